This is an optimization exercise on Yosys and OpenROAD, whose aim is small area and a short achievable clock period, not a production implementation.
RTL that was checked went through simulation tests only; none was proved equivalent to the original.
Order is by start time. A run may have started before the one above it ended, and the first run may already hold edits.
Some runs may be left out. An edit can pass the tests and still lose a function that they never use.
No functional check of the RTL was part of runs 1, 2, 13, 15 to 17 and 19.

$ cat flow/design.v
module uart_tx (
    input wire rst,        	   
    input wire clk,        	   
    input wire [7:0] data, 	   
    input wire [31:0] baudrate,    
    input wire valid,      	   
    input wire [1:0] stop_bits,    
    input wire parity_en,	   
    input wire parity_type,	   
    output reg ready,      	   
    output reg tx	   	   
);
localparam [2:0]
    IDLE        = 3'd0,     
    START_BIT   = 3'd1,     
    DATA_BITS   = 3'd2,     
    PARITY_BIT  = 3'd3,	    
    STOP_BIT    = 3'd4;	    
reg [7:0] shift_reg;
reg [2:0] bit_count;
reg [2:0]  state;
reg parity_bit;
wire final_parity;
assign final_parity = parity_type ? ~(^data) : ^data;
reg [31:0] baud_counter;
wire [31:0] baud_limit;
assign baud_limit = (25000000/baudrate) - 1;
reg valid_prev;
always @(posedge clk or posedge rst) begin
    if (rst) begin
        state <= IDLE;
        tx <= 1'b1;
        ready <= 1'b1;
        shift_reg <= 0;
        bit_count <= 0;
	baud_counter <= 0;
	valid_prev <= 1'b0;
	parity_bit <= 1'b0;
    end else begin
	    valid_prev <= valid;
        case (state)
            IDLE: begin
                tx <= 1'b1;
                if (ready && valid && !valid_prev) begin
                    state <= START_BIT;
                    shift_reg <= data;
		    baud_counter <= 0;
                    ready <= 1'b0;
		    parity_bit <= final_parity;
                end
            end
            START_BIT: begin
                tx <= 1'b0;  
                if (baud_counter == baud_limit) begin
                    state <= DATA_BITS;
		    baud_counter <= 0;
		    bit_count <= 0;
	        end else begin
		    baud_counter <= baud_counter +1;
                end
            end
            DATA_BITS: begin
                tx <= shift_reg[0]; 
                if (baud_counter == baud_limit) begin
                    shift_reg <= {1'b0, shift_reg[7:1]};  
		    baud_counter <= 0;
		    bit_count <= bit_count + 1;
                    if (bit_count == 7) begin  
                        state <= parity_en ? PARITY_BIT : STOP_BIT;
                    end
                end else begin
                    baud_counter <= baud_counter + 1;
                end
            end
	    PARITY_BIT: begin
		    tx <= parity_bit;
		    if (baud_counter == baud_limit) begin
			    state <= STOP_BIT;
		    end else begin
		    baud_counter <= baud_counter +1;
	            end
	    end
            STOP_BIT: begin
                tx <= 1'b1; 
		if (stop_bits == 2'd0) begin
			if (baud_counter == (baud_limit*2)) begin
				baud_counter <= 0;
				state <= IDLE;
				ready <= 1'b1;
                        end else begin
				baud_counter <= baud_counter +1;
			end
		end else if (stop_bits == 2'd1) begin
			if (baud_counter == (baud_limit*3)) begin
                                baud_counter <= 0;
                                state <= IDLE;
                                ready <= 1'b1;
                        end else begin
                                baud_counter <= baud_counter +1;
                        end
	        end else if (stop_bits == 2'd2) begin
			if (baud_counter == (baud_limit*5/2)) begin
				baud_counter <= 0;
				state <= IDLE;
				ready <= 1'b1;
                        end else begin
				baud_counter <= baud_counter +1;
			end
		end
	    end
        endcase
    end
end
endmodule
module uart_rx (
    input wire rst,        	   
    input wire clk,        	   
    input wire rx,	   	   
    input wire [31:0] baudrate,    
    input wire valid,      	   
    input wire [1:0] stop_bits,    
    input wire parity_en,	   
    input wire parity_type,	   
    output wire parity_valid,	   
    output reg ready,      	   
    output reg [7:0] rx_data
);
reg [31:0] baud_counter;
reg [3:0] bit_counter;
reg [2:0] state;
reg parity_bit;
reg parity_calc;
reg rx_prev;
localparam [2:0]
    IDLE        = 3'd0,     
    START_BIT   = 3'd1,     
    DATA_BITS   = 3'd2,       
    PARITY_BIT  = 3'd3,	    
    STOP_BIT    = 3'd4;	    
wire [31:0] baud_limit;
wire [31:0] half_baud_limit;
assign baud_limit = (25000000/baudrate) - 1;
assign half_baud_limit = baud_limit / 2;
always @(posedge clk or posedge rst) begin
    if (rst) begin
        state        <= IDLE;
        bit_counter  <= 0;
	baud_counter <= 0;
	rx_data      <= 0;
	ready        <= 1'b1;
	parity_bit   <= 1'b0;
	parity_calc  <= 1'b0;
	rx_prev      <= 1'b1;
    end else begin
	    rx_prev  <= rx;
	    case (state)
		    IDLE: begin
			    ready   <= 1'b1;
			    rx_data <= 0;
			    if (valid && rx_prev && !rx) begin   
				    state <= START_BIT;
				    baud_counter <= 0;
				    parity_calc  <= 1'b0;
				    ready        <= 1'b0;
			    end
		    end
		    START_BIT: begin
			    if (baud_counter == half_baud_limit) begin
				    if (valid && !rx) begin
					    state <= DATA_BITS;
					    baud_counter <= 0;
					    bit_counter  <= 0;
				    end else begin
					    state <= IDLE;
				    end
			    end else begin
				    baud_counter <= baud_counter +1;
			    end
		    end
		    DATA_BITS: begin
			    if (baud_counter == baud_limit) begin
				    baud_counter <= 0;
				    if (valid) begin
					    rx_data[bit_counter] <= rx;
					    parity_calc <= parity_calc ^ rx;
				    end
				    if (bit_counter == 7) begin
					    if (parity_en) begin
						    state <= PARITY_BIT;
					    end else begin
						    state <= STOP_BIT;
					    end
				    end else begin
					    bit_counter <= bit_counter + 1;
				    end
			    end else begin
				    baud_counter <= baud_counter + 1;
			    end
		    end
		    PARITY_BIT: begin
			    if (baud_counter == baud_limit) begin
				    baud_counter <= 0;
				    if (valid) parity_bit <= rx;
				    state <= STOP_BIT;
		            end else begin
				    baud_counter <= baud_counter + 1;
			    end
		    end
		    STOP_BIT: begin
			    if (stop_bits == 2'd0) begin
				    if (baud_counter == baud_limit) begin
					    baud_counter <= 0;
					    state <= IDLE;
					    ready <= 1'b1;
				    end else begin
					    baud_counter <= baud_counter +1;
				    end
			    end else if (stop_bits == 2'd1) begin
				    if (baud_counter == (baud_limit*2)) begin
					    baud_counter <= 0;
					    state <= IDLE;
					    ready <= 1'b1;
				    end else begin
					    baud_counter <= baud_counter +1;
				    end
			    end else if (stop_bits == 2'd2) begin
				    if (baud_counter == (baud_limit + half_baud_limit)) begin
					    baud_counter <= 0;
					    state <= IDLE;
					    ready <= 1'b1;
				    end else begin
					    baud_counter <= baud_counter +1;
				    end
			    end
		    end
	    endcase
    end
end
assign parity_valid = parity_en ? ((parity_type == 0) ? (parity_calc == parity_bit) : (parity_calc != parity_bit)) : 1'b1;
endmodule
module uart_top (
    input  wire        clk,
    input  wire        rst,
    input  wire [31:0] baudrate,
    input  wire [1:0]  stop_bits,
    input  wire        parity_en,
    input  wire        parity_type,
    input  wire [7:0]  tx_data,
    input  wire        tx_valid,
    output wire        tx_ready,
    output wire        tx,
    input  wire        rx,
    input  wire        rx_valid,
    output wire        rx_ready,
    output wire [7:0]  rx_data,
    output wire        rx_parity_valid
);
uart_tx u_tx (
    .rst(rst),
    .clk(clk),
    .data(tx_data),
    .baudrate(baudrate),
    .valid(tx_valid),
    .stop_bits(stop_bits),
    .parity_en(parity_en),
    .parity_type(parity_type),
    .ready(tx_ready),
    .tx(tx)
);
uart_rx u_rx (
    .rst(rst),
    .clk(clk),
    .rx(rx),
    .baudrate(baudrate),
    .valid(rx_valid),
    .stop_bits(stop_bits),
    .parity_en(parity_en),
    .parity_type(parity_type),
    .parity_valid(rx_parity_valid),
    .ready(rx_ready),
    .rx_data(rx_data)
);
endmodule
$ cat flow/run.sh
#!/bin/bash
# synth_recipe.tcl (not shown) runs the flow's synth.tcl, then flattens the netlist and writes it again
# the make line also repeats each setting of config.mk as NAME=value (left out here)
make -C /OpenROAD-flow-scripts/flow DESIGN_CONFIG=/design/flow/config.mk WORK_HOME=/design/flow/orfs CLKGATE_MAP_FILE= SYNTH_SCRIPT=/design/flow/synth_recipe.tcl finish
$ cat flow/config.mk
export PLATFORM = sky130hd
export DESIGN_NAME = uart_top
export DESIGN_NICKNAME = uart_top
export VERILOG_FILES = /design/flow/design.v
export SDC_FILE = /design/flow/constraint.sdc
export NUM_CORES = 4
export LEC_CHECK = 0
export CAP_MARGIN = 20
export CORE_MARGIN = 2
export CORE_UTILIZATION = 40
export PLACE_DENSITY = 0.6
export SLEW_MARGIN = 20
$ cat flow/constraint.sdc
create_clock -name core_clock -period 120.0 [get_ports {clk}]
set_input_delay 24.0000 -clock core_clock [delete_from_list [all_inputs] [get_ports {clk}]]
set_output_delay 24.0000 -clock core_clock [all_outputs]
set_load 0.01 [all_outputs]
==> reports/metrics.cfg, run 1 <==
[run_status]
run_status=no timing/DRC/antenna violations

[job]
max_cap_violations=0

[placed_design]
finalWeightedCongestion=1.05
place_inst=8028
dp.final_hpwl_mm=156
placement.io_buffers=60

[worst_setup_path]
critical_path.most_common_cell=sky130_fd_sc_hd__ha_1
setup.worst_path.start_class=primary input
critical-path-slowest-cell=sky130_fd_sc_hd__nor4b_2
worst-r2r-cell-count=14
timing.critical_path.required_ns=120.28
slowest_delay_ns=0.96
crit-reg2reg-launch=u_rx.baud_counter[0]
timing_worst_setup_path_type=primary input to flop
setup_slack_reg_to_reg_ns=114.67
cp_top_family=compound AO/OA/AOI/OAI gates
critPathMaxFanout=43
cp.buffers_inverters=25
r2r_end=u_rx.baud_counter[19]
cp-end-kind=flop
critPathArrivalTime_ns=112.64

[timing]
slew_viol_final=0
timing.fmax_mhz=8.90
setup_tns_ns=0
final.period_utilization=0.936
max_slew_margin=0.244
setup_repair_after_global_routing_missed_its_margin=no
period_minus_slack_ns=112.35
worstMarginPinSlew_ns=1.13
timing.clock.skew_ns=0.0198
hold_violation_total_from_the_final_report=0
timing.final.setup_violations=0

[cells_and_area]
final_cell_count_no_fill=8049
num-nets-final=7172
layout.area.seq_mm2=0.00253
n_fill_cell=12000
area_growth_pct=5.25
post_route_cells_drive_above_1_share=0.0606
layout_top_registers=u_rx.baud_counter x32, u_tx.baud_counter x32
multi_input_area_mm2=0.0415

[logic_synthesis]
netlist_area_mm2=0.0463
edff_count_synth=0
synth_async_sr_flop_share=1.00
syn_avg_cell_area_um2=6.97
post-synth-top-area-cell=sky130_fd_sc_hd__ha_1
synth-seq-area-share=0.0547
synthesized_instance_count=6649
netlist-cell-type-count=132
synth_seq_cells=101
postSynth.topFlopCell=sky130_fd_sc_hd__dfrtp_1
synthesis.yosys.warnings=2
area_share_of_the_largest_cell_type_after_synthesis=0.160
synth_top_cells_by_area=sky130_fd_sc_hd__ha_1 (16%), sky130_fd_sc_hd__xnor2_1 (8.3%), sky130_fd_sc_hd__a21oi_1 (5.6%)

[cts]
clk_latency_ns=0.39
cts-root-to-sink-buffers=2
clock_root_buffer=sky130_fd_sc_hd__clkbuf_16
cts_hold_buffers=0
cts_buffers=9
clk_transition_reported_paths_ns=0.09
cts_tree=yes
cts-htree-levels=3
cts_post_setup_buffers_inserted=0
cts_resized=0
cts.sink_count=101

[drt]
detail_route.vias_per_cell=6.51
post_drt_wl_per_cell_um=24.4
routed-via-count=52400
route.final.wire_length_mm=197
drt_pass1_iterations=6
drtIter0Drc=5809
ant_nets=0
drc_errors=0

[grt]
track_usage=0.318
global_route.overflow_total=0
grt_first_pass_wirelength_mm=295
grt_start_max_net_pins=65
first_global_vias=48600
initial_antenna_violation_count=10

[worst_hold_path]
startpoint_of_the_lowest_slack_hold_path=u_rx.rx_data[0]
worstHoldPathType=flop to flop
worstHoldEndpoint=u_rx.rx_data[0]
worst_hold_path.num_cells=1

[floorplan]
initial_core_util=0.404
num_rows=124
dieArea_mm2=0.119
die_h_um=344
floorplan.core_area_mm2=0.115
ioPinCount=61
die_width_um=344

==> kinds of logic (layout without fill, tap and decap cells) <==
| logic type | after synthesis | in the layout | synth area share |
|---|---|---|---|
| other cells | 1 | 5 | 0.0000810 |
| compound gates | 2205 | 2205 | 0.323 |
| buf+inv | 598 | 482 | 0.0527 |
| xor+xnor | 609 | 609 | 0.123 |
| fa+ha+maj | 595 | 595 | 0.161 |
| mux | 130 | 130 | 0.0303 |
| flops | 101 | 101 | 0.0547 |
| simple gates | 2410 | 2410 | 0.256 |
==> synthesized netlist by cell type, types with 58 or more instances <==
cell                         n
sky130_fd_sc_hd__nor2_1    648
sky130_fd_sc_hd__nand2_1   611
sky130_fd_sc_hd__ha_1      593
sky130_fd_sc_hd__a21oi_1   516
sky130_fd_sc_hd__xnor2_1   438
sky130_fd_sc_hd__o21ai_0   413
sky130_fd_sc_hd__inv_1     295
sky130_fd_sc_hd__nor3_1    234
sky130_fd_sc_hd__a21o_1    205
sky130_fd_sc_hd__nand3_1   197
sky130_fd_sc_hd__clkbuf_1  186
sky130_fd_sc_hd__o21a_1    157
sky130_fd_sc_hd__xor2_1    145
sky130_fd_sc_hd__a31oi_1   118
sky130_fd_sc_hd__dfrtp_1    97
sky130_fd_sc_hd__nand2b_1   94
sky130_fd_sc_hd__nand4_1    86
sky130_fd_sc_hd__and3_1     81
sky130_fd_sc_hd__mux2_2     79
sky130_fd_sc_hd__a211oi_1   70
sky130_fd_sc_hd__or3_1      70
sky130_fd_sc_hd__and2_1     67
sky130_fd_sc_hd__nor2b_1    66
sky130_fd_sc_hd__o31ai_1    66
sky130_fd_sc_hd__o21bai_1   65
sky130_fd_sc_hd__nor4_1     58
==> layout make-up <==
cell class / instances / share of cell area
antenna: 4 / 0.000205
clock buffer: 9 / 0.00462
clock inverter: 7 / 0.00187
inverter: 298 / 0.0230
multi-input combinational: 5950 / 0.851
sequential: 101 / 0.0519
tap: 1512 / 0.0388
timing repair buffer: 168 / 0.0289
==> cells in the final DEF, fill, tap and decap left out, types with 45 or more instances in the layout <==
master / instances
sky130_fd_sc_hd__nand4_1: 86
sky130_fd_sc_hd__o211ai_1: 46
sky130_fd_sc_hd__xnor2_1: 438
sky130_fd_sc_hd__xor2_1: 145
sky130_fd_sc_hd__a21o_1: 205
sky130_fd_sc_hd__buf_4: 108
sky130_fd_sc_hd__inv_1: 294
sky130_fd_sc_hd__a21oi_1: 514
sky130_fd_sc_hd__and3_1: 81
sky130_fd_sc_hd__and2_1: 67
sky130_fd_sc_hd__o21a_1: 157
sky130_fd_sc_hd__nor2_1: 645
sky130_fd_sc_hd__ha_1: 593
sky130_fd_sc_hd__mux2_2: 79
sky130_fd_sc_hd__a211oi_1: 70
sky130_fd_sc_hd__nor4_1: 57
sky130_fd_sc_hd__clkdlybuf4s50_1: 59
sky130_fd_sc_hd__a31oi_1: 117
sky130_fd_sc_hd__nand2b_1: 93
sky130_fd_sc_hd__nor2b_1: 65
sky130_fd_sc_hd__mux2i_1: 50
sky130_fd_sc_hd__o21ai_0: 411
sky130_fd_sc_hd__or3_1: 70
sky130_fd_sc_hd__o21bai_1: 65
sky130_fd_sc_hd__or2_2: 45
sky130_fd_sc_hd__dfrtp_1: 97
sky130_fd_sc_hd__nand2_1: 611
sky130_fd_sc_hd__nor3_1: 231
sky130_fd_sc_hd__nand3_1: 197
sky130_fd_sc_hd__o31ai_1: 66
==> how the worst max path moves through the flow <==
stage                            start                     to  slack, ns  cells after the start
final                     baudrate[16]  u_rx.baud_counter[19]       7.65                    311
after global routing      baudrate[16]  u_rx.baud_counter[19]       3.01                    312
after CTS                 baudrate[16]  u_rx.baud_counter[19]      10.13                    312
after detailed placement  baudrate[16]  u_rx.baud_counter[19]      10.02                    312
after global placement    baudrate[16]  u_rx.baud_counter[19]      11.10                    308
after floorplan            baudrate[0]  u_tx.baud_counter[12]      20.74                    356
==> through the flow <==
step | utilization | hold slack [ns] | area [um2] | worst slack, ns
2_1_floorplan | - | 0.456 | 46300 | 20.74
3_3_place_gp | 0.422 | 0.477 | 48400 | 11.10
3_5_place_dp | 0.422 | 0.488 | 48400 | 10.02
4_1_cts | 0.425 | 0.506 | 48700 | 10.13
5_1_grt | 0.425 | 0.532 | 48700 | 3.01
6_report | 0.425 | 0.505 | 48800 | 7.65
==> layer usage <==
metal,global-route usage,up-vias,share of wire
li1,-,24500,-
met1,0.417,24700,0.42
met2,0.511,2622,0.43
met3,0.0467,601,0.088
met4,0.155,6,0.058
met5,0,-,0.00022
Power of run 1 is not shown: the default activity estimate is doubtful for this run.
==> run 2, diff against run 1 <==
==> flow/design.v (replaced) <==
module uart_tx (
    input  wire        rst,
    input  wire        clk,
    input  wire [7:0]  data,
    input  wire [24:0] b,
    input  wire        z,
    input  wire        valid,
    input  wire [1:0]  stop_bits,
    input  wire        parity_en,
    input  wire        parity_type,
    output reg         ready,
    output reg         tx
);
localparam [1:0] START = 2'd0, DATA = 2'd1, PARITY = 2'd2, STOP = 2'd3;
reg [1:0]  state;
reg [7:0]  shift_reg;
reg        parity_bit;
reg [2:0]  cnt;          
reg        valid_prev;
reg [24:0] d;
reg        neg;
wire last = ~ready & neg & ~z;    
reg       tick;
reg [2:0] cmax;
always @(*) begin
    tick = 1'b1;
    cmax = 3'd0;
    if (state == STOP) begin
        case ({parity_en, stop_bits})
            3'b100:         begin tick = 1'b1;                      cmax = 3'd0; end
            3'b101, 3'b000: begin tick = (cnt == 3'd1);             cmax = 3'd1; end
            3'b110:         begin tick = (cnt != 3'd1);             cmax = 3'd2; end
            3'b001:         begin tick = (cnt == 3'd2);             cmax = 3'd2; end
            default:        begin tick = (cnt == 3'd1) | (cnt == 3'd4); cmax = 3'd4; end
        endcase
    end
end
wire        reload = ready | last;
wire [24:0] d_next;
wire        neg_next;
uart_acc acc (
    .d(d), .load(reload), .b(b), .sub1(~reload & tick), .sub2(reload),
    .q(d_next), .neg(neg_next)
);
wire start = ready & valid & ~valid_prev;
always @(posedge clk or posedge rst) begin
    if (rst) begin
        state      <= START;
        tx         <= 1'b1;
        ready      <= 1'b1;
        valid_prev <= 1'b0;
    end else begin
        valid_prev <= valid;
        if (ready) begin
            tx <= 1'b1;
            if (start) begin
                ready <= 1'b0;
                state <= START;
            end
        end else begin
            case (state)
                START:   tx <= 1'b0;
                DATA:    tx <= shift_reg[0];
                PARITY:  tx <= parity_bit;
                default: tx <= 1'b1;
            endcase
            if (last) begin
                case (state)
                    START:   state <= DATA;
                    DATA:    if (cnt == 3'd7) state <= parity_en ? PARITY : STOP;
                    PARITY:  state <= STOP;
                    default: ready <= 1'b1;
                endcase
            end
        end
    end
end
always @(posedge clk) begin
    d   <= d_next;
    neg <= neg_next;
    if (ready) begin
        cnt <= 3'd0;
        if (start) begin
            shift_reg  <= data;
            parity_bit <= parity_type;
        end
    end else if (last) begin
        if (state == DATA) begin
            shift_reg  <= {1'b0, shift_reg[7:1]};
            parity_bit <= parity_bit ^ shift_reg[0];
            cnt        <= cnt + 3'd1;
        end
    end else if (state == STOP) begin
        cnt <= (cnt == cmax) ? 3'd0 : cnt + 3'd1;
    end
end
endmodule
module uart_rx (
    input  wire        rst,
    input  wire        clk,
    input  wire        rx,
    input  wire [24:0] b,
    input  wire        z,
    input  wire        valid,
    input  wire [1:0]  stop_bits,
    input  wire        parity_en,
    input  wire        parity_type,
    output reg         parity_valid,
    output reg         ready,
    output reg  [7:0]  rx_data
);
localparam [2:0] IDLE = 3'd0, START = 3'd1, DATA = 3'd2, PARITY = 3'd3, STOP = 3'd4;
reg [2:0]  state;
reg [2:0]  cnt;
reg        parity_bit;
reg        parity_calc;
reg        rx_prev;
reg [24:0] d;
reg        neg;
reg       tick;
reg [2:0] cmax;
always @(*) begin
    tick = 1'b1;
    cmax = 3'd0;
    if (state == STOP) begin
        case (stop_bits)
            2'd1:    begin tick = (cnt == 3'd1); cmax = 3'd1; end
            2'd2:    begin tick = (cnt != 3'd1); cmax = 3'd2; end
            default: begin tick = 1'b1;          cmax = 3'd0; end
        endcase
    end
end
wire in_start = (state == START);
wire idle     = (state == IDLE);
wire [25:0] bw;
assign bw[0] = 1'b0;
genvar i;
generate
    for (i = 0; i < 25; i = i + 1) begin : g_lt
        assign bw[i+1] = (d[i] & b[i]) | (d[i] & bw[i]) | (b[i] & bw[i]);
    end
endgenerate
wire last = (neg | (in_start & bw[25])) & ~z & ~idle;
wire reload = idle | last;
wire [24:0] d_next;
wire        neg_next;
uart_acc acc (
    .d(d), .load(reload), .b(b),
    .sub1(~reload & ~in_start & tick), .sub2(reload | in_start),
    .q(d_next), .neg(neg_next)
);
always @(posedge clk or posedge rst) begin
    if (rst) begin
        state       <= IDLE;
        rx_data     <= 8'd0;
        ready       <= 1'b1;
        parity_bit  <= 1'b0;
        parity_calc <= 1'b0;
        rx_prev     <= 1'b1;
    end else begin
        rx_prev <= rx;
        case (state)
            IDLE: begin
                ready   <= 1'b1;
                rx_data <= 8'd0;
                if (valid && rx_prev && !rx) begin
                    state       <= START;
                    parity_calc <= 1'b0;
                    ready       <= 1'b0;
                end
            end
            START: if (last) state <= (valid && !rx) ? DATA : IDLE;
            DATA: if (last) begin
                if (valid) begin
                    rx_data[cnt] <= rx;
                    parity_calc  <= parity_calc ^ rx;
                end
                if (cnt == 3'd7) state <= parity_en ? PARITY : STOP;
            end
            PARITY: if (last) begin
                if (valid) parity_bit <= rx;
                state <= STOP;
            end
            default: if (last) begin
                state <= IDLE;
                ready <= 1'b1;
            end
        endcase
    end
end
always @(posedge clk) begin
    parity_valid <= ~parity_en | (parity_calc ^ parity_bit ^ ~parity_type);
    d   <= d_next;
    neg <= neg_next;
    if (idle || in_start) cnt <= 3'd0;
    else if (state == DATA) begin
        if (last) cnt <= cnt + 3'd1;
    end else if (state == STOP) begin
        if (!last) cnt <= (cnt == cmax) ? 3'd0 : cnt + 3'd1;
    end
end
endmodule
module uart_top (
    input  wire        clk,
    input  wire        rst,
    input  wire [31:0] baudrate,
    input  wire [1:0]  stop_bits,
    input  wire        parity_en,
    input  wire        parity_type,
    input  wire [7:0]  tx_data,
    input  wire        tx_valid,
    output wire        tx_ready,
    output wire        tx,
    input  wire        rx,
    input  wire        rx_valid,
    output wire        rx_ready,
    output wire [7:0]  rx_data,
    output wire        rx_parity_valid
);
reg [24:0] b;        
reg        b_hi;     
reg [1:0]  sb;
reg        pe, pt;
always @(posedge clk) begin
    b    <= baudrate[24:0];
    b_hi <= |baudrate[31:25];
    sb   <= stop_bits;
    pe   <= parity_en;
    pt   <= parity_type;
end
wire z = b_hi | (b > 25'd25000000);
uart_tx u_tx (
    .rst(rst), .clk(clk), .data(tx_data), .b(b), .z(z), .valid(tx_valid),
    .stop_bits(sb), .parity_en(pe), .parity_type(pt),
    .ready(tx_ready), .tx(tx)
);
uart_rx u_rx (
    .rst(rst), .clk(clk), .rx(rx), .b(b), .z(z), .valid(rx_valid),
    .stop_bits(sb), .parity_en(pe), .parity_type(pt),
    .parity_valid(rx_parity_valid), .ready(rx_ready), .rx_data(rx_data)
);
endmodule
module uart_acc (
    input  wire [24:0] d,
    input  wire        load,
    input  wire [24:0] b,
    input  wire        sub1,
    input  wire        sub2,
    output wire [24:0] q,
    output wire        neg
);
localparam [24:0] E0 = 25'd8554431;    
wire [26:0] x = {2'b11, load ? E0 : d};
wire [26:0] y = (sub1 ? {2'b00, b} : 27'd0) | (sub2 ? {1'b0, b, 1'b0} : 27'd0);
wire [27:0] c;
assign c[0] = 1'b0;
genvar i;
generate
    for (i = 0; i < 27; i = i + 1) begin : g
        assign c[i+1] = (x[i] & y[i]) | (x[i] & c[i]) | (y[i] & c[i]);
    end
endgenerate
wire [26:0] s = x ^ y ^ c[26:0];
assign q   = s[24:0];
assign neg = ~s[26];
endmodule
==> run 2 against run 1 <==
Net effect:
- sequential share of layout area rose by 27 points
- still clean
- design area fell by 84%
- global-route usage fell by 13 points
- worst hold slack improved by 0.0054 ns
- cell count fell by 88%
- first-iteration DRC count fell by 94%
- die area fell by 85%
- wire length fell by 92%
- register-to-register slack got worse by 7.2 ns
- non-clock buffer count fell by 103
- critical endpoint is now tx_ready
==> reports/metrics.cfg, run 2 <==
[timing]
final.period_utilization=0.217
slew_viol_final=0
timing.fmax_mhz=38.3
timing.final.setup_violations=0
hold_slack_ns=0.510
worstMarginPinSlew_ns=0.855
setup_repair_after_global_routing_missed_its_margin=no
hold_violation_total_from_the_final_report=0
timing.clock.skew_ns=0.00745
max_slew_margin=0.414
setup_tns_ns=0
period_minus_slack_ns=26.10

[floorplan]
initial_core_util=0.407
die_h_um=134
dieArea_mm2=0.0179
floorplan.core_area_mm2=0.0165
num_rows=47
die_width_um=134
ioPinCount=61

[cts]
cts_tree=yes
clock_root_buffer=sky130_fd_sc_hd__clkbuf_16
cts_buffers=17
cts-root-to-sink-buffers=2
clk_transition_reported_paths_ns=0.05
cts_hold_buffers=0
cts-htree-levels=4
cts.sink_count=118
cts_post_setup_buffers_inserted=0
clk_latency_ns=0.42
cts_resized=0

[worst_setup_path]
setup_slack_reg_to_reg_ns=107.50
setup.worst_path.start_class=flop
crit-reg2reg-launch=b[13]
worst-r2r-cell-count=33
critPathArrivalTime_ns=2.10
cp_cell_sequence=clkdlybuf4s50_1
critical-path-slowest-cell=sky130_fd_sc_hd__dfstp_2
cp_top_family=flip-flops
critPathMaxFanout=37
r2r_end=u_rx.d[24]
timing_worst_setup_path_type=flop to output pin
slowest_delay_ns=1.01
cp-end-kind=output pin
timing.critical_path.required_ns=96.00
cp.buffers_inverters=1
crit_start=u_tx.ready
worst-path-stages=1

[logic_synthesis]
synth_common_cells=sky130_fd_sc_hd__dfxtp_1 (89), sky130_fd_sc_hd__nand2_1 (63), sky130_fd_sc_hd__inv_1 (61)
synth_top_cells_by_area=sky130_fd_sc_hd__dfxtp_1 (26%), sky130_fd_sc_hd__fa_1 (14%), sky130_fd_sc_hd__dfrtp_1 (6.0%)
post-synth-top-area-cell=sky130_fd_sc_hd__dfxtp_1
synth-seq-area-share=0.380
synthesis.yosys.warnings=3
synth_seq_cells=118
edff_count_synth=9
postSynth.topFlopCell=sky130_fd_sc_hd__dfxtp_1
syn_avg_cell_area_um2=9.54
synth_async_sr_flop_share=0.169
yosysMostFrequentCell=sky130_fd_sc_hd__dfxtp_1
synthesized_instance_count=705
area_share_of_the_largest_cell_type_after_synthesis=0.265
netlist_area_mm2=0.00673
netlist-cell-type-count=76

[drt]
detail_route.vias_per_cell=5.35
routed-via-count=5253
drt_pass1_iterations=4
drc_errors=0
drtIter0Drc=323
route.final.wire_length_mm=15.6
ant_nets=0
post_drt_wl_per_cell_um=15.8

[worst_hold_path]
startpoint_of_the_lowest_slack_hold_path=u_rx.parity_bit
worstHoldEndpoint=u_rx.parity_bit
worstHoldPathType=flop to flop
worst_hold_path.num_cells=1

[placed_design]
place_inst=950
placement.io_buffers=60
finalWeightedCongestion=0.820
place_area_mm2=0.00742
dp.final_hpwl_mm=10.9

[grt]
global_route.overflow_total=0
first_global_vias=5413
grt_start_max_net_pins=38
initial_antenna_violation_count=0
track_usage=0.187
grt_first_pass_wirelength_mm=26.8

[cells_and_area]
layout.area.seq_mm2=0.00256
num-nets-final=868
area_growth_pct=19.5
layout_top_registers=b x25, u_rx.d x25, u_tx.d x25
final_cell_count_no_fill=982
layout.cells.most_common=sky130_fd_sc_hd__dfxtp_1
multi_input_area_mm2=0.00373
post_route_cells_drive_above_1_share=0.0774
number_of_antenna_diodes=0
n_fill_cell=1553
finish.instance_area_mm2=0.00804
layout_common_cells=sky130_fd_sc_hd__dfxtp_1 (89), sky130_fd_sc_hd__nand2_1 (63), sky130_fd_sc_hd__inv_1 (61)

[job]
max_cap_violations=0

[run_status]
run_status=no timing/DRC/antenna violations

-- run 2: layout make-up --
type,instances,share of cell area
Multi-Input combinational cell,486,0.464
Sequential cell,118,0.318
Timing Repair Buffer,65,0.0794
Clock buffer,25,0.0618
Tap cell,220,0.0342
Inverter,61,0.0285
Clock inverter,7,0.0145
-- run 2: worst max-delay path by stage --
stage	to	slack (ns)
floorplan	u_tx.parity_bit	95.01
global placement	tx_ready	94.36
detailed placement	u_tx.shift_reg[4]	94.33
CTS	tx_ready	93.88
global route	tx_ready	93.80
finish	tx_ready	93.90
-- run 2: logic make-up (layout without fill, tap and decap cells) --
family,count (synthesis),after routing,share of synthesized area
AOI/OAI and AO/OA,151,151,0.152
muxes,15,15,0.0246
and+or+nand+nor,241,241,0.181
adders and majority gates,71,71,0.185
xor gates and xnor gates,8,8,0.0104
DFF,118,118,0.380
buffers and inverters,101,158,0.0668
-- run 2: per-stage QoR --
| step | util | setup WS (ns) |
|---|---|---|
| 6_report | 0.486 | 93.90 |
| 5_1_grt | 0.486 | 93.80 |
| 2_1_floorplan | - | 95.01 |
| 3_3_place_gp | 0.449 | 94.36 |
| 3_5_place_dp | 0.449 | 94.33 |
| 4_1_cts | 0.486 | 93.88 |
-- run 2: per-layer routing --
layer / vias to the layer above / global-route usage / share of wire
met4: 0 / 0.0674 / 0.014
met5: - / 0 / 0
li1: 2521 / - / -
met3: 21 / 0.0415 / 0.042
met1: 2589 / 0.252 / 0.47
met2: 122 / 0.298 / 0.47
Power of run 2 is not shown: the default activity estimate is doubtful for this run.
==> run 3, diff against run 2 <==
--- a/flow/design.v
+++ b/flow/design.v
@@ -9,3 +9,3 @@
     input  wire        parity_en,
-    input  wire        parity_type,
+    input  wire        parity_type,  
     output reg         ready,
@@ -19,5 +19,6 @@
 reg        valid_prev;
+reg        busy;         
 reg [24:0] d;
 reg        neg;
-wire last = ~ready & neg & ~z;    
+wire last = busy & neg & ~z;    
 reg       tick;
@@ -37,3 +38,3 @@
 end
-wire        reload = ready | last;
+wire        reload = ~busy | last;
 wire [24:0] d_next;
@@ -44,8 +45,8 @@
 );
-wire start = ready & valid & ~valid_prev;
+wire start = ~busy & valid & ~valid_prev;
 always @(posedge clk or posedge rst) begin
     if (rst) begin
-        state      <= START;
         tx         <= 1'b1;
         ready      <= 1'b1;
+        busy       <= 1'b0;
         valid_prev <= 1'b0;
@@ -53,3 +54,3 @@
         valid_prev <= valid;
-        if (ready) begin
+        if (!busy) begin
             tx <= 1'b1;
@@ -57,3 +58,3 @@
                 ready <= 1'b0;
-                state <= START;
+                busy  <= 1'b1;
             end
@@ -66,9 +67,5 @@
             endcase
-            if (last) begin
-                case (state)
-                    START:   state <= DATA;
-                    DATA:    if (cnt == 3'd7) state <= parity_en ? PARITY : STOP;
-                    PARITY:  state <= STOP;
-                    default: ready <= 1'b1;
-                endcase
+            if (last && state == STOP) begin
+                ready <= 1'b1;
+                busy  <= 1'b0;
             end
@@ -80,3 +77,12 @@
     neg <= neg_next;
-    if (ready) begin
+    if (!busy) state <= START;
+    else if (last) begin
+        case (state)
+            START:   state <= DATA;
+            DATA:    if (cnt == 3'd7) state <= parity_en ? PARITY : STOP;
+            PARITY:  state <= STOP;
+            default: ;
+        endcase
+    end
+    if (!busy) begin
         cnt <= 3'd0;
@@ -222,3 +228,3 @@
 reg [1:0]  sb;
-reg        pe, pt;
+reg        pe;
 always @(posedge clk) begin
@@ -228,3 +234,2 @@
     pe   <= parity_en;
-    pt   <= parity_type;
 end
@@ -233,3 +238,3 @@
     .rst(rst), .clk(clk), .data(tx_data), .b(b), .z(z), .valid(tx_valid),
-    .stop_bits(sb), .parity_en(pe), .parity_type(pt),
+    .stop_bits(sb), .parity_en(pe), .parity_type(parity_type),
     .ready(tx_ready), .tx(tx)
@@ -238,3 +243,3 @@
     .rst(rst), .clk(clk), .rx(rx), .b(b), .z(z), .valid(rx_valid),
-    .stop_bits(sb), .parity_en(pe), .parity_type(pt),
+    .stop_bits(sb), .parity_en(pe), .parity_type(parity_type),
     .parity_valid(rx_parity_valid), .ready(rx_ready), .rx_data(rx_data)
--- a/flow/config.mk
+++ b/flow/config.mk
@@ -10,2 +10,5 @@
 export CORE_UTILIZATION = 40
+export CTS_BUF_LIST = sky130_fd_sc_hd__clkbuf_4
+export CTS_CLUSTER_DIAMETER = 100
+export CTS_CLUSTER_SIZE = 30
 export PLACE_DENSITY = 0.6
==> run 3 against run 2 <==
Net effect:
- still clean on timing, DRC and antenna
- global-route usage increased by 0.79 points
- synthesized cell count is 3.0% higher
- design area down 0.96%
- synthesized area is 3.6% higher
- die area grew 3.5%
- fmax is 1.8% higher
- sequential cell count unchanged
- critical endpoint is now rx_ready
==> reports/metrics.cfg, run 3 <==
[grt]
track_usage=0.195
initial_antenna_violation_count=1
grt_first_pass_wirelength_mm=28.1
first_global_vias=5610
global_route.overflow_total=0
grt_start_max_net_pins=29

[drt]
wl_met3_um=795
drt_pass1_iterations=6
ant_nets=0
topRoutingLayerUsed=met4
detail_route.vias_per_cell=5.60
post_drt_wl_per_cell_um=17.0
met2WireLength_mm=8.23
routed-via-count=5608
drtIter0Drc=322
route.final.wire_length_mm=17.0
drc_errors=0
m1WireLength_mm=7.74

[logic_synthesis]
synth_top_cells_by_area=sky130_fd_sc_hd__dfxtp_1 (26%), sky130_fd_sc_hd__fa_1 (14%), sky130_fd_sc_hd__dfrtp_1 (5.4%)
synth-seq-area-share=0.366
post-synth-top-area-cell=sky130_fd_sc_hd__dfxtp_1
area_share_of_the_largest_cell_type_after_synthesis=0.259
synthesis.yosys.warnings=3
synthesized_instance_count=726
synth_common_cells=sky130_fd_sc_hd__dfxtp_1 (90), sky130_fd_sc_hd__inv_1 (71), sky130_fd_sc_hd__nand2_1 (58)
netlist-cell-type-count=75
netlist_area_mm2=0.00697
edff_count_synth=9
synth_async_sr_flop_share=0.161
yosysMostFrequentCell=sky130_fd_sc_hd__dfxtp_1
synth_seq_cells=118
syn_avg_cell_area_um2=9.60
postSynth.topFlopCell=sky130_fd_sc_hd__dfxtp_1

[timing]
slew_viol_final=0
hold_violation_total_from_the_final_report=0
timing.clock.skew_ns=0.0151
worstMarginPinSlew_ns=0.843
period_minus_slack_ns=25.65
timing.final.setup_violations=0
final.period_utilization=0.214
setup_tns_ns=0
setup_repair_after_global_routing_missed_its_margin=no
timing.fmax_mhz=39.0
max_slew_margin=0.438

[placed_design]
placement.io_buffers=60
place_inst=969
dp.final_hpwl_mm=12.2
finalWeightedCongestion=0.844

[cts]
clock_root_buffer=sky130_fd_sc_hd__clkbuf_4
cts_hold_buffers=0
cts.sink_count=118
clk_latency_ns=0.55
cts-htree-levels=4
clk_transition_reported_paths_ns=0.10
cts_buffers=17
cts-root-to-sink-buffers=2
cts_tree=yes
cts_resized=0
cts_post_setup_buffers_inserted=0

[worst_setup_path]
crit_start=u_rx.ready
cp_cell_sequence=clkdlybuf4s50_1
slowest_delay_ns=0.56
critPathMaxFanout=2
crit-reg2reg-launch=b[10]
worst-r2r-cell-count=32
r2r_end=u_rx.d[24]
timing.critical_path.required_ns=96.00
setup_slack_reg_to_reg_ns=107.56
cp_top_family=flip-flops
worst-path-stages=1
timing.critical_path.to=rx_ready
timing_worst_setup_path_type=flop to output pin
critPathArrivalTime_ns=1.65
setup.worst_path.start_class=flop
cp-end-kind=output pin
cp.buffers_inverters=1
critical-path-slowest-cell=sky130_fd_sc_hd__dfstp_2

[floorplan]
die_h_um=136
initial_core_util=0.406
die_width_um=136
num_rows=48
dieArea_mm2=0.0185
floorplan.core_area_mm2=0.0172
ioPinCount=61

[cells_and_area]
num-nets-final=881
final_cell_count_no_fill=1002
n_fill_cell=1672
post_route_cells_drive_above_1_share=0.0838
layout_top_registers=b x25, u_rx.d x25, u_tx.d x25
layout_common_cells=sky130_fd_sc_hd__dfxtp_1 (90), sky130_fd_sc_hd__inv_1 (71), sky130_fd_sc_hd__clkdlybuf4s50_1 (60)
area_growth_pct=14.2
layout.cells.most_common=sky130_fd_sc_hd__dfxtp_1

[run_status]
run_status=no timing/DRC/antenna violations

[worst_hold_path]
worstHoldPathType=flop to flop

[job]
max_cap_violations=0

==> run 3: per-stage QoR <==
| stage | utilization | cell area (um2) | hold slack (ns) | setup slack, ns |
|---|---|---|---|---|
| after global placement | 0.448 | 7700 | 0.497 | 94.48 |
| final | 0.464 | 7960 | 0.521 | 94.35 |
| after CTS | 0.463 | 7960 | 0.514 | 94.31 |
| after global routing | 0.464 | 7960 | 0.540 | 94.28 |
| after floorplan | - | 6970 | 0.466 | 95.17 |
| after detailed placement | 0.448 | 7700 | 0.495 | 94.40 |
==> run 3: worst min-delay path by stage <==
stage	from	endpoint	slack [ns]	cells after the start
2_1_floorplan	u_rx.parity_calc	u_rx.parity_calc	0.47	1
3_3_place_gp	u_rx.parity_calc	u_rx.parity_calc	0.50	1
3_5_place_dp	u_rx.parity_calc	u_rx.parity_calc	0.49	1
4_1_cts	u_rx.parity_calc	u_rx.parity_calc	0.51	1
5_1_grt	u_tx.ready	u_tx.ready	0.54	1
6_report	u_rx.parity_calc	u_rx.parity_calc	0.52	1
==> run 3: cell type report <==
class / instances / area [um2] / area share
inverter: 71 / 267 / 0.0335
sequential: 118 / 2550 / 0.321
timing repair buffer: 69 / 668 / 0.0839
clock buffer: 19 / 143 / 0.0179
multi-input combinational: 486 / 3930 / 0.494
antenna: 1 / 2.50 / 0.000314
tap: 225 / 282 / 0.0354
clock inverter: 13 / 115 / 0.0145
==> run 3: logic make-up after synthesis <==
logic type / after synthesis / share of synthesized area
compound gates: 198 / 0.209
xor+xnor: 7 / 0.00880
fa+ha+maj: 70 / 0.177
buf+inv: 122 / 0.0702
flops: 118 / 0.366
mux: 13 / 0.0208
simple gates: 198 / 0.148
==> run 3: routing by layer <==
layer	track usage	up-vias
met4	0.0625	0
li1	-	2679
met5	0	-
met2	0.319	155
met1	0.260	2750
met3	0.0403	24
Power of run 3 is not shown: the default activity estimate is doubtful for this run.
==> run 4, diff against run 3 <==
--- a/flow/config.mk
+++ b/flow/config.mk
@@ -10,5 +10,2 @@
 export CORE_UTILIZATION = 40
-export CTS_BUF_LIST = sky130_fd_sc_hd__clkbuf_4
-export CTS_CLUSTER_DIAMETER = 100
-export CTS_CLUSTER_SIZE = 30
 export PLACE_DENSITY = 0.6
==> run 4 against run 3 <==
Net effect:
- utilization is 1.9 points higher
- worst hold slack worse by 0.0088 ns
- critical path depth stayed put
- clock skew is 0.0071 ns lower
- sequential share of layout area is 1.3 points lower
- sequential cell count stayed put
- still clean on timing, DRC and antenna
- highest routed layer unchanged
- design area is 4.1% higher
- wire length is 0.41% higher
==> reports/metrics.cfg, run 4 <==
[placed_design]
placement.io_buffers=60
place_area_mm2=0.00770
finalWeightedCongestion=0.844
preCtsSetupSlack_ns=94.40
place_inst=969
dp.final_hpwl_mm=12.2

[cts]
clk_transition_reported_paths_ns=0.05
cts-htree-levels=4
cts_tree=yes
cts_buffers=17
cts-root-to-sink-buffers=2
clock_root_buffer=sky130_fd_sc_hd__clkbuf_16
clk_latency_ns=0.41
cts_post_setup_buffers_inserted=0
cts.sink_count=118
cts_hold_buffers=0
cts_resized=0

[grt]
grt_start_max_net_pins=29
grt_first_pass_wirelength_mm=28.4
track_usage=0.197
global_route.overflow_total=0
first_global_vias=5645
initial_antenna_violation_count=0

[cells_and_area]
number_of_antenna_diodes=0
area_growth_pct=18.9
n_fill_cell=1632
layout_common_cells=sky130_fd_sc_hd__dfxtp_1 (90), sky130_fd_sc_hd__inv_1 (71), sky130_fd_sc_hd__clkdlybuf4s50_1 (60)
multi_input_area_mm2=0.00393
layout.cells.most_common=sky130_fd_sc_hd__dfxtp_1
layout.area.seq_mm2=0.00255
finish.instance_area_mm2=0.00829
layout_top_registers=b x25, u_rx.d x25, u_tx.d x25
post_route_cells_drive_above_1_share=0.0863
final_cell_count_no_fill=1001
num-nets-final=881

[drt]
drtIter0Drc=308
drt_pass1_iterations=5
ant_nets=0
routed-via-count=5593
drc_errors=0
met2WireLength_mm=8.27
post_drt_wl_per_cell_um=17.1
topRoutingLayerUsed=met4
wl_met3_um=761
detail_route.vias_per_cell=5.59
m1WireLength_mm=7.80
route.final.wire_length_mm=17.1

[logic_synthesis]
synth-seq-area-share=0.366
syn_avg_cell_area_um2=9.60
synth_top_cells_by_area=sky130_fd_sc_hd__dfxtp_1 (26%), sky130_fd_sc_hd__fa_1 (14%), sky130_fd_sc_hd__dfrtp_1 (5.4%)
netlist-cell-type-count=75
synth_async_sr_flop_share=0.161
synthesized_instance_count=726
synth_common_cells=sky130_fd_sc_hd__dfxtp_1 (90), sky130_fd_sc_hd__inv_1 (71), sky130_fd_sc_hd__nand2_1 (58)
area_share_of_the_largest_cell_type_after_synthesis=0.259
postSynth.topFlopCell=sky130_fd_sc_hd__dfxtp_1
netlist_area_mm2=0.00697
post-synth-top-area-cell=sky130_fd_sc_hd__dfxtp_1
edff_count_synth=9
synthesis.yosys.warnings=3
synth_seq_cells=118
yosysMostFrequentCell=sky130_fd_sc_hd__dfxtp_1

[floorplan]
die_h_um=136
num_rows=48
ioPinCount=61
dieArea_mm2=0.0185
die_width_um=136
floorplan.core_area_mm2=0.0172
initial_core_util=0.406

[worst_setup_path]
timing_worst_setup_path_type=flop to output pin
critPathArrivalTime_ns=1.50
setup.worst_path.start_class=flop
cp_cell_sequence=clkdlybuf4s50_1
critPathMaxFanout=2
cp-end-kind=output pin
cp.buffers_inverters=1
slowest_delay_ns=0.55
timing.critical_path.required_ns=96.00
critical-path-slowest-cell=sky130_fd_sc_hd__clkdlybuf4s50_1
cp_top_family=buffers and inverters

[timing]
max_slew_margin=0.433
setup_tns_ns=0
final.period_utilization=0.213
hold_violation_total_from_the_final_report=0
smallest_setup_slack_after_layout_ns=94.50
timing.final.setup_violations=0
period_minus_slack_ns=25.50
worstMarginPinSlew_ns=0.851
slew_viol_final=0
setup_repair_after_global_routing_missed_its_margin=no
timing.fmax_mhz=39.2
timing.clock.skew_ns=0.00799

[job]
max_cap_violations=0

[run_status]
run_status=no timing/DRC/antenna violations

[worst_hold_path]
worstHoldPathType=flop to flop

## run 4: cell counts after synthesis
Identical to the previous run, type by type.
## run 4: routing by layer
metal,track usage,vias up
met5,0,-
met4,0.0567,0
met3,0.0436,22
met2,0.322,142
met1,0.262,2747
li1,-,2682
## run 4: logic make-up after synthesis
kind of cell,Yosys count,share of synthesized area
AND/OR/NAND/NOR,198,0.148
adder cells (fa/ha/maj),70,0.177
AO/OA/AOI/OAI,198,0.209
flip-flops,118,0.366
multiplexers,13,0.0208
buffers and inverters,122,0.0702
XOR/XNOR,7,0.00880
## run 4: area by class of cell
class / instances / share of cell area
Tap cell: 225 / 0.0340
Multi-Input combinational cell: 486 / 0.474
Clock inverter: 9 / 0.0121
Timing Repair Buffer: 69 / 0.0806
Inverter: 71 / 0.0322
Sequential cell: 118 / 0.308
Clock buffer: 23 / 0.0589
## run 4: worst paths after layout
check                            startpoint          endpoint  slack, ns  depth (start not counted)
max                              u_rx.ready          rx_ready      94.50                          1
min                        u_rx.parity_calc  u_rx.parity_calc       0.51                          1
max reg2reg                           b[10]        u_rx.d[24]     107.54                         32
min reg2reg                u_rx.parity_calc  u_rx.parity_calc       0.51                          1
max in group asynchronous               rst     u_rx.state[1]      95.46                          2
min in group asynchronous               rst   u_tx.valid_prev      24.04                          2
## run 4: through the flow
stage	hold slack, ns	utilization
2_1_floorplan	0.466	-
3_3_place_gp	0.497	0.448
3_5_place_dp	0.495	0.448
4_1_cts	0.507	0.483
5_1_grt	0.531	0.483
6_report	0.513	0.483
Power of run 4 is not shown: the default activity estimate is doubtful for this run.
==> run 5, diff against run 4 <==
--- a/flow/config.mk
+++ b/flow/config.mk
@@ -10,2 +10,5 @@
 export CORE_UTILIZATION = 40
+export CTS_BUF_LIST = sky130_fd_sc_hd__clkbuf_8
+export CTS_CLUSTER_DIAMETER = 200
+export CTS_CLUSTER_SIZE = 50
 export PLACE_DENSITY = 0.6
==> run 5 against run 4 <==
Net effect:
- fmax shrank 0.14%
- non-clock buffer count is the same
- design area shrank 2.3%
- register-to-register slack is essentially flat
- count of clock-buffer cells in the layout shrank 2
- die area is the same
- critical path depth is the same
- clock skew grew 0.0038 ns
==> reports/metrics.cfg, run 5 <==
[logic_synthesis]
edff_count_synth=9
syn_avg_cell_area_um2=9.60
yosysMostFrequentCell=sky130_fd_sc_hd__dfxtp_1
synth_common_cells=sky130_fd_sc_hd__dfxtp_1 (90), sky130_fd_sc_hd__inv_1 (71), sky130_fd_sc_hd__nand2_1 (58)
netlist-cell-type-count=75
postSynth.topFlopCell=sky130_fd_sc_hd__dfxtp_1
area_share_of_the_largest_cell_type_after_synthesis=0.259
netlist_area_mm2=0.00697
synth-seq-area-share=0.366
post-synth-top-area-cell=sky130_fd_sc_hd__dfxtp_1
synthesized_instance_count=726
synth_top_cells_by_area=sky130_fd_sc_hd__dfxtp_1 (26%), sky130_fd_sc_hd__fa_1 (14%), sky130_fd_sc_hd__dfrtp_1 (5.4%)
synthesis.yosys.warnings=3
synth_seq_cells=118
synth_async_sr_flop_share=0.161

[timing]
timing.clock.skew_ns=0.0118
max_slew_margin=0.444
worstMarginPinSlew_ns=0.834
smallest_setup_slack_after_layout_ns=94.46
setup_repair_after_global_routing_missed_its_margin=no
period_minus_slack_ns=25.54
timing.final.setup_violations=0
setup_tns_ns=0
slew_viol_final=0
hold_violation_total_from_the_final_report=0
final.period_utilization=0.213
timing.fmax_mhz=39.2

[floorplan]
dieArea_mm2=0.0185
num_rows=48
initial_core_util=0.406
die_width_um=136
floorplan.core_area_mm2=0.0172
ioPinCount=61
die_h_um=136

[cells_and_area]
area_growth_pct=16.2
number_of_antenna_diodes=0
layout.cells.most_common=sky130_fd_sc_hd__dfxtp_1
post_route_cells_drive_above_1_share=0.0863
num-nets-final=881
layout_common_cells=sky130_fd_sc_hd__dfxtp_1 (90), sky130_fd_sc_hd__inv_1 (73), sky130_fd_sc_hd__clkdlybuf4s50_1 (60)
layout_top_registers=b x25, u_rx.d x25, u_tx.d x25

[drt]
wl_met3_um=751
drtIter0Drc=339
met2WireLength_mm=8.20
ant_nets=0
topRoutingLayerUsed=met4
drt_pass1_iterations=5
m1WireLength_mm=7.79
route.final.wire_length_mm=17.0
detail_route.vias_per_cell=5.58
drc_errors=0
routed-via-count=5583
post_drt_wl_per_cell_um=17.0

[worst_setup_path]
slowest_delay_ns=0.55
setup.worst_path.start_class=flop
cp_cell_sequence=clkdlybuf4s50_1
critical-path-slowest-cell=sky130_fd_sc_hd__dfstp_2
critPathMaxFanout=2
critPathArrivalTime_ns=1.54
timing_worst_setup_path_type=flop to output pin
cp.buffers_inverters=1
timing.critical_path.required_ns=96.00
cp-end-kind=output pin
cp_top_family=flip-flops

[placed_design]
dp.final_hpwl_mm=12.2
placement.io_buffers=60
preCtsSetupSlack_ns=94.40
finalWeightedCongestion=0.844

[cts]
cts_buffers=17
cts_tree=yes
cts-root-to-sink-buffers=2
cts.sink_count=118
cts_hold_buffers=0
clk_latency_ns=0.45
cts-htree-levels=4
cts_resized=0
clk_transition_reported_paths_ns=0.07
cts_post_setup_buffers_inserted=0
clock_root_buffer=sky130_fd_sc_hd__clkbuf_8

[run_status]
run_status=no timing/DRC/antenna violations

[grt]
initial_antenna_violation_count=0
grt_first_pass_wirelength_mm=28.3
grt_start_max_net_pins=29
global_route.overflow_total=0
first_global_vias=5612
track_usage=0.196

[job]
max_cap_violations=0

[worst_hold_path]
worstHoldPathType=flop to flop

==> run 5: cells by family after synthesis <==
| logic type | after synthesis | synth area share |
|---|---|---|
| AOI/OAI and AO/OA | 198 | 0.209 |
| and+or+nand+nor | 198 | 0.148 |
| buffers and inverters | 122 | 0.0702 |
| DFF | 118 | 0.366 |
| adders and majority gates | 70 | 0.177 |
| muxes | 13 | 0.0208 |
| xor gates and xnor gates | 7 | 0.00880 |
==> run 5: cell type report <==
cell class / count / area, um2
Fill cell: 1647 / 9080
Multi-Input combinational cell: 486 / 3930
Sequential cell: 118 / 2550
Timing Repair Buffer: 69 / 668
Clock buffer: 21 / 289
Tap cell: 225 / 282
Inverter: 71 / 267
Clock inverter: 11 / 108
==> run 5: per-stage QoR <==
step           hold WS, ns  std cells   util  instance area (um2)
6_report             0.514       1001  0.471                 8100
5_1_grt              0.534       1001  0.471                 8100
4_1_cts              0.509       1001  0.471                 8100
3_5_place_dp         0.495        969  0.448                 7700
3_3_place_gp         0.497        969  0.448                 7700
2_1_floorplan        0.466        726      -                 6970
==> run 5: per-layer routing <==
layer,GRT usage,vias up
met1,0.262,2754
met5,0,-
met3,0.0414,23
met2,0.318,129
li1,-,2677
met4,0.0625,0
==> run 5: worst paths after layout <==
check,slack [ns],to,start,cells past startpoint
worst max-delay path,94.46,rx_ready,u_rx.ready,1
worst min-delay path,0.51,u_rx.parity_calc,u_rx.parity_calc,1
worst max register to register,107.53,u_rx.d[24],b[10],32
worst min register to register,0.51,u_rx.parity_calc,u_rx.parity_calc,1
max in group asynchronous,95.50,u_rx.state[1],rst,2
min in group asynchronous,24.00,u_tx.valid_prev,rst,2
Power of run 5 is not shown: the default activity estimate is doubtful for this run.
==> run 6, diff against run 5 <==
--- a/flow/config.mk
+++ b/flow/config.mk
@@ -10,5 +10,5 @@
 export CORE_UTILIZATION = 40
-export CTS_BUF_LIST = sky130_fd_sc_hd__clkbuf_8
-export CTS_CLUSTER_DIAMETER = 200
-export CTS_CLUSTER_SIZE = 50
+export CTS_BUF_LIST = sky130_fd_sc_hd__clkbuf_16
+export CTS_CLUSTER_DIAMETER = 500
+export CTS_CLUSTER_SIZE = 100
 export PLACE_DENSITY = 0.6
==> run 6 against run 5 <==
Net effect:
- sequential share of layout area is 0.58 points lower
- still clean on timing, DRC and antenna
- synthesized cell count did not move
- die area stayed put
- sequential cell count is the same
- non-clock buffer count unchanged
- first-iteration DRC count fell by 2.4%
- register-to-register slack about the same
- synthesized area unchanged
==> reports/metrics.cfg, run 6 <==
[grt]
grt_first_pass_wirelength_mm=28.4
track_usage=0.197
global_route.overflow_total=0
grt_start_max_net_pins=29
first_global_vias=5650
initial_antenna_violation_count=0

[logic_synthesis]
netlist_area_mm2=0.00697
synth_top_cells_by_area=sky130_fd_sc_hd__dfxtp_1 (26%), sky130_fd_sc_hd__fa_1 (14%), sky130_fd_sc_hd__dfrtp_1 (5.4%)
synth_async_sr_flop_share=0.161
syn_avg_cell_area_um2=9.60
netlist-cell-type-count=75
edff_count_synth=9
yosysMostFrequentCell=sky130_fd_sc_hd__dfxtp_1
synth_common_cells=sky130_fd_sc_hd__dfxtp_1 (90), sky130_fd_sc_hd__inv_1 (71), sky130_fd_sc_hd__nand2_1 (58)
synth_seq_cells=118
area_share_of_the_largest_cell_type_after_synthesis=0.259
post-synth-top-area-cell=sky130_fd_sc_hd__dfxtp_1
postSynth.topFlopCell=sky130_fd_sc_hd__dfxtp_1
synthesized_instance_count=726
synth-seq-area-share=0.366
synthesis.yosys.warnings=3

[cts]
cts_buffers=17
cts_resized=0
clk_latency_ns=0.41
clk_transition_reported_paths_ns=0.05
cts.sink_count=118
cts_post_setup_buffers_inserted=0
cts_tree=yes
cts-root-to-sink-buffers=2
cts-htree-levels=4
cts_hold_buffers=0
clock_root_buffer=sky130_fd_sc_hd__clkbuf_16

[floorplan]
die_h_um=136
initial_core_util=0.406
ioPinCount=61
floorplan.core_area_mm2=0.0172
num_rows=48
die_width_um=136
dieArea_mm2=0.0185

[timing]
timing.final.setup_violations=0
worstMarginPinSlew_ns=0.849
timing.fmax_mhz=39.2
period_minus_slack_ns=25.50
hold_slack_ns=0.513
final.period_utilization=0.213
setup_tns_ns=0
max_slew_margin=0.434
slew_viol_final=0
hold_violation_total_from_the_final_report=0
setup_repair_after_global_routing_missed_its_margin=no
timing.clock.skew_ns=0.00785

[worst_setup_path]
setup_slack_reg_to_reg_ns=107.53
slowest_delay_ns=0.55
worst-path-stages=1
cp-end-kind=output pin
critPathArrivalTime_ns=1.50
worst-r2r-cell-count=32
timing.critical_path.to=rx_ready
critical-path-slowest-cell=sky130_fd_sc_hd__clkdlybuf4s50_1
r2r_end=u_rx.d[24]
critPathMaxFanout=2
timing_worst_setup_path_type=flop to output pin
cp_top_family=buffers and inverters
crit-reg2reg-launch=b[10]
cp_cell_sequence=clkdlybuf4s50_1
cp.buffers_inverters=1
timing.critical_path.required_ns=96.00
crit_start=u_rx.ready
setup.worst_path.start_class=flop

[cells_and_area]
layout_top_registers=b x25, u_rx.d x25, u_tx.d x25
post_route_cells_drive_above_1_share=0.0812
fraction_of_the_core_area_covered_by_cells_at_the_end_of_the_flow=0.480
number_of_antenna_diodes=0
area_growth_pct=18.4
num-nets-final=881
layout_common_cells=sky130_fd_sc_hd__dfxtp_1 (90), sky130_fd_sc_hd__inv_1 (73), sky130_fd_sc_hd__clkdlybuf4s50_1 (60)
layout.cells.most_common=sky130_fd_sc_hd__dfxtp_1

[drt]
drt_pass1_iterations=5
ant_nets=0
route.final.wire_length_mm=17.1
drtIter0Drc=331
drc_errors=0
post_drt_wl_per_cell_um=17.1
routed-via-count=5584
detail_route.vias_per_cell=5.58

[placed_design]
finalWeightedCongestion=0.844
dp.final_hpwl_mm=12.2
placement.io_buffers=60

[job]
max_cap_violations=0

[worst_hold_path]
worstHoldPathType=flop to flop

[run_status]
run_status=no timing/DRC/antenna violations

-- run 6: cell counts after synthesis --
Identical to the previous run, type by type.
-- run 6: area by class of cell --
| class | instances | area [um2] |
|---|---|---|
| Clock buffer | 17 | 425 |
| Sequential cell | 118 | 2550 |
| Tap cell | 225 | 282 |
| Timing Repair Buffer | 69 | 668 |
| Clock inverter | 15 | 123 |
| Inverter | 71 | 267 |
| Fill cell | 1643 | 8930 |
| Multi-Input combinational cell | 486 | 3930 |
-- run 6: cells by family (layout without fill, tap and decap cells) --
group / count (synthesis) / after routing / synth area share
simple gates: 198 / 198 / 0.148
flops: 118 / 118 / 0.366
fa+ha+maj: 70 / 70 / 0.177
xor+xnor: 7 / 7 / 0.00880
mux: 13 / 13 / 0.0208
buf+inv: 122 / 172 / 0.0702
compound gates: 198 / 198 / 0.209
-- run 6: worst min-delay path by stage --
| stage | start | to | slack [ns] | depth (start not counted) |
|---|---|---|---|---|
| detailed placement | u_rx.parity_calc | u_rx.parity_calc | 0.49 | 1 |
| floorplan | u_rx.parity_calc | u_rx.parity_calc | 0.47 | 1 |
| finish | u_rx.parity_calc | u_rx.parity_calc | 0.51 | 1 |
| global route | u_tx.ready | u_tx.ready | 0.53 | 1 |
| global placement | u_rx.parity_calc | u_rx.parity_calc | 0.50 | 1 |
| CTS | u_rx.parity_calc | u_rx.parity_calc | 0.51 | 1 |
-- run 6: through the flow --
step | setup WS [ns] | cells | instance area [um2]
floorplan | 95.17 | 726 | 6970
global placement | 94.48 | 969 | 7700
detailed placement | 94.40 | 969 | 7700
CTS | 94.49 | 1001 | 8250
global route | 94.45 | 1001 | 8250
finish | 94.50 | 1001 | 8250
-- run 6: layer usage --
layer,track usage,up-vias,share of wire
met1,0.262,2755,0.46
met4,0.0567,0,0.013
met3,0.0447,18,0.043
met5,0,-,0
met2,0.322,128,0.48
li1,-,2683,-
Power of run 6 is not shown: the default activity estimate is doubtful for this run.
==> run 7, diff against run 6 <==
==> flow/flow/run.sh (new file) <==
#!/bin/bash
# The standard layout (standard.sh: the standard flow's synthesis and ORFS flow), with the
# port buffers that placement inserts on every input and output made
# sky130_fd_sc_hd__buf_1 instead of the default buffer cell.
set -euo pipefail
export BUFFER_PORTS_ARGS="-buffer_cell sky130_fd_sc_hd__buf_1"
bash standard.sh > standard.log 2>&1
==> flow/standard.sh (new file) <==
#!/bin/bash
# synth_recipe.tcl (not shown) runs the flow's synth.tcl, then flattens the netlist and writes it again
# the make line also repeats each setting of config.mk as NAME=value (left out here)
make -C /OpenROAD-flow-scripts/flow DESIGN_CONFIG=/design/flow/config.mk WORK_HOME=/design/flow/orfs CLKGATE_MAP_FILE= SYNTH_SCRIPT=/design/flow/synth_recipe.tcl "${@:-finish}"
--- a/flow/config.mk
+++ b/flow/config.mk
@@ -10,5 +10,5 @@
 export CORE_UTILIZATION = 40
-export CTS_BUF_LIST = sky130_fd_sc_hd__clkbuf_16
-export CTS_CLUSTER_DIAMETER = 500
-export CTS_CLUSTER_SIZE = 100
+export CTS_BUF_LIST = sky130_fd_sc_hd__clkbuf_4 sky130_fd_sc_hd__clkbuf_8
+export CTS_CLUSTER_DIAMETER = 100
+export CTS_CLUSTER_SIZE = 30
 export PLACE_DENSITY = 0.6
removed: flow/run.sh
==> run 7 against run 6 <==
Net effect:
- still clean
- sequential cell count did not move
- setup slack improved by 0.34 ns
- sequential share of layout area rose by 1.9 points
- design area fell by 5.7%
- fmax rose by 1.3%
- utilization fell by 2.7 points
- first-iteration DRC count rose by 49%
- wire length rose by 1.7%
- synthesized area did not move
- clock skew rose by 0.0035 ns
- die area did not move
- register-to-register slack got worse by 0.10 ns
==> reports/metrics.cfg, run 7 <==
[cts]
cts-htree-levels=4
cts-root-to-sink-buffers=2
cts_post_setup_buffers_inserted=0
clock_root_buffer=sky130_fd_sc_hd__clkbuf_8
clk_latency_ns=0.45
clk_transition_reported_paths_ns=0.08
cts_tree=yes
cts_hold_buffers=0
cts_resized=0
cts.sink_count=118
cts_buffers=17

[worst_setup_path]
setup.worst_path.start_class=flop
cp_cell_sequence=buf_1
critical-path-slowest-cell=sky130_fd_sc_hd__dfstp_2
cp-end-kind=output pin
timing_worst_setup_path_type=flop to output pin
critPathArrivalTime_ns=1.16
cp_top_family=flip-flops
cp.buffers_inverters=1
slowest_delay_ns=0.55
timing.critical_path.required_ns=96.00
critPathMaxFanout=2

[cells_and_area]
num-nets-final=883
area_growth_pct=11.6
layout_common_cells=sky130_fd_sc_hd__dfxtp_1 (90), sky130_fd_sc_hd__inv_1 (71), sky130_fd_sc_hd__buf_1 (60)
layout.cells.most_common=sky130_fd_sc_hd__dfxtp_1
post_route_cells_drive_above_1_share=0.0900
final_cell_count_no_fill=1003
layout_top_registers=b x25, u_rx.d x25, u_tx.d x25
number_of_antenna_diodes=0

[floorplan]
die_width_um=136
dieArea_mm2=0.0185
num_rows=48
floorplan.core_area_mm2=0.0172
initial_core_util=0.406
die_h_um=136
ioPinCount=61

[logic_synthesis]
post-synth-top-area-cell=sky130_fd_sc_hd__dfxtp_1
yosysMostFrequentCell=sky130_fd_sc_hd__dfxtp_1
area_share_of_the_largest_cell_type_after_synthesis=0.259
synth.mux.area_fraction=0.0208
synth_seq_cells=118
netlist-cell-type-count=75
edff_count_synth=9
combinational_family_with_the_most_area_after_synthesis=compound AO/OA/AOI/OAI gates
synth_xor_xnor_area_share=0.00880
postSynth.topFlopCell=sky130_fd_sc_hd__dfxtp_1
synthesized_instance_count=726
syn_avg_cell_area_um2=9.60
synthesis.yosys.warnings=3
synth_top_cells_by_area=sky130_fd_sc_hd__dfxtp_1 (26%), sky130_fd_sc_hd__fa_1 (14%), sky130_fd_sc_hd__dfrtp_1 (5.4%)
synthAdderAreaFrac=0.177
synth_compound_area_frac=0.209
synth-seq-area-share=0.366
synth_common_cells=sky130_fd_sc_hd__dfxtp_1 (90), sky130_fd_sc_hd__inv_1 (71), sky130_fd_sc_hd__nand2_1 (58)
netlist_area_mm2=0.00697
synth-simple-area-share=0.148
synth_async_sr_flop_share=0.161

[drt]
drc_errors=0
route.final.wire_length_mm=17.4
drt_pass1_iterations=5
drtIter0Drc=493
post_drt_wl_per_cell_um=17.3
routed-via-count=5706
ant_nets=0
detail_route.vias_per_cell=5.69

[grt]
global_route.overflow_total=0
grt_start_max_net_pins=29
first_global_vias=5853
initial_antenna_violation_count=0
grt_first_pass_wirelength_mm=28.9
track_usage=0.199

[placed_design]
place_inst=971
finalWeightedCongestion=0.862
placement.io_buffers=60
dp.final_hpwl_mm=12.1

[timing]
timing.clock.skew_ns=0.0114
setup_repair_after_global_routing_missed_its_margin=no
final.period_utilization=0.210
worstMarginPinSlew_ns=0.889
hold_violation_total_from_the_final_report=0
max_slew_margin=0.408
setup_tns_ns=0
period_minus_slack_ns=25.16
timing.fmax_mhz=39.7
slew_viol_final=0
timing.final.setup_violations=0

[run_status]
run_status=no timing/DRC/antenna violations

[worst_hold_path]
worstHoldPathType=flop to flop

[job]
max_cap_violations=0

==> run 7: cell counts after synthesis <==
Identical to the previous run, type by type.
==> run 7: cells by family (layout without fill, tap and decap cells) <==
logic type / count (synthesis) / count (layout)
compound gates: 198 / 198
buf+inv: 122 / 174
xor+xnor: 7 / 7
flops: 118 / 118
fa+ha+maj: 70 / 70
mux: 13 / 13
simple gates: 198 / 198
==> run 7: layout make-up <==
cell class	instances	area [um2]
timing repair buffer	71	308
clock inverter	15	204
tap	225	282
sequential	118	2550
multi-input combinational	486	3930
inverter	71	267
fill	1665	9400
clock buffer	17	234
==> run 7: through the flow <==
step | setup slack (ns) | util | hold slack [ns] | cell area, um2
after detailed placement | 94.82 | 0.427 | 0.502 | 7340
after floorplan | 95.17 | - | 0.466 | 6970
after global placement | 94.84 | 0.427 | 0.496 | 7340
after global routing | 94.77 | 0.453 | 0.535 | 7780
final | 94.84 | 0.453 | 0.512 | 7780
after CTS | 94.81 | 0.453 | 0.514 | 7780
==> run 7: final timing paths <==
kind	end	startpoint	depth (start not counted)	slack (ns)
max reg2reg	u_rx.d[24]	b[10]	32	107.43
min reg2reg	u_tx.ready	u_tx.ready	1	0.51
max	rx_ready	u_rx.ready	1	94.84
max in group asynchronous	u_rx.rx_data[1]	rst	2	95.85
min in group asynchronous	u_tx.valid_prev	rst	2	23.66
min	u_tx.ready	u_tx.ready	1	0.51
==> run 7: per-layer routing <==
layer / GRT usage / wire, um / vias to the layer above
li1: - / - / 2683
met3: 0.0455 / 1020 / 25
met4: 0.0758 / 317 / 0
met1: 0.253 / 7640 / 2778
met2: 0.331 / 8420 / 220
met5: 0 / 0 / -
Power of run 7 is not shown: the default activity estimate is doubtful for this run.
==> run 8, diff against run 7 <==
==> flow/flow/run.sh (replaced) <==
#!/bin/bash
# The standard layout (standard.sh: the standard flow's synthesis and ORFS flow) with two
# changes: the port buffers that placement inserts on every input and output
# are sky130_fd_sc_hd__buf_1 instead of the default buffer cell, and the
# buffers ABC inserted during synthesis are removed at floorplan (ORFS's
# REMOVE_ABC_BUFFERS), leaving repair_design to buffer what needs it.
set -euo pipefail
export BUFFER_PORTS_ARGS="-buffer_cell sky130_fd_sc_hd__buf_1"
export REMOVE_ABC_BUFFERS=1
bash standard.sh > standard.log 2>&1
==> run 8 against run 7 <==
Net effect:
- still clean
- critical path depth is the same
- wire length decreased by 0.23%
- setup slack better by 0.010 ns
- worst hold slack got worse by 0.0013 ns
- critical path type unchanged
- critical endpoint unchanged
==> reports/metrics.cfg, run 8 <==
[logic_synthesis]
edff_count_synth=9
yosysMostFrequentCell=sky130_fd_sc_hd__dfxtp_1
area_share_of_the_largest_cell_type_after_synthesis=0.259
synthesis.yosys.warnings=3
synth_common_cells=sky130_fd_sc_hd__dfxtp_1 (90), sky130_fd_sc_hd__inv_1 (71), sky130_fd_sc_hd__nand2_1 (58)
postSynth.topFlopCell=sky130_fd_sc_hd__dfxtp_1
synthesized_instance_count=726
synth_seq_cells=118
netlist-cell-type-count=75
netlist_area_mm2=0.00697
synth_top_cells_by_area=sky130_fd_sc_hd__dfxtp_1 (26%), sky130_fd_sc_hd__fa_1 (14%), sky130_fd_sc_hd__dfrtp_1 (5.4%)
post-synth-top-area-cell=sky130_fd_sc_hd__dfxtp_1
synth_async_sr_flop_share=0.161
synth-seq-area-share=0.366
syn_avg_cell_area_um2=9.60

[worst_hold_path]
worstHoldPathType=flop to flop
startpoint_of_the_lowest_slack_hold_path=u_rx.parity_calc

[cells_and_area]
post_route_cells_drive_above_1_share=0.0913
n_fill_cell=1684
number_of_antenna_diodes=0
layout_top_registers=b x25, u_rx.d x25, u_tx.d x25
layout.cells.most_common=sky130_fd_sc_hd__dfxtp_1
layout.area.seq_mm2=0.00255
num-nets-final=883
layout_common_cells=sky130_fd_sc_hd__dfxtp_1 (90), sky130_fd_sc_hd__inv_1 (71), sky130_fd_sc_hd__buf_1 (60)
area_growth_pct=11.8
multi_input_area_mm2=0.00394

[worst_setup_path]
timing_worst_setup_path_type=flop to output pin
timing.critical_path.required_ns=96.00
cp.buffers_inverters=1
cp_cell_sequence=buf_1
critPathArrivalTime_ns=1.15
critical-path-slowest-cell=sky130_fd_sc_hd__dfstp_2
crit-reg2reg-launch=u_rx.state[1]
setup.worst_path.start_class=flop
cp-end-kind=output pin
crit_start=u_rx.ready
cp_top_family=flip-flops
critPathMaxFanout=2
slowest_delay_ns=0.54

[cts]
cts_hold_buffers=0
cts_tree=yes
cts_post_setup_buffers_inserted=0
cts-htree-levels=4
cts.sink_count=118
clk_transition_reported_paths_ns=0.07
clock_root_buffer=sky130_fd_sc_hd__clkbuf_8
cts-root-to-sink-buffers=2
clk_latency_ns=0.47
cts_resized=0
cts_buffers=17

[grt]
grt_util_met2=0.328
grt_first_pass_wirelength_mm=28.9
track_usage=0.201
grt_start_max_net_pins=29
global_route.overflow_total=0
globalRouteMet3Util=0.0533
first_global_vias=5618
initial_antenna_violation_count=0
grtUsageMet1=0.261
globalRoute.busiestLayer=met2

[floorplan]
die_h_um=136
initial_core_util=0.406
ioPinCount=61
floorplan.core_area_mm2=0.0172
dieArea_mm2=0.0185
die_width_um=136
num_rows=48

[drt]
detail_route.vias_per_cell=5.59
drc_errors=0
route.final.wire_length_mm=17.4
drt_pass1_iterations=6
post_drt_wl_per_cell_um=17.3
drtIter0Drc=427
ant_nets=0
routed-via-count=5610

[placed_design]
placement.io_buffers=60
finalWeightedCongestion=0.816
dp.final_hpwl_mm=11.8

[timing]
timing.final.setup_violations=0
worstMarginPinSlew_ns=0.860
slew_viol_final=0
setup_tns_ns=0
period_minus_slack_ns=25.15
final.period_utilization=0.210
hold_slack_ns=0.511
timing.fmax_mhz=39.8
hold_violation_total_from_the_final_report=0
timing.clock.skew_ns=0.0157
max_slew_margin=0.426
setup_repair_after_global_routing_missed_its_margin=no

[job]
max_cap_violations=0

[run_status]
run_status=no timing/DRC/antenna violations

==> run 8: worst paths after layout <==
kind	slack, ns	endpoint	cells past startpoint
setup / recovery	94.85	rx_ready	1
hold / removal	0.51	u_rx.parity_calc	1
setup reg to reg	107.27	u_rx.d[24]	34
hold reg to reg	0.51	u_rx.parity_calc	1
max in group asynchronous	95.88	u_rx.rx_data[7]	2
min in group asynchronous	23.64	u_tx.valid_prev	2
==> run 8: final cells by class <==
type,count,area share
Multi-Input combinational cell,486,0.505
Clock buffer,18,0.0318
Tap cell,225,0.0361
Sequential cell,118,0.328
Timing Repair Buffer,71,0.0395
Inverter,71,0.0342
Clock inverter,14,0.0255
==> run 8: cells by family (layout without fill, tap and decap cells) <==
logic type	count (synthesis)	in the layout	share of synthesized area
muxes	13	13	0.0208
buffers and inverters	122	174	0.0702
adders and majority gates	70	70	0.177
AOI/OAI and AO/OA	198	198	0.209
xor gates and xnor gates	7	7	0.00880
DFF	118	118	0.366
and+or+nand+nor	198	198	0.148
==> run 8: routing by layer <==
metal,routed length [um],share of wire
met5,0,0
met4,260,0.015
met3,981,0.057
met2,8400,0.48
met1,7720,0.44
==> run 8: per-stage QoR <==
stage          setup slack [ns]  std cells  instance area (um2)   util
3_5_place_dp              94.82        971                 7340  0.428
3_3_place_gp              94.85        971                 7340  0.428
5_1_grt                   94.79       1003                 7790  0.454
2_1_floorplan             95.16        675                 6750      -
6_report                  94.85       1003                 7790  0.454
4_1_cts                   94.82       1003                 7790  0.454
Power of run 8 is not shown: the default activity estimate is doubtful for this run.
==> run 9, diff against run 8 <==
==> flow/flow/run.sh (replaced) <==
#!/bin/bash
# The standard layout (standard.sh: the standard flow's synthesis and ORFS flow), with the
# port buffers that placement inserts on every input and output made
# sky130_fd_sc_hd__buf_1 instead of the default buffer cell.
set -euo pipefail
export BUFFER_PORTS_ARGS="-buffer_cell sky130_fd_sc_hd__buf_1"
bash standard.sh > standard.log 2>&1
--- a/flow/config.mk
+++ b/flow/config.mk
@@ -9,7 +9,7 @@
 export CORE_MARGIN = 2
-export CORE_UTILIZATION = 40
-export CTS_BUF_LIST = sky130_fd_sc_hd__clkbuf_4 sky130_fd_sc_hd__clkbuf_8
+export CORE_UTILIZATION = 60
+export CTS_BUF_LIST = sky130_fd_sc_hd__clkbuf_4
 export CTS_CLUSTER_DIAMETER = 100
 export CTS_CLUSTER_SIZE = 30
-export PLACE_DENSITY = 0.6
+export PLACE_DENSITY = 0.7
 export SLEW_MARGIN = 20
==> run 9 against run 8 <==
Net effect:
- still clean on timing, DRC and antenna
- critical path depth is the same
- count of clock-buffer cells in the layout is the same
- fmax shrank 0.32%
- global-route usage grew 7.1 points
- largest cell class unchanged
==> reports/metrics.cfg, run 9 <==
[timing]
timing.final.setup_violations=0
smallest_setup_slack_after_layout_ns=94.77
worstMarginPinSlew_ns=0.855
hold_violation_total_from_the_final_report=0
period_minus_slack_ns=25.23
slew_viol_final=0
setup_repair_after_global_routing_missed_its_margin=no
timing.fmax_mhz=39.6
max_slew_margin=0.430
timing.clock.skew_ns=0.0196
setup_tns_ns=0
final.period_utilization=0.210

[logic_synthesis]
synth_seq_cells=118
netlist_area_mm2=0.00697
netlist-cell-type-count=75
post-synth-top-area-cell=sky130_fd_sc_hd__dfxtp_1
synthesized_instance_count=726
synthesis.yosys.warnings=3
area_share_of_the_largest_cell_type_after_synthesis=0.259
yosysMostFrequentCell=sky130_fd_sc_hd__dfxtp_1
postSynth.topFlopCell=sky130_fd_sc_hd__dfxtp_1
synth-seq-area-share=0.366
synth_common_cells=sky130_fd_sc_hd__dfxtp_1 (90), sky130_fd_sc_hd__inv_1 (71), sky130_fd_sc_hd__nand2_1 (58)
edff_count_synth=9
synth_async_sr_flop_share=0.161
synth_top_cells_by_area=sky130_fd_sc_hd__dfxtp_1 (26%), sky130_fd_sc_hd__fa_1 (14%), sky130_fd_sc_hd__dfrtp_1 (5.4%)
syn_avg_cell_area_um2=9.60

[grt]
grtUsageMet1=0.366
globalRoute.busiestLayer=met2
first_global_vias=5433
globalRouteMet3Util=0.0621
track_usage=0.272
grt_util_met2=0.438
grt_first_pass_wirelength_mm=27.3
global_route.overflow_total=0
initial_antenna_violation_count=1
grt_start_max_net_pins=29

[cells_and_area]
area_growth_pct=8.58
post_route_cells_drive_above_1_share=0.0876
layout_common_cells=sky130_fd_sc_hd__dfxtp_1 (90), sky130_fd_sc_hd__inv_1 (71), sky130_fd_sc_hd__buf_1 (60)
layout_top_registers=b x25, u_rx.d x25, u_tx.d x25
num-nets-final=881
layout.cells.most_common=sky130_fd_sc_hd__dfxtp_1

[floorplan]
floorplan.core_area_mm2=0.0114
dieArea_mm2=0.0125
ioPinCount=61
num_rows=39
initial_core_util=0.613
die_h_um=112
die_width_um=112

[drt]
ant_nets=0
drc_errors=0
routed-via-count=5646
post_drt_wl_per_cell_um=17.8
drt_pass1_iterations=6
drtIter0Drc=428
detail_route.vias_per_cell=6.14
route.final.wire_length_mm=16.4

[cts]
cts_tree=yes
clk_latency_ns=0.54
clk_transition_reported_paths_ns=0.10
cts_resized=0
cts-htree-levels=4
cts_buffers=17
cts.sink_count=118
cts_hold_buffers=0
clock_root_buffer=sky130_fd_sc_hd__clkbuf_4
cts-root-to-sink-buffers=2
cts_post_setup_buffers_inserted=0

[worst_setup_path]
timing_worst_setup_path_type=flop to output pin
slowest_delay_ns=0.55
timing.critical_path.required_ns=96.00
critPathMaxFanout=2
cp-end-kind=output pin
worst-path-stages=1
worst-r2r-cell-count=32
cp_cell_sequence=buf_1
cp_top_family=flip-flops
critical-path-slowest-cell=sky130_fd_sc_hd__dfstp_2
setup.worst_path.start_class=flop
critPathArrivalTime_ns=1.23
cp.buffers_inverters=1

[placed_design]
finalWeightedCongestion=0.896
preCtsSetupSlack_ns=94.80
dp.final_hpwl_mm=11.2
placement.io_buffers=60

[worst_hold_path]
worst_hold_path.num_cells=1
worstHoldPathType=flop to flop

[job]
max_cap_violations=0

[run_status]
run_status=no timing/DRC/antenna violations

[run 9: layout make-up]
| type | instances | area, um2 |
|---|---|---|
| Timing Repair Buffer | 69 | 293 |
| Sequential cell | 118 | 2550 |
| Multi-Input combinational cell | 486 | 3930 |
| Clock inverter | 14 | 206 |
| Inverter | 71 | 267 |
| Clock buffer | 18 | 135 |
| Antenna cell | 1 | 2.50 |
| Tap cell | 143 | 179 |
| Fill cell | 942 | 3800 |
[run 9: path summary, 6_finish.rpt]
| check | from | end | slack, ns |
|---|---|---|---|
| setup / recovery | u_rx.ready | rx_ready | 94.77 |
| hold / removal | u_rx.parity_calc | u_rx.parity_calc | 0.51 |
| setup reg to reg | b[10] | u_rx.d[24] | 107.51 |
| hold reg to reg | u_rx.parity_calc | u_rx.parity_calc | 0.51 |
| max in group asynchronous | rst | u_tx.valid_prev | 96.01 |
| min in group asynchronous | rst | u_tx.busy | 23.53 |
[run 9: metrics by stage]
step	hold slack, ns	utilization	std cells	cell area (um2)
after floorplan	0.466	-	726	6970
after global placement	0.486	0.635	887	7220
after detailed placement	0.502	0.635	887	7220
after CTS	0.516	0.665	919	7560
after global routing	0.526	0.666	920	7570
final	0.511	0.666	920	7570
[run 9: cells by family after synthesis]
logic type,count (synthesis),synth area share
AOI/OAI and AO/OA,198,0.209
DFF,118,0.366
xor gates and xnor gates,7,0.00880
buffers and inverters,122,0.0702
muxes,13,0.0208
adders and majority gates,70,0.177
and+or+nand+nor,198,0.148
[run 9: metal layers]
layer,routed length [um],part of all wire,vias up
met5,0,0,-
met4,298,0.018,0
met3,1040,0.064,22
met2,7850,0.48,225
met1,7210,0.44,2718
li1,-,-,2681
Power of run 9 is not shown: the default activity estimate is doubtful for this run.
==> run 10, diff against run 9 <==
--- a/flow/design.v
+++ b/flow/design.v
@@ -10,4 +10,4 @@
     input  wire        parity_type,  
-    output reg         ready,
-    output reg         tx
+    output wire        ready,
+    output wire        tx
 );
@@ -19,3 +19,8 @@
 reg        valid_prev;
-reg        busy;         
+reg        rdy;          
+reg        busy_o;       
+reg        tx_n;         
+assign ready = ~busy_o;
+assign tx    = ~tx_n;
+wire   busy  = ~rdy;
 reg [24:0] d;
@@ -48,5 +53,5 @@
     if (rst) begin
-        tx         <= 1'b1;
-        ready      <= 1'b1;
-        busy       <= 1'b0;
+        tx_n       <= 1'b0;
+        busy_o     <= 1'b0;
+        rdy        <= 1'b1;
         valid_prev <= 1'b0;
@@ -55,6 +60,6 @@
         if (!busy) begin
-            tx <= 1'b1;
+            tx_n <= 1'b0;
             if (start) begin
-                ready <= 1'b0;
-                busy  <= 1'b1;
+                busy_o <= 1'b1;
+                rdy    <= 1'b0;
             end
@@ -62,10 +67,10 @@
             case (state)
-                START:   tx <= 1'b0;
-                DATA:    tx <= shift_reg[0];
-                PARITY:  tx <= parity_bit;
-                default: tx <= 1'b1;
+                START:   tx_n <= 1'b1;
+                DATA:    tx_n <= ~shift_reg[0];
+                PARITY:  tx_n <= ~parity_bit;
+                default: tx_n <= 1'b0;
             endcase
             if (last && state == STOP) begin
-                ready <= 1'b1;
-                busy  <= 1'b0;
+                busy_o <= 1'b0;
+                rdy    <= 1'b1;
             end
@@ -114,3 +119,3 @@
     output reg         parity_valid,
-    output reg         ready,
+    output wire        ready,
     output reg  [7:0]  rx_data
@@ -123,2 +128,4 @@
 reg        rx_prev;
+reg        busy_o;       
+assign ready = ~busy_o;
 reg [24:0] d;
@@ -161,3 +168,3 @@
         rx_data     <= 8'd0;
-        ready       <= 1'b1;
+        busy_o      <= 1'b0;
         parity_bit  <= 1'b0;
@@ -169,3 +176,3 @@
             IDLE: begin
-                ready   <= 1'b1;
+                busy_o  <= 1'b0;
                 rx_data <= 8'd0;
@@ -174,3 +181,3 @@
                     parity_calc <= 1'b0;
-                    ready       <= 1'b0;
+                    busy_o      <= 1'b1;
                 end
@@ -190,4 +197,4 @@
             default: if (last) begin
-                state <= IDLE;
-                ready <= 1'b1;
+                state  <= IDLE;
+                busy_o <= 1'b0;
             end
==> run 10 against run 9 <==
Net effect:
- register-to-register slack better by 0.07 ns
- synthesized area is 7.1% lower
- die area is 6.8% lower
- setup slack better by 0.073 ns
- first-iteration DRC count is 40% lower
- utilization is 0.89 points higher
- critical path depth is 1 higher
- count of clock-buffer cells in the layout is 2 higher
- sequential cell count stayed put
- sequential share of layout area is 2.6 points higher
- synthesized cell count is 10% lower
- critical path type unchanged
==> reports/metrics.cfg, run 10 <==
[logic_synthesis]
post-synth-top-area-cell=sky130_fd_sc_hd__dfxtp_1
postSynth.topFlopCell=sky130_fd_sc_hd__dfxtp_1
syn_avg_cell_area_um2=9.92
netlist_area_mm2=0.00647
synth-seq-area-share=0.394
yosysMostFrequentCell=sky130_fd_sc_hd__dfxtp_1
netlist-cell-type-count=68
synthesis.yosys.warnings=3
edff_count_synth=9
synth_top_cells_by_area=sky130_fd_sc_hd__dfxtp_1 (28%), sky130_fd_sc_hd__fa_1 (15%), sky130_fd_sc_hd__dfrtp_1 (6.6%)
synth_common_cells=sky130_fd_sc_hd__dfxtp_1 (90), sky130_fd_sc_hd__inv_1 (69), sky130_fd_sc_hd__nand2_1 (58)
synth_seq_cells=118
area_share_of_the_largest_cell_type_after_synthesis=0.278
synthesized_instance_count=653
synth_async_sr_flop_share=0.161

[drt]
route.final.wire_length_mm=13.3
post_drt_wl_per_cell_um=15.5
detail_route.vias_per_cell=5.74
drtIter0Drc=256
drc_errors=0
drt_pass1_iterations=5
ant_nets=0
routed-via-count=4911

[cells_and_area]
layout.cells.most_common=sky130_fd_sc_hd__dfxtp_1
layout_common_cells=sky130_fd_sc_hd__dfxtp_1 (90), sky130_fd_sc_hd__inv_1 (69), sky130_fd_sc_hd__buf_1 (60)
area_growth_pct=8.50
layout_top_registers=b x25, u_rx.d x25, u_tx.d x25
num-nets-final=825
number_of_antenna_diodes=0
n_fill_cell=851
finish.instance_area_mm2=0.00703
post_route_cells_drive_above_1_share=0.0972

[cts]
clk_transition_reported_paths_ns=0.10
cts-htree-levels=4
clk_latency_ns=0.55
cts_post_setup_buffers_inserted=0
cts_resized=0
cts-root-to-sink-buffers=2
cts_buffers=17
clock_root_buffer=sky130_fd_sc_hd__clkbuf_4
cts.sink_count=118
cts_hold_buffers=0
cts_tree=yes

[floorplan]
die_h_um=108
initial_core_util=0.622
num_rows=37
ioPinCount=61
die_width_um=108
dieArea_mm2=0.0116
floorplan.core_area_mm2=0.0104

[worst_hold_path]
worstHoldEndpoint=u_rx.parity_valid
worst_hold_path.num_cells=1
worstHoldPathType=flop to flop
startpoint_of_the_lowest_slack_hold_path=pe

[timing]
setup_tns_ns=0
timing.final.setup_violations=0
worstMarginPinSlew_ns=0.930
period_minus_slack_ns=25.16
timing.fmax_mhz=39.7
timing.clock.skew_ns=0.0158
hold_violation_total_from_the_final_report=0
final.period_utilization=0.210
max_slew_margin=0.380
slew_viol_final=0
setup_repair_after_global_routing_missed_its_margin=no

[job]
max_cap_violations=0

[worst_setup_path]
cp-end-kind=output pin
timing_worst_setup_path_type=flop to output pin
crit_start=u_tx.busy_o
setup.worst_path.start_class=flop
timing.critical_path.required_ns=96.00
r2r_end=u_rx.d[24]
setup_slack_reg_to_reg_ns=107.58
critPathMaxFanout=3
crit-reg2reg-launch=b[15]
critPathArrivalTime_ns=1.16
worst-r2r-cell-count=34

[placed_design]
dp.final_hpwl_mm=9.42
placement.io_buffers=60
finalWeightedCongestion=0.822
place_area_mm2=0.00674

[grt]
grt_first_pass_wirelength_mm=23.1
global_route.overflow_total=0
initial_antenna_violation_count=0
track_usage=0.256
first_global_vias=4834
grt_start_max_net_pins=49

[run_status]
run_status=no timing/DRC/antenna violations

run 10: critical path, stage by stage, from the launching register on:
cell and delay [ns]:
sky130_fd_sc_hd__dfrtp_1 0.42, sky130_fd_sc_hd__inv_1 0.06, sky130_fd_sc_hd__buf_1 0.14
run 10: area by class of cell:
type                       count  area, um2  area share
sequential                   118       2550       0.363
clock buffer                  20        150      0.0214
tap                          136        170      0.0242
clock inverter                12        135      0.0192
inverter                      70        263      0.0374
timing repair buffer          64        255      0.0363
multi-input combinational    436       3500       0.498
run 10: cells by family after synthesis:
| kind of cell | after synthesis | synth area share |
|---|---|---|
| and+or+nand+nor | 191 | 0.146 |
| AOI/OAI and AO/OA | 154 | 0.172 |
| xor gates and xnor gates | 7 | 0.00947 |
| adders and majority gates | 70 | 0.191 |
| DFF | 118 | 0.394 |
| buffers and inverters | 99 | 0.0653 |
| muxes | 14 | 0.0234 |
run 10: through the flow:
stage               worst slack, ns  hold slack [ns]  cells   util
CTS                           94.81            0.479    856  0.674
floorplan                     95.04            0.414    653      -
detailed placement            94.75            0.454    824  0.647
global route                  94.73            0.497    856  0.674
finish                        94.84            0.478    856  0.674
global placement              94.80            0.458    824  0.647
run 10: how the worst max path moves through the flow:
stage,end,depth (start not counted)
global route,tx_ready,2
global placement,u_tx.shift_reg[4],4
detailed placement,u_tx.shift_reg[3],4
CTS,tx_ready,2
floorplan,u_tx.parity_bit,3
finish,tx_ready,2
run 10: routing by layer:
metal,routed length [um],global-route usage,vias up
li1,-,-,2366
met1,6290,0.357,2386
met2,6000,0.386,133
met3,739,0.0678,26
met4,241,0.0916,0
met5,0,0,-
Power of run 10 is not shown: the default activity estimate is doubtful for this run.
==> run 11, diff against run 10 <==
--- a/flow/config.mk
+++ b/flow/config.mk
@@ -9,3 +9,3 @@
 export CORE_MARGIN = 2
-export CORE_UTILIZATION = 60
+export CORE_UTILIZATION = 75
 export CTS_BUF_LIST = sky130_fd_sc_hd__clkbuf_4
@@ -13,3 +13,3 @@
 export CTS_CLUSTER_SIZE = 30
-export PLACE_DENSITY = 0.7
+export PLACE_DENSITY = 0.85
 export SLEW_MARGIN = 20
==> run 11 against run 10 <==
Net effect:
- die area fell by 19%
- critical path depth stayed put
- count of clock-buffer cells in the layout fell by 2
- synthesized cell count unchanged
- fmax up 0.17%
- non-clock buffer count increased by 1
- synthesized area is the same
- sequential share of layout area up 0.13 points
- setup slack gained 0.041 ns
- register-to-register slack better by 0.05 ns
- global-route usage grew 4.8 points
- highest routed layer unchanged
==> reports/metrics.cfg, run 11 <==
[run_status]
run_status=no timing/DRC/antenna violations

[drt]
ant_nets=0
route.final.wire_length_mm=13.9
drtIter0Drc=385
drt_pass1_iterations=7
detail_route.vias_per_cell=6.12
routed-via-count=5053
drc_errors=0
post_drt_wl_per_cell_um=16.8

[grt]
grt_start_max_net_pins=49
global_route.overflow_total=0
grt_first_pass_wirelength_mm=23.3
initial_antenna_violation_count=0
track_usage=0.304
first_global_vias=5011

[cts]
cts_post_setup_buffers_inserted=0
cts_buffers=17
cts.sink_count=118
clk_transition_reported_paths_ns=0.10
clock_root_buffer=sky130_fd_sc_hd__clkbuf_4
clk_latency_ns=0.52
cts_resized=0
cts_tree=yes
cts_hold_buffers=0
cts-htree-levels=4
cts-root-to-sink-buffers=2

[placed_design]
placement.io_buffers=60
place_inst=794
finalWeightedCongestion=0.879
dp.final_hpwl_mm=9.59

[timing]
setup_repair_after_global_routing_missed_its_margin=no
slew_viol_final=0
timing.fmax_mhz=39.8
max_slew_margin=0.282
timing.clock.skew_ns=0.0188
timing.final.setup_violations=0
period_minus_slack_ns=25.12
final.period_utilization=0.209
worstMarginPinSlew_ns=1.07
hold_violation_total_from_the_final_report=0
setup_tns_ns=0

[floorplan]
ioPinCount=61
initial_core_util=0.780
die_width_um=96.9
die_h_um=96.9
floorplan.core_area_mm2=0.00830
num_rows=33
dieArea_mm2=0.00939

[cells_and_area]
final_cell_count_no_fill=825
layout.cells.most_common=sky130_fd_sc_hd__dfxtp_1
number_of_antenna_diodes=0
layout_common_cells=sky130_fd_sc_hd__dfxtp_1 (90), sky130_fd_sc_hd__inv_1 (69), sky130_fd_sc_hd__buf_1 (60)
area_growth_pct=8.12
num-nets-final=826
post_route_cells_drive_above_1_share=0.103
layout_top_registers=b x25, u_rx.d x25, u_tx.d x25
fraction_of_the_core_area_covered_by_cells_at_the_end_of_the_flow=0.844

[logic_synthesis]
synth_async_sr_flop_share=0.161
area_share_of_the_largest_cell_type_after_synthesis=0.278
postSynth.topFlopCell=sky130_fd_sc_hd__dfxtp_1
synth_common_cells=sky130_fd_sc_hd__dfxtp_1 (90), sky130_fd_sc_hd__inv_1 (69), sky130_fd_sc_hd__nand2_1 (58)
synth_seq_cells=118
netlist_area_mm2=0.00647
post-synth-top-area-cell=sky130_fd_sc_hd__dfxtp_1
synthesis.yosys.warnings=3
synthesized_instance_count=653
synth-seq-area-share=0.394
netlist-cell-type-count=68
syn_avg_cell_area_um2=9.92
edff_count_synth=9
synth_top_cells_by_area=sky130_fd_sc_hd__dfxtp_1 (28%), sky130_fd_sc_hd__fa_1 (15%), sky130_fd_sc_hd__dfrtp_1 (6.6%)
yosysMostFrequentCell=sky130_fd_sc_hd__dfxtp_1

[worst_setup_path]
setup.worst_path.start_class=flop
timing.critical_path.required_ns=96.00
critPathArrivalTime_ns=1.12
critical-path-slowest-cell=sky130_fd_sc_hd__dfrtp_1
slowest_delay_ns=0.41
critPathMaxFanout=3
cp-end-kind=output pin
timing_worst_setup_path_type=flop to output pin
setup_slack_reg_to_reg_ns=107.63
cp_cell_sequence=inv_1 > buf_1

[worst_hold_path]
worstHoldPathType=flop to flop

[job]
max_cap_violations=0

## run 11: cell types whose count changed in the layout (fill, tap and decap cells not counted), sizes merged
cell	delta
clkbuf	-2
clkinv	-1
buf	+1
inv	+2
## run 11: worst paths after layout
path | from | endpoint | cells past startpoint
worst max register to register | b[15] | u_rx.d[24] | 34
max in group asynchronous | rst | u_rx.state[1] | 2
worst max-delay path | u_tx.busy_o | tx_ready | 2
worst min-delay path | pe | u_rx.parity_valid | 1
min in group asynchronous | rst | u_rx.rx_data[6] | 2
worst min register to register | pe | u_rx.parity_valid | 1
## run 11: per-layer routing
| layer | share of wire | track usage | up-vias |
|---|---|---|---|
| met5 | 0 | 0 | - |
| met4 | 0.015 | 0.0964 | 0 |
| met3 | 0.069 | 0.0578 | 28 |
| met2 | 0.47 | 0.487 | 231 |
| met1 | 0.44 | 0.423 | 2435 |
| li1 | - | - | 2359 |
## run 11: cell type report
cell class	instances	area (um2)
Clock inverter	13	156
Timing Repair Buffer	65	263
Tap cell	105	131
Sequential cell	118	2550
Multi-Input combinational cell	436	3500
Clock buffer	18	135
Inverter	70	263
Fill cell	489	1300
## run 11: worst max-delay path, delay by kind of cell, from the launching register on
family   cells  cell delay [ns]
flops        1             0.41
buf+inv      2             0.20
## run 11: stage by stage
step                hold WS (ns)  area, um2  setup WS, ns
floorplan                  0.414       6470         95.04
global placement           0.464       6710         94.83
detailed placement         0.476       6710         94.77
CTS                        0.500       7000         94.86
global route               0.518       7000         94.80
finish                     0.501       7000         94.88
## run 11: cell families (layout without fill, tap and decap cells)
kind of cell | count (synthesis) | after routing | synth area share
multiplexers | 14 | 14 | 0.0234
flip-flops | 118 | 118 | 0.394
AND/OR/NAND/NOR | 191 | 191 | 0.146
AO/OA/AOI/OAI | 154 | 154 | 0.172
XOR/XNOR | 7 | 7 | 0.00947
adder cells (fa/ha/maj) | 70 | 70 | 0.191
buffers and inverters | 99 | 166 | 0.0653
Power of run 11 is not shown: the default activity estimate is doubtful for this run.
==> run 12, diff against run 11 <==
==> flow/flow/run.sh (replaced) <==
#!/bin/bash
# The standard layout (standard.sh: the standard flow's synthesis and ORFS flow) with two
# changes:
#  - the port buffers that placement inserts on every input and output are
#    sky130_fd_sc_hd__buf_1 instead of the default buffer cell;
set -euo pipefail
export BUFFER_PORTS_ARGS="-buffer_cell sky130_fd_sc_hd__buf_1"
export CTS_ARGS="-sink_clustering_enable -repair_clock_nets -sink_clustering_size 30 -sink_clustering_max_diameter 100 -buf_list sky130_fd_sc_hd__clkbuf_4 -dont_use_dummy_load"
bash standard.sh > standard.log 2>&1
--- a/flow/config.mk
+++ b/flow/config.mk
@@ -9,3 +9,3 @@
 export CORE_MARGIN = 2
-export CORE_UTILIZATION = 75
+export CORE_UTILIZATION = 60
 export CTS_BUF_LIST = sky130_fd_sc_hd__clkbuf_4
@@ -13,3 +13,3 @@
 export CTS_CLUSTER_SIZE = 30
-export PLACE_DENSITY = 0.85
+export PLACE_DENSITY = 0.7
 export SLEW_MARGIN = 20
==> run 12 against run 11 <==
Net effect:
- critical path type unchanged
- fmax hardly changed
- design area is 1.9% lower
- clock skew is 0.0079 ns higher
- register-to-register slack worse by 0.03 ns
- synthesized cell count stayed put
- synthesized area stayed put
- global-route usage is 5.3 points lower
- sequential cell count stayed put
- via count is 3.5% lower
- worst hold slack worse by 0.028 ns
- critical endpoint unchanged
- setup slack better by 0.0016 ns
==> reports/metrics.cfg, run 12 <==
[run_status]
run_status=no timing/DRC/antenna violations

[cells_and_area]
layout_top_registers=b x25, u_rx.d x25, u_tx.d x25
post_route_cells_drive_above_1_share=0.0837
finish.instance_area_mm2=0.00687
num-nets-final=825
n_fill_cell=871
area_growth_pct=6.07
layout_common_cells=sky130_fd_sc_hd__dfxtp_1 (90), sky130_fd_sc_hd__inv_1 (69), sky130_fd_sc_hd__buf_1 (60)
number_of_antenna_diodes=0
layout.cells.most_common=sky130_fd_sc_hd__dfxtp_1

[timing]
period_minus_slack_ns=25.12
slew_viol_final=0
setup_tns_ns=0
hold_violation_total_from_the_final_report=0
final.period_utilization=0.209
timing.clock.skew_ns=0.0267
max_slew_margin=0.379
timing.final.setup_violations=0
setup_repair_after_global_routing_missed_its_margin=no
timing.fmax_mhz=39.8
worstMarginPinSlew_ns=0.931

[logic_synthesis]
netlist-cell-type-count=68
synth_top_cells_by_area=sky130_fd_sc_hd__dfxtp_1 (28%), sky130_fd_sc_hd__fa_1 (15%), sky130_fd_sc_hd__dfrtp_1 (6.6%)
yosysMostFrequentCell=sky130_fd_sc_hd__dfxtp_1
post-synth-top-area-cell=sky130_fd_sc_hd__dfxtp_1
synth-seq-area-share=0.394
postSynth.topFlopCell=sky130_fd_sc_hd__dfxtp_1
synth_common_cells=sky130_fd_sc_hd__dfxtp_1 (90), sky130_fd_sc_hd__inv_1 (69), sky130_fd_sc_hd__nand2_1 (58)
synthesized_instance_count=653
synth_seq_cells=118
synthesis.yosys.warnings=3
syn_avg_cell_area_um2=9.92
edff_count_synth=9
synth_async_sr_flop_share=0.161
netlist_area_mm2=0.00647
area_share_of_the_largest_cell_type_after_synthesis=0.278

[worst_hold_path]
worst_hold_path.num_cells=1
worstHoldPathType=flop to flop

[worst_setup_path]
worst-r2r-cell-count=34
cp-end-kind=output pin
timing.critical_path.to=tx_ready
r2r_end=u_rx.d[24]
setup.worst_path.start_class=flop
timing_worst_setup_path_type=flop to output pin
timing.critical_path.required_ns=96.00
crit-reg2reg-launch=b[15]
setup_slack_reg_to_reg_ns=107.60
critPathMaxFanout=3
crit_start=u_tx.busy_o
critPathArrivalTime_ns=1.12

[drt]
post_drt_wl_per_cell_um=15.6
ant_nets=0
met2WireLength_mm=5.91
drc_errors=0
route.final.wire_length_mm=13.2
m1WireLength_mm=6.37
topRoutingLayerUsed=met4
detail_route.vias_per_cell=5.80
drtIter0Drc=243
wl_met3_um=678
drt_pass1_iterations=8
routed-via-count=4877

[cts]
cts_hold_buffers=0
cts_buffers=17
cts_tree=yes
cts-root-to-sink-buffers=2
cts_resized=0
clk_transition_reported_paths_ns=0.09
clk_latency_ns=0.52
cts.sink_count=118
cts_post_setup_buffers_inserted=0
cts-htree-levels=4
clock_root_buffer=sky130_fd_sc_hd__clkbuf_4

[placed_design]
place_area_mm2=0.00674
dp.final_hpwl_mm=9.42
finalWeightedCongestion=0.822
placement.io_buffers=60

[floorplan]
dieArea_mm2=0.0116
floorplan.core_area_mm2=0.0104
ioPinCount=61
initial_core_util=0.622
die_h_um=108
die_width_um=108
num_rows=37

[grt]
grt_start_max_net_pins=49
first_global_vias=4803
global_route.overflow_total=0
grt_first_pass_wirelength_mm=22.8
initial_antenna_violation_count=0
track_usage=0.251

[job]
max_cap_violations=0

-- run 12: layer usage --
layer / track usage / vias to the layer above
li1: - / 2350
met1: 0.356 / 2375
met2: 0.375 / 130
met3: 0.0617 / 22
met4: 0.0907 / 0
met5: 0 / -
-- run 12: kinds of logic after synthesis --
| group | after synthesis | share of synthesized area |
|---|---|---|
| simple gates | 191 | 0.146 |
| compound gates | 154 | 0.172 |
| flops | 118 | 0.394 |
| buf+inv | 99 | 0.0653 |
| fa+ha+maj | 70 | 0.191 |
| mux | 14 | 0.0234 |
| xor+xnor | 7 | 0.00947 |
-- run 12: how the worst min path moves through the flow --
stage                     start           endpoint
after global routing         pe  u_rx.parity_valid
final                        pe  u_rx.parity_valid
after global placement       pe  u_rx.parity_valid
after detailed placement     pe  u_rx.parity_valid
after floorplan              pe  u_rx.parity_valid
after CTS                    pe  u_rx.parity_valid
-- run 12: cell type report --
cell class	count	area, um2	share of cell area
clock buffer	17	128	0.0186
inverter	70	263	0.0383
multi-input combinational	436	3500	0.510
tap	136	170	0.0248
timing repair buffer	64	255	0.0372
sequential	118	2550	0.371
-- run 12: critical path, stage by stage, from the launching register on --
cell and delay [ns]:
sky130_fd_sc_hd__dfrtp_1 0.41, sky130_fd_sc_hd__inv_1 0.06, sky130_fd_sc_hd__buf_1 0.14
-- run 12: metrics by stage --
step                      setup WS [ns]  utilization  hold slack, ns  cells
after floorplan                   95.04            -           0.414    653
after global placement            94.80        0.647           0.458    824
after detailed placement          94.75        0.647           0.454    824
after CTS                         94.85        0.659           0.477    841
after global routing              94.78        0.659           0.495    841
final                             94.88        0.659           0.473    841
Power of run 12 is not shown: the default activity estimate is doubtful for this run.
==> run 13, diff against run 12 <==
--- a/flow/design.v
+++ b/flow/design.v
@@ -15,3 +15,4 @@
 reg [1:0]  state;
-reg [7:0]  shift_reg;
+reg [7:0]  data_r;       
+wire       bit_cur = data_r[cnt];
 reg        parity_bit;
@@ -68,3 +69,3 @@
                 START:   tx_n <= 1'b1;
-                DATA:    tx_n <= ~shift_reg[0];
+                DATA:    tx_n <= ~bit_cur;
                 PARITY:  tx_n <= ~parity_bit;
@@ -94,3 +95,3 @@
         if (start) begin
-            shift_reg  <= data;
+            data_r     <= data;
             parity_bit <= parity_type;
@@ -99,4 +100,3 @@
         if (state == DATA) begin
-            shift_reg  <= {1'b0, shift_reg[7:1]};
-            parity_bit <= parity_bit ^ shift_reg[0];
+            parity_bit <= parity_bit ^ bit_cur;
             cnt        <= cnt + 3'd1;
==> run 13 against run 12 <==
Net effect:
- largest cell class unchanged
- worst hold slack gained 0.0039 ns
- utilization shrank 1.3 points
- count of clock-buffer cells in the layout is the same
- still clean on timing, DRC and antenna
- sequential share of layout area shrank 0.43 points
- clock skew grew 0.0043 ns
- synthesized area grew 0.81%
==> reports/metrics.cfg, run 13 <==
[logic_synthesis]
syn_avg_cell_area_um2=9.60
synth-seq-area-share=0.391
yosysMostFrequentCell=sky130_fd_sc_hd__dfxtp_1
edff_count_synth=9
synth_common_cells=sky130_fd_sc_hd__dfxtp_1 (90), sky130_fd_sc_hd__nand2_1 (76), sky130_fd_sc_hd__inv_1 (68)
netlist_area_mm2=0.00653
synth_seq_cells=118
post-synth-top-area-cell=sky130_fd_sc_hd__dfxtp_1
synth_async_sr_flop_share=0.161
postSynth.topFlopCell=sky130_fd_sc_hd__dfxtp_1
synth_top_cells_by_area=sky130_fd_sc_hd__dfxtp_1 (28%), sky130_fd_sc_hd__fa_1 (15%), sky130_fd_sc_hd__dfrtp_1 (6.5%)
netlist-cell-type-count=65
synthesis.yosys.warnings=3
synthesized_instance_count=680
area_share_of_the_largest_cell_type_after_synthesis=0.276

[worst_setup_path]
setup.worst_path.start_class=flop
cp.buffers_inverters=2
timing.critical_path.to=tx_ready
cp_top_family=flip-flops
cp-end-kind=output pin
worst-r2r-cell-count=34
slowest_delay_ns=0.38
worst-path-stages=2
critPathMaxFanout=2
timing.critical_path.required_ns=96.00
crit-reg2reg-launch=b[24]
r2r_end=u_rx.d[24]
setup_slack_reg_to_reg_ns=107.75
crit_start=u_tx.busy_o
timing_worst_setup_path_type=flop to output pin
cp_cell_sequence=inv_1 > buf_1
critPathArrivalTime_ns=1.09
critical-path-slowest-cell=sky130_fd_sc_hd__dfrtp_1

[drt]
drt_pass1_iterations=5
ant_nets=0
drc_errors=0
route.final.wire_length_mm=13.0
post_drt_wl_per_cell_um=15.0
drtIter0Drc=234
detail_route.vias_per_cell=5.59
routed-via-count=4849

[timing]
setup_tns_ns=0
timing.clock.skew_ns=0.0310
smallest_setup_slack_after_layout_ns=94.91
period_minus_slack_ns=25.09
setup_repair_after_global_routing_missed_its_margin=no
max_slew_margin=0.417
hold_violation_total_from_the_final_report=0
worstMarginPinSlew_ns=0.873
timing.fmax_mhz=39.8
final.period_utilization=0.209
timing.final.setup_violations=0
slew_viol_final=0

[job]
max_cap_violations=0

[cts]
cts_resized=0
clk_latency_ns=0.54
cts_buffers=17
cts_post_setup_buffers_inserted=0
cts_tree=yes
cts-htree-levels=4
clock_root_buffer=sky130_fd_sc_hd__clkbuf_4
cts-root-to-sink-buffers=2
clk_transition_reported_paths_ns=0.08
cts.sink_count=118
cts_hold_buffers=0

[cells_and_area]
num-nets-final=847
layout.cells.most_common=sky130_fd_sc_hd__dfxtp_1
layout_common_cells=sky130_fd_sc_hd__dfxtp_1 (90), sky130_fd_sc_hd__nand2_1 (76), sky130_fd_sc_hd__inv_1 (68)
layout_top_registers=b x25, u_rx.d x25, u_tx.d x25
final_cell_count_no_fill=867
fraction_of_the_core_area_covered_by_cells_at_the_end_of_the_flow=0.647
area_growth_pct=6.46
number_of_antenna_diodes=0
post_route_cells_drive_above_1_share=0.0564

[floorplan]
die_h_um=108
ioPinCount=61
num_rows=38
floorplan.core_area_mm2=0.0107
die_width_um=108
dieArea_mm2=0.0117
initial_core_util=0.607

[placed_design]
finalWeightedCongestion=0.837
preCtsSetupSlack_ns=94.59
placement.io_buffers=60
place_inst=850
dp.final_hpwl_mm=9.33

[worst_hold_path]
worstHoldPathType=flop to flop

[grt]
track_usage=0.247
initial_antenna_violation_count=0
global_route.overflow_total=0
grt_first_pass_wirelength_mm=22.5
first_global_vias=4878
grt_start_max_net_pins=51

[run_status]
run_status=no timing/DRC/antenna violations

==> run 13: worst min path at each step <==
stage,from,to,cells after the start
floorplan,u_tx.busy_o,u_tx.busy_o,2
CTS,u_tx.busy_o,u_tx.busy_o,2
finish,u_tx.busy_o,u_tx.busy_o,2
detailed placement,u_tx.busy_o,u_tx.busy_o,2
global route,pe,u_rx.parity_valid,1
global placement,u_tx.busy_o,u_tx.busy_o,2
==> run 13: cell families (layout without fill, tap and decap cells) <==
logic type | Yosys count | after routing | synth area share
AO/OA/AOI/OAI | 136 | 136 | 0.136
XOR/XNOR | 7 | 7 | 0.00939
adder cells (fa/ha/maj) | 71 | 71 | 0.191
buffers and inverters | 101 | 148 | 0.0615
flip-flops | 118 | 118 | 0.391
multiplexers | 11 | 11 | 0.0211
AND/OR/NAND/NOR | 236 | 236 | 0.191
==> run 13: per-layer routing <==
metal,share of wire,routed length (um),vias to the layer above,GRT usage
li1,-,-,2406,-
met2,0.50,6500,104,0.408
met1,0.44,5740,2325,0.314
met4,0.013,172,0,0.0778
met5,0,0,-,0
met3,0.045,587,14,0.0735
==> run 13: stage by stage <==
stage	hold WS, ns	cell area, um2
after floorplan	0.446	6530
after detailed placement	0.465	6820
final	0.477	6950
after global routing	0.521	6950
after global placement	0.465	6820
after CTS	0.484	6950
==> run 13: worst min-delay path, stage by stage, from the launching register on <==
cell and delay, ns:
sky130_fd_sc_hd__dfrtp_1 0.35, sky130_fd_sc_hd__nand2_1 0.05, sky130_fd_sc_hd__nand2_1 0.05
==> run 13: area by class of cell <==
type | instances | area, um2
Fill cell | 951 | 3800
Multi-Input combinational cell | 461 | 3590
Sequential cell | 118 | 2550
Inverter | 68 | 255
Timing Repair Buffer | 63 | 248
Tap cell | 140 | 175
Clock buffer | 17 | 128
Power of run 13 is not shown: the default activity estimate is doubtful for this run.
==> run 14, diff against run 13 <==
--- a/flow/design.v
+++ b/flow/design.v
@@ -15,4 +15,3 @@
 reg [1:0]  state;
-reg [7:0]  data_r;       
-wire       bit_cur = data_r[cnt];
+reg [7:0]  shift_reg;
 reg        parity_bit;
@@ -69,3 +68,3 @@
                 START:   tx_n <= 1'b1;
-                DATA:    tx_n <= ~bit_cur;
+                DATA:    tx_n <= ~shift_reg[0];
                 PARITY:  tx_n <= ~parity_bit;
@@ -95,3 +94,3 @@
         if (start) begin
-            data_r     <= data;
+            shift_reg  <= data;
             parity_bit <= parity_type;
@@ -100,3 +99,4 @@
         if (state == DATA) begin
-            parity_bit <= parity_bit ^ bit_cur;
+            shift_reg  <= {1'b0, shift_reg[7:1]};
+            parity_bit <= parity_bit ^ shift_reg[0];
             cnt        <= cnt + 3'd1;
==> flow/flow/run.sh (replaced) <==
#!/bin/bash
# The standard layout (standard.sh: the standard flow's synthesis and ORFS flow) with three
# changes:
#  - the port buffers that placement inserts on every input and output are
#    sky130_fd_sc_hd__buf_1 instead of the default buffer cell;
#  - after the placement resize step, cells are sized down where the timing
#    slack allows (flow/recover.tcl).
# make's full output goes to standard.log; ORFS keeps each tool's log under
# orfs/logs.
set -euo pipefail
export BUFFER_PORTS_ARGS="-buffer_cell sky130_fd_sc_hd__buf_1"
export CTS_ARGS="-sink_clustering_enable -repair_clock_nets -sink_clustering_size 30 -sink_clustering_max_diameter 100 -buf_list sky130_fd_sc_hd__clkbuf_4 -dont_use_dummy_load"
export POST_RESIZE_TCL="$PWD/flow/recover.tcl"
bash standard.sh > standard.log 2>&1
==> flow/flow/recover.tcl (new file) <==
# Sourced by ORFS after its placement resize step (POST_RESIZE_TCL): size
# cells down where the timing slack allows.
repair_timing -recover_power 100
==> run 14 against run 13 <==
Net effect:
- utilization increased by 1.2 points
- critical path depth unchanged
- count of clock-buffer cells in the layout unchanged
- wire length increased by 2.3%
- cell count decreased by 2.9%
- die area decreased by 0.78%
- via count increased by 0.54%
- sequential cell count unchanged
- synthesized area decreased by 0.81%
==> reports/metrics.cfg, run 14 <==
[timing]
worstMarginPinSlew_ns=0.963
timing.final.setup_violations=0
period_minus_slack_ns=25.12
final.period_utilization=0.209
setup_tns_ns=0
hold_violation_total_from_the_final_report=0
timing.clock.skew_ns=0.0365
slew_viol_final=0
setup_repair_after_global_routing_missed_its_margin=no
max_slew_margin=0.358
timing.fmax_mhz=39.8

[grt]
track_usage=0.253
first_global_vias=4780
grt_util_met2=0.383
global_route.overflow_total=0
grtUsageMet1=0.354
grt_start_max_net_pins=49
initial_antenna_violation_count=0
globalRoute.busiestLayer=met2
grt_first_pass_wirelength_mm=22.8
globalRouteMet3Util=0.0690

[worst_setup_path]
worst-path-stages=2
crit-reg2reg-launch=b[9]
setup_slack_reg_to_reg_ns=107.36
critPathArrivalTime_ns=1.12
cp.buffers_inverters=2
cp-end-kind=output pin
critical-path-slowest-cell=sky130_fd_sc_hd__dfrtp_1
worst-r2r-cell-count=34
r2r_end=u_rx.d[24]
setup.worst_path.start_class=flop
critPathMaxFanout=3
cp_cell_sequence=inv_1 > buf_1
timing_worst_setup_path_type=flop to output pin
timing.critical_path.required_ns=96.00
slowest_delay_ns=0.41
cp_top_family=flip-flops

[drt]
detail_route.vias_per_cell=5.79
drc_errors=0
routed-via-count=4875
ant_nets=0
post_drt_wl_per_cell_um=15.8
drt_pass1_iterations=6
route.final.wire_length_mm=13.3
drtIter0Drc=301

[cells_and_area]
layout_top_registers=b x25, u_rx.d x25, u_tx.d x25
layout.cells.most_common=sky130_fd_sc_hd__dfxtp_1
num-nets-final=826
fraction_of_the_core_area_covered_by_cells_at_the_end_of_the_flow=0.658
layout_common_cells=sky130_fd_sc_hd__dfxtp_1 (90), sky130_fd_sc_hd__inv_1 (69), sky130_fd_sc_hd__buf_1 (60)
final_cell_count_no_fill=842
area_growth_pct=5.91
number_of_antenna_diodes=0
post_route_cells_drive_above_1_share=0.0793

[floorplan]
num_rows=37
floorplan.core_area_mm2=0.0104
die_width_um=108
dieArea_mm2=0.0116
die_h_um=108
initial_core_util=0.622
ioPinCount=61

[cts]
clk_transition_reported_paths_ns=0.09
cts_buffers=17
cts_post_setup_buffers_inserted=0
cts-htree-levels=4
clock_root_buffer=sky130_fd_sc_hd__clkbuf_4
cts_tree=yes
cts_hold_buffers=0
cts_resized=0
cts.sink_count=118
cts-root-to-sink-buffers=2
clk_latency_ns=0.53

[logic_synthesis]
synth_top_cells_by_area=sky130_fd_sc_hd__dfxtp_1 (28%), sky130_fd_sc_hd__fa_1 (15%), sky130_fd_sc_hd__dfrtp_1 (6.6%)
postSynth.topFlopCell=sky130_fd_sc_hd__dfxtp_1
synthesized_instance_count=653
synth-seq-area-share=0.394
area_share_of_the_largest_cell_type_after_synthesis=0.278
synthesis.yosys.warnings=3
netlist-cell-type-count=68
netlist_area_mm2=0.00647
post-synth-top-area-cell=sky130_fd_sc_hd__dfxtp_1
synth_common_cells=sky130_fd_sc_hd__dfxtp_1 (90), sky130_fd_sc_hd__inv_1 (69), sky130_fd_sc_hd__nand2_1 (58)
edff_count_synth=9
synth_async_sr_flop_share=0.161
synth_seq_cells=118
yosysMostFrequentCell=sky130_fd_sc_hd__dfxtp_1
syn_avg_cell_area_um2=9.92

[worst_hold_path]
worstHoldEndpoint=u_rx.parity_valid
worstHoldPathType=flop to flop
startpoint_of_the_lowest_slack_hold_path=pe
worst_hold_path.num_cells=1

[placed_design]
finalWeightedCongestion=0.822
dp.final_hpwl_mm=9.43
placement.io_buffers=60
place_inst=824

[run_status]
run_status=no timing/DRC/antenna violations

[job]
max_cap_violations=0

run 14: changes by cell type in the layout (fill, tap and decap cells not counted), sizes merged, moves of 6 or more:
| cell | previous run | this run |
|---|---|---|
| nand3 | 22 | 10 |
| nor2 | 29 | 39 |
| and3 | 14 | 4 |
| nor3b | 24 | 0 |
| a22o | 1 | 20 |
| a21oi | 53 | 22 |
| or2 | 4 | 16 |
| nand2 | 76 | 58 |
| mux2 | 2 | 9 |
| a22oi | 8 | 14 |
| a31oi | 5 | 25 |
| nand2b | 21 | 9 |
| nor2b | 5 | 23 |
run 14: cell families (layout without fill, tap and decap cells):
family	Yosys count	after routing	synth area share
XOR/XNOR	7	7	0.00947
AO/OA/AOI/OAI	154	154	0.172
AND/OR/NAND/NOR	191	191	0.146
flip-flops	118	118	0.394
buffers and inverters	99	152	0.0653
adder cells (fa/ha/maj)	70	70	0.191
multiplexers	14	14	0.0234
run 14: final cells by class:
| cell class | count | area [um2] |
|---|---|---|
| flip-flops and latches | 118 | 2550 |
| fillers | 867 | 3560 |
| multi-input cells | 436 | 3480 |
| clock buffers | 17 | 128 |
| repair buffers | 65 | 269 |
| well taps | 136 | 170 |
| inverters | 70 | 263 |
run 14: stage by stage:
stage	setup slack (ns)	instance area (um2)	hold WS (ns)
final	94.88	6860	0.475
after global placement	94.80	6740	0.458
after CTS	94.83	6830	0.480
after floorplan	95.04	6470	0.414
after detailed placement	94.76	6710	0.456
after global routing	94.75	6860	0.494
run 14: worst max path at each step:
stage           startpoint           endpoint
2_1_floorplan     tx_valid    u_tx.parity_bit
3_3_place_gp      tx_valid  u_tx.shift_reg[4]
3_5_place_dp      tx_valid  u_tx.shift_reg[3]
4_1_cts        u_tx.busy_o           tx_ready
5_1_grt        u_tx.busy_o           tx_ready
6_report       u_tx.busy_o           tx_ready
run 14: worst register-to-register path: cells and delay by family (launching register included):
family / cells / cell delay [ns]
simple gates: 3 / 0.79
fa+ha+maj: 24 / 9.60
buf+inv: 3 / 0.54
flops: 1 / 0.40
compound gates: 4 / 1.20
run 14: metal layers:
| layer | vias to the layer above | routed length, um | share of wire |
|---|---|---|---|
| li1 | 2346 | - | - |
| met1 | 2365 | 6210 | 0.47 |
| met2 | 152 | 6130 | 0.46 |
| met3 | 12 | 833 | 0.063 |
| met4 | 0 | 126 | 0.0095 |
| met5 | - | 0 | 0 |
Power of run 14 is not shown: the default activity estimate is doubtful for this run.
==> run 15, diff against run 14 <==
--- a/flow/design.v
+++ b/flow/design.v
@@ -147,19 +147,24 @@
 wire idle     = (state == IDLE);
-wire [25:0] bw;
-assign bw[0] = 1'b0;
+wire last     = neg & ~z & ~idle;
+wire [26:0] x = idle ? {2'b00, b} : last ? 27'd0 : {2'b00, d};
+wire [26:0] y = (idle | in_start | last) ? {1'b0, b, 1'b0} : tick ? {2'b00, b} : 27'd0;
+wire [27:0] c;
+assign c[0] = 1'b0;
 genvar i;
 generate
-    for (i = 0; i < 25; i = i + 1) begin : g_lt
-        assign bw[i+1] = (d[i] & b[i]) | (d[i] & bw[i]) | (b[i] & bw[i]);
+    for (i = 0; i < 27; i = i + 1) begin : g
+        assign c[i+1] = (x[i] & y[i]) | (x[i] & c[i]) | (y[i] & c[i]);
     end
 endgenerate
-wire last = (neg | (in_start & bw[25])) & ~z & ~idle;
-wire reload = idle | last;
-wire [24:0] d_next;
-wire        neg_next;
-uart_acc acc (
-    .d(d), .load(reload), .b(b),
-    .sub1(~reload & ~in_start & tick), .sub2(reload | in_start),
-    .q(d_next), .neg(neg_next)
-);
+wire [26:0] s = x ^ y ^ c[26:0];
+wire [24:0] d_next   = s[24:0];
+localparam [26:0] K = 27'd109217727;
+wire [27:0] gc;
+assign gc[0] = 1'b0;
+generate
+    for (i = 0; i < 27; i = i + 1) begin : g_gt
+        assign gc[i+1] = K[i] ? (s[i] | gc[i]) : (s[i] & gc[i]);
+    end
+endgenerate
+wire        neg_next = gc[27];
 always @(posedge clk or posedge rst) begin
==> flow/flow/run.sh (replaced) <==
#!/bin/bash
# The standard layout (standard.sh: the standard flow's synthesis and ORFS flow) with two
# changes:
#  - the port buffers that placement inserts on every input and output are
#    sky130_fd_sc_hd__buf_1 instead of the default buffer cell;
set -euo pipefail
export BUFFER_PORTS_ARGS="-buffer_cell sky130_fd_sc_hd__buf_1"
export CTS_ARGS="-sink_clustering_enable -repair_clock_nets -sink_clustering_size 30 -sink_clustering_max_diameter 100 -buf_list sky130_fd_sc_hd__clkbuf_4 -dont_use_dummy_load"
bash standard.sh > standard.log 2>&1
removed: flow/flow/recover.tcl
==> run 15 against run 14 <==
Net effect:
- still clean
- global-route usage is 0.094 points higher
- synthesized cell count is 1.7% higher
- critical path depth stayed put
- worst hold slack better by 0.034 ns
==> reports/metrics.cfg, run 15 <==
[timing]
worstMarginPinSlew_ns=0.969
timing.final.setup_violations=0
hold_slack_ns=0.509
slew_viol_final=0
max_slew_margin=0.354
final.period_utilization=0.209
hold_violation_total_from_the_final_report=0
setup_tns_ns=0
timing.fmax_mhz=39.8
period_minus_slack_ns=25.11
setup_repair_after_global_routing_missed_its_margin=no
smallest_setup_slack_after_layout_ns=94.89
timing.clock.skew_ns=0.0269

[worst_setup_path]
timing.critical_path.required_ns=96.00
setup.worst_path.start_class=flop
timing_worst_setup_path_type=flop to output pin
cp-end-kind=output pin
critPathArrivalTime_ns=1.11
critPathMaxFanout=3

[logic_synthesis]
area_share_of_the_largest_cell_type_after_synthesis=0.280
postSynth.topFlopCell=sky130_fd_sc_hd__dfxtp_1
synth_top_cells_by_area=sky130_fd_sc_hd__dfxtp_1 (28%), sky130_fd_sc_hd__fa_1 (15%), sky130_fd_sc_hd__dfrtp_1 (6.6%)
synth_seq_cells=118
edff_count_synth=9
post-synth-top-area-cell=sky130_fd_sc_hd__dfxtp_1
synthesis.yosys.warnings=3
synth_async_sr_flop_share=0.161
synth-seq-area-share=0.396
netlist_area_mm2=0.00644
syn_avg_cell_area_um2=9.69
synthesized_instance_count=664
synth_common_cells=sky130_fd_sc_hd__nand2_1 (99), sky130_fd_sc_hd__dfxtp_1 (90), sky130_fd_sc_hd__o21ai_0 (70)
yosysMostFrequentCell=sky130_fd_sc_hd__nand2_1
netlist-cell-type-count=64

[grt]
global_route.overflow_total=0
first_global_vias=4952
grt_first_pass_wirelength_mm=23.0
track_usage=0.254
grt_start_max_net_pins=59
initial_antenna_violation_count=2

[placed_design]
preCtsSetupSlack_ns=94.49
finalWeightedCongestion=0.827
dp.final_hpwl_mm=9.39
placement.io_buffers=60

[cells_and_area]
area_growth_pct=6.53
fraction_of_the_core_area_covered_by_cells_at_the_end_of_the_flow=0.661
layout_top_registers=b x25, u_rx.d x25, u_tx.d x25
num-nets-final=832
layout.cells.most_common=sky130_fd_sc_hd__nand2_1
layout_common_cells=sky130_fd_sc_hd__nand2_1 (99), sky130_fd_sc_hd__dfxtp_1 (90), sky130_fd_sc_hd__o21ai_0 (70)
post_route_cells_drive_above_1_share=0.0845

[floorplan]
floorplan.core_area_mm2=0.0104
num_rows=37
dieArea_mm2=0.0116
die_width_um=108
initial_core_util=0.621
ioPinCount=61
die_h_um=108

[drt]
route.final.wire_length_mm=13.5
routed-via-count=4860
drtIter0Drc=275
detail_route.vias_per_cell=5.74
ant_nets=0
post_drt_wl_per_cell_um=15.9
drc_errors=0
drt_pass1_iterations=7

[cts]
cts_post_setup_buffers_inserted=0
cts_hold_buffers=0
cts-htree-levels=4
cts_buffers=17
cts-root-to-sink-buffers=2
cts_resized=0
clk_transition_reported_paths_ns=0.08
clk_latency_ns=0.52
clock_root_buffer=sky130_fd_sc_hd__clkbuf_4
cts_tree=yes
cts.sink_count=118

[worst_hold_path]
worstHoldPathType=flop to flop

[run_status]
run_status=no timing/DRC/antenna violations

[job]
max_cap_violations=0

[run 15: final cells by class]
cell class	count	area, um2
sequential	118	2550
clock buffer	17	128
multi-input combinational	460	3550
antenna	1	2.50
tap	136	170
inverter	48	180
timing repair buffer	67	278
fill	883	3510
[run 15: metal layers]
layer | routed length, um | vias up | part of all wire | track usage
met4 | 89 | 0 | 0.0066 | 0.0751
met3 | 747 | 7 | 0.055 | 0.0672
met1 | 6260 | 2375 | 0.46 | 0.343
met5 | 0 | - | 0 | 0
met2 | 6390 | 138 | 0.47 | 0.404
li1 | - | 2340 | - | -
[run 15: worst max-delay path, cell delays in order, from the launching register on]
cell	delay [ns]
sky130_fd_sc_hd__dfrtp_1	0.40
sky130_fd_sc_hd__inv_1	0.06
sky130_fd_sc_hd__buf_1	0.15
[run 15: cell families after synthesis]
| group | count (synthesis) | share of synthesized area |
|---|---|---|
| flip-flops | 118 | 0.396 |
| XOR/XNOR | 8 | 0.0109 |
| buffers and inverters | 86 | 0.0570 |
| adder cells (fa/ha/maj) | 71 | 0.194 |
| AO/OA/AOI/OAI | 168 | 0.163 |
| multiplexers | 17 | 0.0288 |
| AND/OR/NAND/NOR | 196 | 0.150 |
[run 15: path summary, 6_finish.rpt]
path | start | to | slack [ns] | cells past startpoint
min | u_rx.rx_data[4] | u_rx.rx_data[4] | 0.51 | 1
min in group asynchronous | rst | u_tx.tx_n | 23.60 | 2
max reg2reg | b[9] | u_rx.neg | 107.43 | 38
max | u_tx.busy_o | tx_ready | 94.89 | 2
min reg2reg | u_rx.rx_data[4] | u_rx.rx_data[4] | 0.51 | 1
max in group asynchronous | rst | u_rx.state[1] | 95.86 | 2
[run 15: metrics by stage]
stage          cell area, um2  std cells
3_5_place_dp             6720        829
2_1_floorplan            6440        664
6_report                 6860        847
5_1_grt                  6860        847
3_3_place_gp             6720        829
4_1_cts                  6840        846
Power of run 15 is not shown: the default activity estimate is doubtful for this run.
==> run 16, diff against run 15 <==
--- a/flow/design.v
+++ b/flow/design.v
@@ -16,3 +16,3 @@
 reg [7:0]  shift_reg;
-reg        parity_bit;
+reg        parity_bit;   
 reg [2:0]  cnt;          
@@ -22,2 +22,4 @@
 reg        tx_n;         
+reg [24:0] d;            
+reg        neg;          
 assign ready = ~busy_o;
@@ -25,5 +27,3 @@
 wire   busy  = ~rdy;
-reg [24:0] d;
-reg        neg;
-wire last = busy & neg & ~z;    
+wire   last  = busy & neg & ~z;
 reg       tick;
@@ -35,7 +35,7 @@
         case ({parity_en, stop_bits})
-            3'b100:         begin tick = 1'b1;                      cmax = 3'd0; end
-            3'b101, 3'b000: begin tick = (cnt == 3'd1);             cmax = 3'd1; end
-            3'b110:         begin tick = (cnt != 3'd1);             cmax = 3'd2; end
-            3'b001:         begin tick = (cnt == 3'd2);             cmax = 3'd2; end
-            default:        begin tick = (cnt == 3'd1) | (cnt == 3'd4); cmax = 3'd4; end
+            3'b100:         begin tick = 1'b1;                          cmax = 3'd0; end  
+            3'b101, 3'b000: begin tick = (cnt == 3'd1);                 cmax = 3'd1; end  
+            3'b110:         begin tick = (cnt != 3'd1);                 cmax = 3'd2; end  
+            3'b001:         begin tick = (cnt == 3'd2);                 cmax = 3'd2; end  
+            default:        begin tick = (cnt == 3'd1) | (cnt == 3'd4); cmax = 3'd4; end  
         endcase
@@ -53,8 +53,6 @@
     if (rst) begin
-        tx_n       <= 1'b0;
-        busy_o     <= 1'b0;
-        rdy        <= 1'b1;
-        valid_prev <= 1'b0;
+        tx_n   <= 1'b0;
+        busy_o <= 1'b0;
+        rdy    <= 1'b1;
     end else begin
-        valid_prev <= valid;
         if (!busy) begin
@@ -80,2 +78,3 @@
 always @(posedge clk) begin
+    valid_prev <= valid;
     d   <= d_next;
@@ -124,3 +123,3 @@
 reg [2:0]  state;
-reg [2:0]  cnt;
+reg [2:0]  cnt;          
 reg        parity_bit;
@@ -129,5 +128,5 @@
 reg        busy_o;       
+reg [24:0] d;            
+reg        neg;          
 assign ready = ~busy_o;
-reg [24:0] d;
-reg        neg;
 reg       tick;
@@ -139,5 +138,5 @@
         case (stop_bits)
-            2'd1:    begin tick = (cnt == 3'd1); cmax = 3'd1; end
-            2'd2:    begin tick = (cnt != 3'd1); cmax = 3'd2; end
-            default: begin tick = 1'b1;          cmax = 3'd0; end
+            2'd1:    begin tick = (cnt == 3'd1); cmax = 3'd1; end  
+            2'd2:    begin tick = (cnt != 3'd1); cmax = 3'd2; end  
+            default: begin tick = 1'b1;          cmax = 3'd0; end  
         endcase
@@ -159,3 +158,2 @@
 wire [26:0] s = x ^ y ^ c[26:0];
-wire [24:0] d_next   = s[24:0];
 localparam [26:0] K = 27'd109217727;
@@ -168,3 +166,2 @@
 endgenerate
-wire        neg_next = gc[27];
 always @(posedge clk or posedge rst) begin
@@ -176,5 +173,3 @@
         parity_calc <= 1'b0;
-        rx_prev     <= 1'b1;
     end else begin
-        rx_prev <= rx;
         case (state)
@@ -209,5 +204,6 @@
 always @(posedge clk) begin
+    rx_prev      <= rx;
     parity_valid <= ~parity_en | (parity_calc ^ parity_bit ^ ~parity_type);
-    d   <= d_next;
-    neg <= neg_next;
+    d            <= s[24:0];
+    neg          <= gc[27];
     if (idle || in_start) cnt <= 3'd0;
@@ -247,3 +243,3 @@
 end
-wire z = b_hi | (b > 25'd25000000);
+wire z = b_hi | (b > 25'd25000000);    
 uart_tx u_tx (
==> run 16 against run 15 <==
Net effect:
- still clean
- synthesized area is 1.7% higher
- critical path depth stayed put
- synthesized cell count is 5.3% higher
- sequential cell count stayed put
- cell count is 4.4% higher
- setup slack worse by 0.038 ns
- die area is 1.6% higher
- worst hold slack better by 0.0056 ns
- via count is 3.6% higher
- global-route usage is 1.0 points higher
- design area is 1.2% higher
- count of clock-buffer cells in the layout stayed put
- critical endpoint is now rx_ready
==> reports/metrics.cfg, run 16 <==
[timing]
hold_violation_total_from_the_final_report=0
worstMarginPinSlew_ns=0.685
timing.final.setup_violations=0
max_slew_margin=0.543
timing.clock.skew_ns=0.0304
final.period_utilization=0.210
setup_repair_after_global_routing_missed_its_margin=no
timing.fmax_mhz=39.8
period_minus_slack_ns=25.15
setup_tns_ns=0
slew_viol_final=0

[cells_and_area]
n_fill_cell=907
area_growth_pct=6.02
layout.cells.most_common=sky130_fd_sc_hd__nand2_1
number_of_antenna_diodes=0
layout_common_cells=sky130_fd_sc_hd__nand2_1 (131), sky130_fd_sc_hd__dfxtp_1 (92), sky130_fd_sc_hd__o21ai_0 (71)
num-nets-final=865
layout_top_registers=b x25, u_rx.d x25, u_tx.d x25
post_route_cells_drive_above_1_share=0.0699

[worst_setup_path]
timing_worst_setup_path_type=flop to output pin
timing.critical_path.required_ns=96.00
critPathArrivalTime_ns=1.15
critPathMaxFanout=2
worst-r2r-cell-count=40
setup.worst_path.start_class=flop
cp-end-kind=output pin

[logic_synthesis]
netlist_area_mm2=0.00654
netlist-cell-type-count=67
synthesized_instance_count=699
syn_avg_cell_area_um2=9.36
postSynth.topFlopCell=sky130_fd_sc_hd__dfxtp_1
edff_count_synth=9
synthesis.yosys.warnings=3
synth_seq_cells=118
area_share_of_the_largest_cell_type_after_synthesis=0.281
post-synth-top-area-cell=sky130_fd_sc_hd__dfxtp_1
synth_top_cells_by_area=sky130_fd_sc_hd__dfxtp_1 (28%), sky130_fd_sc_hd__fa_1 (15%), sky130_fd_sc_hd__nand2_1 (7.5%)
synth_common_cells=sky130_fd_sc_hd__nand2_1 (131), sky130_fd_sc_hd__dfxtp_1 (92), sky130_fd_sc_hd__o21ai_0 (71)
synth_async_sr_flop_share=0.144
yosysMostFrequentCell=sky130_fd_sc_hd__nand2_1
synth-seq-area-share=0.388

[grt]
global_route.overflow_total=0
first_global_vias=4864
track_usage=0.264
initial_antenna_violation_count=0
grt_start_max_net_pins=51
grt_first_pass_wirelength_mm=24.0

[cts]
cts_post_setup_buffers_inserted=0
clk_latency_ns=0.55
cts.sink_count=118
cts-htree-levels=4
clk_transition_reported_paths_ns=0.10
cts-root-to-sink-buffers=2
cts_hold_buffers=0
cts_resized=0
clock_root_buffer=sky130_fd_sc_hd__clkbuf_4
cts_buffers=17
cts_tree=yes

[drt]
detail_route.vias_per_cell=5.69
post_drt_wl_per_cell_um=16.0
routed-via-count=5034
drtIter0Drc=319
drt_pass1_iterations=5
ant_nets=0
route.final.wire_length_mm=14.2
drc_errors=0

[floorplan]
die_width_um=108
dieArea_mm2=0.0118
die_h_um=108
initial_core_util=0.609
floorplan.core_area_mm2=0.0107
ioPinCount=61
num_rows=38

[placed_design]
dp.final_hpwl_mm=9.92
finalWeightedCongestion=0.836
placement.io_buffers=60

[worst_hold_path]
worst_hold_path.num_cells=1
worstHoldPathType=flop to flop

[run_status]
run_status=no timing/DRC/antenna violations

[job]
max_cap_violations=0

## run 16: cell type report
class / instances / area [um2] / share of cell area
repair buffers: 68 / 285 / 0.0411
multi-input cells: 496 / 3640 / 0.525
flip-flops and latches: 118 / 2540 / 0.366
well taps: 140 / 175 / 0.0252
clock buffers: 17 / 128 / 0.0184
inverters: 45 / 169 / 0.0243
## run 16: critical path, stage by stage, from the launching register on
cell	delay, ns
sky130_fd_sc_hd__dfrtp_1	0.40
sky130_fd_sc_hd__inv_1	0.07
sky130_fd_sc_hd__buf_1	0.15
## run 16: final timing paths
| check | startpoint | to | slack, ns |
|---|---|---|---|
| max | u_rx.busy_o | rx_ready | 94.85 |
| min | pe | u_rx.parity_valid | 0.51 |
| max reg2reg | b[10] | u_rx.neg | 107.76 |
| min reg2reg | pe | u_rx.parity_valid | 0.51 |
| max in group asynchronous | rst | u_rx.rx_data[6] | 96.02 |
| min in group asynchronous | rst | u_rx.state[2] | 23.51 |
## run 16: layer usage
metal,share of wire,wire length [um],up-vias,track usage
li1,-,-,2442,-
met1,0.45,6450,2374,0.367
met2,0.46,6470,194,0.404
met3,0.074,1050,24,0.0772
met4,0.014,202,0,0.0760
met5,0,0,-,0
## run 16: logic make-up (layout without fill, tap and decap cells)
group | Yosys count | count (layout) | share of synthesized area
simple gates | 249 | 249 | 0.186
compound gates | 149 | 149 | 0.137
flops | 118 | 118 | 0.388
buf+inv | 85 | 130 | 0.0562
fa+ha+maj | 70 | 70 | 0.189
mux | 18 | 18 | 0.0304
xor+xnor | 10 | 10 | 0.0134
## run 16: per-stage QoR
stage               cells  worst slack (ns)  area (um2)  hold slack [ns]   util
finish                884             94.85        6940            0.514  0.646
global route          884             94.79        6940            0.550  0.646
CTS                   884             94.82        6940            0.518  0.646
detailed placement    867             94.88        6810            0.494  0.634
global placement      867             94.94        6810            0.484  0.634
floorplan             699             95.16        6540            0.466      -
Power of run 16 is not shown: the default activity estimate is doubtful for this run.
==> run 17, diff against run 16 <==
==> flow/flow/run.sh (replaced) <==
#!/bin/bash
# The standard layout (standard.sh: the standard flow's synthesis and ORFS flow) with two
# changes:
#  - the port buffers that placement inserts on every input and output are
#    sky130_fd_sc_hd__buf_1 instead of the default buffer cell;
#  - clock tree synthesis uses clkbuf_4 buffers under a clkbuf_16 root and adds
#    no dummy loads for balancing (the rest as config.mk's CTS settings).
# make's full output goes to standard.log; ORFS keeps each tool's log under
# orfs/logs.
set -euo pipefail
export BUFFER_PORTS_ARGS="-buffer_cell sky130_fd_sc_hd__buf_1"
export CTS_ARGS="-sink_clustering_enable -repair_clock_nets -sink_clustering_size 30 -sink_clustering_max_diameter 100 -buf_list sky130_fd_sc_hd__clkbuf_4 -root_buf sky130_fd_sc_hd__clkbuf_16 -dont_use_dummy_load"
bash standard.sh > standard.log 2>&1
==> run 17 against run 16 <==
Net effect:
- still clean
- setup slack better by 0.19 ns
- design area rose by 0.25%
- fmax rose by 0.74%
==> reports/metrics.cfg, run 17 <==
[cts]
clock_root_buffer=sky130_fd_sc_hd__clkbuf_16
cts-htree-levels=4
cts_buffers=17
clk_latency_ns=0.37
cts_hold_buffers=0
cts_tree=yes
cts_post_setup_buffers_inserted=0
cts_resized=0
cts-root-to-sink-buffers=2
clk_transition_reported_paths_ns=0.08
cts.sink_count=118

[logic_synthesis]
edff_count_synth=9
synth_top_cells_by_area=sky130_fd_sc_hd__dfxtp_1 (28%), sky130_fd_sc_hd__fa_1 (15%), sky130_fd_sc_hd__nand2_1 (7.5%)
postSynth.topFlopCell=sky130_fd_sc_hd__dfxtp_1
yosysMostFrequentCell=sky130_fd_sc_hd__nand2_1
syn_avg_cell_area_um2=9.36
synthesized_instance_count=699
synth_common_cells=sky130_fd_sc_hd__nand2_1 (131), sky130_fd_sc_hd__dfxtp_1 (92), sky130_fd_sc_hd__o21ai_0 (71)
area_share_of_the_largest_cell_type_after_synthesis=0.281
synth_seq_cells=118
synth-seq-area-share=0.388
netlist-cell-type-count=67
netlist_area_mm2=0.00654
synth_async_sr_flop_share=0.144
synthesis.yosys.warnings=3
post-synth-top-area-cell=sky130_fd_sc_hd__dfxtp_1

[floorplan]
die_h_um=108
dieArea_mm2=0.0118
initial_core_util=0.609
floorplan.core_area_mm2=0.0107
die_width_um=108
ioPinCount=61
num_rows=38

[placed_design]
dp.final_hpwl_mm=9.92
finalWeightedCongestion=0.836
placement.io_buffers=60

[worst_setup_path]
timing_worst_setup_path_type=flop to output pin
cp_cell_sequence=inv_1 > buf_1
timing.critical_path.required_ns=96.00
slowest_delay_ns=0.40
setup.worst_path.start_class=flop
critical-path-slowest-cell=sky130_fd_sc_hd__dfrtp_1
critPathArrivalTime_ns=0.96
cp-end-kind=output pin
critPathMaxFanout=2
cp.buffers_inverters=2
cp_top_family=flip-flops

[timing]
setup_tns_ns=0
final.period_utilization=0.208
worstMarginPinSlew_ns=0.685
slew_viol_final=0
timing.clock.skew_ns=0.0300
max_slew_margin=0.543
hold_violation_total_from_the_final_report=0
timing.fmax_mhz=40.1
setup_repair_after_global_routing_missed_its_margin=no
timing.final.setup_violations=0
period_minus_slack_ns=24.96

[cells_and_area]
fraction_of_the_core_area_covered_by_cells_at_the_end_of_the_flow=0.647
num-nets-final=865
area_growth_pct=6.29
layout_common_cells=sky130_fd_sc_hd__nand2_1 (131), sky130_fd_sc_hd__dfxtp_1 (92), sky130_fd_sc_hd__o21ai_0 (71)
layout_top_registers=b x25, u_rx.d x25, u_tx.d x25
post_route_cells_drive_above_1_share=0.0699
number_of_antenna_diodes=0
layout.cells.most_common=sky130_fd_sc_hd__nand2_1
n_fill_cell=904

[grt]
first_global_vias=4865
grt_start_max_net_pins=51
global_route.overflow_total=0
track_usage=0.264
grt_first_pass_wirelength_mm=24.0
initial_antenna_violation_count=0

[drt]
routed-via-count=4995
post_drt_wl_per_cell_um=16.0
drc_errors=0
drt_pass1_iterations=5
m1WireLength_mm=6.45
wl_met3_um=948
ant_nets=0
drtIter0Drc=298
detail_route.vias_per_cell=5.65
topRoutingLayerUsed=met4
met2WireLength_mm=6.56
route.final.wire_length_mm=14.1

[run_status]
run_status=no timing/DRC/antenna violations

[job]
max_cap_violations=0

[worst_hold_path]
worstHoldPathType=flop to flop

[run 17: cell counts after synthesis]
Identical to the previous run, type by type.
[run 17: per-stage QoR]
stage,setup slack (ns),hold WS (ns),instances,instance area (um2)
detailed placement,94.88,0.494,867,6810
finish,95.04,0.514,884,6960
global placement,94.94,0.484,867,6810
CTS,95.01,0.517,884,6960
global route,94.98,0.549,884,6960
floorplan,95.16,0.466,699,6540
[run 17: kinds of logic after synthesis]
logic type	Yosys count	share of synthesized area
mux	18	0.0304
compound gates	149	0.137
buf+inv	85	0.0562
xor+xnor	10	0.0134
simple gates	249	0.186
fa+ha+maj	70	0.189
flops	118	0.388
[run 17: final timing paths]
kind	start	endpoint	slack, ns	cells after the start
min reg2reg	u_tx.busy_o	u_tx.busy_o	0.51	1
max in group asynchronous	rst	u_rx.rx_data[6]	95.84	2
min	u_tx.busy_o	u_tx.busy_o	0.51	1
max	u_rx.busy_o	rx_ready	95.04	2
min in group asynchronous	rst	u_rx.state[2]	23.69	2
max reg2reg	b[10]	u_rx.neg	107.78	40
[run 17: layout make-up]
cell class	count	area (um2)	area share
timing repair buffer	68	285	0.0410
inverter	45	169	0.0243
clock buffer	17	145	0.0209
sequential	118	2540	0.365
multi-input combinational	496	3640	0.524
tap	140	175	0.0252
[run 17: worst reg2reg max path: cells and delay by family (launching register included)]
kind            cells  cell delay (ns)
fa+ha+maj          26             9.18
simple gates        5             1.39
buf+inv             7             0.70
compound gates      2             0.48
flops               1             0.38
[run 17: layer usage]
layer	vias to the layer above	track usage
met5	-	0
met4	0	0.0760
met3	16	0.0772
met2	148	0.404
met1	2392	0.366
li1	2439	-
Power of run 17 is not shown: the default activity estimate is doubtful for this run.
==> run 18, diff against run 17 <==
--- a/flow/design.v
+++ b/flow/design.v
@@ -16,3 +16,3 @@
 reg [7:0]  shift_reg;
-reg        parity_bit;   
+reg        parity_bit;
 reg [2:0]  cnt;          
@@ -22,4 +22,2 @@
 reg        tx_n;         
-reg [24:0] d;            
-reg        neg;          
 assign ready = ~busy_o;
@@ -27,6 +25,8 @@
 wire   busy  = ~rdy;
-wire   last  = busy & neg & ~z;
+reg [24:0] d;
+reg        neg;
+wire last = busy & neg & ~z;    
 reg       tick;
-reg [2:0] cmax;
-always @(*) begin
+reg [2:0] cmax;          
+always @(*) begin        
     tick = 1'b1;
@@ -35,6 +35,6 @@
         case ({parity_en, stop_bits})
-            3'b100:         begin tick = 1'b1;                          cmax = 3'd0; end  
-            3'b101, 3'b000: begin tick = (cnt == 3'd1);                 cmax = 3'd1; end  
-            3'b110:         begin tick = (cnt != 3'd1);                 cmax = 3'd2; end  
-            3'b001:         begin tick = (cnt == 3'd2);                 cmax = 3'd2; end  
+            3'b100:         begin tick = 1'b1;                      cmax = 3'd0; end  
+            3'b101, 3'b000: begin tick = (cnt == 3'd1);             cmax = 3'd1; end  
+            3'b110:         begin tick = (cnt != 3'd1);             cmax = 3'd2; end  
+            3'b001:         begin tick = (cnt == 3'd2);             cmax = 3'd2; end  
             default:        begin tick = (cnt == 3'd1) | (cnt == 3'd4); cmax = 3'd4; end  
@@ -53,6 +53,8 @@
     if (rst) begin
-        tx_n   <= 1'b0;
-        busy_o <= 1'b0;
-        rdy    <= 1'b1;
+        tx_n       <= 1'b0;
+        busy_o     <= 1'b0;
+        rdy        <= 1'b1;
+        valid_prev <= 1'b0;
     end else begin
+        valid_prev <= valid;
         if (!busy) begin
@@ -78,3 +80,2 @@
 always @(posedge clk) begin
-    valid_prev <= valid;
     d   <= d_next;
@@ -123,3 +124,3 @@
 reg [2:0]  state;
-reg [2:0]  cnt;          
+reg [2:0]  cnt;
 reg        parity_bit;
@@ -128,5 +129,5 @@
 reg        busy_o;       
-reg [24:0] d;            
-reg        neg;          
 assign ready = ~busy_o;
+reg [24:0] d;
+reg        neg;
 reg       tick;
@@ -138,5 +139,5 @@
         case (stop_bits)
-            2'd1:    begin tick = (cnt == 3'd1); cmax = 3'd1; end  
-            2'd2:    begin tick = (cnt != 3'd1); cmax = 3'd2; end  
-            default: begin tick = 1'b1;          cmax = 3'd0; end  
+            2'd1:    begin tick = (cnt == 3'd1); cmax = 3'd1; end
+            2'd2:    begin tick = (cnt != 3'd1); cmax = 3'd2; end
+            default: begin tick = 1'b1;          cmax = 3'd0; end
         endcase
@@ -158,2 +159,3 @@
 wire [26:0] s = x ^ y ^ c[26:0];
+wire [24:0] d_next   = s[24:0];
 localparam [26:0] K = 27'd109217727;
@@ -166,2 +168,3 @@
 endgenerate
+wire        neg_next = gc[27];
 always @(posedge clk or posedge rst) begin
@@ -173,3 +176,5 @@
         parity_calc <= 1'b0;
+        rx_prev     <= 1'b1;
     end else begin
+        rx_prev <= rx;
         case (state)
@@ -204,6 +209,5 @@
 always @(posedge clk) begin
-    rx_prev      <= rx;
-    parity_valid <= ~parity_en | (parity_calc ^ parity_bit ^ ~parity_type);
-    d            <= s[24:0];
-    neg          <= gc[27];
+    parity_valid <= ~parity_en | (parity_calc ^ parity_bit ^ ~parity_type);  
+    d   <= d_next;
+    neg <= neg_next;
     if (idle || in_start) cnt <= 3'd0;
@@ -243,3 +247,3 @@
 end
-wire z = b_hi | (b > 25'd25000000);    
+wire z = b_hi | (b > 25'd25000000);
 uart_tx u_tx (
==> run 18 against run 17 <==
Net effect:
- first-iteration DRC count increased by 1.0%
- critical endpoint is now u_rx.rx_data[7]
- critical path type is now primary input to flop
- worst hold slack got worse by 0.0057 ns
- still clean
- via count decreased by 2.5%
==> reports/metrics.cfg, run 18 <==
[cts]
clk_transition_reported_paths_ns=0.09
cts_post_setup_buffers_inserted=0
cts_resized=0
cts-root-to-sink-buffers=2
clk_latency_ns=0.36
cts-htree-levels=4
cts_tree=yes
cts_buffers=17
clock_root_buffer=sky130_fd_sc_hd__clkbuf_16
cts_hold_buffers=0
cts.sink_count=118

[logic_synthesis]
synth_xor_xnor_area_share=0.0109
postSynth.topFlopCell=sky130_fd_sc_hd__dfxtp_1
synth.mux.area_fraction=0.0288
combinational_family_with_the_most_area_after_synthesis=adder cells
netlist_area_mm2=0.00644
synth_common_cells=sky130_fd_sc_hd__nand2_1 (99), sky130_fd_sc_hd__dfxtp_1 (90), sky130_fd_sc_hd__o21ai_0 (70)
synth_seq_cells=118
yosysMostFrequentCell=sky130_fd_sc_hd__nand2_1
synth_async_sr_flop_share=0.161
synthesis.yosys.warnings=3
synth_top_cells_by_area=sky130_fd_sc_hd__dfxtp_1 (28%), sky130_fd_sc_hd__fa_1 (15%), sky130_fd_sc_hd__dfrtp_1 (6.6%)
synthesized_instance_count=664
area_share_of_the_largest_cell_type_after_synthesis=0.280
synthAdderAreaFrac=0.194
post-synth-top-area-cell=sky130_fd_sc_hd__dfxtp_1
synth-seq-area-share=0.396
synth-simple-area-share=0.150
synth_compound_area_frac=0.163
edff_count_synth=9
syn_avg_cell_area_um2=9.69
netlist-cell-type-count=64

[placed_design]
dp.final_hpwl_mm=9.39
place_inst=829
placement.io_buffers=60
finalWeightedCongestion=0.827

[floorplan]
die_h_um=108
dieArea_mm2=0.0116
die_width_um=108
floorplan.core_area_mm2=0.0104
num_rows=37
initial_core_util=0.621
ioPinCount=61

[worst_setup_path]
timing.critical_path.required_ns=120.26
worst-r2r-cell-count=38
cp-end-kind=flop
critPathMaxFanout=7
timing_worst_setup_path_type=primary input to flop
setup.worst_path.start_class=primary input
critPathArrivalTime_ns=25.40

[timing]
hold_slack_ns=0.508
timing.clock.skew_ns=0.0238
worstMarginPinSlew_ns=0.944
hold_violation_total_from_the_final_report=0
period_minus_slack_ns=25.14
setup_repair_after_global_routing_missed_its_margin=no
slew_viol_final=0
max_slew_margin=0.371
timing.final.setup_violations=0
setup_tns_ns=0
final.period_utilization=0.210
timing.fmax_mhz=39.8

[cells_and_area]
layout_top_registers=b x25, u_rx.d x25, u_tx.d x25
layout_common_cells=sky130_fd_sc_hd__nand2_1 (99), sky130_fd_sc_hd__dfxtp_1 (90), sky130_fd_sc_hd__o21ai_0 (70)
number_of_antenna_diodes=0
num-nets-final=832
layout.cells.most_common=sky130_fd_sc_hd__nand2_1
post_route_cells_drive_above_1_share=0.0845
final_cell_count_no_fill=846
area_growth_pct=6.77

[grt]
grt_first_pass_wirelength_mm=23.0
grt_start_max_net_pins=59
initial_antenna_violation_count=1
first_global_vias=4952
track_usage=0.254
global_route.overflow_total=0

[drt]
route.final.wire_length_mm=13.5
routed-via-count=4868
topRoutingLayerUsed=met4
detail_route.vias_per_cell=5.75
drtIter0Drc=301
wl_met3_um=745
m1WireLength_mm=6.23
ant_nets=0
post_drt_wl_per_cell_um=15.9
drc_errors=0
met2WireLength_mm=6.40
drt_pass1_iterations=5

[run_status]
run_status=no timing/DRC/antenna violations

[job]
max_cap_violations=0

[worst_hold_path]
worstHoldPathType=flop to flop
worst_hold_path.num_cells=1

[run 18: changes by cell type after synthesis, sizes merged, moves of 7 or more]
cell / before / now
a21oi: 31 / 23
or2: 0 / 15
o21ai: 80 / 87
nand2: 131 / 99
nand3: 26 / 9
and3: 17 / 1
nand2b: 21 / 7
a22o: 4 / 18
a22oi: 1 / 13
[run 18: worst max-delay path: stages]
cell and delay, ns:
sky130_fd_sc_hd__buf_1 0.26, sky130_fd_sc_hd__nor2b_1 0.10, sky130_fd_sc_hd__nor4_1 0.33, sky130_fd_sc_hd__and3_1 0.38, sky130_fd_sc_hd__nand3_1 0.11, sky130_fd_sc_hd__o21ai_0 0.22
[run 18: layout make-up]
cell class | count | area [um2]
tap | 136 | 170
sequential | 118 | 2550
clock buffer | 17 | 145
fill | 877 | 3500
multi-input combinational | 460 | 3550
inverter | 48 | 180
timing repair buffer | 67 | 278
[run 18: layer usage]
layer | track usage | vias to the layer above
met5 | 0 | -
li1 | - | 2341
met2 | 0.404 | 134
met1 | 0.343 | 2385
met3 | 0.0672 | 8
met4 | 0.0751 | 0
[run 18: path summary, 6_finish.rpt]
kind	startpoint	endpoint	slack, ns
setup / recovery	rx_valid	u_rx.rx_data[7]	94.86
hold / removal	u_rx.rx_data[4]	u_rx.rx_data[4]	0.51
setup reg to reg	b[9]	u_rx.neg	107.42
hold reg to reg	u_rx.rx_data[4]	u_rx.rx_data[4]	0.51
max in group asynchronous	rst	u_rx.state[1]	95.70
min in group asynchronous	rst	u_tx.tx_n	23.76
[run 18: cell families after synthesis]
| logic type | count (synthesis) |
|---|---|
| buffers and inverters | 86 |
| AO/OA/AOI/OAI | 168 |
| XOR/XNOR | 8 |
| adder cells (fa/ha/maj) | 71 |
| flip-flops | 118 |
| AND/OR/NAND/NOR | 196 |
| multiplexers | 17 |
[run 18: through the flow]
stage	worst slack, ns	area (um2)	util
after floorplan	94.98	6440	-
after global placement	94.63	6720	0.648
after detailed placement	94.49	6720	0.648
after CTS	94.86	6860	0.662
after global routing	94.69	6870	0.663
final	94.86	6870	0.663
Power of run 18 is not shown: the default activity estimate is doubtful for this run.
==> run 19, diff against run 18 <==
--- a/flow/design.v
+++ b/flow/design.v
@@ -191,6 +191,4 @@
             DATA: if (last) begin
-                if (valid) begin
-                    rx_data[cnt] <= rx;
-                    parity_calc  <= parity_calc ^ rx;
-                end
+                rx_data[cnt] <= valid & rx;
+                parity_calc  <= parity_calc ^ (valid & rx);
                 if (cnt == 3'd7) state <= parity_en ? PARITY : STOP;
==> run 19 against run 18 <==
Net effect:
- synthesized area is 5.2% higher
- fmax is 0.72% higher
- global-route usage is 2.9 points higher
- design area is 4.9% higher
- first-iteration DRC count is 39% higher
- sequential share of layout area is 1.7 points lower
- critical endpoint is now u_rx.state[2]
- register-to-register slack better by 0.19 ns
- non-clock buffer count is 4 higher
- still clean on timing, DRC and antenna
- worst hold slack better by 0.011 ns
- critical path type unchanged
- setup slack better by 0.18 ns
==> reports/metrics.cfg, run 19 <==
[cts]
cts_post_setup_buffers_inserted=0
cts.sink_count=118
clk_latency_ns=0.37
cts_resized=0
cts-htree-levels=4
cts-root-to-sink-buffers=2
clk_transition_reported_paths_ns=0.07
cts_tree=yes
cts_buffers=17
clock_root_buffer=sky130_fd_sc_hd__clkbuf_16
cts_hold_buffers=0

[grt]
grt_first_pass_wirelength_mm=26.0
grt_start_max_net_pins=59
initial_antenna_violation_count=0
global_route.overflow_total=0
first_global_vias=5440
track_usage=0.283

[floorplan]
dieArea_mm2=0.0121
die_width_um=110
num_rows=38
initial_core_util=0.619
ioPinCount=61
floorplan.core_area_mm2=0.0109
die_h_um=110

[logic_synthesis]
synth_top_cells_by_area=sky130_fd_sc_hd__dfxtp_1 (27%), sky130_fd_sc_hd__fa_1 (14%), sky130_fd_sc_hd__o21ai_0 (7.8%)
synthesis.yosys.warnings=3
synth_seq_cells=118
postSynth.topFlopCell=sky130_fd_sc_hd__dfxtp_1
synth-seq-area-share=0.377
edff_count_synth=9
post-synth-top-area-cell=sky130_fd_sc_hd__dfxtp_1
netlist_area_mm2=0.00677
syn_avg_cell_area_um2=9.32
yosysMostFrequentCell=sky130_fd_sc_hd__o21ai_0
synth_async_sr_flop_share=0.161
synth_common_cells=sky130_fd_sc_hd__o21ai_0 (106), sky130_fd_sc_hd__dfxtp_1 (90), sky130_fd_sc_hd__inv_1 (78)
synthesized_instance_count=726
area_share_of_the_largest_cell_type_after_synthesis=0.266
netlist-cell-type-count=69

[cells_and_area]
number_of_antenna_diodes=0
layout.cells.most_common=sky130_fd_sc_hd__o21ai_0
fraction_of_the_core_area_covered_by_cells_at_the_end_of_the_flow=0.659
num-nets-final=894
layout_common_cells=sky130_fd_sc_hd__o21ai_0 (106), sky130_fd_sc_hd__dfxtp_1 (90), sky130_fd_sc_hd__inv_1 (78)
post_route_cells_drive_above_1_share=0.0777
n_fill_cell=923
multi_input_area_mm2=0.00374
layout_top_registers=b x25, u_rx.d x25, u_tx.d x25
layout.area.seq_mm2=0.00255
area_growth_pct=6.54

[timing]
setup_repair_after_global_routing_missed_its_margin=no
timing.clock.skew_ns=0.0373
hold_violation_total_from_the_final_report=0
max_slew_margin=0.453
worstMarginPinSlew_ns=0.819
setup_tns_ns=0
timing.fmax_mhz=40.1
slew_viol_final=0
final.period_utilization=0.208
period_minus_slack_ns=24.96
timing.final.setup_violations=0

[drt]
route.final.wire_length_mm=15.9
post_drt_wl_per_cell_um=17.5
drt_pass1_iterations=5
ant_nets=0
drtIter0Drc=419
detail_route.vias_per_cell=6.02
routed-via-count=5491
drc_errors=0

[worst_setup_path]
crit-reg2reg-launch=b[24]
critPathMaxFanout=5
cp-end-kind=flop
critPathArrivalTime_ns=25.20
timing_worst_setup_path_type=primary input to flop
timing.critical_path.required_ns=120.24
crit_start=rx
setup.worst_path.start_class=primary input

[worst_hold_path]
startpoint_of_the_lowest_slack_hold_path=u_tx.state[1]
worstHoldPathType=flop to flop

[run_status]
run_status=no timing/DRC/antenna violations

[job]
max_cap_violations=0

[placed_design]
placement.io_buffers=60
dp.final_hpwl_mm=11.0
finalWeightedCongestion=0.861

-- run 19: changes by cell type after synthesis, moves of 17 or more --
cell                      before  now
sky130_fd_sc_hd__a22o_1       18    1
sky130_fd_sc_hd__nand3_1       9   29
sky130_fd_sc_hd__inv_1        47   78
sky130_fd_sc_hd__nand2_1      99   66
sky130_fd_sc_hd__o21ai_0      70  106
-- run 19: final timing paths --
kind	slack [ns]	cells after the start	to
worst max register to register	107.61	41	u_rx.neg
worst min register to register	0.52	2	u_tx.state[1]
worst min-delay path	0.52	2	u_tx.state[1]
max in group asynchronous	95.71	2	u_tx.busy_o
worst max-delay path	95.04	6	u_rx.state[2]
min in group asynchronous	23.77	2	u_rx.rx_data[4]
-- run 19: area by class of cell --
class / count / area share
Tap cell: 140 / 0.0243
Multi-Input combinational cell: 488 / 0.519
Inverter: 78 / 0.0406
Sequential cell: 118 / 0.354
Timing Repair Buffer: 71 / 0.0427
Clock buffer: 17 / 0.0201
-- run 19: layer usage --
layer	part of all wire	vias up	global-route usage
met3	0.064	26	0.0711
met5	0	-	0
li1	-	2598	-
met2	0.49	202	0.484
met1	0.42	2665	0.350
met4	0.019	0	0.0929
-- run 19: logic make-up (layout without fill, tap and decap cells) --
family / after synthesis / count (layout) / synth area share
AO/OA/AOI/OAI: 202 / 202 / 0.185
AND/OR/NAND/NOR: 195 / 195 / 0.150
buffers and inverters: 120 / 166 / 0.0725
flip-flops: 118 / 118 / 0.377
adder cells (fa/ha/maj): 71 / 71 / 0.185
multiplexers: 13 / 13 / 0.0220
XOR/XNOR: 7 / 7 / 0.00906
-- run 19: per-stage QoR --
| step | std cells | setup slack (ns) | cell area, um2 | hold slack [ns] |
|---|---|---|---|---|
| after global placement | 895 | 94.79 | 7070 | 0.487 |
| after detailed placement | 895 | 94.69 | 7070 | 0.509 |
| after floorplan | 726 | 95.01 | 6770 | 0.461 |
| final | 912 | 95.04 | 7210 | 0.519 |
| after CTS | 912 | 95.03 | 7210 | 0.521 |
| after global routing | 912 | 94.87 | 7210 | 0.549 |
-- run 19: worst max-delay path, stage by stage --
cell	delay [ns]
sky130_fd_sc_hd__buf_1	0.17
sky130_fd_sc_hd__nor2_1	0.09
sky130_fd_sc_hd__nand2_1	0.09
sky130_fd_sc_hd__o21ai_0	0.08
sky130_fd_sc_hd__o21ai_0	0.37
sky130_fd_sc_hd__mux2_2	0.40
Power of run 19 is not shown: the default activity estimate is doubtful for this run.
==> run 20, diff against run 19 <==
--- a/flow/design.v
+++ b/flow/design.v
@@ -191,4 +191,6 @@
             DATA: if (last) begin
-                rx_data[cnt] <= valid & rx;
-                parity_calc  <= parity_calc ^ (valid & rx);
+                if (valid) begin
+                    rx_data[cnt] <= rx;
+                    parity_calc  <= parity_calc ^ rx;
+                end
                 if (cnt == 3'd7) state <= parity_en ? PARITY : STOP;
==> flow/flow/run.sh (replaced) <==
#!/bin/bash
# The standard layout (standard.sh: the standard flow's synthesis and ORFS flow) with two
# changes:
#  - the port buffers that placement inserts on every input and output are
#    sky130_fd_sc_hd__buf_1 instead of the default buffer cell;
#  - clock tree synthesis uses clkbuf_4 buffers under a clkbuf_8 root and adds
#    no dummy loads for balancing (the rest as config.mk's CTS settings).
# make's full output goes to standard.log; ORFS keeps each tool's log under
# orfs/logs.
set -euo pipefail
export BUFFER_PORTS_ARGS="-buffer_cell sky130_fd_sc_hd__buf_1"
export CTS_ARGS="-sink_clustering_enable -repair_clock_nets -sink_clustering_size 30 -sink_clustering_max_diameter 100 -buf_list sky130_fd_sc_hd__clkbuf_4 -root_buf sky130_fd_sc_hd__clkbuf_8 -dont_use_dummy_load"
bash standard.sh > standard.log 2>&1
==> run 20 against run 19 <==
Net effect:
- global-route usage is 2.8 points lower
- via count decreased by 11%
- fmax shrank 0.50%
- first-iteration DRC count shrank 33%
- sequential cell count stayed put
- worst hold slack worse by 0.011 ns
- setup slack got worse by 0.13 ns
- cell count shrank 7.2%
- design area is 4.9% lower
- non-clock buffer count shrank 4
- synthesized cell count is 8.5% lower
- highest routed layer unchanged
==> reports/metrics.cfg, run 20 <==
[run_status]
run_status=no timing/DRC/antenna violations

[cells_and_area]
num-nets-final=832
final_cell_count_no_fill=846
n_fill_cell=879
area_growth_pct=6.59
layout.cells.most_common=sky130_fd_sc_hd__nand2_1
layout_top_registers=b x25, u_rx.d x25, u_tx.d x25
post_route_cells_drive_above_1_share=0.0845
fraction_of_the_core_area_covered_by_cells_at_the_end_of_the_flow=0.662
layout_common_cells=sky130_fd_sc_hd__nand2_1 (99), sky130_fd_sc_hd__dfxtp_1 (90), sky130_fd_sc_hd__o21ai_0 (70)
number_of_antenna_diodes=0

[floorplan]
num_rows=37
ioPinCount=61
die_h_um=108
dieArea_mm2=0.0116
initial_core_util=0.621
floorplan.core_area_mm2=0.0104
die_width_um=108

[logic_synthesis]
synth_seq_cells=118
post-synth-top-area-cell=sky130_fd_sc_hd__dfxtp_1
postSynth.topFlopCell=sky130_fd_sc_hd__dfxtp_1
area_share_of_the_largest_cell_type_after_synthesis=0.280
synth_top_cells_by_area=sky130_fd_sc_hd__dfxtp_1 (28%), sky130_fd_sc_hd__fa_1 (15%), sky130_fd_sc_hd__dfrtp_1 (6.6%)
synth_async_sr_flop_share=0.161
netlist-cell-type-count=64
synthesis.yosys.warnings=3
yosysMostFrequentCell=sky130_fd_sc_hd__nand2_1
syn_avg_cell_area_um2=9.69
synthesized_instance_count=664
netlist_area_mm2=0.00644
synth-seq-area-share=0.396
synth_common_cells=sky130_fd_sc_hd__nand2_1 (99), sky130_fd_sc_hd__dfxtp_1 (90), sky130_fd_sc_hd__o21ai_0 (70)
edff_count_synth=9

[timing]
hold_violation_total_from_the_final_report=0
max_slew_margin=0.382
timing.final.setup_violations=0
final.period_utilization=0.209
worstMarginPinSlew_ns=0.927
period_minus_slack_ns=25.09
setup_tns_ns=0
timing.fmax_mhz=39.9
setup_repair_after_global_routing_missed_its_margin=no
timing.clock.skew_ns=0.0229
slew_viol_final=0

[grt]
grt_start_max_net_pins=59
global_route.overflow_total=0
track_usage=0.255
initial_antenna_violation_count=0
first_global_vias=4947
grt_first_pass_wirelength_mm=23.0

[drt]
routed-via-count=4881
post_drt_wl_per_cell_um=16.0
detail_route.vias_per_cell=5.77
drtIter0Drc=282
drc_errors=0
drt_pass1_iterations=5
ant_nets=0
route.final.wire_length_mm=13.6

[cts]
cts_tree=yes
cts-htree-levels=4
clock_root_buffer=sky130_fd_sc_hd__clkbuf_8
cts_post_setup_buffers_inserted=0
clk_transition_reported_paths_ns=0.09
cts_buffers=17
cts_resized=0
cts.sink_count=118
clk_latency_ns=0.41
cts-root-to-sink-buffers=2
cts_hold_buffers=0

[worst_setup_path]
setup_slack_reg_to_reg_ns=107.45
worst-r2r-cell-count=38
timing_worst_setup_path_type=primary input to flop
cp_cell_sequence=buf_1 > nor2b_1 > nor4_1 > and3_1 > nand3_1 > o21ai_0
critPathMaxFanout=7
cp.buffers_inverters=1
cp_top_family=simple AND/OR/NAND/NOR gates
r2r_end=u_rx.neg
critPathArrivalTime_ns=25.40
crit-reg2reg-launch=b[9]
critical-path-slowest-cell=sky130_fd_sc_hd__and3_1
timing.critical_path.required_ns=120.31
setup.worst_path.start_class=primary input
cp-end-kind=flop
slowest_delay_ns=0.38

[worst_hold_path]
worst_hold_path.num_cells=1
worstHoldEndpoint=u_rx.rx_data[4]
worstHoldPathType=flop to flop
startpoint_of_the_lowest_slack_hold_path=u_rx.rx_data[4]

[placed_design]
place_inst=829
dp.final_hpwl_mm=9.39
placement.io_buffers=60
finalWeightedCongestion=0.827

[job]
max_cap_violations=0

run 20: cell types whose count changed after synthesis, moves of 12 or more:
cell                      delta
sky130_fd_sc_hd__o21ai_0    -36
sky130_fd_sc_hd__nand2_1    +33
sky130_fd_sc_hd__inv_1      -31
sky130_fd_sc_hd__nand3_1    -20
sky130_fd_sc_hd__a22o_1     +17
sky130_fd_sc_hd__o21ai_1    +15
sky130_fd_sc_hd__or3_1      -15
sky130_fd_sc_hd__o31ai_1    -14
sky130_fd_sc_hd__nor2_1     -13
sky130_fd_sc_hd__or2_2      +12
run 20: through the flow:
| step | cell area (um2) | hold WS (ns) | worst slack [ns] |
|---|---|---|---|
| after floorplan | 6440 | 0.471 | 94.98 |
| after global placement | 6720 | 0.489 | 94.63 |
| after detailed placement | 6720 | 0.488 | 94.49 |
| after CTS | 6850 | 0.508 | 94.92 |
| after global routing | 6860 | 0.522 | 94.75 |
| final | 6860 | 0.508 | 94.91 |
run 20: per-layer routing:
layer / share of wire / up-vias / track usage / wire [um]
met4: 0.010 / 0 / 0.0852 / 138
met3: 0.060 / 13 / 0.0666 / 811
met1: 0.45 / 2377 / 0.344 / 6170
li1: - / 2343 / - / -
met2: 0.48 / 148 / 0.400 / 6450
met5: 0 / - / 0 / 0
run 20: layout make-up:
class                   instances  area (um2)  share of cell area
clock buffers                  17         134              0.0195
multi-input cells             460        3550               0.517
inverters                      48         180              0.0263
repair buffers                 67         278              0.0405
well taps                     136         170              0.0248
flip-flops and latches        118        2550               0.372
run 20: cells by family after synthesis:
family | after synthesis | synth area share
AND/OR/NAND/NOR | 196 | 0.150
adder cells (fa/ha/maj) | 71 | 0.194
AO/OA/AOI/OAI | 168 | 0.163
multiplexers | 17 | 0.0288
flip-flops | 118 | 0.396
buffers and inverters | 86 | 0.0570
XOR/XNOR | 8 | 0.0109
run 20: how the worst max path moves through the flow:
stage | depth (start not counted) | start | slack, ns | end
floorplan | 6 | rx_valid | 94.98 | u_rx.rx_data[1]
global placement | 6 | rx_valid | 94.63 | u_rx.rx_data[1]
detailed placement | 6 | rx_valid | 94.49 | u_rx.rx_data[7]
CTS | 6 | rx_valid | 94.92 | u_rx.rx_data[7]
global route | 6 | rx_valid | 94.75 | u_rx.rx_data[7]
finish | 6 | rx_valid | 94.91 | u_rx.rx_data[7]
Power of run 20 is not shown: the default activity estimate is doubtful for this run.
==> run 21, diff against run 20 <==
==> flow/flow/run.sh (replaced) <==
#!/bin/bash
# The standard layout (standard.sh: the standard flow's synthesis and ORFS flow) with two
# changes:
#  - the port buffers that placement inserts on every input and output are
#    sky130_fd_sc_hd__buf_1 instead of the default buffer cell;
set -euo pipefail
export BUFFER_PORTS_ARGS="-buffer_cell sky130_fd_sc_hd__buf_1"
export CTS_ARGS="-sink_clustering_enable -repair_clock_nets -sink_clustering_size 30 -sink_clustering_max_diameter 100 -buf_list sky130_fd_sc_hd__clkbuf_4 -dont_use_dummy_load"
bash standard.sh > standard.log 2>&1
==> run 21 against run 20 <==
Net effect:
- still clean
- via count shrank 0.43%
- synthesized area is the same
- wire length is 0.61% lower
- die area unchanged
- fmax hardly changed
- sequential share of layout area hardly changed
- worst hold slack is essentially flat
- register-to-register slack worse by 0.02 ns
- cell count rose by 0.12%
- setup slack got worse by 0.022 ns
- utilization barely moved
- critical path type is now flop to output pin
- highest routed layer unchanged
==> reports/metrics.cfg, run 21 <==
[worst_setup_path]
cp.buffers_inverters=2
timing.critical_path.required_ns=96.00
cp_cell_sequence=inv_1 > buf_1
slowest_delay_ns=0.40
critical-path-slowest-cell=sky130_fd_sc_hd__dfrtp_1
crit_start=u_tx.busy_o
setup.worst_path.start_class=flop
cp-end-kind=output pin
critPathMaxFanout=3
cp_top_family=flip-flops
crit-reg2reg-launch=b[9]
timing_worst_setup_path_type=flop to output pin
critPathArrivalTime_ns=1.11

[drt]
routed-via-count=4860
ant_nets=0
drt_pass1_iterations=7
drc_errors=0
detail_route.vias_per_cell=5.74
route.final.wire_length_mm=13.5
post_drt_wl_per_cell_um=15.9
drtIter0Drc=275

[logic_synthesis]
synth_top_cells_by_area=sky130_fd_sc_hd__dfxtp_1 (28%), sky130_fd_sc_hd__fa_1 (15%), sky130_fd_sc_hd__dfrtp_1 (6.6%)
synth_seq_cells=118
synthesized_instance_count=664
postSynth.topFlopCell=sky130_fd_sc_hd__dfxtp_1
synth-seq-area-share=0.396
netlist_area_mm2=0.00644
synth_common_cells=sky130_fd_sc_hd__nand2_1 (99), sky130_fd_sc_hd__dfxtp_1 (90), sky130_fd_sc_hd__o21ai_0 (70)
area_share_of_the_largest_cell_type_after_synthesis=0.280
yosysMostFrequentCell=sky130_fd_sc_hd__nand2_1
synth_async_sr_flop_share=0.161
edff_count_synth=9
syn_avg_cell_area_um2=9.69
synthesis.yosys.warnings=3
netlist-cell-type-count=64
post-synth-top-area-cell=sky130_fd_sc_hd__dfxtp_1

[run_status]
run_status=no timing/DRC/antenna violations

[cells_and_area]
layout.area.seq_mm2=0.00255
num-nets-final=832
layout.cells.most_common=sky130_fd_sc_hd__nand2_1
layout_common_cells=sky130_fd_sc_hd__nand2_1 (99), sky130_fd_sc_hd__dfxtp_1 (90), sky130_fd_sc_hd__o21ai_0 (70)
multi_input_area_mm2=0.00355
post_route_cells_drive_above_1_share=0.0845
area_growth_pct=6.53
layout_top_registers=b x25, u_rx.d x25, u_tx.d x25
n_fill_cell=883

[cts]
cts_tree=yes
clock_root_buffer=sky130_fd_sc_hd__clkbuf_4
cts_hold_buffers=0
cts_post_setup_buffers_inserted=0
cts-root-to-sink-buffers=2
cts.sink_count=118
cts_buffers=17
cts_resized=0
clk_transition_reported_paths_ns=0.08
clk_latency_ns=0.52
cts-htree-levels=4

[floorplan]
dieArea_mm2=0.0116
ioPinCount=61
num_rows=37
initial_core_util=0.621
die_width_um=108
floorplan.core_area_mm2=0.0104
die_h_um=108

[timing]
hold_violation_total_from_the_final_report=0
timing.clock.skew_ns=0.0269
max_slew_margin=0.354
final.period_utilization=0.209
hold_slack_ns=0.509
setup_tns_ns=0
slew_viol_final=0
timing.fmax_mhz=39.8
setup_repair_after_global_routing_missed_its_margin=no
timing.final.setup_violations=0
worstMarginPinSlew_ns=0.969
period_minus_slack_ns=25.11

[placed_design]
finalWeightedCongestion=0.827
dp.final_hpwl_mm=9.39
placement.io_buffers=60

[grt]
grt_first_pass_wirelength_mm=23.0
track_usage=0.254
first_global_vias=4952
initial_antenna_violation_count=2
global_route.overflow_total=0
grt_start_max_net_pins=59

[job]
max_cap_violations=0

[worst_hold_path]
startpoint_of_the_lowest_slack_hold_path=u_rx.rx_data[4]
worstHoldPathType=flop to flop

==> run 21: cell counts after synthesis <==
No cell type changed its count.
==> run 21: area by class of cell <==
cell class | instances | area share
Multi-Input combinational cell | 460 | 0.518
Sequential cell | 118 | 0.372
Timing Repair Buffer | 67 | 0.0405
Inverter | 48 | 0.0263
Tap cell | 136 | 0.0248
Clock buffer | 17 | 0.0186
Antenna cell | 1 | 0.000365
==> run 21: kinds of logic after synthesis <==
logic type	after synthesis	share of synthesized area
AO/OA/AOI/OAI	168	0.163
XOR/XNOR	8	0.0109
adder cells (fa/ha/maj)	71	0.194
buffers and inverters	86	0.0570
flip-flops	118	0.396
multiplexers	17	0.0288
AND/OR/NAND/NOR	196	0.150
==> run 21: path summary, 6_finish.rpt <==
| kind | endpoint | slack (ns) | cells after the start |
|---|---|---|---|
| worst max-delay path | tx_ready | 94.89 | 2 |
| worst min-delay path | u_rx.rx_data[4] | 0.51 | 1 |
| worst max register to register | u_rx.neg | 107.43 | 38 |
| worst min register to register | u_rx.rx_data[4] | 0.51 | 1 |
| max in group asynchronous | u_rx.state[1] | 95.86 | 2 |
| min in group asynchronous | u_tx.tx_n | 23.60 | 2 |
==> run 21: per-layer routing <==
metal,GRT usage,up-vias,share of wire
met2,0.404,138,0.47
met4,0.0751,0,0.0066
li1,-,2340,-
met3,0.0672,7,0.055
met1,0.343,2375,0.46
met5,0,-,0
==> run 21: through the flow <==
step            util  setup slack (ns)  cells  instance area (um2)
2_1_floorplan      -             94.98    664                 6440
3_3_place_gp   0.648             94.63    829                 6720
3_5_place_dp   0.648             94.49    829                 6720
4_1_cts        0.660             94.84    846                 6840
5_1_grt        0.661             94.77    847                 6860
6_report       0.661             94.89    847                 6860
==> run 21: worst reg2reg max path: cells and delay by family, from the launching register on <==
| family | cells | cell delay [ns] |
|---|---|---|
| simple gates | 5 | 2.22 |
| fa+ha+maj | 26 | 9.25 |
| buf+inv | 6 | 0.38 |
| compound gates | 1 | 0.24 |
| flops | 1 | 0.37 |
Power of run 21 is not shown: the default activity estimate is doubtful for this run.
==> run 22, diff against run 21 <==
--- a/flow/design.v
+++ b/flow/design.v
@@ -15,5 +15,5 @@
 reg [1:0]  state;
-reg [7:0]  shift_reg;
+reg [8:0]  shift_reg;    
 reg        parity_bit;
-reg [2:0]  cnt;          
+reg [2:0]  ph;           
 reg        valid_prev;
@@ -28,14 +28,14 @@
 wire last = busy & neg & ~z;    
-reg       tick;
-reg [2:0] cmax;          
-always @(*) begin        
+reg tick;
+reg fb;
+always @(*) begin
     tick = 1'b1;
-    cmax = 3'd0;
+    fb   = 1'b0;
     if (state == STOP) begin
         case ({parity_en, stop_bits})
-            3'b100:         begin tick = 1'b1;                      cmax = 3'd0; end  
-            3'b101, 3'b000: begin tick = (cnt == 3'd1);             cmax = 3'd1; end  
-            3'b110:         begin tick = (cnt != 3'd1);             cmax = 3'd2; end  
-            3'b001:         begin tick = (cnt == 3'd2);             cmax = 3'd2; end  
-            default:        begin tick = (cnt == 3'd1) | (cnt == 3'd4); cmax = 3'd4; end  
+            3'b100:         begin tick = 1'b1;                     fb = 1'b0;             end  
+            3'b101, 3'b000: begin tick = ph[0];                    fb = ~ph[0];           end  
+            3'b110:         begin tick = ~ph[0];                   fb = ~(ph[1] | ph[0]); end  
+            3'b001:         begin tick = ph[1];                    fb = ~(ph[1] | ph[0]); end  
+            default:        begin tick = ~ph[1] & (ph[0] | ph[2]); fb = ~(ph[2] | ph[1]); end  
         endcase
@@ -86,3 +86,3 @@
             START:   state <= DATA;
-            DATA:    if (cnt == 3'd7) state <= parity_en ? PARITY : STOP;
+            DATA:    if (shift_reg[8:2] == 7'd0) state <= parity_en ? PARITY : STOP;
             PARITY:  state <= STOP;
@@ -92,5 +92,5 @@
     if (!busy) begin
-        cnt <= 3'd0;
+        ph <= 3'd0;
         if (start) begin
-            shift_reg  <= data;
+            shift_reg  <= {1'b1, data};
             parity_bit <= parity_type;
@@ -99,8 +99,7 @@
         if (state == DATA) begin
-            shift_reg  <= {1'b0, shift_reg[7:1]};
+            shift_reg  <= {1'b0, shift_reg[8:1]};
             parity_bit <= parity_bit ^ shift_reg[0];
-            cnt        <= cnt + 3'd1;
         end
     end else if (state == STOP) begin
-        cnt <= (cnt == cmax) ? 3'd0 : cnt + 3'd1;
+        ph <= {ph[1:0], fb};
     end
@@ -124,3 +123,3 @@
 reg [2:0]  state;
-reg [2:0]  cnt;
+reg [3:0]  j;            
 reg        parity_bit;
@@ -132,15 +131,17 @@
 reg        neg;
-reg       tick;
-reg [2:0] cmax;
+reg tick;
+reg fb;
 always @(*) begin
     tick = 1'b1;
-    cmax = 3'd0;
+    fb   = 1'b0;
     if (state == STOP) begin
         case (stop_bits)
-            2'd1:    begin tick = (cnt == 3'd1); cmax = 3'd1; end
-            2'd2:    begin tick = (cnt != 3'd1); cmax = 3'd2; end
-            default: begin tick = 1'b1;          cmax = 3'd0; end
-        endcase
-    end
-end
+            2'd1:    begin tick = j[0];  fb = ~j[0];          end  
+            2'd2:    begin tick = ~j[0]; fb = ~(j[1] | j[0]); end  
+            default: begin tick = 1'b1;  fb = 1'b0;           end  
+        endcase
+    end
+end
+wire [7:0] at = {~j[2] & j[3], ~j[1] & j[2], ~j[0] & j[1], j[3] & j[0],
+                 j[2] & ~j[3], j[1] & ~j[2], j[0] & ~j[1], ~j[3] & ~j[0]};
 wire in_start = (state == START);
@@ -192,6 +193,6 @@
                 if (valid) begin
-                    rx_data[cnt] <= rx;
-                    parity_calc  <= parity_calc ^ rx;
+                    rx_data     <= rx_data | ({8{rx}} & at);
+                    parity_calc <= parity_calc ^ rx;
                 end
-                if (cnt == 3'd7) state <= parity_en ? PARITY : STOP;
+                if (at[7]) state <= parity_en ? PARITY : STOP;
             end
@@ -212,7 +213,7 @@
     neg <= neg_next;
-    if (idle || in_start) cnt <= 3'd0;
+    if (idle || in_start) j <= 4'd0;
     else if (state == DATA) begin
-        if (last) cnt <= cnt + 3'd1;
+        if (last) j <= {j[2:0], ~j[3]};
     end else if (state == STOP) begin
-        if (!last) cnt <= (cnt == cmax) ? 3'd0 : cnt + 3'd1;
+        if (!last) j <= {j[3:2], j[0], fb};
     end
==> run 22 against run 21 <==
Net effect:
- register-to-register slack better by 0.20 ns
- critical path depth is the same
- count of clock-buffer cells in the layout unchanged
- utilization up 0.39 points
- highest routed layer unchanged
==> reports/metrics.cfg, run 22 <==
[run_status]
run_status=no timing/DRC/antenna violations

[timing]
max_slew_margin=0.356
period_minus_slack_ns=25.06
timing.clock.skew_ns=0.0381
timing.fmax_mhz=39.9
hold_violation_total_from_the_final_report=0
slew_viol_final=0
timing.final.setup_violations=0
setup_repair_after_global_routing_missed_its_margin=no
setup_tns_ns=0
worstMarginPinSlew_ns=0.962
final.period_utilization=0.209

[floorplan]
ioPinCount=61
die_width_um=104
dieArea_mm2=0.0109
initial_core_util=0.617
floorplan.core_area_mm2=0.00977
num_rows=36
die_h_um=104

[cells_and_area]
num-nets-final=772
fraction_of_the_core_area_covered_by_cells_at_the_end_of_the_flow=0.665
layout_common_cells=sky130_fd_sc_hd__nand2_1 (105), sky130_fd_sc_hd__dfxtp_1 (91), sky130_fd_sc_hd__buf_1 (60)
multi_input_area_mm2=0.00316
layout_top_registers=b x25, u_rx.d x25, u_tx.d x25
area_growth_pct=7.78
number_of_antenna_diodes=0
layout.area.seq_mm2=0.00260
n_fill_cell=818
layout.cells.most_common=sky130_fd_sc_hd__nand2_1
post_route_cells_drive_above_1_share=0.0620

[worst_setup_path]
critPathArrivalTime_ns=1.06
timing_worst_setup_path_type=flop to output pin
critPathMaxFanout=2
setup.worst_path.start_class=flop
timing.critical_path.required_ns=96.00
cp_cell_sequence=inv_1 > buf_1
cp-end-kind=output pin
worst-r2r-cell-count=40
slowest_delay_ns=0.39
critical-path-slowest-cell=sky130_fd_sc_hd__dfrtp_1
crit-reg2reg-launch=b[24]
r2r_end=u_rx.neg
setup_slack_reg_to_reg_ns=107.63

[worst_hold_path]
startpoint_of_the_lowest_slack_hold_path=u_tx.ph[2]
worstHoldPathType=flop to flop
worstHoldEndpoint=u_tx.ph[2]
worst_hold_path.num_cells=2

[placed_design]
placement.io_buffers=60
finalWeightedCongestion=0.811
dp.final_hpwl_mm=8.58

[logic_synthesis]
netlist-cell-type-count=61
postSynth.topFlopCell=sky130_fd_sc_hd__dfxtp_1
post-synth-top-area-cell=sky130_fd_sc_hd__dfxtp_1
synth_seq_cells=120
synth_top_cells_by_area=sky130_fd_sc_hd__dfxtp_1 (30%), sky130_fd_sc_hd__fa_1 (16%), sky130_fd_sc_hd__dfrtp_1 (7.1%)
area_share_of_the_largest_cell_type_after_synthesis=0.302
synth_async_sr_flop_share=0.158
edff_count_synth=10
synth-seq-area-share=0.431
synthesis.yosys.warnings=3
yosysMostFrequentCell=sky130_fd_sc_hd__nand2_1
synth_common_cells=sky130_fd_sc_hd__nand2_1 (105), sky130_fd_sc_hd__dfxtp_1 (91), sky130_fd_sc_hd__fa_1 (48)
synthesized_instance_count=609
netlist_area_mm2=0.00603
syn_avg_cell_area_um2=9.90

[grt]
global_route.overflow_total=0
grt_first_pass_wirelength_mm=21.6
first_global_vias=4495
grt_start_max_net_pins=34
track_usage=0.247
initial_antenna_violation_count=0

[cts]
cts_hold_buffers=0
cts.sink_count=120
cts-htree-levels=4
clock_root_buffer=sky130_fd_sc_hd__clkbuf_4
clk_transition_reported_paths_ns=0.07
cts_post_setup_buffers_inserted=0
cts_resized=0
cts_tree=yes
cts-root-to-sink-buffers=2
clk_latency_ns=0.50
cts_buffers=17

[drt]
route.final.wire_length_mm=12.2
drc_errors=0
drtIter0Drc=189
detail_route.vias_per_cell=5.63
routed-via-count=4472
ant_nets=0
drt_pass1_iterations=14
post_drt_wl_per_cell_um=15.3

[job]
max_cap_violations=0

run 22: per-stage QoR:
| stage | hold slack [ns] | instances | setup WS (ns) | area [um2] |
|---|---|---|---|---|
| finish | 0.481 | 794 | 94.94 | 6500 |
| CTS | 0.473 | 794 | 94.90 | 6500 |
| global placement | 0.454 | 777 | 94.72 | 6370 |
| detailed placement | 0.465 | 777 | 94.65 | 6370 |
| global route | 0.506 | 794 | 94.81 | 6500 |
| floorplan | 0.439 | 609 | 94.51 | 6030 |
run 22: critical path: cells and delay by family, from the launching register on:
family                 cells  cell delay (ns)
flip-flops                 1             0.39
buffers and inverters      2             0.19
run 22: area by class of cell:
class                      count  area share
multi-input combinational    411       0.486
inverter                      46      0.0266
timing repair buffer          67      0.0427
clock buffer                  17      0.0196
sequential                   120       0.400
tap                          133      0.0256
run 22: worst max path at each step:
| stage | cells after the start | end | from |
|---|---|---|---|
| 2_1_floorplan | 5 | u_rx.rx_data[1] | rx_valid |
| 3_3_place_gp | 7 | u_rx.rx_data[1] | rx |
| 3_5_place_dp | 7 | u_rx.rx_data[1] | rx |
| 4_1_cts | 2 | tx_ready | u_tx.busy_o |
| 5_1_grt | 2 | tx_ready | u_tx.busy_o |
| 6_report | 2 | tx_ready | u_tx.busy_o |
run 22: cell families (layout without fill, tap and decap cells):
group / count (synthesis) / count (layout) / synth area share
multiplexers: 14 / 14 / 0.0253
AND/OR/NAND/NOR: 214 / 214 / 0.172
adder cells (fa/ha/maj): 60 / 60 / 0.184
flip-flops: 120 / 120 / 0.431
AO/OA/AOI/OAI: 120 / 120 / 0.133
buffers and inverters: 78 / 130 / 0.0498
XOR/XNOR: 3 / 3 / 0.00436
run 22: layer usage:
layer / vias to the layer above / track usage / share of wire
met1: 2171 / 0.330 / 0.44
li1: 2165 / - / -
met3: 13 / 0.0602 / 0.051
met5: - / 0 / 0
met4: 0 / 0.0849 / 0.013
met2: 123 / 0.397 / 0.50
Power of run 22 is not shown: the default activity estimate is doubtful for this run.
==> run 23, diff against run 22 <==
==> flow/flow/run.sh (replaced) <==
#!/bin/bash
# The standard layout (standard.sh: the standard flow's synthesis and ORFS flow) with two
# changes:
#  - the port buffers that placement inserts on every input and output are
#    sky130_fd_sc_hd__buf_1 instead of the default buffer cell;
#  - clock tree synthesis uses clkbuf_4 buffers under a clkbuf_16 root and adds
#    no dummy loads for balancing (the rest as config.mk's CTS settings).
# make's full output goes to standard.log; ORFS keeps each tool's log under
# orfs/logs.
set -euo pipefail
export BUFFER_PORTS_ARGS="-buffer_cell sky130_fd_sc_hd__buf_1"
export CTS_ARGS="-sink_clustering_enable -repair_clock_nets -sink_clustering_size 30 -sink_clustering_max_diameter 100 -buf_list sky130_fd_sc_hd__clkbuf_4 -root_buf sky130_fd_sc_hd__clkbuf_16 -dont_use_dummy_load"
bash standard.sh > standard.log 2>&1
==> run 23 against run 22 <==
Net effect:
- worst hold slack lost 0.0071 ns
- synthesized cell count did not move
- utilization up 0.18 points
- critical path depth increased by 5
- synthesized area did not move
- sequential share of layout area down 0.11 points
- count of clock-buffer cells in the layout unchanged
- critical endpoint is now u_rx.rx_data[1]
==> reports/metrics.cfg, run 23 <==
[cells_and_area]
n_fill_cell=818
area_growth_pct=8.07
layout.cells.most_common=sky130_fd_sc_hd__nand2_1
post_route_cells_drive_above_1_share=0.0620
layout_top_registers=b x25, u_rx.d x25, u_tx.d x25
layout_common_cells=sky130_fd_sc_hd__nand2_1 (105), sky130_fd_sc_hd__dfxtp_1 (91), sky130_fd_sc_hd__buf_1 (60)
number_of_antenna_diodes=0
num-nets-final=772

[logic_synthesis]
synth_seq_cells=120
synthesized_instance_count=609
area_share_of_the_largest_cell_type_after_synthesis=0.302
combinational_family_with_the_most_area_after_synthesis=adder cells
synthAdderAreaFrac=0.184
yosysMostFrequentCell=sky130_fd_sc_hd__nand2_1
synth-simple-area-share=0.172
netlist-cell-type-count=61
synthesis.yosys.warnings=3
post-synth-top-area-cell=sky130_fd_sc_hd__dfxtp_1
netlist_area_mm2=0.00603
syn_avg_cell_area_um2=9.90
synth-seq-area-share=0.431
synth_xor_xnor_area_share=0.00436
synth_top_cells_by_area=sky130_fd_sc_hd__dfxtp_1 (30%), sky130_fd_sc_hd__fa_1 (16%), sky130_fd_sc_hd__dfrtp_1 (7.1%)
synth_async_sr_flop_share=0.158
postSynth.topFlopCell=sky130_fd_sc_hd__dfxtp_1
synth_common_cells=sky130_fd_sc_hd__nand2_1 (105), sky130_fd_sc_hd__dfxtp_1 (91), sky130_fd_sc_hd__fa_1 (48)
synth_compound_area_frac=0.133
edff_count_synth=10
synth.mux.area_fraction=0.0253

[grt]
first_global_vias=4476
initial_antenna_violation_count=0
global_route.overflow_total=0
grt_first_pass_wirelength_mm=21.6
grt_start_max_net_pins=34
track_usage=0.249

[cts]
cts.sink_count=120
cts-root-to-sink-buffers=2
cts_resized=0
cts-htree-levels=4
clk_transition_reported_paths_ns=0.10
cts_hold_buffers=0
cts_buffers=17
clock_root_buffer=sky130_fd_sc_hd__clkbuf_16
cts_post_setup_buffers_inserted=0
cts_tree=yes
clk_latency_ns=0.36

[timing]
smallest_setup_slack_after_layout_ns=95.02
timing.clock.skew_ns=0.0375
hold_violation_total_from_the_final_report=0
slew_viol_final=0
setup_tns_ns=0
worstMarginPinSlew_ns=0.985
setup_repair_after_global_routing_missed_its_margin=no
period_minus_slack_ns=24.98
max_slew_margin=0.341
timing.final.setup_violations=0
timing.fmax_mhz=40.0
final.period_utilization=0.208

[drt]
wl_met3_um=429
ant_nets=0
drtIter0Drc=234
drt_pass1_iterations=9
drc_errors=0
post_drt_wl_per_cell_um=15.4
topRoutingLayerUsed=met4
route.final.wire_length_mm=12.2
met2WireLength_mm=6.14
m1WireLength_mm=5.54
detail_route.vias_per_cell=5.60
routed-via-count=4450

[worst_hold_path]
worstHoldPathType=flop to flop

[job]
max_cap_violations=0

[worst_setup_path]
setup.worst_path.start_class=primary input
cp-end-kind=flop
critPathMaxFanout=7
timing_worst_setup_path_type=primary input to flop
timing.critical_path.required_ns=120.29
critPathArrivalTime_ns=25.27
setup_slack_reg_to_reg_ns=107.62

[floorplan]
die_width_um=104
initial_core_util=0.617
floorplan.core_area_mm2=0.00977
num_rows=36
die_h_um=104
dieArea_mm2=0.0109
ioPinCount=61

[run_status]
run_status=no timing/DRC/antenna violations

[placed_design]
preCtsSetupSlack_ns=94.65
dp.final_hpwl_mm=8.58
finalWeightedCongestion=0.811
placement.io_buffers=60

==> run 23: per-stage QoR <==
stage	cells	util	hold slack, ns	instance area, um2
2_1_floorplan	609	-	0.439	6030
3_3_place_gp	777	0.652	0.454	6370
3_5_place_dp	777	0.652	0.465	6370
4_1_cts	794	0.667	0.473	6520
5_1_grt	794	0.667	0.506	6520
6_report	794	0.667	0.474	6520
==> run 23: worst paths after layout <==
| check | startpoint | to | depth (start not counted) |
|---|---|---|---|
| worst max-delay path | rx | u_rx.rx_data[1] | 7 |
| worst min-delay path | u_tx.ph[2] | u_tx.ph[2] | 2 |
| worst max register to register | b[24] | u_rx.neg | 40 |
| worst min register to register | u_tx.ph[2] | u_tx.ph[2] | 2 |
| max in group asynchronous | rst | u_rx.rx_data[2] | 2 |
| min in group asynchronous | rst | u_rx.rx_data[6] | 2 |
==> run 23: per-layer routing <==
layer  track usage  vias up
li1              -     2160
met4        0.0705        0
met1         0.331     2194
met5             0        -
met2         0.406       84
met3        0.0608       12
==> run 23: layout make-up <==
type	count	area (um2)	area share
clock buffers	17	145	0.0223
well taps	133	166	0.0255
multi-input cells	411	3160	0.484
inverters	46	173	0.0265
flip-flops and latches	120	2600	0.399
repair buffers	67	278	0.0426
==> run 23: logic make-up (layout without fill, tap and decap cells) <==
family,Yosys count,in the layout
AO/OA/AOI/OAI,120,120
XOR/XNOR,3,3
adder cells (fa/ha/maj),60,60
buffers and inverters,78,130
flip-flops,120,120
multiplexers,14,14
AND/OR/NAND/NOR,214,214
==> run 23: worst max-delay path, stage by stage <==
cell,delay (ns)
sky130_fd_sc_hd__buf_1,0.20
sky130_fd_sc_hd__nand2b_1,0.12
sky130_fd_sc_hd__a2111oi_0,0.39
sky130_fd_sc_hd__buf_4,0.21
sky130_fd_sc_hd__nor2b_1,0.17
sky130_fd_sc_hd__a21oi_1,0.09
sky130_fd_sc_hd__nor2_1,0.10
Power of run 23 is not shown: the default activity estimate is doubtful for this run.
==> run 24, diff against run 23 <==
--- a/flow/design.v
+++ b/flow/design.v
@@ -17,3 +17,3 @@
 reg        parity_bit;
-reg [2:0]  ph;           
+wire [2:0] ph = shift_reg[3:1];
 reg        valid_prev;
@@ -92,3 +92,2 @@
     if (!busy) begin
-        ph <= 3'd0;
         if (start) begin
@@ -103,3 +102,3 @@
     end else if (state == STOP) begin
-        ph <= {ph[1:0], fb};
+        shift_reg[3:1] <= {ph[1:0], fb};
     end
==> flow/flow/run.sh (replaced) <==
#!/bin/bash
# The standard layout (standard.sh: the standard flow's synthesis and ORFS flow) with two
# changes:
#  - the port buffers that placement inserts on every input and output are
#    sky130_fd_sc_hd__buf_1 instead of the default buffer cell;
set -euo pipefail
export BUFFER_PORTS_ARGS="-buffer_cell sky130_fd_sc_hd__buf_1"
export CTS_ARGS="-sink_clustering_enable -repair_clock_nets -sink_clustering_size 30 -sink_clustering_max_diameter 100 -buf_list sky130_fd_sc_hd__clkbuf_4 -dont_use_dummy_load"
bash standard.sh > standard.log 2>&1
==> run 24 against run 23 <==
Net effect:
- utilization is 0.66 points lower
- fmax shrank 0.58%
- worst hold slack better by 0.028 ns
- sequential cell count down 3
- via count up 0.49%
- sequential share of layout area decreased by 0.35 points
- register-to-register slack got worse by 0.07 ns
- first-iteration DRC count rose by 12%
- setup slack lost 0.14 ns
- clock skew decreased by 0.015 ns
- cell count decreased by 0.25%
==> reports/metrics.cfg, run 24 <==
[run_status]
run_status=no timing/DRC/antenna violations

[worst_setup_path]
timing.critical_path.required_ns=96.00
critPathMaxFanout=2
setup.worst_path.start_class=flop
critPathArrivalTime_ns=1.13
worst-r2r-cell-count=41
cp-end-kind=output pin
timing_worst_setup_path_type=flop to output pin

[grt]
global_route.overflow_total=0
grt_first_pass_wirelength_mm=21.8
initial_antenna_violation_count=0
grt_start_max_net_pins=34
first_global_vias=4621
track_usage=0.252

[drt]
drt_pass1_iterations=5
routed-via-count=4472
drc_errors=0
drtIter0Drc=261
ant_nets=0
post_drt_wl_per_cell_um=16.0
detail_route.vias_per_cell=5.65
route.final.wire_length_mm=12.7

[worst_hold_path]
worstHoldPathType=flop to flop
worst_hold_path.num_cells=2

[placed_design]
place_area_mm2=0.00629
finalWeightedCongestion=0.783
dp.final_hpwl_mm=9.01
placement.io_buffers=60

[timing]
hold_violation_total_from_the_final_report=0
timing.clock.skew_ns=0.0228
setup_repair_after_global_routing_missed_its_margin=no
period_minus_slack_ns=25.13
worstMarginPinSlew_ns=1.08
slew_viol_final=0
timing.final.setup_violations=0
setup_tns_ns=0
final.period_utilization=0.209
timing.fmax_mhz=39.8
max_slew_margin=0.275
hold_slack_ns=0.503

[floorplan]
dieArea_mm2=0.0108
num_rows=36
initial_core_util=0.616
die_h_um=104
die_width_um=104
floorplan.core_area_mm2=0.00973
ioPinCount=61

[logic_synthesis]
syn_avg_cell_area_um2=9.87
area_share_of_the_largest_cell_type_after_synthesis=0.294
synth_seq_cells=117
netlist-cell-type-count=63
synth_common_cells=sky130_fd_sc_hd__nand2_1 (102), sky130_fd_sc_hd__dfxtp_1 (88), sky130_fd_sc_hd__fa_1 (48)
netlist_area_mm2=0.00599
yosysMostFrequentCell=sky130_fd_sc_hd__nand2_1
edff_count_synth=10
synthesized_instance_count=607
synthesis.yosys.warnings=3
synth-seq-area-share=0.424
post-synth-top-area-cell=sky130_fd_sc_hd__dfxtp_1
synth_top_cells_by_area=sky130_fd_sc_hd__dfxtp_1 (29%), sky130_fd_sc_hd__fa_1 (16%), sky130_fd_sc_hd__dfrtp_1 (7.1%)
synth_async_sr_flop_share=0.162
postSynth.topFlopCell=sky130_fd_sc_hd__dfxtp_1

[cts]
cts.sink_count=117
clock_root_buffer=sky130_fd_sc_hd__clkbuf_4
clk_latency_ns=0.52
clk_transition_reported_paths_ns=0.09
cts_hold_buffers=0
cts_post_setup_buffers_inserted=0
cts-htree-levels=4
cts_buffers=17
cts-root-to-sink-buffers=2
cts_resized=0
cts_tree=yes

[cells_and_area]
multi_input_area_mm2=0.00314
layout.cells.most_common=sky130_fd_sc_hd__nand2_1
n_fill_cell=851
number_of_antenna_diodes=0
num-nets-final=770
layout.area.seq_mm2=0.00254
finish.instance_area_mm2=0.00642
post_route_cells_drive_above_1_share=0.0561
area_growth_pct=7.27
layout_top_registers=b x25, u_rx.d x25, u_tx.d x25
layout_common_cells=sky130_fd_sc_hd__nand2_1 (102), sky130_fd_sc_hd__dfxtp_1 (88), sky130_fd_sc_hd__buf_1 (60)

[job]
max_cap_violations=0

-- run 24: cell type report --
| class | instances | share of cell area |
|---|---|---|
| Clock buffer | 17 | 0.0199 |
| Multi-Input combinational cell | 412 | 0.489 |
| Timing Repair Buffer | 66 | 0.0426 |
| Inverter | 47 | 0.0275 |
| Tap cell | 133 | 0.0259 |
| Sequential cell | 117 | 0.395 |
-- run 24: cells by family after synthesis --
kind of cell / synth area share
buf+inv: 0.0533
compound gates: 0.143
xor+xnor: 0.00439
fa+ha+maj: 0.186
mux: 0.0215
flops: 0.424
simple gates: 0.168
-- run 24: metal layers --
layer / vias to the layer above / GRT usage / share of wire
met5: - / 0 / 0
met3: 16 / 0.0652 / 0.038
li1: 2156 / - / -
met1: 2190 / 0.329 / 0.44
met2: 110 / 0.405 / 0.51
met4: 0 / 0.0975 / 0.011
-- run 24: through the flow --
stage	setup WS, ns	util	std cells
2_1_floorplan	94.76	-	607
3_3_place_gp	94.35	0.646	774
3_5_place_dp	94.15	0.647	775
4_1_cts	94.70	0.660	792
5_1_grt	94.84	0.660	792
6_report	94.87	0.660	792
-- run 24: path summary, 6_finish.rpt --
kind / from / end / slack (ns)
max: u_rx.busy_o / rx_ready / 94.87
min: u_rx.rx_data[1] / u_rx.rx_data[1] / 0.50
max reg2reg: b[10] / u_rx.neg / 107.55
min reg2reg: u_rx.rx_data[1] / u_rx.rx_data[1] / 0.50
max in group asynchronous: rst / u_rx.rx_data[3] / 95.91
min in group asynchronous: rst / u_rx.state[2] / 23.59
-- run 24: worst max-delay path: stages, from the launching register on --
cell and delay [ns]:
sky130_fd_sc_hd__dfrtp_1 0.41, sky130_fd_sc_hd__inv_1 0.07, sky130_fd_sc_hd__buf_1 0.15
Power of run 24 is not shown: the default activity estimate is doubtful for this run.

afterwards: timing with drivers on the ports:
How much do the figures lean on ideal ports? The routed layouts below were timed once more, with nothing changed but the port constraints.
Step 1 sets driving cells, clkbuf_16 on the clock port and buf_2 on the other inputs (assumed; they add their load-dependent delay and slew).
Step 2 moves the port delays by t, midway between the first and last clock arrival at a register: inputs arrive t later, outputs are due t later. That takes back most of the time a late clock gives input paths.
Three values: ideal, step 1, step 2; two values: the first two.
run | t, ns | setup slack, ns | worst setup path after step 2 | worst slew at a driven data input, ns | cell pins on the clock port's net
run 1 | 0.428 | 7.648 / 7.667 / 7.239 | input to register | 0.07 | 1
run 2 | 0.461 | 93.900 / 93.856 / 94.300 | input to register | 0.04 | 1
run 3 | 0.577 | 94.354 / 94.315 / 94.424 | input to register | 0.04 | 1
run 4 | 0.454 | 94.500 / 94.454 / 94.408 | input to register | 0.04 | 1
run 5 | 0.481 | 94.464 / 94.422 / 94.419 | input to register | 0.04 | 1
run 6 | 0.457 | 94.499 / 94.453 / 94.404 | input to register | 0.04 | 1
run 7 | 0.483 | 94.837 / 94.796 / 94.807 | input to register | 0.04 | 1
run 8 | 0.496 | 94.847 / 94.808 / 94.768 | input to register | 0.04 | 1
run 9 | 0.571 | 94.766 / 94.728 / 94.786 | input to register | 0.03 | 1
run 10 | 0.574 | 94.840 / 94.808 / 94.818 | input to register | 0.04 | 1
run 11 | 0.540 | 94.881 / 94.850 / 94.815 | input to register | 0.03 | 1
run 12 | 0.545 | 94.883 / 94.849 / 94.829 | input to register | 0.04 | 1
run 13 | 0.557 | 94.906 / 94.872 / 94.536 | input to register | 0.04 | 1
run 14 | 0.544 | 94.884 / 94.850 / 94.838 | input to register | 0.03 | 1
run 15 | 0.538 | 94.891 / 94.856 / 94.483 | input to register | 0.04 | 1
run 16 | 0.569 | 94.853 / 94.821 / 94.892 | input to register | 0.06 | 1
run 17 | 0.391 | 95.038 / 95.000 / 94.893 | input to register | 0.06 | 1
run 18 | 0.387 | 94.858 / 94.872 / 94.485 | input to register | 0.04 | 1
run 19 | 0.396 | 95.038 / 95.008 / 94.659 | input to register | 0.05 | 1
run 20 | 0.435 | 94.912 / 94.922 / 94.486 | input to register | 0.04 | 1
run 21 | 0.538 | 94.891 / 94.856 / 94.483 | input to register | 0.04 | 1
run 22 | 0.511 | 94.942 / 94.911 / 94.658 | input to register | 0.03 | 1
run 23 | 0.379 | 95.016 / 95.034 / 94.655 | input to register | 0.03 | 1
run 24 | 0.538 | 94.871 / 94.839 / 94.454 | input to register | 0.04 | 1
After both steps setup and hold are still met in every run listed. For run 20, which loses most, drivers alone change the setup slack by +0.010 ns; drivers and shift together by -0.426 ns.
